Source: an optimization exercise on an open RTL-to-GDS flow (aim: small area). Production flows keep margins and buffers that such runs may drop.
Where RTL was checked, it was by simulation tests only, not by an equivalence proof against the original.
The runs stand in the order in which they began. Some may have run side by side, so a run need not build on the results above it, and the first need not be the original design.
Some runs may be left out. An edit can pass the tests and still lose a function that they never use.
Function not checked in runs 1 to 4, 10, 11 and 30: the RTL went through the layout flow alone.
In runs 7 to 30 the design's own scripts or RTL, not TritonCTS, make the clock network.
The clock input has no modelled driver; a real chip could not lean on it and would need a root buffer or a full tree.
Power figures rest on the tool's default switching activity, not on a simulated workload.

===== flow/run.sh =====
#!/bin/bash
# synth_recipe.tcl (not shown) runs the flow's synth.tcl, then flattens the netlist and writes it again
# the make line also repeats each setting of config.mk as NAME=value (left out here)
make -C /OpenROAD-flow-scripts/flow DESIGN_CONFIG=/design/flow/config.mk WORK_HOME=/design/flow/orfs CLKGATE_MAP_FILE= SYNTH_SCRIPT=/design/flow/synth_recipe.tcl finish

===== flow/config.mk =====
export PLATFORM = sky130hd
export DESIGN_NAME = pwm_hw
export DESIGN_NICKNAME = pwm_hw
export VERILOG_FILES = /design/flow/design.v
export SDC_FILE = /design/flow/constraint.sdc
export NUM_CORES = 4
export LEC_CHECK = 0
export CAP_MARGIN = 20
export CORE_MARGIN = 2
export CORE_UTILIZATION = 40
export PLACE_DENSITY = 0.6
export SLEW_MARGIN = 20

===== flow/constraint.sdc =====
create_clock -name core_clock -period 2.0 [get_ports {clk}]
set_input_delay 0.4000 -clock core_clock [delete_from_list [all_inputs] [get_ports {clk}]]
set_output_delay 0.4000 -clock core_clock [all_outputs]
set_load 0.01 [all_outputs]

===== flow/design.v =====
module pwm_hw(
input clk,      			 
input reset,  			     
input red,                   
input green,                 
input blue,                  
output [19:0] Red_High_HW,   
output [19:0] Red_Low_HW,    
output [19:0] Green_High_HW, 
output [19:0] Green_Low_HW,  
output [19:0] Blue_High_HW,  
output [19:0] Blue_Low_HW    
             );
HW_PWM Red(.clk(clk),.reset(reset),.Colour_input(red),.High_Count(Red_High_HW),.Low_Count(Red_Low_HW));           
HW_PWM Green(.clk(clk),.reset(reset),.Colour_input(green),.High_Count(Green_High_HW), .Low_Count(Green_Low_HW));  
HW_PWM Blue(.clk(clk),.reset(reset),.Colour_input(blue),.High_Count(Blue_High_HW), .Low_Count(Blue_Low_HW));      
endmodule
module HW_PWM(
input clk,                     
input reset,                   
input Colour_input,            
output reg [19:0] High_Count,  
output reg [19:0] Low_Count    
            );
reg PrevPwm;                   
reg [19:0]Count;               
always@(posedge clk)
begin
if (!reset)                    
    begin
	Count<=20'b0;
	High_Count<=20'b0;
	Low_Count<=20'b0;          
	PrevPwm<=1'b0;
	end
else if(Colour_input==1)       
   begin
	if(PrevPwm!=Colour_input)  
		begin
 		Low_Count<=Count;      
		PrevPwm<=1'b1;         
		Count<=20'b0;          
		end
	else
		begin                  
		Count<=Count+1'b1;     
		end
  end
else if(Colour_input==0)       
	begin
	if(PrevPwm!=Colour_input)  
		begin
		High_Count<=Count;     
		PrevPwm<=Colour_input; 
		Count<=20'b0;          
		end
else
     begin                     
     Count<=Count+1'b1;        
     end     
end
end			
endmodule			

==> flow_summary.yaml, run 1 <==
global_route:
  globalRouteTotalUtil: 0.169
  grt_pass1_wl_microns: 27000
  grt_pass1_vias: 5449
  gr-total-overflow: 0
  antenna_found_initial: 0
  grt_max_degree: 46
critical_path:
  crit_family: "simple AND/OR/NAND/NOR gates"
  crit_arrival_ns: 2.10
  path_class: "register to register"
  cp-end-kind: "register"
  start_kind: "register"
  slowest_stage: "or4_4"
  crit_chain: "nand4_1 -> or4_4 -> or3_1 -> a21oi_1"
  worst-path-buf-inv: 0
  max_stage_delay_ns: 0.55
  required_ns: 2.35
  crit_fanout: 6
routing:
  first_pass_iters: 4
  wl_per_cell_microns: 14.8
  drt_iter0_drc: 155
  wl_microns: 16000
  routed_via_density: 4.92
  vias: 5327
  ant_nets: 0
  drc: 0
clocking:
  numCtsBuffers: 17
  cts_tree: "yes"
  root_buffer: "clkbuf_16"
  cts.repair.resized: 0
  post-cts-setup-buffers: 0
  cts_buffer_depth: 2
  clkSinkCount: 183
  htree_levels: 4
  cts_hold_buf: 0
  clk-insertion-delay-late_ns: 0.42
  clkTransAtPathRegs_ns: 0.07
finish:
  final_cell_mix: "dfxtp_1 (183), mux2i_1 (125), nor2b_1 (123), clkdlybuf4s50_1 (123), nor2_1 (43)"
  drive_gt1_frac: 0.0831
  final_area_sq_um: 9540
  final_cells: 1083
  final_nets: 856
  layout_commonest_cell: "dfxtp_1"
  utilization: 0.533
  diodes: 0
  area_growth_pct: 31.5
timing:
  max_slew.worst_pin.slew_ns: 0.356
  hold_slack_ns: 0.304
  relSlewSlack: 0.759
  maxSlewViolCount: 0
  clock_skew_ns: 0.00720
  hold_viol_final: 0
  finalCriticalPeriod_ns: 1.75
  fmax_ghz: 0.570
  rsz0062_at_grt: "false"
  fin_crit_sh: 0.877
  final.setup.tns_ns: 0
  finalSetupViolations: 0
synth:
  synthCells: 703
  ys_types: 33
  avgSynthCellArea_sq_um: 10.3
  yosysSeqAreaShare: 0.505
  syn_area_sq_um: 7260
  synth_warnings: 1
  synth_fp_nets: 717
  ys_ff_latch: 183
placed_design:
  dp.cells: 1052
  portBuffers: 124
  place_area_sq_um: 8940
  routabilityCongestion: 0.830
  hpwl_microns: 11400
job:
  maxCapViolCount: 0
min_path:
  hold_class: "input port to register"
floorplan:
  num_rows: 49
  ioPinCount: 125
  die_w_microns: 139
  die_h_microns: 139
  dieArea_sq_um: 19200
  core_sq_um: 17900
  initial_utilization: 0.405
outcome:
  outcome: "finished clean"
power_and_ir_drop:
  power_density_nw_per_um2: 788
  p_leak_nw: 3.33
  ir_drop_v: 0.000584
==> kinds of logic after synthesis <==
kind of cell,synth area share
compound gates,0.0247
xor+xnor,0.0434
fa+ha+maj,0.0155
buf+inv,0.0288
flops,0.505
mux,0.172
simple gates,0.210
==> worst reg2reg max path: stages (launching register included) <==
cell	delay (ns)
dfxtp_1	0.46
nand4_1	0.18
or4_4	0.55
or3_1	0.33
a21oi_1	0.16
==> routing by layer <==
metal | track usage | part of all wire | vias to the layer above
met5 | 0 | 0 | -
met4 | 0.0606 | 0.015 | 0
met3 | 0.0383 | 0.036 | 17
li1 | - | - | 2674
met2 | 0.290 | 0.49 | 114
met1 | 0.210 | 0.46 | 2522
==> final timing paths <==
path,slack [ns],start,cells after the start,to
worst max-delay path,0.25,Red.Count[4],4,Red.Count[15]
worst min-delay path,0.30,reset,2,Green.PrevPwm
worst max register to register,0.25,Red.Count[4],4,Red.Count[15]
worst min register to register,0.50,Red.Count[0],1,Red.Count[0]
==> registers in the layout, indices dropped and copies added (netlist names) <==
register / cells
Green.Low_Count: 20
Blue.Low_Count: 20
Green.PrevPwm: 1
Red.High_Count: 20
Blue.High_Count: 20
Green.High_Count: 20
Red.PrevPwm: 1
Green.Count: 20
Red.Low_Count: 20
Blue.Count: 20
Red.Count: 20
Blue.PrevPwm: 1
==> cell type report <==
cell class	instances	area (sq um)
multi-input combinational	470	3390
sequential	183	3660
fill	1599	8360
inverter	11	41.3
clock inverter	7	119
clock buffer	24	482
timing repair buffer	159	1560
tap	229	287
==> cells in the mapped netlist (all sizes together) <==
| cell | count | share of area |
|---|---|---|
| dfxtp | 183 | 0.50 |
| mux2i | 125 | 0.17 |
| nor2b | 123 | 0.11 |
| nor2 | 43 | 0.022 |
| clkbuf | 36 | 0.021 |
| nand3 | 27 | 0.019 |
| xnor2 | 23 | 0.028 |
| nand4 | 15 | 0.014 |
| a21oi | 13 | 0.0090 |
| nand2 | 13 | 0.0071 |
| xor2 | 13 | 0.016 |
| or3 | 12 | 0.010 |
| inv | 11 | 0.0057 |
| o21ai | 11 | 0.0076 |
| nor3 | 10 | 0.0069 |
| and3 | 9 | 0.0078 |
| ha | 9 | 0.016 |
| nor4 | 7 | 0.0060 |
| and4 | 4 | 0.0050 |
| buf | 3 | 0.0017 |
| a31o | 2 | 0.0024 |
| a31oi | 2 | 0.0017 |
| a41o | 2 | 0.0028 |
| nor4b | 2 | 0.0024 |
| or2 | 2 | 0.0017 |
| or4 | 2 | 0.0026 |
| o2111ai | 1 | 0.0012 |
==> through the flow <==
step                power, mW  setup slack (ns)
finish                   7.52             0.246
global route             7.78            0.0789
CTS                      7.61             0.228
detailed placement       4.19            0.0163
global placement         4.18            0.0309
floorplan                4.04             0.243
==> report_power, final <==
| group | total [mW] | switching [mW] | leakage [nW] | internal (mW) |
|---|---|---|---|---|
| sequential | 3.69 | 0.0254 | 1.48 | 3.67 |
| clock | 3.42 | 1.36 | 0.287 | 2.06 |
| combinational | 0.407 | 0.206 | 1.57 | 0.201 |
| total | 7.52 | 1.59 | 3.33 | 5.93 |
==> run 2: changes to the inputs <==
==> flow/design.v (replaced) <==
module pwm_hw(
input clk,                    
input reset,                  
input red,                    
input green,                  
input blue,                   
output [19:0] Red_High_HW,    
output [19:0] Red_Low_HW,     
output [19:0] Green_High_HW,  
output [19:0] Green_Low_HW,   
output [19:0] Blue_High_HW,   
output [19:0] Blue_Low_HW     
             );
HW_PWM Red  (.clk(clk), .reset(reset), .Colour_input(red),   .High_Count(Red_High_HW),   .Low_Count(Red_Low_HW));
HW_PWM Green(.clk(clk), .reset(reset), .Colour_input(green), .High_Count(Green_High_HW), .Low_Count(Green_Low_HW));
HW_PWM Blue (.clk(clk), .reset(reset), .Colour_input(blue),  .High_Count(Blue_High_HW),  .Low_Count(Blue_Low_HW));
endmodule
module HW_PWM(
input clk,
input reset,
input Colour_input,
output reg [19:0] High_Count,
output reg [19:0] Low_Count
            );
reg PrevPwm;
reg [19:0] Count;
wire rise = Colour_input & ~PrevPwm;
wire fall = ~Colour_input & PrevPwm;
wire run  = reset & ~(Colour_input ^ PrevPwm);    
wire ld_high   = reset & fall;
wire hold_high = reset & ~fall;
wire ld_low    = reset & rise;
wire hold_low  = reset & ~rise;
always @(posedge clk) begin
    PrevPwm    <= reset & Colour_input;
    Count      <= {20{run}} & (Count + 20'd1);
    High_Count <= ({20{ld_high}} & Count) | ({20{hold_high}} & High_Count);
    Low_Count  <= ({20{ld_low}}  & Count) | ({20{hold_low}}  & Low_Count);
end
endmodule
==> flow/flow/run.sh (new file) <==
#!/bin/bash
# Own layout flow: the standard ORFS flow, with the port buffers made as
# the smallest buffer and clock tree synthesis without dummy load cells.
set -euo pipefail
cd "$(dirname "$0")/.."
bash standard.sh finish \
  "BUFFER_PORTS_ARGS=-buffer_cell sky130_fd_sc_hd__buf_1" \
  "CTS_ARGS=-sink_clustering_enable -repair_clock_nets -dont_use_dummy_load" \
  > flow_make.log 2>&1
==> flow/standard.sh (new file) <==
#!/bin/bash
# synth_recipe.tcl (not shown) runs the flow's synth.tcl, then flattens the netlist and writes it again
# the make line also repeats each setting of config.mk as NAME=value (left out here)
make -C /OpenROAD-flow-scripts/flow DESIGN_CONFIG=/design/flow/config.mk WORK_HOME=/design/flow/orfs CLKGATE_MAP_FILE= SYNTH_SCRIPT=/design/flow/synth_recipe.tcl "${@:-finish}"
removed: flow/run.sh
==> run 2 against run 1 <==
  * Still clean
  * Power fell by 12%
  * Sequential share of layout area rose by 4.6 points
  * Worst hold slack got worse by 0.046 ns
  * Area after synthesis fell by 0.29%
  * Largest power group unchanged
==> flow_summary.yaml, run 2 <==
outcome:
  outcome: "finished clean"
job:
  maxCapViolCount: 0
power_and_ir_drop:
  pwr-share-seq: 0.554
  p_clk_frac: 0.404
  p_leak_nw: 2.87
  finalPower_mw: 6.64
  p_switching_mw: 1.38
  power_density_nw_per_um2: 779
  p_sw_frac: 0.207
  p_comb_frac: 0.042
  p_int_mw: 5.26
  ir_drop_v: 0.000575
finish:
  layout_commonest_cell: "dfxtp_1"
  final_cell_mix: "dfxtp_1 (183), buf_1 (123), mux2i_1 (121)"
  final_nets: 854
  drive_gt1_frac: 0.0752
  final_area_sq_um: 8520
  utilization: 0.478
  final_cells: 1067
  area_growth_pct: 17.7
  diodes: 0
synth:
  synth_top_area_cell: "dfxtp_1"
  ys_types: 29
  syn_area_sq_um: 7240
  yosysMostFrequentCell: "dfxtp_1"
  synth_warnings: 1
  async_flop_share: 0
  synth_fp_nets: 715
  ys.flop_type: "dfxtp_1"
  synth-edff-count: 0
  synth.area.top_cells: "dfxtp_1 (51%), mux2i_1 (17%), nor2b_1 (10%), xnor2_1 (2.7%), nor2_1 (1.8%)"
  synthCells: 701
  ys_ff_latch: 183
  avgSynthCellArea_sq_um: 10.3
  yosys.area.top_type_share: 0.506
  yosysSeqAreaShare: 0.506
  yosys-top-cells-count: "dfxtp_1 (183), mux2i_1 (121), nor2b_1 (120)"
placed_design:
  hpwl_microns: 10200
  pre_cts_slack_ns: 0.141
  portBuffers: 124
  routabilityCongestion: 0.764
  dp.cells: 1050
  place_area_sq_um: 8090
clocking:
  root_buffer: "clkbuf_16"
  cts_hold_buf: 0
  cts_tree: "yes"
  cts.repair.resized: 0
  clkTransAtPathRegs_ns: 0.06
  clkSinkCount: 183
  clk-insertion-delay-late_ns: 0.42
  numCtsBuffers: 17
  htree_levels: 4
  post-cts-setup-buffers: 0
  cts_buffer_depth: 2
timing:
  hold_viol_final: 0
  clock_skew_ns: 0.0180
  relSlewSlack: 0.737
  final.setup.tns_ns: 0
  fin_crit_sh: 0.918
  fmax_ghz: 0.545
  worst_slack_ns: 0.164
  finalSetupViolations: 0
  hold_slack_ns: 0.258
  max_slew.worst_pin.slew_ns: 0.389
  finalCriticalPeriod_ns: 1.84
  rsz0062_at_grt: "false"
  maxSlewViolCount: 0
critical_path:
  crit_chain: "nand3_2 -> or4_1 -> or3_1 -> a21oi_1"
  slowest_stage: "or4_1"
  max_stage_delay_ns: 0.66
  start_kind: "register"
  required_ns: 2.34
  path_class: "register to register"
  worstReg2RegStart: "Green.Count[10]"
  cp-end-kind: "register"
  crit_arrival_ns: 2.18
  startpoint: "Green.Count[10]"
  crit_fanout: 8
routing:
  first_pass_iters: 4
  routed_via_density: 4.77
  wl_microns: 14900
  vias: 5090
  drt_iter0_drc: 216
  wl_per_cell_microns: 14.0
  drc: 0
  ant_nets: 0
global_route:
  grt_pass1_vias: 5033
  globalRouteTotalUtil: 0.161
  gr-total-overflow: 0
  antenna_found_initial: 0
  grt_max_degree: 46
  grt_pass1_wl_microns: 25400
floorplan:
  ioPinCount: 125
  die_w_microns: 139
  die_h_microns: 139
  num_rows: 49
  dieArea_sq_um: 19200
  initial_utilization: 0.406
  core_sq_um: 17800
min_path:
  worstHoldStart: "green"
  hold_class: "input port to register"
[run 2: area by class of cell]
class                           instances  area [sq um]
Clock buffer                           17           425
Fill cell                            1733          9320
Sequential cell                       183          3660
Inverter                               12          45.0
Multi-Input combinational cell        468          3360
Tap cell                              229           287
Timing Repair Buffer                  158           734
[run 2: power by group through the flow]
stage,Sequential (mW),Clock (mW),Combinational [mW]
floorplan,3.76,0,0.204
global placement,3.76,0,0.285
detailed placement,3.76,0,0.286
CTS,3.68,2.77,0.285
global route,3.68,2.93,0.306
finish,3.68,2.68,0.279
[run 2: critical path: cells and delay by family, from the launching register on]
kind	cells	cell delay, ns
DFF	1	0.43
AOI/OAI and AO/OA	1	0.14
and+or+nand+nor	3	1.17
[run 2: worst paths after layout]
kind,slack [ns],cells past startpoint,to
worst min register to register,0.49,1,Blue.Count[0]
worst max-delay path,0.16,4,Green.Count[19]
worst min-delay path,0.26,2,Green.PrevPwm
worst max register to register,0.16,4,Green.Count[19]
[run 2: cell families (layout without fill, tap and decap cells)]
| group | after synthesis | after routing | share of synthesized area |
|---|---|---|---|
| multiplexers | 121 | 121 | 0.167 |
| buffers and inverters | 50 | 187 | 0.0294 |
| flip-flops | 183 | 183 | 0.506 |
| AND/OR/NAND/NOR | 264 | 264 | 0.214 |
| adder cells (fa/ha/maj) | 9 | 9 | 0.0156 |
| AO/OA/AOI/OAI | 42 | 42 | 0.0290 |
| XOR/XNOR | 32 | 32 | 0.0387 |
[run 2: per-layer routing]
layer	global-route usage	vias to the layer above	routed length, microns
met4	0.0596	0	266
met3	0.0447	18	608
li1	-	2653	-
met5	0	-	0
met1	0.219	2329	7440
met2	0.246	90	6600
==> run 3: changes to the inputs <==
==> flow/flow/run.sh (replaced) <==
#!/bin/bash
# Own layout flow: the standard ORFS flow with three changes:
#  - synthesis maps the logic with an area-oriented ABC script (flow/area.abc);
#    everything else in synthesis, including flip-flop mapping, is the standard flow's own
#    synth_recipe.tcl unchanged;
#  - the port buffers are the smallest buffer cell;
#  - clock tree synthesis uses small clock buffers and no dummy load cells.
# Each tool's output goes to flow_make.log here; ORFS keeps per-step logs in orfs/logs.
set -euo pipefail
W="$(cd "$(dirname "$0")/.." && pwd)"
cd "$W"
{
  echo "proc abc {args} {"
  echo "  set i [lsearch -exact \$args -script]"
  echo "  if {\$i >= 0} { lset args [expr {\$i + 1}] $W/flow/area.abc }"
  echo "  yosys abc {*}\$args"
  echo "}"
  cat synth_recipe.tcl
} > area_synth.tcl
bash standard.sh finish \
  "SYNTH_SCRIPT=$W/area_synth.tcl" \
  "BUFFER_PORTS_ARGS=-buffer_cell sky130_fd_sc_hd__buf_1" \
  "CTS_ARGS=-sink_clustering_enable -repair_clock_nets -dont_use_dummy_load -buf_list {sky130_fd_sc_hd__clkbuf_8} -root_buf sky130_fd_sc_hd__clkbuf_16" \
  > flow_make.log 2>&1
==> flow/flow/area.abc (new file) <==
strash
&get -n
&fraig -x
&syn2
&dch -f
&nf -R 1000
&put
--- a/flow/config.mk
+++ b/flow/config.mk
@@ -9,4 +9,5 @@
 export CORE_MARGIN = 2
 export CORE_UTILIZATION = 40
+export GPL_TIMING_DRIVEN = 0
 export PLACE_DENSITY = 0.6
 export SLEW_MARGIN = 20
==> run 3 against run 2 <==
  * Still clean on timing, DRC and antenna
  * Maximum frequency down 3.4%
  * Power down 4.4%
  * Area after synthesis down 11%
  * Via count up 5.3%
  * Sequential share of layout area up 5.5 points
  * Flip-flop and latch count unchanged
  * Final area down 11%
  * Synthesized cell count up 8.1%
  * Register-to-register slack worse by 0.07 ns
  * Sequential power up 5%
  * Worst hold slack better by 0.048 ns
  * Critical path type unchanged
  * Largest cell class unchanged
==> flow_summary.yaml, run 3 <==
synth:
  yosys.area.top_type_share: 0.570
  ys.flop_type: "dfxtp_1"
  synthCells: 758
  synth-edff-count: 0
  syn_area_sq_um: 6430
  synth.area.top_cells: "dfxtp_1 (57%), nor2_1 (17%), o21ai_0 (9.7%), xor2_1 (2.9%), and3_1 (2.4%)"
  yosysMostFrequentCell: "nor2_1"
  synth_warnings: 1
  async_flop_share: 0
  yosysSeqAreaShare: 0.570
  synth_fp_nets: 772
  ys_ff_latch: 183
  ys_types: 21
  synth_top_area_cell: "dfxtp_1"
  yosys-top-cells-count: "nor2_1 (284), dfxtp_1 (183), o21ai_0 (124)"
  avgSynthCellArea_sq_um: 8.48
finish:
  final_cell_mix: "nor2_1 (283), dfxtp_1 (178), o21ai_0 (124)"
  drive_gt1_frac: 0.0584
  final_cells: 1123
  final_nets: 923
  layout_commonest_cell: "nor2_1"
  final_area_sq_um: 7580
  area_growth_pct: 17.9
  diodes: 0
floorplan:
  ioPinCount: 125
  core_sq_um: 15800
  die_h_microns: 131
  die_w_microns: 131
  num_rows: 46
  dieArea_sq_um: 17100
  initial_utilization: 0.408
timing:
  clock_skew_ns: 0.0269
  hold_viol_final: 0
  max_slew.worst_pin.slew_ns: 0.689
  finalCriticalPeriod_ns: 1.90
  relSlewSlack: 0.539
  fmax_ghz: 0.526
  rsz0062_at_grt: "true"
  fin_crit_sh: 0.951
  maxSlewViolCount: 0
  hold_slack_ns: 0.306
  finalSetupViolations: 0
critical_path:
  crit_fanout: 5
  path_class: "register to register"
  start_kind: "register"
  required_ns: 2.25
  cp-end-kind: "register"
  crit_arrival_ns: 2.15
routing:
  ant_nets: 0
  drt_iter0_drc: 332
  wl_per_cell_microns: 12.9
  first_pass_iters: 4
  wl_microns: 14500
  drc: 0
  routed_via_density: 4.77
  vias: 5362
global_route:
  grt_pass1_wl_microns: 23200
  grt_max_degree: 59
  gr-total-overflow: 0
  grt_pass1_vias: 4730
  antenna_found_initial: 0
  globalRouteTotalUtil: 0.171
clocking:
  clk-insertion-delay-late_ns: 0.39
  root_buffer: "clkbuf_16"
  clkSinkCount: 183
  clkTransAtPathRegs_ns: 0.10
  cts_tree: "yes"
  htree_levels: 4
  numCtsBuffers: 17
  cts_buffer_depth: 2
power_and_ir_drop:
  p_leak_nw: 2.76
  p_sw_frac: 0.248
  ir_drop_v: 0.000465
  p_int_mw: 4.78
  power_density_nw_per_um2: 838
  pwr-share-seq: 0.609
  p_switching_mw: 1.57
  p_clk_frac: 0.303
  p_comb_frac: 0.088
placed_design:
  place_area_sq_um: 7210
  hpwl_microns: 9360
  dp.cells: 1100
  portBuffers: 124
  routabilityCongestion: 0.724
outcome:
  outcome: "finished clean"
job:
  maxCapViolCount: 0
min_path:
  hold_class: "input port to register"
==> run 3: changes by cell type in the layout (fill, tap and decap cells not counted), sizes merged, moves of 16 or more <==
cell	delta
and3	+20
o21ai	+103
nor2	+249
mux2i	-121
buf	-26
nor2b	-119
or3	-16
==> run 3: cell families (layout without fill, tap and decap cells) <==
group / after synthesis / in the layout / share of synthesized area
xor+xnor: 33 / 33 / 0.0450
compound gates: 150 / 150 / 0.120
flops: 183 / 183 / 0.570
simple gates: 371 / 371 / 0.240
fa+ha+maj: 9 / 9 / 0.0175
buf+inv: 12 / 161 / 0.00701
==> run 3: metrics by stage <==
stage          worst slack (ns)  power, mW  TNS [ns]  utilization
2_1_floorplan            0.0726       4.28         0            -
3_3_place_gp              -3.71       4.51   -456.78        0.454
3_5_place_dp             -0.727       4.52    -72.98        0.457
4_1_cts                  0.0140       6.44         0        0.476
5_1_grt                 -0.0361       6.66   -0.0361        0.481
6_report                 0.0987       6.35         0        0.481
==> run 3: final timing paths <==
kind                    startpoint               end  slack, ns  cells after the start
setup / recovery    Green.Count[6]   Green.Count[19]        0.1                      9
hold reg to reg   Red.Low_Count[4]  Red.Low_Count[4]       0.47                      2
setup reg to reg    Green.Count[6]   Green.Count[19]        0.1                      9
hold / removal               green     Green.PrevPwm       0.31                      2
==> run 3: cell type report <==
| class | count | area (sq um) |
|---|---|---|
| tap | 216 | 270 |
| inverter | 12 | 52.6 |
| multi-input combinational | 563 | 2770 |
| fill | 1660 | 8190 |
| timing repair buffer | 132 | 559 |
| sequential | 183 | 3680 |
| clock buffer | 17 | 245 |
==> run 3: what timing repair did <==
action                     4_1_cts  5_1_grt
hold endpoints to repair         0        0
hold buffers                     0        0
pin swaps                        2        3
setup endpoints to repair      131       12
setup buffers                    1        5
gates resized for setup         22       12
==> run 3: worst max-delay path: stages (launching register included) <==
cell     delay [ns]
dfxtp_4        0.36
and3_4         0.20
and3_4         0.20
and2_4         0.16
and3_4         0.19
nand4_1        0.14
nor2_2         0.16
nand4_1        0.12
xor2_1         0.18
nor2_1         0.05
==> run 3: layer usage <==
| layer | wire length, microns | global-route usage | vias to the layer above | part of all wire |
|---|---|---|---|---|
| met5 | 0 | 0 | - | 0 |
| met4 | 177 | 0.0732 | 0 | 0.012 |
| met3 | 793 | 0.0448 | 11 | 0.055 |
| met2 | 6520 | 0.267 | 104 | 0.45 |
| met1 | 7020 | 0.224 | 2427 | 0.48 |
| li1 | - | - | 2820 | - |
==> run 3: power by group through the flow <==
stage | sequential, mW | combinational, mW | clock [mW]
floorplan | 4.01 | 0.275 | 0
global placement | 3.95 | 0.560 | 0
detailed placement | 3.96 | 0.563 | 0
CTS | 3.87 | 0.568 | 2.00
global route | 3.89 | 0.647 | 2.13
finish | 3.87 | 0.558 | 1.92
==> run 4: changes to the inputs <==
--- a/flow/flow/run.sh
+++ b/flow/flow/run.sh
@@ -21,4 +21,4 @@
   "SYNTH_SCRIPT=$W/area_synth.tcl" \
   "BUFFER_PORTS_ARGS=-buffer_cell sky130_fd_sc_hd__buf_1" \
-  "CTS_ARGS=-sink_clustering_enable -repair_clock_nets -dont_use_dummy_load -buf_list {sky130_fd_sc_hd__clkbuf_8} -root_buf sky130_fd_sc_hd__clkbuf_16" \
+  "CTS_ARGS=-sink_clustering_enable -repair_clock_nets -dont_use_dummy_load -buf_list {sky130_fd_sc_hd__clkbuf_8} -root_buf sky130_fd_sc_hd__clkbuf_8 -sink_clustering_size 20" \
   > flow_make.log 2>&1
==> flow/flow/area.abc (replaced) <==
strash
&get -n
&fraig -x
&put
strash
&get -n
&dch -f
&nf -R 1000
&put
==> run 4 against run 3 <==
  * Clock power shrank 4%
  * Flip-flop and latch count is the same
  * Synthesized cell count shrank 28%
  * Area after synthesis shrank 4.8%
  * Utilization shrank 0.72 points
  * First-iteration DRC count shrank 27%
  * Combinational power shrank 66%
  * Critical endpoint is now Red.Count[18]
==> flow_summary.yaml, run 4 <==
outcome:
  outcome: "finished clean"
power_and_ir_drop:
  ir_drop_v: 0.000438
  p_clk_frac: 0.322
  finalPower_mw: 5.70
  p_leak_nw: 2.54
  pwr-share-seq: 0.645
  power_density_nw_per_um2: 798
  p_sw_frac: 0.219
  p_int_mw: 4.46
  p_comb_frac: 0.033
  p_switching_mw: 1.25
timing:
  rsz0062_at_grt: "false"
  fin_crit_sh: 0.917
  clock_skew_ns: 0.0256
  finalSetupViolations: 0
  finalCriticalPeriod_ns: 1.83
  worst_slack_ns: 0.166
  hold_viol_final: 0
  fmax_ghz: 0.545
  relSlewSlack: 0.382
  maxSlewViolCount: 0
  max_slew.worst_pin.slew_ns: 0.923
job:
  maxCapViolCount: 0
floorplan:
  dieArea_sq_um: 16300
  die_w_microns: 128
  die_h_microns: 128
  initial_utilization: 0.405
  num_rows: 45
  core_sq_um: 15100
  ioPinCount: 125
synth:
  yosys-top-cells-count: "dfxtp_1 (183), a22o_1 (120), nor2_1 (41)"
  synth_warnings: 1
  synth_fp_nets: 562
  ys_types: 23
  avgSynthCellArea_sq_um: 11.2
  synth_top_area_cell: "dfxtp_1"
  yosysMostFrequentCell: "dfxtp_1"
  ys_ff_latch: 183
  syn_area_sq_um: 6120
  synth-edff-count: 0
  synth.area.top_cells: "dfxtp_1 (60%), a22o_1 (17%), nor2_1 (2.5%), a21oi_1 (1.9%), xnor2_1 (1.9%)"
  async_flop_share: 0
  yosys.area.top_type_share: 0.599
  synthCells: 548
  yosysSeqAreaShare: 0.599
  ys.flop_type: "dfxtp_1"
finish:
  area_growth_pct: 16.8
  final_nets: 709
  final_area_sq_um: 7140
  final_cell_mix: "dfxtp_1 (183), buf_1 (124), a22o_1 (120)"
  layout_commonest_cell: "dfxtp_1"
  drive_gt1_frac: 0.0447
  diodes: 0
clocking:
  numCtsBuffers: 17
  clk-insertion-delay-late_ns: 0.46
  clkTransAtPathRegs_ns: 0.08
  cts_buffer_depth: 2
  root_buffer: "clkbuf_8"
  htree_levels: 4
  clkSinkCount: 183
  cts_tree: "yes"
  cts_hold_buf: 0
routing:
  routed_via_density: 5.42
  vias: 4779
  ant_nets: 0
  drt_iter0_drc: 243
  drc: 0
  wl_per_cell_microns: 16.2
  wl_microns: 14300
  first_pass_iters: 4
placed_design:
  place_area_sq_um: 6880
  pre_cts_slack_ns: -0.310
  hpwl_microns: 9840
  routabilityCongestion: 0.837
  portBuffers: 124
global_route:
  antenna_found_initial: 0
  globalRouteTotalUtil: 0.178
  grt_pass1_vias: 4570
  grt_pass1_wl_microns: 23000
  gr-total-overflow: 0
  grt_max_degree: 24
critical_path:
  cp-end-kind: "register"
  path_class: "register to register"
  crit_fanout: 4
  start_kind: "register"
  crit_arrival_ns: 2.18
  required_ns: 2.35
min_path:
  hold_class: "input port to register"
==> run 4: cell count changes in the layout (fill, tap and decap cells not counted), sizes merged, moves of 6 or more <==
cell    before  now
a22o         0  120
nor4         0   10
nand4        5   17
and3        25    9
xor2        21   12
a211oi       6    0
nor2       284   41
a21oi       14   23
o21ai      124   17
==> run 4: what timing repair did <==
item                                    CTS  global route
pin swaps                                 0             0
endpoints found under the setup margin    2             5
setup buffers                             0             0
resized for setup                         1             4
==> run 4: worst max-delay path, stage by stage, from the launching register on <==
cell,delay [ns]
dfxtp_1,0.41
ha_1,0.25
nand3_1,0.11
nor2_1,0.18
nand3_1,0.15
nor4_2,0.37
a21oi_1,0.12
o21a_1,0.13
==> run 4: through the flow <==
stage                     cells  setup TNS [ns]  hold slack (ns)   util
after floorplan             548               0            0.441      -
after global placement      860          -62.19            0.455  0.452
after detailed placement    864          -21.97            0.462  0.456
after CTS                   881               0            0.206  0.472
after global routing        881               0            0.211  0.473
final                       881               0            0.236  0.473
==> run 4: cells by family (layout without fill, tap and decap cells) <==
group                      count (synthesis)  count (layout)  synth area share
and+or+nand+nor                          151             151             0.124
DFF                                      183             183             0.599
adders and majority gates                  9               9            0.0184
xor gates and xnor gates                  25              25            0.0358
AOI/OAI and AO/OA                        171             171             0.218
buffers and inverters                      9             154           0.00552
==> run 4: final timing paths <==
| check | startpoint | end | slack, ns | cells past startpoint |
|---|---|---|---|---|
| setup / recovery | Red.Count[1] | Red.Count[18] | 0.17 | 7 |
| hold / removal | green | Green.PrevPwm | 0.24 | 2 |
| setup reg to reg | Red.Count[1] | Red.Count[18] | 0.17 | 7 |
| hold reg to reg | Green.Low_Count[13] | Green.Low_Count[13] | 0.48 | 1 |
==> run 4: metal layers <==
metal | global-route usage | share of wire | vias up
met5 | 0 | 0 | -
met4 | 0.0601 | 0.013 | 0
met1 | 0.223 | 0.46 | 2300
met3 | 0.0597 | 0.051 | 18
met2 | 0.288 | 0.48 | 107
li1 | - | - | 2354
==> run 4: area by class of cell <==
class / instances / area, sq um
Fill cell: 1456 / 7950
Sequential cell: 183 / 3660
Multi-Input combinational cell: 356 / 2460
Timing Repair Buffer: 128 / 514
Tap cell: 188 / 235
Clock buffer: 17 / 234
Inverter: 9 / 33.8
==> run 4: power groups by stage <==
stage	Sequential (mW)	Combinational (mW)	Clock, mW
global route	3.68	0.209	2.06
finish	3.68	0.190	1.84
floorplan	3.76	0.103	0
CTS	3.68	0.191	1.91
detailed placement	3.76	0.191	0
global placement	3.76	0.166	0
==> run 5: changes to the inputs <==
--- a/flow/design.v
+++ b/flow/design.v
@@ -32,7 +32,25 @@
 wire ld_low    = reset & rise;
 wire hold_low  = reset & ~rise;
+wire [19:0] c;
+wire [4:0]  g;                 
+wire [4:0]  p;                 
+genvar j;
+generate
+    for (j = 0; j < 5; j = j + 1) begin : grp
+        assign g[j] = &Count[4*j+3:4*j];
+        assign c[4*j]   = p[j];
+        assign c[4*j+1] = p[j] & Count[4*j];
+        assign c[4*j+2] = p[j] & (&Count[4*j+1:4*j]);
+        assign c[4*j+3] = p[j] & (&Count[4*j+2:4*j]);
+    end
+endgenerate
+assign p[0] = 1'b1;
+assign p[1] = g[0];
+assign p[2] = &g[1:0];
+assign p[3] = &g[2:0];
+assign p[4] = &g[3:0];
 always @(posedge clk) begin
     PrevPwm    <= reset & Colour_input;
-    Count      <= {20{run}} & (Count + 20'd1);
+    Count      <= {20{run}} & (Count ^ c);
     High_Count <= ({20{ld_high}} & Count) | ({20{hold_high}} & High_Count);
     Low_Count  <= ({20{ld_low}}  & Count) | ({20{hold_low}}  & Low_Count);
--- a/flow/flow/run.sh
+++ b/flow/flow/run.sh
@@ -20,4 +20,5 @@
 bash standard.sh finish \
   "SYNTH_SCRIPT=$W/area_synth.tcl" \
+  "ADDER_MAP_FILE=" \
   "BUFFER_PORTS_ARGS=-buffer_cell sky130_fd_sc_hd__buf_1" \
   "CTS_ARGS=-sink_clustering_enable -repair_clock_nets -dont_use_dummy_load -buf_list {sky130_fd_sc_hd__clkbuf_8} -root_buf sky130_fd_sc_hd__clkbuf_8 -sink_clustering_size 20" \
==> run 5 against run 4 <==
  * Largest cell class unchanged
  * Power rose by 0.43%
  * Combinational power down 4%
  * Setup slack worse by 0.060 ns
  * Final cell count is 6.5% lower
  * First-iteration DRC count is 33% higher
  * Final area down 3.9%
  * Highest routed layer unchanged
  * Sequential power hardly changed
  * Via count shrank 5.2%
==> flow_summary.yaml, run 5 <==
timing:
  max_slew.worst_pin.slew_ns: 0.925
  hold_viol_final: 0
  clock_skew_ns: 0.0219
  hold_slack_ns: 0.220
  finalSetupViolations: 0
  finalCriticalPeriod_ns: 1.89
  maxSlewViolCount: 0
  relSlewSlack: 0.383
  worst_slack_ns: 0.106
  fin_crit_sh: 0.947
  fmax_ghz: 0.528
routing:
  ant_nets: 0
  drt_iter0_drc: 324
  vias: 4530
  wl_per_cell_microns: 16.5
  first_pass_iters: 4
  wl_microns: 13600
  routed_via_density: 5.50
  drc: 0
placed_design:
  routabilityCongestion: 0.725
  hpwl_microns: 9020
  pre_cts_slack_ns: -0.715
  portBuffers: 124
synth:
  yosysSeqAreaShare: 0.638
  synth_top_area_cell: "dfxtp_1"
  avgSynthCellArea_sq_um: 11.6
  yosys-top-cells-count: "dfxtp_1 (183), a22o_1 (120), a21oi_1 (38)"
  yosysMostFrequentCell: "dfxtp_1"
  yosys.area.top_type_share: 0.638
  synth-edff-count: 0
  ys_types: 18
  synth_fp_nets: 500
  ys.flop_type: "dfxtp_1"
  syn_area_sq_um: 5740
  synth.area.top_cells: "dfxtp_1 (64%), a22o_1 (18%), a21oi_1 (3.3%), nor3_1 (2.5%), nor2_1 (2.4%)"
  ys_ff_latch: 183
  synth_warnings: 1
  async_flop_share: 0
  synthCells: 495
floorplan:
  die_h_microns: 124
  num_rows: 43
  initial_utilization: 0.412
  core_sq_um: 13900
  dieArea_sq_um: 15300
  die_w_microns: 124
  ioPinCount: 125
clocking:
  clkTransAtPathRegs_ns: 0.08
  clkSinkCount: 183
  numCtsBuffers: 17
  cts_tree: "yes"
  cts_buffer_depth: 2
  htree_levels: 4
  root_buffer: "clkbuf_8"
  clk-insertion-delay-late_ns: 0.47
finish:
  drive_gt1_frac: 0.0839
  diodes: 0
  area_growth_pct: 19.6
  layout_commonest_cell: "dfxtp_1"
  final_nets: 651
  final_cell_mix: "dfxtp_1 (175), buf_1 (124), a22o_1 (120)"
min_path:
  worstHoldStart: "red"
  hold_class: "input port to register"
critical_path:
  path_class: "register to register"
  worstReg2RegStart: "Red.Count[1]"
  crit_family: "simple AND/OR/NAND/NOR gates"
  crit_fanout: 7
  start_kind: "register"
  required_ns: 2.33
  crit_arrival_ns: 2.22
  worstSetupEndpoint: "Red.Count[19]"
  cp-end-kind: "register"
  r2r_end: "Red.Count[19]"
  crit_chain: "and4_4 -> nand4_1 -> nor4_4 -> and3_4 -> and3_1 -> nor3_1"
  r2r_cells: 6
  worstSetupPathDepth: 6
  slowest_stage: "nor4_4"
  max_stage_delay_ns: 0.41
  startpoint: "Red.Count[1]"
  worst-path-buf-inv: 0
  rrSetupSlack_ns: 0.11
outcome:
  outcome: "finished clean"
global_route:
  gr-total-overflow: 0
  antenna_found_initial: 0
  globalRouteTotalUtil: 0.179
  grt_max_degree: 21
  grt_pass1_vias: 4180
  grt_pass1_wl_microns: 21200
power_and_ir_drop:
  finalPower_mw: 5.73
  ir_drop_v: 0.000429
  power_density_nw_per_um2: 835
  p_leak_nw: 2.51
job:
  maxCapViolCount: 0
-- run 5: cell types whose count changed in the layout (fill, tap and decap cells not counted), sizes merged, moves of 11 or more --
cell	delta
a211oi	+13
a21oi	+15
nand2	-12
nand3	-14
nand4	-11
nor3	+16
xor2	-12
-- run 5: worst min-delay path by stage --
stage | to | slack, ns | cells past startpoint
after global routing | Green.PrevPwm | 0.22 | 3
after CTS | Red.PrevPwm | 0.20 | 3
final | Red.PrevPwm | 0.22 | 3
after floorplan | Blue.Count[0] | 0.46 | 1
after detailed placement | Green.Low_Count[10] | 0.46 | 1
after global placement | Blue.Low_Count[8] | 0.46 | 1
-- run 5: power breakdown --
group          internal [mW]  switching (mW)  total, mW
Clock                  0.751            1.11       1.86
Combinational         0.0417           0.142      0.183
Sequential              3.66          0.0214       3.68
-- run 5: logic make-up after synthesis --
family / after synthesis / share of synthesized area
buffers and inverters: 4 / 0.00262
AOI/OAI and AO/OA: 182 / 0.244
and+or+nand+nor: 122 / 0.109
xor gates and xnor gates: 4 / 0.00610
DFF: 183 / 0.638
-- run 5: cell type report --
type,instances,area (sq um)
multi-input combinational,308,2160
fill,1289,7070
inverter,4,18.8
tap,180,225
clock buffer,17,234
sequential,183,3680
timing repair buffer,132,544
-- run 5: repair_timing --
item / in CTS / in global routing
pin swaps: 3 / 2
setup buffers: 0 / 4
setup endpoints to repair: 44 / 18
hold buffers: 0 / 0
gates resized for setup: 13 / 20
hold endpoints to repair: 0 / 0
-- run 5: tightest hold or removal path, delay by kind of cell --
kind | cells | cell delay [ns]
simple gates | 1 | 0.04
buf+inv | 2 | 0.18
-- run 5: metrics by stage --
stage               setup TNS [ns]  utilization  instances  cell area, sq um
finish                           0        0.493        824              6860
global route               -0.0149        0.493        824              6860
CTS                              0        0.488        820              6800
detailed placement          -29.54        0.466        803              6500
global placement           -154.77        0.461        799              6430
floorplan                   -11.55            -        495              5740
-- run 5: routing by layer --
layer / track usage / part of all wire / vias up
met5: 0 / 0 / -
met4: 0.0632 / 0.012 / 0
met3: 0.0595 / 0.068 / 16
met2: 0.276 / 0.45 / 125
met1: 0.236 / 0.47 / 2182
li1: - / - / 2207
==> run 6: changes to the inputs <==
--- a/flow/config.mk
+++ b/flow/config.mk
@@ -8,6 +8,6 @@
 export CAP_MARGIN = 20
 export CORE_MARGIN = 2
-export CORE_UTILIZATION = 40
+export CORE_UTILIZATION = 65
 export GPL_TIMING_DRIVEN = 0
-export PLACE_DENSITY = 0.6
+export PLACE_DENSITY = 0.8
 export SLEW_MARGIN = 20
==> run 6 against run 5 <==
  * Still clean
  * Final cell count is 8.7% lower
  * Sequential power hardly changed
  * Via count is 1.5% higher
  * Power is 1.3% lower
  * Worst hold slack better by 0.0035 ns
  * Synthesized cell count stayed put
  * First-iteration DRC count is 40% lower
  * Utilization is 29 points higher
  * Register-to-register slack hardly changed
  * Die area is 37% lower
==> flow_summary.yaml, run 6 <==
timing:
  finalCriticalPeriod_ns: 1.90
  clock_skew_ns: 0.0399
  maxSlewViolCount: 0
  hold_slack_ns: 0.223
  hold_viol_final: 0
  max_slew.worst_pin.slew_ns: 0.967
  finalSetupViolations: 0
  relSlewSlack: 0.355
  fin_crit_sh: 0.948
  fmax_ghz: 0.527
finish:
  final_cell_mix: "dfxtp_1 (176), buf_1 (124), a22o_1 (120)"
  final_nets: 651
  utilization: 0.783
  final_area_sq_um: 6760
  drive_gt1_frac: 0.0839
  final_cells: 752
  area_growth_pct: 17.8
  layout_commonest_cell: "dfxtp_1"
  diodes: 0
clocking:
  cts_buffer_depth: 2
  htree_levels: 4
  numCtsBuffers: 17
  clkTransAtPathRegs_ns: 0.08
  cts_tree: "yes"
  clkSinkCount: 183
  root_buffer: "clkbuf_8"
  cts_hold_buf: 0
  clk-insertion-delay-late_ns: 0.44
critical_path:
  crit_fanout: 7
  start_kind: "register"
  required_ns: 2.29
  path_class: "register to register"
  cp-end-kind: "register"
  crit_arrival_ns: 2.19
routing:
  drt_iter0_drc: 195
  drc: 0
  wl_microns: 12900
  vias: 4600
  ant_nets: 0
  wl_per_cell_microns: 17.1
  routed_via_density: 6.12
  first_pass_iters: 6
floorplan:
  die_h_microns: 98.0
  dieArea_sq_um: 9600
  die_w_microns: 98.0
  initial_utilization: 0.664
  core_sq_um: 8640
  num_rows: 34
  ioPinCount: 125
power_and_ir_drop:
  finalPower_mw: 5.65
  ir_drop_v: 0.000483
  power_density_nw_per_um2: 836
  p_leak_nw: 2.50
synth:
  yosysMostFrequentCell: "dfxtp_1"
  yosys.area.top_type_share: 0.638
  synthAdderAreaFrac: 0
  synth_fp_nets: 500
  synth_mux_area_frac: 0
  ys_ff_latch: 183
  synth-edff-count: 0
  yosysSeqAreaShare: 0.638
  async_flop_share: 0
  yosys-top-cells-count: "dfxtp_1 (183), a22o_1 (120), a21oi_1 (38)"
  yosys.area_share.simple: 0.109
  ys_types: 18
  synth_top_family_by_area: "compound AO/OA/AOI/OAI gates"
  synth_top_area_cell: "dfxtp_1"
  avgSynthCellArea_sq_um: 11.6
  synth_warnings: 1
  synthXorXnorAreaFrac: 0.00611
  ys.flop_type: "dfxtp_1"
  synth_compound_area_frac: 0.244
  synthCells: 495
  synth.area.top_cells: "dfxtp_1 (64%), a22o_1 (18%), a21oi_1 (3.3%), nor3_1 (2.5%), nor2_1 (2.4%)"
  syn_area_sq_um: 5740
placed_design:
  hpwl_microns: 8420
  place_area_sq_um: 6390
  portBuffers: 124
  dp.cells: 730
  routabilityCongestion: 0.796
job:
  maxCapViolCount: 0
outcome:
  outcome: "finished clean"
global_route:
  grt_pass1_wl_microns: 20500
  antenna_found_initial: 0
  grt_pass1_vias: 4185
  grt_max_degree: 21
  globalRouteTotalUtil: 0.265
  gr-total-overflow: 0
min_path:
  hold_class: "input port to register"
run 6: worst max-delay path, cell delays in order, from the launching register on:
cell	delay [ns]
dfxtp_1	0.39
and4_4	0.28
nand4_1	0.19
nor4_4	0.43
and3_4	0.27
xnor2_1	0.14
nor2_1	0.07
run 6: worst paths after layout:
path                                          start                   to  slack (ns)  depth (start not counted)
worst min-delay path                            red          Red.PrevPwm        0.22                          3
worst min register to register  Blue.High_Count[15]  Blue.High_Count[15]        0.48                          1
worst max-delay path                 Green.Count[3]      Green.Count[18]        0.10                          6
worst max register to register       Green.Count[3]      Green.Count[18]        0.10                          6
run 6: timing repair:
item | in CTS | in global routing
endpoints found under the setup margin | 28 | 26
gates resized for setup | 14 | 17
pin swaps | 2 | 2
buffers inserted | 1 | 4
run 6: logic make-up (layout without fill, tap and decap cells):
group                  after synthesis  after routing
flip-flops                         183            183
XOR/XNOR                             4              4
AO/OA/AOI/OAI                      182            182
buffers and inverters                4            153
AND/OR/NAND/NOR                    122            122
run 6: cell type report:
| cell class | count | area (sq um) |
|---|---|---|
| tap | 108 | 135 |
| fill | 611 | 1880 |
| clock buffer | 17 | 234 |
| multi-input combinational | 308 | 2170 |
| inverter | 4 | 15.0 |
| timing repair buffer | 132 | 537 |
| sequential | 183 | 3670 |
run 6: power breakdown:
| part | internal, mW | switching, mW | total [mW] | leakage [nW] |
|---|---|---|---|---|
| registers | 3.66 | 0.0200 | 3.68 | 1.48 |
| clock network | 0.753 | 1.04 | 1.79 | 0.122 |
| logic | 0.0400 | 0.139 | 0.179 | 0.900 |
| total | 4.45 | 1.20 | 5.65 | 2.50 |
run 6: metrics by stage:
| step | setup slack [ns] | setup TNS [ns] |
|---|---|---|
| 5_1_grt | -0.0232 | -0.0765 |
| 6_report | 0.104 | 0 |
| 2_1_floorplan | -0.360 | -11.55 |
| 3_3_place_gp | -1.58 | -129.32 |
| 3_5_place_dp | -0.612 | -23.14 |
| 4_1_cts | 0.000866 | 0 |
run 6: routing by layer:
metal | up-vias | GRT usage | share of wire
li1 | 2204 | - | -
met1 | 2226 | 0.358 | 0.45
met2 | 155 | 0.415 | 0.47
met3 | 15 | 0.0795 | 0.065
met4 | 0 | 0.0812 | 0.013
met5 | - | 0 | 0
==> run 7: changes to the inputs <==
--- a/flow/flow/run.sh
+++ b/flow/flow/run.sh
@@ -5,5 +5,5 @@
 #    synth_recipe.tcl unchanged;
 #  - the port buffers are the smallest buffer cell;
-#  - clock tree synthesis uses small clock buffers and no dummy load cells.
+#  - the clock tree is built by hand from inverters (flow/cts_hook.tcl).
 # Each tool's output goes to flow_make.log here; ORFS keeps per-step logs in orfs/logs.
 set -euo pipefail
@@ -22,4 +22,4 @@
   "ADDER_MAP_FILE=" \
   "BUFFER_PORTS_ARGS=-buffer_cell sky130_fd_sc_hd__buf_1" \
-  "CTS_ARGS=-sink_clustering_enable -repair_clock_nets -dont_use_dummy_load -buf_list {sky130_fd_sc_hd__clkbuf_8} -root_buf sky130_fd_sc_hd__clkbuf_8 -sink_clustering_size 20" \
+  "PRE_CTS_TCL=$W/flow/cts_hook.tcl" \
   > flow_make.log 2>&1
==> flow/flow/cts_hook.tcl (new file) <==
# PRE_CTS_TCL hook: build the clock tree by hand (flow/manual_cts.tcl) from
# inverters, two levels (an even number of inversions): one root inverter on
# the clock port driving leaf inverters, each leaf driving a balanced cluster
# of flip-flops. ORFS's own clock_tree_synthesis and repair_clock_inverters
# are then skipped; the rest of cts.tcl (placement legalisation, timing
# repair) runs as usual.
set ::env(MCTS_NET) clk
set ::env(MCTS_LEAVES) 9
set ::env(MCTS_LEAF) sky130_fd_sc_hd__inv_8
set ::env(MCTS_ROOT) sky130_fd_sc_hd__inv_8
source [file join [file dirname [info script]] manual_cts.tcl]
mcts_build
set_propagated_clock [all_clocks]
proc repair_clock_inverters {args} { puts "repair_clock_inverters skipped: clock tree built by cts_hook.tcl" }
proc clock_tree_synthesis {args} { puts "clock_tree_synthesis skipped: clock tree built by cts_hook.tcl" }
==> flow/flow/manual_cts.tcl (new file) <==
proc mcts_split {pins n} {
  if {$n <= 1} { return [list $pins] }
  set xs {}; set ys {}
  foreach p $pins { lappend xs [lindex $p 1]; lappend ys [lindex $p 2] }
  set dx [expr {[tcl::mathfunc::max {*}$xs] - [tcl::mathfunc::min {*}$xs]}]
  set dy [expr {[tcl::mathfunc::max {*}$ys] - [tcl::mathfunc::min {*}$ys]}]
  set idx [expr {$dx >= $dy ? 1 : 2}]
  set sorted [lsort -real -index $idx $pins]
  set n1 [expr {$n / 2}]
  set k [expr {round(double([llength $pins]) * $n1 / $n)}]
  return [concat [mcts_split [lrange $sorted 0 [expr {$k - 1}]] $n1] \
                 [mcts_split [lrange $sorted $k end] [expr {$n - $n1}]]]
}
proc mcts_build {} {
  set db [ord::get_db]
  set block [ord::get_db_block]
  set clknet [$block findNet $::env(MCTS_NET)]
  set pins {}
  foreach it [$clknet getITerms] {
    set inst [$it getInst]
    set bb [$inst getBBox]
    lappend pins [list $it [expr {([$bb xMin] + [$bb xMax]) / 2.0}] [expr {([$bb yMin] + [$bb yMax]) / 2.0}]]
  }
  set nleaf $::env(MCTS_LEAVES)
  set clusters [mcts_split $pins $nleaf]
  set leafm [$db findMaster $::env(MCTS_LEAF)]
  set rootnet $clknet
  if {$::env(MCTS_ROOT) ne ""} {
    set rootm [$db findMaster $::env(MCTS_ROOT)]
    set root [odb::dbInst_create $block $rootm mcts_root]
    set rootnet [odb::dbNet_create $block mcts_clk_root]
    $rootnet setSigType CLOCK
    [$root findITerm A] connect $clknet
    [$root findITerm [expr {[$root findITerm X] ne "NULL" ? "X" : "Y"}]] connect $rootnet
  }
  set i 0; set sx 0; set sy 0
  foreach c $clusters {
    set net [odb::dbNet_create $block mcts_clk_$i]
    $net setSigType CLOCK
    set inst [odb::dbInst_create $block $leafm mcts_leaf_$i]
    set cx 0; set cy 0
    foreach p $c {
      set it [lindex $p 0]
      $it disconnect
      $it connect $net
      set cx [expr {$cx + [lindex $p 1]}]; set cy [expr {$cy + [lindex $p 2]}]
    }
    set cx [expr {int($cx / [llength $c])}]; set cy [expr {int($cy / [llength $c])}]
    $inst setLocation $cx $cy
    $inst setPlacementStatus PLACED
    [$inst findITerm A] connect $rootnet
    set out [$inst findITerm X]
    if {$out eq "NULL"} { set out [$inst findITerm Y] }
    $out connect $net
    puts "mcts leaf $i: [llength $c] sinks at $cx $cy"
    set sx [expr {$sx + $cx}]; set sy [expr {$sy + $cy}]
    incr i
  }
  if {$::env(MCTS_ROOT) ne ""} {
    $root setLocation [expr {int($sx / $i)}] [expr {int($sy / $i)}]
    $root setPlacementStatus PLACED
  }
}
--- a/flow/config.mk
+++ b/flow/config.mk
@@ -8,6 +8,6 @@
 export CAP_MARGIN = 20
 export CORE_MARGIN = 2
-export CORE_UTILIZATION = 65
+export CORE_UTILIZATION = 40
 export GPL_TIMING_DRIVEN = 0
-export PLACE_DENSITY = 0.8
+export PLACE_DENSITY = 0.6
 export SLEW_MARGIN = 20
==> run 7 against run 6 <==
  * Final area fell by 0.11%
  * Synthesized cell count did not move
  * Critical endpoint is now Red.Count[19]
  * Area after synthesis did not move
  * Worst hold slack improved by 0.20 ns
  * Flip-flop and latch count did not move
  * Setup slack improved by 0.027 ns
  * Still clean
  * Final cell count rose by 8.8%
==> flow_summary.yaml, run 7 <==
outcome:
  outcome: "finished clean"
placed_design:
  portBuffers: 124
  dp.cells: 803
  place_area_sq_um: 6500
  hpwl_microns: 9020
  routabilityCongestion: 0.725
floorplan:
  core_sq_um: 13900
  initial_utilization: 0.412
  die_h_microns: 124
  ioPinCount: 125
  die_w_microns: 124
  num_rows: 43
  dieArea_sq_um: 15300
finish:
  final_nets: 645
  final_area_sq_um: 6750
  diodes: 0
  final_cell_mix: "dfxtp_1 (174), buf_1 (124), a22o_1 (120)"
  fillers: 1304
  utilization: 0.485
  layout_commonest_cell: "dfxtp_1"
  drive_gt1_frac: 0.0799
  area_growth_pct: 17.7
  final_cells: 818
synth:
  synth_fp_nets: 500
  synth_top_area_cell: "dfxtp_1"
  ys_types: 18
  yosys-top-cells-count: "dfxtp_1 (183), a22o_1 (120), a21oi_1 (38)"
  yosys.area.top_type_share: 0.638
  yosysMostFrequentCell: "dfxtp_1"
  syn_area_sq_um: 5740
  synth_warnings: 1
  synthCells: 495
  synth-edff-count: 0
  ys.flop_type: "dfxtp_1"
  ys_ff_latch: 183
  synth.area.top_cells: "dfxtp_1 (64%), a22o_1 (18%), a21oi_1 (3.3%), nor3_1 (2.5%), nor2_1 (2.4%)"
  avgSynthCellArea_sq_um: 11.6
  async_flop_share: 0
  yosysSeqAreaShare: 0.638
timing:
  finalSetupViolations: 0
  finalCriticalPeriod_ns: 1.87
  clock_skew_ns: 0.0116
  fin_crit_sh: 0.935
  maxSlewViolCount: 0
  rsz0062_at_grt: "false"
  relSlewSlack: 0.384
  max_slew.worst_pin.slew_ns: 0.922
  hold_viol_final: 0
  fmax_ghz: 0.535
routing:
  wl_per_cell_microns: 16.5
  first_pass_iters: 4
  routed_via_density: 5.47
  ant_nets: 0
  drc: 0
  top_layer: "met4"
  wl_met1_microns: 6240
  drt_iter0_drc: 359
  wl_microns: 13500
  wl_met2_microns: 6170
  vias: 4473
  met3_length_microns: 883
critical_path:
  cp-end-kind: "register"
  crit_fanout: 7
  start_kind: "register"
  required_ns: 2.12
  path_class: "register to register"
  crit_arrival_ns: 1.99
power_and_ir_drop:
  pwr-share-seq: 0.697
  p_comb_frac: 0.035
  finalPower_mw: 5.28
  ir_drop_v: 0.000452
  p_sw_frac: 0.265
  power_density_nw_per_um2: 782
  p_int_mw: 3.88
  p_clk_frac: 0.268
  p_switching_mw: 1.40
  p_leak_nw: 2.45
min_path:
  hold_class: "input port to register"
global_route:
  antenna_found_initial: 0
  globalRouteTotalUtil: 0.167
  gr-total-overflow: 0
  grt_max_degree: 22
  grt_pass1_wl_microns: 21200
  grt_pass1_vias: 4151
clocking:
  clk-insertion-delay-late_ns: 0.24
  clkTransAtPathRegs_ns: 0.11
job:
  maxCapViolCount: 0
-- run 7: cell counts after synthesis --
Identical to the previous run, type by type.
-- run 7: metal layers --
layer	vias up	GRT usage
met2	123	0.274
li1	2192	-
met3	15	0.0275
met4	0	0.0263
met1	2143	0.236
met5	-	0
-- run 7: logic make-up after synthesis --
| kind of cell | Yosys count | share of synthesized area |
|---|---|---|
| flops | 183 | 0.638 |
| compound gates | 182 | 0.244 |
| simple gates | 122 | 0.109 |
| xor+xnor | 4 | 0.00610 |
| buf+inv | 4 | 0.00262 |
-- run 7: path summary, 6_finish.rpt --
path,from,endpoint,slack [ns],cells after the start
setup / recovery,Red.Count[1],Red.Count[19],0.13,6
hold / removal,red,Red.PrevPwm,0.42,3
setup reg to reg,Red.Count[1],Red.Count[19],0.13,6
hold reg to reg,Blue.Count[0],Blue.Count[0],0.48,1
-- run 7: timing repair --
action | CTS | global route
buffers inserted | 0 | 5
resized for setup | 16 | 21
endpoints found under the setup margin | 49 | 20
pin swaps | 3 | 3
endpoints found under the hold margin | 0 | 0
hold buffers | 0 | 0
-- run 7: layout make-up --
cell class                      count  area [sq um]  share of cell area
Sequential cell                   183          3680               0.545
Timing Repair Buffer              133           552              0.0817
Tap cell                          180           225              0.0334
Inverter                           14           129              0.0191
Multi-Input combinational cell    308          2170               0.321
-- run 7: power by group through the flow --
stage | Clock [mW] | Combinational, mW | Sequential (mW)
finish | 1.41 | 0.185 | 3.68
global placement | 0 | 0.158 | 3.76
global route | 1.61 | 0.202 | 3.69
floorplan | 0 | 0.0960 | 3.76
detailed placement | 0 | 0.178 | 3.76
CTS | 1.50 | 0.182 | 3.68
-- run 7: stage by stage --
| step | setup WS (ns) | hold WS (ns) | TNS (ns) |
|---|---|---|---|
| CTS | 0.0224 | 0.397 | 0 |
| global route | 0.00583 | 0.432 | 0 |
| detailed placement | -0.715 | 0.462 | -29.54 |
| finish | 0.131 | 0.419 | 0 |
| global placement | -1.82 | 0.459 | -154.77 |
| floorplan | -0.360 | 0.460 | -11.55 |
-- run 7: critical path, cell delays in order (launching register included) --
cell	delay (ns)
dfxtp_2	0.40
and4_4	0.27
nand4_1	0.20
nor4_4	0.41
and3_4	0.27
and3_1	0.15
nor3_1	0.04
==> run 8: changes to the inputs <==
--- a/flow/config.mk
+++ b/flow/config.mk
@@ -6,8 +6,8 @@
 export NUM_CORES = 4
 export LEC_CHECK = 0
-export CAP_MARGIN = 20
+export CAP_MARGIN = 0
 export CORE_MARGIN = 2
 export CORE_UTILIZATION = 40
 export GPL_TIMING_DRIVEN = 0
 export PLACE_DENSITY = 0.6
-export SLEW_MARGIN = 20
+export SLEW_MARGIN = 0
==> run 8 against run 7 <==
  * Clock power is essentially flat
  * Worst hold slack lost 0.0012 ns
  * Area after synthesis is the same
  * Utilization increased by 0.42 points
  * Critical path type unchanged
  * Critical endpoint unchanged
  * Largest power group unchanged
  * Highest routed layer unchanged
==> flow_summary.yaml, run 8 <==
outcome:
  outcome: "finished clean"
job:
  maxCapViolCount: 0
finish:
  final_cell_mix: "dfxtp_1 (175), buf_1 (124), a22o_1 (120)"
  layout_commonest_cell: "dfxtp_1"
  utilization: 0.489
  area_growth_pct: 18.7
  drive_gt1_frac: 0.0872
  diodes: 0
  final_cells: 822
  final_nets: 649
critical_path:
  slowest_stage: "nor4_4"
  required_ns: 2.12
  max_stage_delay_ns: 0.42
  cp-end-kind: "register"
  path_class: "register to register"
  crit_chain: "and4_4 -> nand4_1 -> nor4_4 -> and3_4 -> and3_1 -> nor3_1"
  crit_fanout: 7
  start_kind: "register"
  crit_arrival_ns: 2.01
synth:
  synth.area.top_cells: "dfxtp_1 (64%), a22o_1 (18%), a21oi_1 (3.3%), nor3_1 (2.5%), nor2_1 (2.4%)"
  async_flop_share: 0
  synth-edff-count: 0
  synthCells: 495
  avgSynthCellArea_sq_um: 11.6
  ys_ff_latch: 183
  yosys-top-cells-count: "dfxtp_1 (183), a22o_1 (120), a21oi_1 (38)"
  ys_types: 18
  yosysSeqAreaShare: 0.638
  synth_warnings: 1
  syn_area_sq_um: 5740
  ys.flop_type: "dfxtp_1"
  synth_fp_nets: 500
  synth_top_area_cell: "dfxtp_1"
  yosys.area.top_type_share: 0.638
  yosysMostFrequentCell: "dfxtp_1"
routing:
  drc: 0
  routed_via_density: 5.54
  wl_per_cell_microns: 16.6
  first_pass_iters: 4
  wl_microns: 13700
  vias: 4556
  drt_iter0_drc: 403
  ant_nets: 0
global_route:
  globalRouteTotalUtil: 0.169
  gr-total-overflow: 0
  grt_pass1_wl_microns: 21300
  grt_max_degree: 22
  antenna_found_initial: 0
  grt_pass1_vias: 4115
floorplan:
  num_rows: 43
  dieArea_sq_um: 15300
  initial_utilization: 0.412
  ioPinCount: 125
  die_h_microns: 124
  core_sq_um: 13900
  die_w_microns: 124
timing:
  hold_viol_final: 0
  fin_crit_sh: 0.943
  finalSetupViolations: 0
  worst_slack_ns: 0.115
  relSlewSlack: 0.203
  finalCriticalPeriod_ns: 1.89
  clock_skew_ns: 0.0163
  max_slew.worst_pin.slew_ns: 1.20
  fmax_ghz: 0.530
  maxSlewViolCount: 0
  hold_slack_ns: 0.418
clocking:
  clk-insertion-delay-late_ns: 0.25
  clkTransAtPathRegs_ns: 0.11
placed_design:
  portBuffers: 124
  pre_cts_slack_ns: -0.670
  routabilityCongestion: 0.725
  dp.cells: 804
  hpwl_microns: 9040
power_and_ir_drop:
  p_clk_frac: 0.269
  power_density_nw_per_um2: 780
  finalPower_mw: 5.31
  ir_drop_v: 0.000466
  p_leak_nw: 2.47
  pwr-share-seq: 0.694
  p_comb_frac: 0.037
  p_sw_frac: 0.268
  p_switching_mw: 1.42
  p_int_mw: 3.89
min_path:
  hold_class: "input port to register"
-- run 8: cell count changes in the layout (fill, tap and decap cells not counted), sizes merged --
cell,change
clkinv,-1
clkinvlp,+1
buf,+4
-- run 8: power groups by stage --
stage	clock, mW	combinational, mW	sequential (mW)
after detailed placement	0	0.182	3.76
final	1.43	0.197	3.68
after floorplan	0	0.0960	3.76
after CTS	1.50	0.191	3.68
after global routing	1.62	0.214	3.69
after global placement	0	0.158	3.76
-- run 8: final cells by class --
cell class | count | area [sq um]
inverter | 14 | 131
timing repair buffer | 137 | 593
multi-input combinational | 308 | 2190
fill | 1288 | 7120
sequential | 183 | 3680
tap | 180 | 225
-- run 8: critical path, delay by kind of cell, from the launching register on --
kind | cells | cell delay (ns)
and+or+nand+nor | 6 | 1.36
DFF | 1 | 0.39
-- run 8: logic make-up (layout without fill, tap and decap cells) --
logic type | count (synthesis) | count (layout) | share of synthesized area
xor gates and xnor gates | 4 | 4 | 0.00610
buffers and inverters | 4 | 151 | 0.00262
AOI/OAI and AO/OA | 182 | 182 | 0.244
DFF | 183 | 183 | 0.638
and+or+nand+nor | 122 | 122 | 0.109
-- run 8: per-layer routing --
layer	global-route usage	share of wire	up-vias
met3	0.0284	0.067	17
met1	0.243	0.46	2202
met5	0	0	-
li1	-	-	2205
met4	0.0298	0.019	0
met2	0.269	0.45	132
-- run 8: per-stage QoR --
step / instance area [sq um] / TNS, ns
finish: 6810 / 0
global route: 6810 / -0.000261
CTS: 6710 / 0
detailed placement: 6510 / -36.40
global placement: 6430 / -154.77
floorplan: 5740 / -11.55
-- run 8: worst paths after layout --
| path | startpoint | end | slack, ns | depth (start not counted) |
|---|---|---|---|---|
| max reg2reg | Red.Count[3] | Red.Count[19] | 0.11 | 6 |
| min reg2reg | Red.Count[0] | Red.Count[0] | 0.48 | 1 |
| max | Red.Count[3] | Red.Count[19] | 0.11 | 6 |
| min | red | Red.PrevPwm | 0.42 | 3 |
-- run 8: repair_timing --
item / in CTS / in global routing
resized for setup: 17 / 27
pin swaps: 3 / 5
endpoints found under the setup margin: 65 / 56
hold endpoints to repair: 0 / 0
hold buffers: 0 / 0
setup buffers: 2 / 6
==> run 9: changes to the inputs <==
--- a/flow/config.mk
+++ b/flow/config.mk
@@ -8,6 +8,6 @@
 export CAP_MARGIN = 0
 export CORE_MARGIN = 2
-export CORE_UTILIZATION = 40
+export CORE_UTILIZATION = 65
 export GPL_TIMING_DRIVEN = 0
-export PLACE_DENSITY = 0.6
+export PLACE_DENSITY = 0.8
 export SLEW_MARGIN = 0
==> run 9 against run 8 <==
  * Setup slack got worse by 0.0034 ns
  * Final cell count fell by 9.2%
  * Synthesized cell count did not move
  * Register-to-register slack barely moved
  * Largest power group unchanged
  * Critical path depth rose by 1
  * First-iteration DRC count fell by 40%
  * Power fell by 1.4%
  * Highest routed layer unchanged
  * Maximum frequency fell by 0.18%
  * Critical endpoint is now Red.Count[15]
  * Still clean
  * Final area fell by 2.1%
  * Die area fell by 37%
  * Area after synthesis did not move
==> flow_summary.yaml, run 9 <==
outcome:
  outcome: "finished clean"
global_route:
  grt_max_degree: 22
  globalRouteTotalUtil: 0.239
  grt_pass1_wl_microns: 19700
  grt_pass1_vias: 4030
  gr-total-overflow: 0
  antenna_found_initial: 0
floorplan:
  initial_utilization: 0.664
  die_w_microns: 98.0
  die_h_microns: 98.0
  dieArea_sq_um: 9600
  num_rows: 34
  core_sq_um: 8640
  ioPinCount: 125
placed_design:
  dp.cells: 729
  hpwl_microns: 8270
  place_area_sq_um: 6380
  portBuffers: 124
  routabilityCongestion: 0.796
  pre_cts_slack_ns: -0.882
synth:
  yosys.area.top_type_share: 0.638
  yosysSeqAreaShare: 0.638
  ys_types: 18
  synthCells: 495
  synth-edff-count: 0
  async_flop_share: 0
  avgSynthCellArea_sq_um: 11.6
  synth_warnings: 1
  synth_fp_nets: 500
  ys.flop_type: "dfxtp_1"
  ys_ff_latch: 183
  syn_area_sq_um: 5740
  yosys-top-cells-count: "dfxtp_1 (183), a22o_1 (120), a21oi_1 (38)"
  synth_top_area_cell: "dfxtp_1"
  synth.area.top_cells: "dfxtp_1 (64%), a22o_1 (18%), a21oi_1 (3.3%), nor3_1 (2.5%), nor2_1 (2.4%)"
  yosysMostFrequentCell: "dfxtp_1"
critical_path:
  required_ns: 2.15
  start_kind: "register"
  crit_fanout: 7
  crit_arrival_ns: 2.04
  path_class: "register to register"
  cp-end-kind: "register"
power_and_ir_drop:
  ir_drop_v: 0.000663
  p_leak_nw: 2.45
  power_density_nw_per_um2: 786
  finalPower_mw: 5.24
timing:
  worst_slack_ns: 0.111
  hold_viol_final: 0
  maxSlewViolCount: 0
  max_slew.worst_pin.slew_ns: 1.13
  relSlewSlack: 0.248
  finalCriticalPeriod_ns: 1.89
  clock_skew_ns: 0.00655
  hold_slack_ns: 0.408
  fmax_ghz: 0.529
  finalSetupViolations: 0
  fin_crit_sh: 0.944
routing:
  first_pass_iters: 5
  ant_nets: 0
  wl_per_cell_microns: 16.9
  drc: 0
  routed_via_density: 6.14
  wl_microns: 12600
  drt_iter0_drc: 242
  vias: 4579
finish:
  final_nets: 645
  drive_gt1_frac: 0.0784
  final_cells: 746
  final_cell_mix: "dfxtp_1 (174), buf_1 (124), a22o_1 (120)"
  layout_commonest_cell: "dfxtp_1"
  area_growth_pct: 16.2
  diodes: 0
  final_area_sq_um: 6670
job:
  maxCapViolCount: 0
min_path:
  hold_class: "input port to register"
clocking:
  cts_hold_buf: 0
  clk-insertion-delay-late_ns: 0.23
  clkTransAtPathRegs_ns: 0.10
[run 9: cell types whose count changed in the layout (fill, tap and decap cells not counted), moves of 2 or more]
cell,delta
buf_8,-2
and3_1,+2
buf_4,-2
a21oi_2,+2
[run 9: repair_timing]
action,CTS,global route
buffers inserted,0,6
gates resized for setup,20,23
pin swaps,3,4
cloned,0,1
setup endpoints to repair,100,82
[run 9: cell families after synthesis]
| logic type | after synthesis | synth area share |
|---|---|---|
| compound gates | 182 | 0.244 |
| simple gates | 122 | 0.109 |
| flops | 183 | 0.638 |
| buf+inv | 4 | 0.00262 |
| xor+xnor | 4 | 0.00610 |
[run 9: layout make-up]
type                    count  area (sq um)
multi-input cells         309          2180
inverters                  14           131
flip-flops and latches    183          3680
well taps                 108           135
repair buffers            132           537
fillers                   621          1970
[run 9: final timing paths]
path                  startpoint              to  slack (ns)  cells after the start
setup / recovery    Red.Count[2]   Red.Count[15]        0.11                      7
hold / removal               red     Red.PrevPwm        0.41                      3
setup reg to reg    Red.Count[2]   Red.Count[15]        0.11                      7
hold reg to reg   Green.Count[0]  Green.Count[0]        0.47                      1
[run 9: metal layers]
metal	global-route usage	vias to the layer above	share of wire	wire length, microns
met2	0.386	184	0.46	5760
met4	0.0556	0	0.022	278
met5	0	-	0	0
met3	0.0258	24	0.074	940
li1	-	2188	-	-
met1	0.350	2183	0.45	5640
[run 9: worst max-delay path, stage by stage (launching register included)]
cell,delay [ns]
dfxtp_1,0.42
and4_4,0.30
and4_2,0.29
and3_2,0.25
nand3_1,0.11
nor2_2,0.21
a21oi_1,0.11
nor3_1,0.14
[run 9: through the flow]
step            util  TNS, ns
6_report       0.772        0
5_1_grt        0.772  -0.0151
4_1_cts        0.761  -0.0366
3_5_place_dp   0.738   -47.33
3_3_place_gp   0.734  -129.32
2_1_floorplan      -   -11.55
[run 9: where the power goes]
| part | switching [mW] | internal, mW | leakage, nW |
|---|---|---|---|
| Combinational | 0.143 | 0.0422 | 0.907 |
| Clock | 1.19 | 0.177 | 0.0605 |
| Sequential | 0.0207 | 3.66 | 1.48 |
==> run 10: changes to the inputs <==
--- a/flow/design.v
+++ b/flow/design.v
@@ -32,4 +32,18 @@
 wire ld_low    = reset & rise;
 wire hold_low  = reset & ~rise;
+wire [19:0] Count_next;          
+HW_PWM_INC Inc(.Count(Count), .run(run), .Count_next(Count_next));
+always @(posedge clk) begin
+    PrevPwm    <= reset & Colour_input;
+    Count      <= Count_next;
+    High_Count <= ({20{ld_high}} & Count) | ({20{hold_high}} & High_Count);
+    Low_Count  <= ({20{ld_low}}  & Count) | ({20{hold_low}}  & Low_Count);
+end
+endmodule
+module HW_PWM_INC(
+input  [19:0] Count,
+input         run,
+output [19:0] Count_next
+            );
 wire [19:0] c;
 wire [4:0]  g;                 
@@ -50,9 +64,4 @@
 assign p[3] = &g[2:0];
 assign p[4] = &g[3:0];
-always @(posedge clk) begin
-    PrevPwm    <= reset & Colour_input;
-    Count      <= {20{run}} & (Count ^ c);
-    High_Count <= ({20{ld_high}} & Count) | ({20{hold_high}} & High_Count);
-    Low_Count  <= ({20{ld_low}}  & Count) | ({20{hold_low}}  & Low_Count);
-end
+assign Count_next = {20{run}} & (Count ^ c);
 endmodule
==> flow/flow/run.sh (replaced) <==
#!/bin/bash
# Own layout flow: the standard ORFS flow with these changes:
#  - synthesis: ORFS's adder extraction is off, the incrementer module
#    HW_PWM_INC is kept apart until mapping and mapped with flow/inc.abc, the
#    rest with the area-oriented flow/area.abc; everything else, including
#    flip-flop mapping and the final flatten, is the standard flow's own synth_recipe.tcl;
#  - the port buffers are the smallest buffer cell;
#  - the clock tree is built by hand from inverters (flow/cts_hook.tcl).
# Each tool's output goes to flow_make.log here; ORFS keeps per-step logs in orfs/logs.
set -euo pipefail
W="$(cd "$(dirname "$0")/.." && pwd)"
cd "$W"
{
  echo "proc abc {args} {"
  echo "  set i [expr {[lsearch -exact \$args -script] + 1}]"
  echo "  set a1 \$args; lset a1 \$i $W/flow/inc.abc"
  echo "  yosys abc {*}\$a1 HW_PWM_INC"
  echo "  set a2 \$args; lset a2 \$i $W/flow/area.abc"
  echo "  yosys abc {*}\$a2"
  echo "}"
  cat synth_recipe.tcl
} > area_synth.tcl
bash standard.sh finish \
  "SYNTH_SCRIPT=$W/area_synth.tcl" \
  "SYNTH_KEEP_MODULES=HW_PWM_INC" \
  "ADDER_MAP_FILE=" \
  "BUFFER_PORTS_ARGS=-buffer_cell sky130_fd_sc_hd__buf_1" \
  "PRE_CTS_TCL=$W/flow/cts_hook.tcl" \
  > flow_make.log 2>&1
==> flow/flow/inc.abc (new file) <==
strash
&get -n
&fraig -x
&put
strash
&get -n
&dch -f
&nf -R 1000
&put
--- a/flow/config.mk
+++ b/flow/config.mk
@@ -6,8 +6,8 @@
 export NUM_CORES = 4
 export LEC_CHECK = 0
-export CAP_MARGIN = 0
+export CAP_MARGIN = 20
 export CORE_MARGIN = 2
-export CORE_UTILIZATION = 65
+export CORE_UTILIZATION = 40
 export GPL_TIMING_DRIVEN = 0
-export PLACE_DENSITY = 0.8
-export SLEW_MARGIN = 0
+export PLACE_DENSITY = 0.6
+export SLEW_MARGIN = 20
==> run 10 against run 9 <==
  * Synthesized cell count up 0.61%
  * Utilization decreased by 28 points
  * Flip-flop and latch count unchanged
  * Sequential power hardly changed
  * Sequential share of layout area down 2.0 points
  * First-iteration DRC count down 11%
  * Setup slack gained 0.0097 ns
  * Register-to-register slack is essentially flat
  * Critical path depth shrank 2
  * Maximum frequency rose by 0.52%
  * Via count shrank 2.3%
  * Die area is 61% higher
  * Largest cell class unchanged
  * Highest routed layer unchanged
==> flow_summary.yaml, run 10 <==
outcome:
  outcome: "finished clean"
floorplan:
  initial_utilization: 0.414
  core_sq_um: 14000
  die_w_microns: 124
  dieArea_sq_um: 15500
  ioPinCount: 125
  die_h_microns: 124
  num_rows: 43
critical_path:
  path_class: "register to register"
  cp-end-kind: "register"
  worst-path-buf-inv: 2
  crit_fanout: 12
  crit_family: "simple AND/OR/NAND/NOR gates"
  crit_chain: "clkinv_1 -> nor2_1 -> and2_0 -> buf_6 -> a22o_1"
  start_kind: "register"
  crit_arrival_ns: 2.06
  slowest_stage: "and2_0"
  max_stage_delay_ns: 0.60
  required_ns: 2.18
synth:
  avgSynthCellArea_sq_um: 11.6
  synthXorXnorAreaFrac: 0
  yosysSeqAreaShare: 0.633
  ys_types: 17
  syn_area_sq_um: 5790
  synth.area.top_cells: "dfxtp_1 (63%), a22o_1 (18%), a21oi_1 (4.7%), nor3b_1 (2.7%), o21ai_0 (2.6%)"
  synth_top_area_cell: "dfxtp_1"
  ys.flop_type: "dfxtp_1"
  synthAdderAreaFrac: 0
  yosys.area_share.simple: 0.103
  yosysMostFrequentCell: "dfxtp_1"
  yosys.area.top_type_share: 0.633
  synth_fp_nets: 503
  yosys-top-cells-count: "dfxtp_1 (183), a22o_1 (120), a21oi_1 (54)"
  synth_compound_area_frac: 0.262
  synth_mux_area_frac: 0
  synthCells: 498
  async_flop_share: 0
  synth_top_family_by_area: "compound AO/OA/AOI/OAI gates"
  synth-edff-count: 0
  ys_ff_latch: 183
  synth_warnings: 1
finish:
  drive_gt1_frac: 0.0899
  final_cell_mix: "dfxtp_1 (177), buf_1 (123), a22o_1 (120)"
  layout_commonest_cell: "dfxtp_1"
  fillers: 1307
  multi_input_area_sq_um: 2320
  final_area_sq_um: 6900
  regArea_sq_um: 3670
  diodes: 0
  final_nets: 652
  utilization: 0.493
  area_growth_pct: 19.1
power_and_ir_drop:
  finalPower_mw: 5.28
  pwr-share-seq: 0.697
  p_int_mw: 3.90
  p_sw_frac: 0.262
  p_leak_nw: 2.49
  power_density_nw_per_um2: 765
  ir_drop_v: 0.000548
  p_switching_mw: 1.38
  p_clk_frac: 0.265
  p_comb_frac: 0.039
routing:
  vias: 4474
  first_pass_iters: 4
  drt_iter0_drc: 215
  routed_via_density: 5.42
  ant_nets: 0
  drc: 0
  wl_per_cell_microns: 16.6
  wl_microns: 13700
global_route:
  grt_max_degree: 22
  gr-total-overflow: 0
  grt_pass1_wl_microns: 21600
  antenna_found_initial: 0
  globalRouteTotalUtil: 0.159
  grt_pass1_vias: 4171
timing:
  fmax_ghz: 0.532
  fin_crit_sh: 0.940
  finalCriticalPeriod_ns: 1.88
  relSlewSlack: 0.431
  max_slew.worst_pin.slew_ns: 0.853
  finalSetupViolations: 0
  maxSlewViolCount: 0
  hold_slack_ns: 0.460
  hold_viol_final: 0
  clock_skew_ns: 0.0141
  rsz0062_at_grt: "true"
  final.setup.tns_ns: 0
placed_design:
  routabilityCongestion: 0.755
  hpwl_microns: 8900
  place_area_sq_um: 6580
  portBuffers: 124
min_path:
  hold_class: "register to register"
clocking:
  cts_hold_buf: 0
  clkTransAtPathRegs_ns: 0.11
  clk-insertion-delay-late_ns: 0.24
job:
  maxCapViolCount: 0
-- run 10: changes by cell type after synthesis, moves of 4 or more --
cell,previous run,this run
nor3_1,29,0
nor2_1,36,15
nor3b_1,0,21
o21ai_0,9,30
a21oi_1,38,54
a211oi_1,13,0
nor2b_1,0,9
and2_0,13,18
and3_1,14,9
xnor2_1,4,0
-- run 10: cells by family after synthesis --
logic type	count (synthesis)
AOI/OAI and AO/OA	210
and+or+nand+nor	102
buffers and inverters	3
DFF	183
-- run 10: metrics by stage --
stage	std cells	worst slack (ns)
final	825	0.121
after global routing	825	-0.0176
after CTS	821	0.00116
after detailed placement	808	-1.05
after global placement	802	-0.978
after floorplan	498	0.0611
-- run 10: final timing paths --
| check | slack (ns) | to | startpoint | cells past startpoint |
|---|---|---|---|---|
| hold reg to reg | 0.46 | Red.Count[0] | Red.Count[0] | 1 |
| hold / removal | 0.46 | Red.Count[0] | Red.Count[0] | 1 |
| setup / recovery | 0.12 | Blue.High_Count[9] | Blue.PrevPwm | 5 |
| setup reg to reg | 0.12 | Blue.High_Count[9] | Blue.PrevPwm | 5 |
-- run 10: per-module statistics from Yosys (local to each module, per instance) --
module      cells inside  times used  flops+latches  cell area (sq um)
HW_PWM_INC            57           3              0                313
pwm_hw               327           1            183               4850
-- run 10: repair_timing --
action                     in CTS  in global routing
gates cloned                    0                  3
gates resized for setup        29                 15
pin swaps                       3                  4
setup buffers                   3                  1
setup endpoints to repair      60                 41
-- run 10: worst reg2reg max path: stages, from the launching register on --
cell and delay (ns):
dfxtp_1 0.33, clkinv_1 0.17, nor2_1 0.33, and2_0 0.60, buf_6 0.25, a22o_1 0.15
-- run 10: routing by layer --
metal	up-vias	global-route usage	share of wire
met2	98	0.265	0.47
li1	2219	-	-
met5	-	0	0
met4	0	0.0159	0.0089
met1	2150	0.224	0.47
met3	7	0.0292	0.054
-- run 10: final cells by class --
type | instances | share of cell area
multi-input combinational | 315 | 0.336
sequential | 183 | 0.532
inverter | 13 | 0.0180
timing repair buffer | 134 | 0.0813
tap | 180 | 0.0327
-- run 10: power by group through the flow --
stage	logic [mW]	clock network, mW	registers, mW
floorplan	0.101	0	3.76
global placement	0.162	0	3.76
detailed placement	0.180	0	3.76
CTS	0.191	1.47	3.68
global route	0.224	1.60	3.68
finish	0.204	1.40	3.68
==> run 11: changes to the inputs <==
==> flow/flow/inc.abc (replaced) <==
&get -n
&st
&dch
&nf
&st
&syn2
&if -g -K 6
&synch2
&nf
&st
&syn2
&if -g -K 6
&synch2
&nf
&st
&syn2
&if -g -K 6
&synch2
&nf
&st
&syn2
&if -g -K 6
&synch2
&nf
&st
&syn2
&if -g -K 6
&synch2
&nf
&put
buffer -c
upsize -c
dnsize -c
==> run 11 against run 10 <==
  * Die area grew 7.1%
  * Setup slack got worse by 0.045 ns
  * Power rose by 0.57%
  * Maximum frequency fell by 2.3%
  * Final area is 5.1% higher
  * Sequential share of layout area down 2.0 points
  * First-iteration DRC count is 18% higher
  * Worst hold slack lost 0.018 ns
  * Combinational power decreased by 6%
  * Highest routed layer unchanged
==> flow_summary.yaml, run 11 <==
finish:
  area_growth_pct: 16.5
  final_nets: 707
  final_cell_mix: "dfxtp_1 (158), buf_1 (123), a22o_1 (120)"
  final_cells: 888
  layout_commonest_cell: "dfxtp_1"
  final_area_sq_um: 7250
  diodes: 0
  drive_gt1_frac: 0.0929
global_route:
  grt_pass1_vias: 4540
  use_met2: 0.285
  grt_pass1_wl_microns: 22800
  globalRouteTotalUtil: 0.162
  gr-total-overflow: 0
  antenna_found_initial: 0
  met1_usage: 0.219
  met3_usage: 0.0241
  grt_max_degree: 22
  busiest_layer: "met2"
power_and_ir_drop:
  power_density_nw_per_um2: 733
  p_leak_nw: 2.50
  ir_drop_v: 0.000590
  finalPower_mw: 5.31
synth:
  synth.area.top_cells: "dfxtp_1 (59%), a22o_1 (17%), xnor2_1 (3.4%), nor2_1 (2.9%), xor2_1 (2.5%)"
  yosysMostFrequentCell: "dfxtp_1"
  synthCells: 555
  synth-edff-count: 0
  ys_ff_latch: 183
  async_flop_share: 0
  synth_warnings: 1
  synth_fp_nets: 560
  yosys-top-cells-count: "dfxtp_1 (183), a22o_1 (120), nor2_1 (48)"
  ys.flop_type: "dfxtp_1"
  ys_types: 25
  yosys.area.top_type_share: 0.589
  synth_top_area_cell: "dfxtp_1"
  avgSynthCellArea_sq_um: 11.2
  syn_area_sq_um: 6220
  yosysSeqAreaShare: 0.589
timing:
  finalCriticalPeriod_ns: 1.92
  finalSetupViolations: 0
  fmax_ghz: 0.520
  worst_slack_ns: 0.0757
  rsz0062_at_grt: "false"
  hold_viol_final: 0
  final.setup.tns_ns: 0
  maxSlewViolCount: 0
  clock_skew_ns: 0.00878
  max_slew.worst_pin.slew_ns: 0.887
  fin_crit_sh: 0.962
  relSlewSlack: 0.409
floorplan:
  initial_utilization: 0.409
  die_w_microns: 129
  num_rows: 45
  ioPinCount: 125
  dieArea_sq_um: 16600
  core_sq_um: 15200
  die_h_microns: 129
critical_path:
  path_class: "register to register"
  crit_arrival_ns: 2.10
  max_stage_delay_ns: 0.60
  slowest_stage: "or4_4"
  required_ns: 2.18
  crit_chain: "nand4_4 -> or4_4 -> or4_1 -> a21oi_1"
  worst-path-buf-inv: 0
  start_kind: "register"
  cp-end-kind: "register"
  crit_family: "simple AND/OR/NAND/NOR gates"
  crit_fanout: 9
routing:
  vias: 4823
  ant_nets: 0
  drc: 0
  drt_iter0_drc: 254
  wl_microns: 14100
  routed_via_density: 5.43
  wl_per_cell_microns: 15.9
  first_pass_iters: 6
placed_design:
  place_area_sq_um: 7020
  hpwl_microns: 9760
  portBuffers: 124
  pre_cts_slack_ns: -0.244
  dp.cells: 874
  routabilityCongestion: 0.753
min_path:
  hold_class: "input port to register"
clocking:
  clk-insertion-delay-late_ns: 0.24
  cts_hold_buf: 0
  clkTransAtPathRegs_ns: 0.11
outcome:
  outcome: "finished clean"
job:
  maxCapViolCount: 0
[run 11: final timing paths]
path              slack (ns)            endpoint          startpoint  cells past startpoint
setup / recovery        0.08      Blue.Count[19]       Blue.Count[4]                      4
hold / removal          0.44        Blue.PrevPwm                blue                      2
hold reg to reg         0.49  Green.Low_Count[8]  Green.Low_Count[8]                      1
setup reg to reg        0.08      Blue.Count[19]       Blue.Count[4]                      4
[run 11: area by class of cell]
type,instances,area [sq um]
Inverter,28,180
Buffer,9,33.8
Timing Repair Buffer,135,576
Sequential cell,183,3710
Fill cell,1452,7960
Multi-Input combinational cell,345,2510
Tap cell,188,235
[run 11: logic make-up (layout without fill, tap and decap cells)]
kind of cell,count (synthesis),after routing,share of synthesized area
buf+inv,27,172,0.0163
xor+xnor,42,42,0.0591
flops,183,183,0.589
compound gates,150,150,0.197
simple gates,153,153,0.139
[run 11: per-layer routing]
layer / wire (microns) / vias to the layer above / part of all wire
met5: 0 / - / 0
met4: 136 / 0 / 0.0096
met3: 713 / 9 / 0.050
met2: 6800 / 106 / 0.48
met1: 6500 / 2352 / 0.46
li1: - / 2356 / -
[run 11: through the flow]
stage	hold WS [ns]	utilization
5_1_grt	0.475	0.477
2_1_floorplan	0.466	-
3_3_place_gp	0.460	0.455
4_1_cts	0.429	0.473
6_report	0.442	0.477
3_5_place_dp	0.462	0.462
[run 11: Yosys stat by module, one instance, submodules excluded]
module	cells inside	area [sq um]	flops+latches
pwm_hw	327	4850	183
HW_PWM_INC	76	455	0
[run 11: timing repair]
item                                    in CTS  in global routing
setup buffers                                2                  2
gates resized for setup                     18                 20
pin swaps                                    2                  1
endpoints found under the setup margin       6                 23
[run 11: report_power, final]
group          leakage, nW  total, mW  internal (mW)  switching, mW
combinational        0.948      0.192         0.0512          0.140
sequential            1.49       3.68           3.66         0.0256
clock               0.0605       1.44          0.177           1.26
[run 11: worst reg2reg max path, stage by stage, from the launching register on]
cell     delay [ns]
dfxtp_2        0.45
nand4_4        0.18
or4_4          0.60
or4_1          0.48
a21oi_1        0.14
==> run 12: changes to the inputs <==
--- a/flow/design.v
+++ b/flow/design.v
@@ -32,18 +32,4 @@
 wire ld_low    = reset & rise;
 wire hold_low  = reset & ~rise;
-wire [19:0] Count_next;          
-HW_PWM_INC Inc(.Count(Count), .run(run), .Count_next(Count_next));
-always @(posedge clk) begin
-    PrevPwm    <= reset & Colour_input;
-    Count      <= Count_next;
-    High_Count <= ({20{ld_high}} & Count) | ({20{hold_high}} & High_Count);
-    Low_Count  <= ({20{ld_low}}  & Count) | ({20{hold_low}}  & Low_Count);
-end
-endmodule
-module HW_PWM_INC(
-input  [19:0] Count,
-input         run,
-output [19:0] Count_next
-            );
 wire [19:0] c;
 wire [4:0]  g;                 
@@ -64,4 +50,9 @@
 assign p[3] = &g[2:0];
 assign p[4] = &g[3:0];
-assign Count_next = {20{run}} & (Count ^ c);
+always @(posedge clk) begin
+    PrevPwm    <= reset & Colour_input;
+    Count      <= {20{run}} & (Count ^ c);
+    High_Count <= ({20{ld_high}} & Count) | ({20{hold_high}} & High_Count);
+    Low_Count  <= ({20{ld_low}}  & Count) | ({20{hold_low}}  & Low_Count);
+end
 endmodule
==> flow/flow/run.sh (replaced) <==
#!/bin/bash
# Own layout flow: the standard ORFS flow with three changes:
#  - synthesis maps the logic with an area-oriented ABC script (flow/area.abc);
#    everything else in synthesis, including flip-flop mapping, is the standard flow's own
#    synth_recipe.tcl unchanged;
#  - the port buffers are the smallest buffer cell;
#  - the clock tree is built by hand from inverters (flow/cts_hook.tcl).
# Each tool's output goes to flow_make.log here; ORFS keeps per-step logs in orfs/logs.
set -euo pipefail
W="$(cd "$(dirname "$0")/.." && pwd)"
cd "$W"
{
  echo "proc abc {args} {"
  echo "  set i [lsearch -exact \$args -script]"
  echo "  if {\$i >= 0} { lset args [expr {\$i + 1}] $W/flow/area.abc }"
  echo "  yosys abc {*}\$args"
  echo "}"
  cat synth_recipe.tcl
} > area_synth.tcl
bash standard.sh finish \
  "SYNTH_SCRIPT=$W/area_synth.tcl" \
  "ADDER_MAP_FILE=" \
  "BUFFER_PORTS_ARGS=-buffer_cell sky130_fd_sc_hd__buf_1" \
  "RECOVER_POWER=100" \
  "PRE_CTS_TCL=$W/flow/cts_hook.tcl" \
  > flow_make.log 2>&1
removed: flow/flow/inc.abc
==> run 12 against run 11 <==
  * Still clean
  * Critical path depth increased by 2
  * Die area decreased by 7.5%
  * Utilization increased by 0.60 points
  * Clock power about the same
  * Via count decreased by 7.4%
  * Final area decreased by 7.2%
  * Register-to-register slack improved by 0.06 ns
  * Sequential share of layout area increased by 3.4 points
  * Setup slack improved by 0.056 ns
  * First-iteration DRC count increased by 41%
  * Flip-flop and latch count unchanged
  * Clock skew increased by 0.0031 ns
  * Largest power group unchanged
==> flow_summary.yaml, run 12 <==
outcome:
  outcome: "finished clean"
critical_path:
  startpoint: "Red.Count[1]"
  crit_fanout: 7
  worstReg2RegStart: "Red.Count[1]"
  rrSetupSlack_ns: 0.13
  cp-end-kind: "register"
  start_kind: "register"
  path_class: "register to register"
  crit_arrival_ns: 1.99
  required_ns: 2.12
power_and_ir_drop:
  ir_drop_v: 0.000452
  p_leak_nw: 2.45
  power_density_nw_per_um2: 784
timing:
  worst_slack_ns: 0.132
  hold_viol_final: 0
  clock_skew_ns: 0.0119
  fin_crit_sh: 0.934
  max_slew.worst_pin.slew_ns: 1.23
  finalCriticalPeriod_ns: 1.87
  relSlewSlack: 0.181
  finalSetupViolations: 0
  fmax_ghz: 0.535
  final.setup.tns_ns: 0
  maxSlewViolCount: 0
  rsz0062_at_grt: "false"
synth:
  ys_types: 18
  synth_fp_nets: 500
  avgSynthCellArea_sq_um: 11.6
  async_flop_share: 0
  ys.flop_type: "dfxtp_1"
  syn_area_sq_um: 5740
  ys_ff_latch: 183
  yosys-top-cells-count: "dfxtp_1 (183), a22o_1 (120), a21oi_1 (38)"
  synth.area.top_cells: "dfxtp_1 (64%), a22o_1 (18%), a21oi_1 (3.3%), nor3_1 (2.5%), nor2_1 (2.4%)"
  synth-edff-count: 0
  synth_top_area_cell: "dfxtp_1"
  yosysSeqAreaShare: 0.638
  yosys.area.top_type_share: 0.638
  synth_warnings: 1
  yosysMostFrequentCell: "dfxtp_1"
  synthCells: 495
placed_design:
  pre_cts_slack_ns: -0.715
  portBuffers: 124
  hpwl_microns: 9020
  routabilityCongestion: 0.725
  dp.cells: 803
  place_area_sq_um: 6500
global_route:
  grt_pass1_vias: 4151
  antenna_found_initial: 0
  globalRouteTotalUtil: 0.167
  grt_pass1_wl_microns: 21200
  gr-total-overflow: 0
  grt_max_degree: 22
finish:
  diodes: 0
  final_area_sq_um: 6730
  utilization: 0.483
  final_cell_mix: "dfxtp_1 (174), buf_1 (123), a22o_1 (120)"
  layout_commonest_cell: "dfxtp_1"
  area_growth_pct: 17.2
  fillers: 1310
  final_cells: 818
  final_nets: 645
  drive_gt1_frac: 0.0737
floorplan:
  die_w_microns: 124
  ioPinCount: 125
  initial_utilization: 0.412
  die_h_microns: 124
  num_rows: 43
  core_sq_um: 13900
  dieArea_sq_um: 15300
min_path:
  worstHoldStart: "red"
  hold_class: "input port to register"
routing:
  first_pass_iters: 4
  ant_nets: 0
  wl_per_cell_microns: 16.5
  drt_iter0_drc: 359
  routed_via_density: 5.46
  wl_microns: 13500
  drc: 0
  vias: 4464
clocking:
  clkTransAtPathRegs_ns: 0.11
  clk-insertion-delay-late_ns: 0.24
job:
  maxCapViolCount: 0
[run 12: cell types whose count changed after synthesis, sizes merged, moves of 13 or more]
cell / previous run / this run
xnor2: 24 / 4
and3: 0 / 14
inv: 15 / 0
nor3: 6 / 29
a211oi: 0 / 13
a21oi: 15 / 38
xor2: 18 / 0
[run 12: power by group]
group	switching, mW	internal [mW]	total (mW)
clock	1.24	0.177	1.41
sequential	0.0201	3.66	3.68
combinational	0.139	0.0412	0.181
[run 12: timing repair]
item	CTS	global route
setup buffers	0	5
hold buffers	0	0
pin swaps	3	3
resized for setup	16	21
endpoints found under the setup margin	49	20
[run 12: path summary, 6_finish.rpt]
path              cells past startpoint             to
setup / recovery                      6  Red.Count[19]
hold / removal                        3    Red.PrevPwm
setup reg to reg                      6  Red.Count[19]
hold reg to reg                       1   Red.Count[0]
[run 12: critical path, stage by stage, from the launching register on]
cell and delay [ns]:
dfxtp_2 0.40, and4_4 0.27, nand4_1 0.20, nor4_4 0.41
and3_4 0.27, and3_1 0.15, nor3_1 0.04
[run 12: area by class of cell]
type / count / area, sq um / share of cell area
Tap cell: 180 / 225 / 0.0335
Sequential cell: 183 / 3680 / 0.547
Timing Repair Buffer: 133 / 552 / 0.0820
Inverter: 14 / 129 / 0.0192
Multi-Input combinational cell: 308 / 2140 / 0.318
[run 12: cell families (layout without fill, tap and decap cells)]
logic type             after synthesis  count (layout)  share of synthesized area
AND/OR/NAND/NOR                    122             122                      0.109
flip-flops                         183             183                      0.638
AO/OA/AOI/OAI                      182             182                      0.244
XOR/XNOR                             4               4                    0.00610
buffers and inverters                4             147                    0.00262
[run 12: stage by stage]
stage | power (mW) | hold slack (ns)
after CTS | 5.36 | 0.397
after global placement | 3.92 | 0.459
after detailed placement | 3.94 | 0.462
after global routing | 5.50 | 0.392
after floorplan | 3.86 | 0.460
final | 5.28 | 0.379
[run 12: metal layers]
metal | global-route usage | wire, microns | up-vias
met5 | 0 | 0 | -
li1 | - | - | 2194
met1 | 0.236 | 6220 | 2132
met4 | 0.0263 | 216 | 0
met2 | 0.274 | 6160 | 123
met3 | 0.0275 | 893 | 15
==> run 13: changes to the inputs <==
--- a/flow/config.mk
+++ b/flow/config.mk
@@ -11,3 +11,4 @@
 export GPL_TIMING_DRIVEN = 0
 export PLACE_DENSITY = 0.6
+export SETUP_SLACK_MARGIN = -0.05
 export SLEW_MARGIN = 20
==> run 13 against run 12 <==
  * Via count decreased by 0.11%
  * Register-to-register slack worse by 0.03 ns
  * Sequential share of layout area about the same
  * Maximum frequency fell by 1.4%
  * Clock power hardly changed
  * Flip-flop and latch count stayed put
  * Die area stayed put
  * Critical endpoint is now Red.Count[14]
  * Largest power group unchanged
==> flow_summary.yaml, run 13 <==
timing:
  max_slew.worst_pin.slew_ns: 0.931
  fmax_ghz: 0.528
  clock_skew_ns: 0.0155
  relSlewSlack: 0.379
  maxSlewViolCount: 0
  final.setup.tns_ns: 0
  hold_slack_ns: 0.414
  fin_crit_sh: 0.947
  hold_viol_final: 0
  finalSetupViolations: 0
  finalCriticalPeriod_ns: 1.89
critical_path:
  start_kind: "input port"
  crit_arrival_ns: 2.07
  r2r_end: "Red.Count[19]"
  r2r_cells: 6
  crit_fanout: 20
  cp-end-kind: "register"
  required_ns: 2.17
  path_class: "input port to register"
  worstReg2RegStart: "Red.Count[0]"
  rrSetupSlack_ns: 0.11
job:
  maxCapViolCount: 0
outcome:
  outcome: "finished clean"
synth:
  yosysMostFrequentCell: "dfxtp_1"
  ys_ff_latch: 183
  yosys-top-cells-count: "dfxtp_1 (183), a22o_1 (120), a21oi_1 (38)"
  syn_area_sq_um: 5740
  synth_top_area_cell: "dfxtp_1"
  ys.flop_type: "dfxtp_1"
  synth_warnings: 1
  synth_fp_nets: 500
  yosys.area.top_type_share: 0.638
  yosysSeqAreaShare: 0.638
  synthCells: 495
  synth-edff-count: 0
  ys_types: 18
  avgSynthCellArea_sq_um: 11.6
  synth.area.top_cells: "dfxtp_1 (64%), a22o_1 (18%), a21oi_1 (3.3%), nor3_1 (2.5%), nor2_1 (2.4%)"
  async_flop_share: 0
finish:
  area_growth_pct: 17.0
  final_cells: 815
  utilization: 0.482
  fillers: 1302
  diodes: 0
  multi_input_area_sq_um: 2160
  regArea_sq_um: 3670
  final_cell_mix: "dfxtp_1 (175), buf_1 (124), a22o_1 (120)"
  drive_gt1_frac: 0.0709
  layout_commonest_cell: "dfxtp_1"
  final_nets: 642
global_route:
  grt_pass1_vias: 4133
  grt_pass1_wl_microns: 21100
  gr-total-overflow: 0
  antenna_found_initial: 0
  globalRouteTotalUtil: 0.167
  grt_max_degree: 22
power_and_ir_drop:
  ir_drop_v: 0.000453
  p_leak_nw: 2.44
  power_density_nw_per_um2: 788
  finalPower_mw: 5.29
floorplan:
  num_rows: 43
  initial_utilization: 0.412
  die_h_microns: 124
  die_w_microns: 124
  core_sq_um: 13900
  dieArea_sq_um: 15300
  ioPinCount: 125
clocking:
  clkTransAtPathRegs_ns: 0.11
  clk-insertion-delay-late_ns: 0.24
  cts_hold_buf: 0
routing:
  ant_nets: 0
  wl_per_cell_microns: 16.6
  first_pass_iters: 4
  drc: 0
  wl_microns: 13500
  drt_iter0_drc: 338
  routed_via_density: 5.47
  vias: 4459
min_path:
  whs_path_depth: 3
  min_to: "Red.PrevPwm"
  hold_class: "input port to register"
  worstHoldStart: "red"
placed_design:
  routabilityCongestion: 0.725
  portBuffers: 124
  dp.cells: 803
  hpwl_microns: 9020
## run 13: cell counts after synthesis
No cell type changed its count.
## run 13: how the worst max path moves through the flow
stage	startpoint	depth (start not counted)	slack (ns)	end
floorplan	reset	5	-0.36	Green.Count[14]
global placement	reset	6	-1.82	Red.Count[14]
detailed placement	reset	7	-0.72	Red.Count[14]
CTS	Blue.Count[1]	6	-0.05	Blue.Count[19]
global route	reset	7	-0.05	Red.Count[14]
finish	reset	7	0.11	Red.Count[14]
## run 13: worst max-delay path: stages
cell	delay [ns]
buf_1	0.23
clkinv_2	0.24
a21oi_4	0.35
buf_8	0.21
nand2_2	0.26
o21bai_1	0.26
a21oi_1	0.11
## run 13: stage by stage
stage	setup slack, ns	cell area (sq um)
final	0.105	6720
after global routing	-0.0490	6720
after CTS	-0.0469	6680
after detailed placement	-0.715	6500
after global placement	-1.82	6430
after floorplan	-0.360	5740
## run 13: per-layer routing
metal,GRT usage,routed length [microns]
met1,0.236,6350
met2,0.272,6160
met3,0.0275,822
met4,0.0263,199
met5,0,0
## run 13: layout make-up
cell class,count,area share
repair buffers,130,0.0788
multi-input cells,308,0.321
well taps,180,0.0335
inverters,14,0.0192
flip-flops and latches,183,0.547
## run 13: logic make-up (layout without fill, tap and decap cells)
family,Yosys count,in the layout,share of synthesized area
XOR/XNOR,4,4,0.00610
AO/OA/AOI/OAI,182,182,0.244
flip-flops,183,183,0.638
AND/OR/NAND/NOR,122,122,0.109
buffers and inverters,4,144,0.00262
## run 13: report_power, final
| group | internal (mW) | leakage, nW | total (mW) | switching, mW |
|---|---|---|---|---|
| clock network | 0.177 | 0.0605 | 1.43 | 1.25 |
| logic | 0.0416 | 0.898 | 0.183 | 0.141 |
| registers | 3.66 | 1.48 | 3.68 | 0.0211 |
| total | 3.88 | 2.44 | 5.29 | 1.41 |
## run 13: repair_timing
action,4_1_cts,5_1_grt
gates cloned,0,0
pin swaps,2,3
endpoints found under the hold margin,0,0
setup buffers,0,2
gates resized for setup,15,16
endpoints found under the setup margin,43,15
==> run 14: changes to the inputs <==
--- a/flow/flow/run.sh
+++ b/flow/flow/run.sh
@@ -14,5 +14,5 @@
   echo "  set i [lsearch -exact \$args -script]"
   echo "  if {\$i >= 0} { lset args [expr {\$i + 1}] $W/flow/area.abc }"
-  echo "  yosys abc {*}\$args"
+  echo "  yosys abc {*}\$args -dont_use sky130_fd_sc_hd__nor4_* -dont_use sky130_fd_sc_hd__or4_* -dont_use sky130_fd_sc_hd__nor4b_* -dont_use sky130_fd_sc_hd__or4b_*"
   echo "}"
   cat synth_recipe.tcl
--- a/flow/config.mk
+++ b/flow/config.mk
@@ -11,4 +11,4 @@
 export GPL_TIMING_DRIVEN = 0
 export PLACE_DENSITY = 0.6
-export SETUP_SLACK_MARGIN = -0.05
+export SETUP_SLACK_MARGIN = -0.1
 export SLEW_MARGIN = 20
==> run 14 against run 13 <==
  * Setup slack worse by 0.030 ns
  * Synthesized cell count up 0.40%
  * Critical path depth down 1
==> flow_summary.yaml, run 14 <==
min_path:
  min_to: "Red.PrevPwm"
  worstHoldStart: "red"
  whs_path_depth: 3
  hold_class: "input port to register"
floorplan:
  ioPinCount: 125
  initial_utilization: 0.412
  die_w_microns: 124
  num_rows: 43
  dieArea_sq_um: 15300
  core_sq_um: 13900
  die_h_microns: 124
synth:
  ys.flop_type: "dfxtp_1"
  yosysMostFrequentCell: "dfxtp_1"
  yosys-top-cells-count: "dfxtp_1 (183), a22o_1 (120), nor2_1 (38)"
  ys_types: 17
  synth_fp_nets: 502
  async_flop_share: 0
  avgSynthCellArea_sq_um: 11.6
  synth_mux_area_frac: 0
  synthCells: 497
  synth-edff-count: 0
  yosys.area_share.simple: 0.115
  ys_ff_latch: 183
  synth_compound_area_frac: 0.239
  syn_area_sq_um: 5750
  synth_top_area_cell: "dfxtp_1"
  synthXorXnorAreaFrac: 0.00610
  synth_warnings: 1
  synth.area.top_cells: "dfxtp_1 (64%), a22o_1 (18%), a21oi_1 (3.1%), nor3_1 (3.0%), nor2_1 (2.5%)"
  yosysSeqAreaShare: 0.637
  synth_top_family_by_area: "compound AO/OA/AOI/OAI gates"
  synthAdderAreaFrac: 0
  yosys.area.top_type_share: 0.637
placed_design:
  routabilityCongestion: 0.726
  portBuffers: 124
  dp.cells: 805
  hpwl_microns: 8830
routing:
  vias: 4492
  drc: 0
  wl_per_cell_microns: 16.3
  drt_iter0_drc: 248
  ant_nets: 0
  first_pass_iters: 4
  routed_via_density: 5.51
  wl_microns: 13300
finish:
  area_growth_pct: 16.0
  fillers: 1292
  layout_commonest_cell: "dfxtp_1"
  utilization: 0.478
  final_nets: 642
  regArea_sq_um: 3670
  drive_gt1_frac: 0.0551
  multi_input_area_sq_um: 2130
  final_cells: 815
  final_cell_mix: "dfxtp_1 (179), buf_1 (123), a22o_1 (120)"
  diodes: 0
global_route:
  use_met2: 0.269
  globalRouteTotalUtil: 0.165
  grt_pass1_wl_microns: 21000
  grt_pass1_vias: 4171
  gr-total-overflow: 0
  met1_usage: 0.234
  busiest_layer: "met2"
  grt_max_degree: 22
  antenna_found_initial: 0
  met3_usage: 0.0261
power_and_ir_drop:
  ir_drop_v: 0.000459
  power_density_nw_per_um2: 794
  finalPower_mw: 5.29
  p_leak_nw: 2.38
critical_path:
  required_ns: 2.12
  crit_chain: "and4_2 -> nand4_1 -> nor3_2 -> and3_1 -> and3_1 -> nor3_1"
  crit_fanout: 7
  max_stage_delay_ns: 0.45
  worst-path-buf-inv: 0
  slowest_stage: "dfxtp_1"
  worstReg2RegStart: "Red.Count[1]"
  cp_common_cell: "and3_1"
  r2r_end: "Red.Count[19]"
  start_kind: "register"
  path_class: "register to register"
  crit_arrival_ns: 2.04
  crit_family: "simple AND/OR/NAND/NOR gates"
  rrSetupSlack_ns: 0.07
  cp-end-kind: "register"
  r2r_cells: 6
timing:
  max_slew.worst_pin.slew_ns: 0.942
  clock_skew_ns: 0.0114
  finalSetupViolations: 0
  fmax_ghz: 0.519
  final.setup.tns_ns: 0
  maxSlewViolCount: 0
  finalCriticalPeriod_ns: 1.93
  fin_crit_sh: 0.963
  hold_viol_final: 0
  relSlewSlack: 0.371
clocking:
  clkTransAtPathRegs_ns: 0.11
  clk-insertion-delay-late_ns: 0.24
  cts_hold_buf: 0
outcome:
  outcome: "finished clean"
job:
  maxCapViolCount: 0
## run 14: cell count changes in the layout (fill, tap and decap cells not counted), moves of 3 or more
| cell | before | now |
|---|---|---|
| dfxtp_2 | 8 | 4 |
| and3_2 | 3 | 0 |
| dfxtp_1 | 175 | 179 |
| nor4_4 | 3 | 0 |
| and3_1 | 11 | 14 |
| nand2_1 | 7 | 4 |
| nand4_1 | 6 | 9 |
| nor3_2 | 0 | 3 |
## run 14: layout make-up
class / instances / share of cell area
flip-flops and latches: 183 / 0.550
multi-input cells: 310 / 0.320
well taps: 180 / 0.0338
repair buffers: 128 / 0.0768
inverters: 14 / 0.0193
## run 14: logic make-up (layout without fill, tap and decap cells)
logic type,Yosys count,count (layout)
flops,183,183
compound gates,178,178
simple gates,128,128
xor+xnor,4,4
buf+inv,4,142
## run 14: tightest hold or removal path: stages
cell and delay, ns:
buf_1 0.09, clkinv_1 0.08, nor2_1 0.04
## run 14: routing by layer
layer  up-vias  part of all wire
met1      2183              0.47
met3        15             0.059
met2       114              0.46
met4         0             0.017
li1       2180                 -
met5         -                 0
## run 14: timing repair
action                     in CTS  in global routing
resized for setup               6                 13
buffers inserted                0                  0
setup endpoints to repair      30                 15
cloned                          0                  0
## run 14: worst max-delay path by stage
stage                 endpoint  cells past startpoint  slack (ns)           start
2_1_floorplan  Green.Count[14]                      5       -0.36           reset
3_3_place_gp   Green.Count[14]                      6       -1.67           reset
4_1_cts          Red.Count[19]                      6       -0.05    Red.Count[0]
5_1_grt        Green.Count[15]                      7       -0.09  Green.Count[1]
6_report         Red.Count[19]                      6        0.07    Red.Count[1]
3_5_place_dp   Green.Count[14]                      7       -0.70           reset
## run 14: power by group
group,internal (mW),switching [mW]
registers,3.66,0.0200
clock network,0.177,1.25
logic,0.0378,0.140
## run 14: stage by stage
stage | setup slack [ns] | cell area (sq um) | hold WS (ns)
2_1_floorplan | -0.361 | 5750 | 0.460
3_3_place_gp | -1.67 | 6440 | 0.460
3_5_place_dp | -0.696 | 6510 | 0.462
4_1_cts | -0.0519 | 6650 | 0.385
5_1_grt | -0.0920 | 6670 | 0.388
6_report | 0.0750 | 6670 | 0.406
==> run 15: changes to the inputs <==
--- a/flow/flow/run.sh
+++ b/flow/flow/run.sh
@@ -14,5 +14,5 @@
   echo "  set i [lsearch -exact \$args -script]"
   echo "  if {\$i >= 0} { lset args [expr {\$i + 1}] $W/flow/area.abc }"
-  echo "  yosys abc {*}\$args -dont_use sky130_fd_sc_hd__nor4_* -dont_use sky130_fd_sc_hd__or4_* -dont_use sky130_fd_sc_hd__nor4b_* -dont_use sky130_fd_sc_hd__or4b_*"
+  echo "  yosys abc {*}\$args"
   echo "}"
   cat synth_recipe.tcl
==> run 15 against run 14 <==
  * Still clean
  * Critical path depth is 1 higher
  * Clock skew decreased by 0.00063 ns
  * Flip-flop and latch count is the same
  * Global-route usage grew 0.20 points
  * Power fell by 0.31%
  * Utilization grew 0.21 points
  * Combinational power about the same
  * Final area rose by 0.43%
  * Maximum frequency fell by 0.31%
  * Worst hold slack got worse by 0.013 ns
  * Clock power about the same
==> flow_summary.yaml, run 15 <==
timing:
  maxSlewViolCount: 0
  finalSetupViolations: 0
  relSlewSlack: 0.384
  worst_slack_ns: 0.0690
  finalCriticalPeriod_ns: 1.93
  clock_skew_ns: 0.0108
  final.setup.tns_ns: 0
  fmax_ghz: 0.518
  hold_viol_final: 0
  fin_crit_sh: 0.965
  max_slew.worst_pin.slew_ns: 0.922
critical_path:
  start_kind: "register"
  required_ns: 2.16
  crit_fanout: 8
  worst-path-buf-inv: 0
  crit_chain: "and4_2 -> and4_2 -> and3_1 -> nand3_1 -> nor2_1 -> a21oi_1 -> nor3_1"
  path_class: "register to register"
  slowest_stage: "dfxtp_2"
  cp_common_cell: "and4_2"
  max_stage_delay_ns: 0.42
  crit_arrival_ns: 2.09
  rrSetupSlack_ns: 0.07
  cp-end-kind: "register"
  crit_family: "simple AND/OR/NAND/NOR gates"
min_path:
  hold_class: "input port to register"
synth:
  yosys-top-cells-count: "dfxtp_1 (183), a22o_1 (120), a21oi_1 (38)"
  yosysSeqAreaShare: 0.638
  yosysMostFrequentCell: "dfxtp_1"
  avgSynthCellArea_sq_um: 11.6
  ys_ff_latch: 183
  async_flop_share: 0
  synth.area.top_cells: "dfxtp_1 (64%), a22o_1 (18%), a21oi_1 (3.3%), nor3_1 (2.5%), nor2_1 (2.4%)"
  synth-edff-count: 0
  synth_warnings: 1
  syn_area_sq_um: 5740
  ys_types: 18
  synth_top_area_cell: "dfxtp_1"
  yosys.area.top_type_share: 0.638
  synthCells: 495
  ys.flop_type: "dfxtp_1"
  synth_fp_nets: 500
global_route:
  use_met2: 0.271
  grt_pass1_wl_microns: 21100
  grt_max_degree: 22
  busiest_layer: "met2"
  met3_usage: 0.0275
  met1_usage: 0.238
  antenna_found_initial: 0
  globalRouteTotalUtil: 0.167
  grt_pass1_vias: 4129
  gr-total-overflow: 0
placed_design:
  portBuffers: 124
  pre_cts_slack_ns: -0.715
  routabilityCongestion: 0.725
  hpwl_microns: 9020
routing:
  first_pass_iters: 4
  vias: 4460
  wl_per_cell_microns: 16.5
  wl_microns: 13500
  ant_nets: 0
  routed_via_density: 5.47
  drt_iter0_drc: 363
  drc: 0
job:
  maxCapViolCount: 0
power_and_ir_drop:
  power_density_nw_per_um2: 788
  p_comb_frac: 0.034
  pwr-share-seq: 0.698
  p_sw_frac: 0.264
  ir_drop_v: 0.000453
  p_leak_nw: 2.43
  p_switching_mw: 1.40
  p_clk_frac: 0.268
  p_int_mw: 3.88
finish:
  final_cell_mix: "dfxtp_1 (177), buf_1 (123), a22o_1 (120)"
  area_growth_pct: 16.7
  layout_commonest_cell: "dfxtp_1"
  drive_gt1_frac: 0.0614
  final_nets: 642
  diodes: 0
clocking:
  clk-insertion-delay-late_ns: 0.24
  clkTransAtPathRegs_ns: 0.10
floorplan:
  ioPinCount: 125
  initial_utilization: 0.412
  num_rows: 43
  die_w_microns: 124
  dieArea_sq_um: 15300
  core_sq_um: 13900
  die_h_microns: 124
outcome:
  outcome: "finished clean"
## run 15: changes by cell type after synthesis, sizes merged, moves of 3 or more
cell / change
nor3: -5
nand2: +3
nand4: -3
nor4: +3
## run 15: kinds of logic after synthesis
group / count (synthesis) / share of synthesized area
flip-flops: 183 / 0.638
buffers and inverters: 4 / 0.00262
XOR/XNOR: 4 / 0.00610
AO/OA/AOI/OAI: 182 / 0.244
AND/OR/NAND/NOR: 122 / 0.109
## run 15: path summary, 6_finish.rpt
path                                         start                  to  cells after the start
worst min-delay path                         green       Green.PrevPwm                      3
worst min register to register  Blue.Low_Count[11]  Blue.Low_Count[11]                      1
worst max register to register       Blue.Count[0]      Blue.Count[15]                      7
worst max-delay path                 Blue.Count[0]      Blue.Count[15]                      7
## run 15: cell type report
cell class,count,area (sq um)
repair buffers,130,529
well taps,180,225
fillers,1306,7240
multi-input cells,308,2140
flip-flops and latches,183,3670
inverters,14,129
## run 15: metrics by stage
step           hold WS, ns  instance area [sq um]   util  total power, mW  instances
6_report             0.393                   6700  0.480             5.28        815
5_1_grt              0.392                   6700  0.480             5.50        815
4_1_cts              0.397                   6690  0.480             5.37        814
3_5_place_dp         0.462                   6500  0.466             3.94        803
3_3_place_gp         0.459                   6430  0.461             3.92        799
2_1_floorplan        0.460                   5740      -             3.86        495
## run 15: timing repair
action	in CTS	in global routing
pin swaps	0	3
cloned	0	0
setup endpoints to repair	43	15
endpoints found under the hold margin	0	0
resized for setup	14	9
hold buffers	0	0
buffers inserted	1	1
## run 15: tightest hold or removal path, cell delays in order
cell      delay, ns
buf_1          0.09
clkinv_1       0.07
nor2_1         0.04
## run 15: power groups by stage
| stage | sequential (mW) | combinational (mW) | clock, mW |
|---|---|---|---|
| 6_report | 3.68 | 0.180 | 1.41 |
| 5_1_grt | 3.69 | 0.198 | 1.61 |
| 4_1_cts | 3.68 | 0.184 | 1.50 |
| 3_5_place_dp | 3.76 | 0.178 | 0 |
| 3_3_place_gp | 3.76 | 0.158 | 0 |
| 2_1_floorplan | 3.76 | 0.0960 | 0 |
## run 15: routing by layer
layer / vias up / share of wire
met5: - / 0
met4: 0 / 0.016
met3: 15 / 0.059
met2: 106 / 0.46
met1: 2148 / 0.47
li1: 2191 / -
==> run 16: changes to the inputs <==
--- a/flow/flow/run.sh
+++ b/flow/flow/run.sh
@@ -14,5 +14,5 @@
   echo "  set i [lsearch -exact \$args -script]"
   echo "  if {\$i >= 0} { lset args [expr {\$i + 1}] $W/flow/area.abc }"
-  echo "  yosys abc {*}\$args"
+  echo "  yosys abc {*}\$args -dont_use sky130_fd_sc_hd__nor4_*"
   echo "}"
   cat synth_recipe.tcl
==> flow/flow/area.abc (replaced) <==
strash
&get -n
&fraig -x
&put
strash
&get -n
&dch -f
&nf -R 1000
&put
strash
&get -n
&dch -f
&nf -R 1000
&put
strash
&get -n
&dch -f
&nf -R 1000
&put
strash
&get -n
&dch -f
&nf -R 1000
&put
strash
&get -n
&dch -f
&nf -R 1000
&put
==> run 16 against run 15 <==
  * Now fails the layout checks on negative setup slack
  * Wire length grew 8.0%
  * Via count grew 3.3%
  * Clock power is essentially flat
  * Global-route usage grew 1.5 points
  * Area after synthesis shrank 1.6%
  * Flip-flop and latch count is the same
  * Setup slack lost 0.40 ns
  * Critical path type unchanged
  * Critical endpoint is now Red.Count[19]
==> flow_summary.yaml, run 16 <==
critical_path:
  crit_arrival_ns: 2.45
  worstSetupPathDepth: 11
  max_stage_delay_ns: 0.36
  cp_common_cell: "and3_4"
  cp-end-kind: "register"
  worst-path-buf-inv: 0
  crit_chain: "and3_4 -> and3_4 -> and2_4 -> and3_4 -> and3_4 -> and3_4 -> and4_4 -> and2_4 -> and3_4 -> and3_1 -> nor3_1"
  startpoint: "Red.Count[1]"
  crit_fanout: 5
  rrSetupSlack_ns: -0.33
  worstSetupEndpoint: "Red.Count[19]"
  crit_family: "simple AND/OR/NAND/NOR gates"
  r2r_end: "Red.Count[19]"
  worstReg2RegStart: "Red.Count[1]"
  required_ns: 2.12
  start_kind: "register"
  r2r_cells: 11
  slowest_stage: "dfxtp_4"
  path_class: "register to register"
placed_design:
  portBuffers: 124
  hpwl_microns: 8640
  routabilityCongestion: 0.686
synth:
  synthCells: 481
  synth-edff-count: 0
  yosys-top-cells-count: "dfxtp_1 (183), a22o_1 (120), a21oi_1 (50)"
  ys.flop_type: "dfxtp_1"
  synthAdderAreaFrac: 0
  async_flop_share: 0
  synth_fp_nets: 486
  synthXorXnorAreaFrac: 0.00310
  yosysSeqAreaShare: 0.649
  synth_warnings: 1
  ys_ff_latch: 183
  synth_top_area_cell: "dfxtp_1"
  avgSynthCellArea_sq_um: 11.7
  yosys.area.top_type_share: 0.649
  yosys.area_share.simple: 0.0889
  synth_compound_area_frac: 0.256
  synth_mux_area_frac: 0
  synth_top_family_by_area: "compound AO/OA/AOI/OAI gates"
  synth.area.top_cells: "dfxtp_1 (65%), a22o_1 (19%), a21oi_1 (4.4%), and3_1 (3.0%), o21ai_0 (2.6%)"
  ys_types: 13
  syn_area_sq_um: 5640
  yosysMostFrequentCell: "dfxtp_1"
outcome:
  so_faults: "negative setup slack"
  outcome: "finished with violations"
floorplan:
  die_w_microns: 123
  ioPinCount: 125
  initial_utilization: 0.408
  dieArea_sq_um: 15100
  num_rows: 43
  die_h_microns: 123
  core_sq_um: 13800
global_route:
  grt_pass1_vias: 4414
  antenna_found_initial: 0
  grt_pass1_wl_microns: 22700
  gr-total-overflow: 0
  grt_max_degree: 22
  globalRouteTotalUtil: 0.182
timing:
  fmax_ghz: 0.429
  worst_slack_ns: -0.332
  rsz0062_at_grt: "true"
  finalSetupViolations: 13
  fin_crit_sh: 1.17
  hold_viol_final: 0
  finalCriticalPeriod_ns: 2.33
  clock_skew_ns: 0.00578
  max_slew.worst_pin.slew_ns: 0.981
  relSlewSlack: 0.346
  hold_slack_ns: 0.483
  maxSlewViolCount: 0
finish:
  final_nets: 678
  diodes: 0
  layout_commonest_cell: "dfxtp_1"
  area_growth_pct: 26.5
  final_cell_mix: "dfxtp_1 (174), buf_1 (122), a22o_1 (120)"
  drive_gt1_frac: 0.188
  utilization: 0.516
routing:
  vias: 4605
  routed_via_density: 5.41
  first_pass_iters: 5
  drc: 0
  ant_nets: 0
  wl_per_cell_microns: 17.1
  drt_iter0_drc: 287
  wl_microns: 14500
min_path:
  hold_class: "input port to register"
power_and_ir_drop:
  power_density_nw_per_um2: 744
  p_leak_nw: 2.71
  finalPower_mw: 5.31
  ir_drop_v: 0.000425
clocking:
  cts_hold_buf: 0
  clkTransAtPathRegs_ns: 0.10
  clk-insertion-delay-late_ns: 0.24
job:
  maxCapViolCount: 0
[run 16: changes by cell type after synthesis, sizes merged, moves of 3 or more]
cell    delta
a211oi    -13
a21oi     +12
and3      +13
and4       -4
nand2      -6
nand3      -3
nand4      -6
nor2      -18
nor3       -3
nor4       -3
o21ai     +20
[run 16: final cells by class]
cell class | instances | area (sq um)
Tap cell | 180 | 225
Fill cell | 1278 | 6690
Inverter | 14 | 129
Sequential cell | 183 | 3690
Timing Repair Buffer | 177 | 878
Multi-Input combinational cell | 297 | 2220
[run 16: what timing repair did]
action	CTS	global route
endpoints found under the setup margin	60	34
gates cloned	3	0
resized for setup	26	18
pin swaps	6	5
setup buffers	36	18
[run 16: how the worst min path moves through the flow]
stage	start	end	slack, ns	cells after the start
2_1_floorplan	Blue.Count[0]	Blue.Count[0]	0.44	1
3_3_place_gp	Blue.Count[0]	Blue.Count[0]	0.45	1
3_5_place_dp	Blue.Low_Count[1]	Blue.Low_Count[1]	0.46	1
4_1_cts	green	Green.PrevPwm	0.47	3
5_1_grt	red	Red.PrevPwm	0.49	3
6_report	red	Red.PrevPwm	0.48	3
[run 16: kinds of logic (layout without fill, tap and decap cells)]
kind of cell,after synthesis,in the layout
AND/OR/NAND/NOR,93,93
XOR/XNOR,2,2
flip-flops,183,183
AO/OA/AOI/OAI,199,202
buffers and inverters,4,191
[run 16: stage by stage]
step | TNS (ns) | std cells | setup slack (ns) | instance area, sq um
after CTS | -2.53 | 835 | -0.328 | 6980
after global routing | -5.05 | 851 | -0.416 | 7140
final | -2.51 | 851 | -0.332 | 7140
after detailed placement | -68.39 | 787 | -0.923 | 6500
after floorplan | -2.12 | 481 | -0.338 | 5780
after global placement | -79.60 | 785 | -0.794 | 6470
[run 16: routing by layer]
| layer | vias up | track usage | share of wire |
|---|---|---|---|
| met5 | - | 0 | 0 |
| met4 | 0 | 0.0374 | 0.021 |
| met3 | 22 | 0.0223 | 0.047 |
| met2 | 118 | 0.308 | 0.48 |
| met1 | 2225 | 0.251 | 0.45 |
| li1 | 2240 | - | - |
[run 16: report_power, final]
| group | internal [mW] | total, mW | switching, mW |
|---|---|---|---|
| clock | 0.177 | 1.42 | 1.24 |
| combinational | 0.0531 | 0.224 | 0.171 |
| sequential | 3.66 | 3.67 | 0.0129 |
[run 16: tightest hold or removal path, delay by kind of cell]
family	cells	cell delay (ns)
buf+inv	2	0.22
simple gates	1	0.06
==> run 17: changes to the inputs <==
--- a/flow/flow/area.abc
+++ b/flow/flow/area.abc
@@ -28,2 +28,17 @@
 &nf -R 1000
 &put
+strash
+&get -n
+&dch -f
+&nf -R 1000
+&put
+strash
+&get -n
+&dch -f
+&nf -R 1000
+&put
+strash
+&get -n
+&dch -f
+&nf -R 1000
+&put
==> run 17 against run 16 <==
  * Sequential share of layout area is 0.85 points higher
  * Synthesized cell count is 0.21% lower
  * Utilization is 0.85 points lower
  * Via count is 2.0% lower
  * Highest routed layer unchanged
  * Still fails the layout checks on negative setup slack
  * Worst hold slack worse by 0.069 ns
  * Maximum frequency is 0.57% lower
  * Critical path type unchanged
  * Clock power hardly changed
==> flow_summary.yaml, run 17 <==
outcome:
  outcome: "finished with violations"
  so_faults: "negative setup slack"
finish:
  diodes: 0
  area_growth_pct: 24.6
  final_cells: 836
  fillers: 1287
  final_nets: 663
  layout_commonest_cell: "dfxtp_1"
  final_area_sq_um: 7020
  drive_gt1_frac: 0.171
  final_cell_mix: "dfxtp_1 (173), buf_1 (123), a22o_1 (120)"
critical_path:
  cp_common_cell: "and3_4"
  cp-end-kind: "register"
  slowest_stage: "dfxtp_4"
  max_stage_delay_ns: 0.35
  crit_arrival_ns: 2.47
  worst-path-buf-inv: 0
  required_ns: 2.12
  crit_fanout: 5
  path_class: "register to register"
  start_kind: "register"
  crit_family: "simple AND/OR/NAND/NOR gates"
  crit_chain: "and3_4 -> and3_4 -> and3_4 -> and3_4 -> and3_4 -> and2_4 -> and3_4 -> and3_4 -> and3_4 -> and3_4 -> nor3_2"
synth:
  yosys.area.top_type_share: 0.650
  synthAdderAreaFrac: 0
  yosys-top-cells-count: "dfxtp_1 (183), a22o_1 (120), a21oi_1 (49)"
  synth_warnings: 1
  async_flop_share: 0
  syn_area_sq_um: 5640
  avgSynthCellArea_sq_um: 11.7
  synthCells: 480
  synth_top_area_cell: "dfxtp_1"
  synth_top_family_by_area: "compound AO/OA/AOI/OAI gates"
  synth_compound_area_frac: 0.257
  yosysMostFrequentCell: "dfxtp_1"
  yosysSeqAreaShare: 0.650
  ys_types: 13
  synthXorXnorAreaFrac: 0.00311
  synth_mux_area_frac: 0
  yosys.area_share.simple: 0.0877
  synth_fp_nets: 485
  ys_ff_latch: 183
  ys.flop_type: "dfxtp_1"
  synth-edff-count: 0
  synth.area.top_cells: "dfxtp_1 (65%), a22o_1 (19%), a21oi_1 (4.4%), and3_1 (2.8%), o21ai_0 (2.7%)"
timing:
  worst_slack_ns: -0.346
  fin_crit_sh: 1.17
  finalSetupViolations: 38
  max_slew.worst_pin.slew_ns: 0.918
  fmax_ghz: 0.426
  finalCriticalPeriod_ns: 2.35
  hold_slack_ns: 0.414
  clock_skew_ns: 0.00974
  relSlewSlack: 0.387
  hold_viol_final: 0
  maxSlewViolCount: 0
  rsz0062_at_grt: "true"
power_and_ir_drop:
  p_clk_frac: 0.266
  pwr-share-seq: 0.696
  p_sw_frac: 0.264
  p_leak_nw: 2.65
  ir_drop_v: 0.000461
  power_density_nw_per_um2: 751
  p_switching_mw: 1.39
  p_comb_frac: 0.038
  p_int_mw: 3.88
global_route:
  busiest_layer: "met2"
  gr-total-overflow: 0
  globalRouteTotalUtil: 0.168
  grt_pass1_vias: 4262
  grt_max_degree: 22
  met3_usage: 0.0125
  grt_pass1_wl_microns: 21100
  met1_usage: 0.232
  use_met2: 0.285
  antenna_found_initial: 0
floorplan:
  core_sq_um: 13800
  die_w_microns: 123
  num_rows: 43
  dieArea_sq_um: 15100
  initial_utilization: 0.408
  die_h_microns: 123
  ioPinCount: 125
routing:
  ant_nets: 0
  first_pass_iters: 4
  drc: 0
  drt_iter0_drc: 246
  vias: 4515
  wl_per_cell_microns: 16.3
  wl_microns: 13600
  routed_via_density: 5.40
clocking:
  clkTransAtPathRegs_ns: 0.10
  clk-insertion-delay-late_ns: 0.23
  cts_hold_buf: 0
placed_design:
  place_area_sq_um: 6520
  hpwl_microns: 8820
  dp.cells: 788
  routabilityCongestion: 0.727
  portBuffers: 124
min_path:
  hold_class: "input port to register"
job:
  maxCapViolCount: 0
## run 17: cells by family after synthesis
kind of cell | after synthesis
xor+xnor | 2
buf+inv | 4
simple gates | 92
compound gates | 199
flops | 183
## run 17: layout make-up
| class | instances | area (sq um) | area share |
|---|---|---|---|
| Inverter | 14 | 129 | 0.0184 |
| Multi-Input combinational cell | 293 | 2190 | 0.311 |
| Tap cell | 180 | 225 | 0.0321 |
| Timing Repair Buffer | 166 | 793 | 0.113 |
| Sequential cell | 183 | 3690 | 0.525 |
## run 17: stage by stage
step	TNS (ns)	utilization	power (mW)	setup slack, ns
3_3_place_gp	-144.43	0.467	3.92	-1.43
5_1_grt	-17.56	0.508	5.48	-0.425
2_1_floorplan	-5.86	-	3.86	-0.381
6_report	-5.10	0.508	5.27	-0.346
3_5_place_dp	-22.39	0.472	3.94	-0.565
4_1_cts	-2.57	0.503	5.34	-0.328
## run 17: final timing paths
kind | slack, ns | to | cells after the start | startpoint
worst max register to register | -0.35 | Blue.Count[19] | 11 | Blue.Count[1]
worst max-delay path | -0.35 | Blue.Count[19] | 11 | Blue.Count[1]
worst min register to register | 0.49 | Green.Low_Count[4] | 1 | Green.Low_Count[4]
worst min-delay path | 0.41 | Green.PrevPwm | 3 | green
## run 17: metal layers
metal / vias to the layer above / routed length, microns
met2: 109 / 6380
met4: 0 / 345
met5: - / 0
li1: 2196 / -
met1: 2189 / 6270
met3: 21 / 593
## run 17: power by group through the flow
stage                     combinational [mW]  sequential, mW  clock (mW)
final                                  0.199            3.67        1.40
after global routing                   0.218            3.67        1.58
after CTS                              0.203            3.67        1.47
after detailed placement               0.176            3.76           0
after global placement                 0.159            3.76           0
after floorplan                       0.0961            3.76           0
## run 17: worst min-delay path, stage by stage
cell and delay [ns]:
buf_1 0.10, clkinv_1 0.08, nor2_1 0.04
## run 17: timing repair
item	CTS	global route
gates resized for setup	26	19
pin swaps	5	6
endpoints found under the setup margin	30	38
endpoints found under the hold margin	0	0
setup buffers	33	8
==> run 18: changes to the inputs <==
==> flow/flow/area.abc (replaced) <==
strash
&get -n
&fraig -x
&put
strash
&get -n
&dch -f
&nf -R 1000
&put
==> run 18 against run 17 <==
  * First-iteration DRC count grew 0.81%
  * Synthesized cell count grew 3.5%
  * Maximum frequency grew 22%
  * Register-to-register slack gained 0.42 ns
  * Worst hold slack lost 0.0083 ns
  * Clock power is essentially flat
  * Wire length shrank 2.2%
  * Clock skew grew 0.0017 ns
  * Now clean on timing, DRC and antenna
  * Critical endpoint is now Red.Count[19]
  * Global-route usage shrank 0.29 points
==> flow_summary.yaml, run 18 <==
finish:
  layout_commonest_cell: "dfxtp_1"
  final_cell_mix: "dfxtp_1 (179), buf_1 (123), a22o_1 (120)"
  diodes: 0
  final_nets: 642
  drive_gt1_frac: 0.0551
  area_growth_pct: 16.0
  final_area_sq_um: 6670
synth:
  synth_fp_nets: 502
  yosysMostFrequentCell: "dfxtp_1"
  avgSynthCellArea_sq_um: 11.6
  synth_warnings: 1
  synth.area.top_cells: "dfxtp_1 (64%), a22o_1 (18%), a21oi_1 (3.1%), nor3_1 (3.0%), nor2_1 (2.5%)"
  synthCells: 497
  synth-edff-count: 0
  yosysSeqAreaShare: 0.637
  yosys-top-cells-count: "dfxtp_1 (183), a22o_1 (120), nor2_1 (38)"
  yosys.area.top_type_share: 0.637
  ys.flop_type: "dfxtp_1"
  ys_ff_latch: 183
  syn_area_sq_um: 5750
  async_flop_share: 0
  ys_types: 17
  synth_top_area_cell: "dfxtp_1"
timing:
  fin_crit_sh: 0.963
  finalSetupViolations: 0
  max_slew.worst_pin.slew_ns: 0.942
  clock_skew_ns: 0.0114
  maxSlewViolCount: 0
  relSlewSlack: 0.371
  finalCriticalPeriod_ns: 1.93
  hold_viol_final: 0
  fmax_ghz: 0.519
  worst_slack_ns: 0.0750
global_route:
  globalRouteTotalUtil: 0.165
  grt_max_degree: 22
  grt_pass1_wl_microns: 21000
  grt_pass1_vias: 4171
  antenna_found_initial: 0
  gr-total-overflow: 0
job:
  maxCapViolCount: 0
floorplan:
  initial_utilization: 0.412
  ioPinCount: 125
  num_rows: 43
  dieArea_sq_um: 15300
  die_h_microns: 124
  core_sq_um: 13900
  die_w_microns: 124
clocking:
  post-cts-setup-buffers: 0
  clkTransAtPathRegs_ns: 0.11
  clk-insertion-delay-late_ns: 0.24
  cts_hold_buf: 0
routing:
  vias: 4492
  wl_microns: 13300
  ant_nets: 0
  wl_per_cell_microns: 16.3
  routed_via_density: 5.51
  first_pass_iters: 4
  drc: 0
  drt_iter0_drc: 248
power_and_ir_drop:
  power_density_nw_per_um2: 794
  ir_drop_v: 0.000459
  p_leak_nw: 2.38
critical_path:
  cp_common_cell: "and3_1"
  slowest_stage: "dfxtp_1"
  worstReg2RegStart: "Red.Count[1]"
  max_stage_delay_ns: 0.45
  rrSetupSlack_ns: 0.07
  r2r_cells: 6
  crit_arrival_ns: 2.04
  crit_fanout: 7
  worstSetupEndpoint: "Red.Count[19]"
  path_class: "register to register"
  cp-end-kind: "register"
  startpoint: "Red.Count[1]"
  r2r_end: "Red.Count[19]"
  start_kind: "register"
  crit_chain: "and4_2 -> nand4_1 -> nor3_2 -> and3_1 -> and3_1 -> nor3_1"
  required_ns: 2.12
placed_design:
  portBuffers: 124
  hpwl_microns: 8830
  place_area_sq_um: 6510
  routabilityCongestion: 0.726
  pre_cts_slack_ns: -0.696
min_path:
  hold_class: "input port to register"
outcome:
  outcome: "finished clean"
[run 18: report_power, final]
part,internal [mW],switching (mW)
registers,3.66,0.0200
logic,0.0378,0.140
clock network,0.177,1.25
total,3.88,1.41
[run 18: cells by family after synthesis]
| logic type | after synthesis | synth area share |
|---|---|---|
| AO/OA/AOI/OAI | 178 | 0.239 |
| XOR/XNOR | 4 | 0.00610 |
| buffers and inverters | 4 | 0.00261 |
| flip-flops | 183 | 0.637 |
| AND/OR/NAND/NOR | 128 | 0.115 |
[run 18: routing by layer]
layer / share of wire / wire length [microns] / vias up / track usage
met5: 0 / 0 / - / 0
met4: 0.017 / 228 / 0 / 0.0284
met3: 0.059 / 780 / 15 / 0.0261
met2: 0.46 / 6070 / 114 / 0.269
met1: 0.47 / 6210 / 2183 / 0.234
li1: - / - / 2180 / -
[run 18: worst min path at each step]
stage | to | start | slack, ns | cells after the start
floorplan | Blue.Count[0] | Blue.Count[0] | 0.46 | 1
global placement | Blue.High_Count[10] | Blue.High_Count[10] | 0.46 | 1
detailed placement | Green.High_Count[9] | Green.High_Count[9] | 0.46 | 1
CTS | Red.PrevPwm | red | 0.38 | 3
global route | Red.PrevPwm | red | 0.39 | 3
finish | Red.PrevPwm | red | 0.41 | 3
[run 18: worst max-delay path: cells and delay by family (launching register included)]
| family | cells | cell delay (ns) |
|---|---|---|
| AND/OR/NAND/NOR | 6 | 1.34 |
| flip-flops | 1 | 0.45 |
[run 18: repair_timing]
action	4_1_cts	5_1_grt
resized for setup	6	13
pin swaps	0	0
setup endpoints to repair	30	15
cloned	0	0
[run 18: final cells by class]
cell class / count / area [sq um]
inverters: 14 / 129
repair buffers: 128 / 512
flip-flops and latches: 183 / 3670
well taps: 180 / 225
fillers: 1292 / 7270
multi-input cells: 310 / 2130
[run 18: per-stage QoR]
stage | util | power (mW) | instances | hold WS (ns) | setup TNS (ns)
after global routing | 0.478 | 5.51 | 815 | 0.388 | -0.645
after CTS | 0.477 | 5.35 | 815 | 0.385 | -0.144
after floorplan | - | 3.86 | 497 | 0.460 | -11.46
final | 0.478 | 5.29 | 815 | 0.406 | 0
after detailed placement | 0.467 | 3.94 | 805 | 0.462 | -27.71
after global placement | 0.462 | 3.92 | 801 | 0.460 | -151.86
==> run 19: changes to the inputs <==
--- a/flow/flow/cts_hook.tcl
+++ b/flow/flow/cts_hook.tcl
@@ -6,6 +6,6 @@
 # repair) runs as usual.
 set ::env(MCTS_NET) clk
-set ::env(MCTS_LEAVES) 9
-set ::env(MCTS_LEAF) sky130_fd_sc_hd__inv_8
+set ::env(MCTS_LEAVES) 6
+set ::env(MCTS_LEAF) sky130_fd_sc_hd__inv_12
 set ::env(MCTS_ROOT) sky130_fd_sc_hd__inv_8
 source [file join [file dirname [info script]] manual_cts.tcl]
==> run 19 against run 18 <==
  * Highest routed layer unchanged
  * Sequential share of layout area hardly changed
  * Combinational power is essentially flat
  * Still clean
  * Final area about the same
==> flow_summary.yaml, run 19 <==
synth:
  yosys.area.top_type_share: 0.637
  ys.flop_type: "dfxtp_1"
  ys_types: 17
  synth_top_area_cell: "dfxtp_1"
  synth-edff-count: 0
  yosys-top-cells-count: "dfxtp_1 (183), a22o_1 (120), nor2_1 (38)"
  syn_area_sq_um: 5750
  synthCells: 497
  ys_ff_latch: 183
  yosysSeqAreaShare: 0.637
  synth_warnings: 1
  async_flop_share: 0
  synth_fp_nets: 502
  synth.area.top_cells: "dfxtp_1 (64%), a22o_1 (18%), a21oi_1 (3.1%), nor3_1 (3.0%), nor2_1 (2.5%)"
  yosysMostFrequentCell: "dfxtp_1"
  avgSynthCellArea_sq_um: 11.6
power_and_ir_drop:
  p_clk_frac: 0.264
  p_sw_frac: 0.262
  power_density_nw_per_um2: 788
  p_switching_mw: 1.37
  p_leak_nw: 2.37
  ir_drop_v: 0.000485
  p_comb_frac: 0.034
  p_int_mw: 3.88
  pwr-share-seq: 0.702
critical_path:
  start_kind: "register"
  max_stage_delay_ns: 0.45
  crit_chain: "and4_2 -> and4_1 -> and3_1 -> nand3_1 -> nor2_2 -> a21oi_1 -> nor3_1"
  path_class: "register to register"
  rrSetupSlack_ns: 0.09
  r2r_cells: 7
  startpoint: "Green.Count[1]"
  crit_arrival_ns: 2.07
  crit_fanout: 7
  r2r_end: "Green.Count[15]"
  required_ns: 2.17
  cp-end-kind: "register"
  worstReg2RegStart: "Green.Count[1]"
  slowest_stage: "dfxtp_1"
floorplan:
  core_sq_um: 13900
  num_rows: 43
  die_h_microns: 124
  die_w_microns: 124
  initial_utilization: 0.412
  dieArea_sq_um: 15300
  ioPinCount: 125
timing:
  finalSetupViolations: 0
  hold_viol_final: 0
  final.setup.tns_ns: 0
  fmax_ghz: 0.524
  finalCriticalPeriod_ns: 1.91
  fin_crit_sh: 0.955
  clock_skew_ns: 0.0136
  hold_slack_ns: 0.401
  max_slew.worst_pin.slew_ns: 0.929
  maxSlewViolCount: 0
  relSlewSlack: 0.380
outcome:
  outcome: "finished clean"
global_route:
  globalRouteTotalUtil: 0.163
  busiest_layer: "met2"
  grt_pass1_vias: 4124
  antenna_found_initial: 0
  gr-total-overflow: 0
  met1_usage: 0.229
  grt_max_degree: 32
  grt_pass1_wl_microns: 20800
  use_met2: 0.272
  met3_usage: 0.0256
routing:
  wl_per_cell_microns: 16.2
  drc: 0
  drt_iter0_drc: 190
  vias: 4461
  first_pass_iters: 4
  wl_microns: 13200
  routed_via_density: 5.49
  ant_nets: 0
finish:
  final_nets: 639
  regArea_sq_um: 3670
  drive_gt1_frac: 0.0522
  diodes: 0
  area_growth_pct: 16.0
  fillers: 1293
  final_cell_mix: "dfxtp_1 (179), buf_1 (123), a22o_1 (120)"
  multi_input_area_sq_um: 2130
  layout_commonest_cell: "dfxtp_1"
min_path:
  hold_class: "input port to register"
  min_to: "Red.PrevPwm"
  worstHoldStart: "red"
  whs_path_depth: 3
job:
  maxCapViolCount: 0
placed_design:
  routabilityCongestion: 0.726
  hpwl_microns: 8830
  portBuffers: 124
clocking:
  clkTransAtPathRegs_ns: 0.12
  cts_hold_buf: 0
  clk-insertion-delay-late_ns: 0.24
==> run 19: cell type report <==
cell class,count,area share
inverters,11,0.0188
multi-input cells,310,0.320
flip-flops and latches,183,0.550
well taps,180,0.0338
repair buffers,128,0.0768
==> run 19: worst max-delay path by stage <==
stage	end	slack, ns
2_1_floorplan	Green.Count[14]	-0.36
3_3_place_gp	Green.Count[14]	-1.67
3_5_place_dp	Green.Count[14]	-0.70
4_1_cts	Red.Count[19]	-0.06
5_1_grt	Green.Count[15]	-0.09
6_report	Green.Count[15]	0.09
==> run 19: cells by family (layout without fill, tap and decap cells) <==
logic type / after synthesis / count (layout) / synth area share
buffers and inverters: 4 / 139 / 0.00261
and+or+nand+nor: 128 / 128 / 0.115
AOI/OAI and AO/OA: 178 / 178 / 0.239
xor gates and xnor gates: 4 / 4 / 0.00610
DFF: 183 / 183 / 0.637
==> run 19: through the flow <==
step                      instances  setup WS [ns]  utilization  cell area, sq um  power [mW]
after global routing            812        -0.0914        0.478              6670        5.45
after CTS                       812        -0.0582        0.477              6640        5.32
after detailed placement        805         -0.696        0.467              6510        3.94
after global placement          801          -1.67        0.462              6440        3.92
after floorplan                 497         -0.361            -              5750        3.86
final                           812         0.0909        0.478              6670        5.25
==> run 19: timing repair <==
item / CTS / global route
endpoints found under the setup margin: 30 / 16
cloned: 0 / 0
gates resized for setup: 6 / 14
buffers inserted: 0 / 0
==> run 19: worst max-delay path, delay by kind of cell (launching register included) <==
| kind | cells | cell delay (ns) |
|---|---|---|
| simple gates | 6 | 1.31 |
| compound gates | 1 | 0.09 |
| flops | 1 | 0.45 |
==> run 19: metal layers <==
metal / wire, microns / part of all wire
met1: 6150 / 0.47
met2: 6050 / 0.46
met3: 753 / 0.057
met4: 202 / 0.015
met5: 0 / 0
==> run 19: power groups by stage <==
stage               logic [mW]  registers [mW]  clock network [mW]
finish                   0.178            3.68                1.39
global route             0.195            3.69                1.57
CTS                      0.182            3.68                1.46
detailed placement       0.177            3.76                   0
global placement         0.155            3.76                   0
floorplan               0.0960            3.76                   0
==> run 20: changes to the inputs <==
--- a/flow/flow/run.sh
+++ b/flow/flow/run.sh
@@ -21,5 +21,6 @@
   "SYNTH_SCRIPT=$W/area_synth.tcl" \
   "ADDER_MAP_FILE=" \
-  "BUFFER_PORTS_ARGS=-buffer_cell sky130_fd_sc_hd__buf_1" \
+  "BUFFER_PORTS_ARGS=-outputs -buffer_cell sky130_fd_sc_hd__buf_1" \
+  "PRE_GLOBAL_PLACE_TCL=$W/flow/place_hook.tcl" \
   "RECOVER_POWER=100" \
   "PRE_CTS_TCL=$W/flow/cts_hook.tcl" \
--- a/flow/flow/cts_hook.tcl
+++ b/flow/flow/cts_hook.tcl
@@ -6,6 +6,6 @@
 # repair) runs as usual.
 set ::env(MCTS_NET) clk
-set ::env(MCTS_LEAVES) 6
-set ::env(MCTS_LEAF) sky130_fd_sc_hd__inv_12
+set ::env(MCTS_LEAVES) 9
+set ::env(MCTS_LEAF) sky130_fd_sc_hd__inv_8
 set ::env(MCTS_ROOT) sky130_fd_sc_hd__inv_8
 source [file join [file dirname [info script]] manual_cts.tcl]
==> flow/flow/place_hook.tcl (new file) <==
# PRE_GLOBAL_PLACE_TCL hook: buffer the input ports with buf_2 here; ORFS's own
# buffer_ports call that follows buffers the output ports (BUFFER_PORTS_ARGS).
buffer_ports -inputs -buffer_cell sky130_fd_sc_hd__buf_2
==> run 20 against run 19 <==
  * Register-to-register slack lost 0.03 ns
  * Power up 0.29%
  * Utilization rose by 0.11 points
  * Critical path depth decreased by 1
  * Clock skew down 0.0076 ns
  * Final area is 0.23% higher
  * Worst hold slack improved by 0.016 ns
  * Area after synthesis unchanged
  * Largest cell class unchanged
  * Largest power group unchanged
==> flow_summary.yaml, run 20 <==
routing:
  wl_microns: 13000
  drc: 0
  wl_per_cell_microns: 16.0
  vias: 4441
  routed_via_density: 5.45
  ant_nets: 0
  first_pass_iters: 4
  drt_iter0_drc: 210
placed_design:
  routabilityCongestion: 0.724
  portBuffers: 124
  hpwl_microns: 8850
job:
  maxCapViolCount: 0
timing:
  finalSetupViolations: 0
  relSlewSlack: 0.400
  final.setup.tns_ns: 0
  hold_viol_final: 0
  max_slew.worst_pin.slew_ns: 0.899
  fin_crit_sh: 0.970
  finalCriticalPeriod_ns: 1.94
  fmax_ghz: 0.515
  clock_skew_ns: 0.00607
  maxSlewViolCount: 0
clocking:
  clk-insertion-delay-late_ns: 0.24
  clkTransAtPathRegs_ns: 0.10
  post-cts-setup-buffers: 0
  cts_hold_buf: 0
synth:
  async_flop_share: 0
  synth_warnings: 1
  yosysMostFrequentCell: "dfxtp_1"
  synth.area.top_cells: "dfxtp_1 (64%), a22o_1 (18%), a21oi_1 (3.1%), nor3_1 (3.0%), nor2_1 (2.5%)"
  yosys.area.top_type_share: 0.637
  syn_area_sq_um: 5750
  ys_ff_latch: 183
  synth_top_area_cell: "dfxtp_1"
  synth-edff-count: 0
  synthCells: 497
  yosys-top-cells-count: "dfxtp_1 (183), a22o_1 (120), nor2_1 (38)"
  ys.flop_type: "dfxtp_1"
  avgSynthCellArea_sq_um: 11.6
  synth_fp_nets: 502
  yosysSeqAreaShare: 0.637
  ys_types: 17
finish:
  area_growth_pct: 16.2
  final_nets: 642
  layout_commonest_cell: "dfxtp_1"
  drive_gt1_frac: 0.0598
  final_cell_mix: "dfxtp_1 (179), a22o_1 (120), buf_1 (120)"
  diodes: 0
global_route:
  antenna_found_initial: 1
  grt_max_degree: 22
  globalRouteTotalUtil: 0.163
  grt_pass1_vias: 4159
  grt_pass1_wl_microns: 21000
  gr-total-overflow: 0
outcome:
  outcome: "finished clean"
power_and_ir_drop:
  ir_drop_v: 0.000509
  power_density_nw_per_um2: 788
  p_leak_nw: 2.41
  finalPower_mw: 5.26
critical_path:
  worst-path-buf-inv: 0
  crit_fanout: 7
  cp-end-kind: "register"
  max_stage_delay_ns: 0.45
  path_class: "register to register"
  start_kind: "register"
  crit_family: "simple AND/OR/NAND/NOR gates"
  slowest_stage: "dfxtp_1"
  required_ns: 2.12
  crit_arrival_ns: 2.06
  crit_chain: "and4_4 -> nand4_1 -> nor3_1 -> and3_1 -> and3_1 -> nor3_1"
floorplan:
  core_sq_um: 13900
  die_h_microns: 124
  ioPinCount: 125
  dieArea_sq_um: 15300
  die_w_microns: 124
  initial_utilization: 0.412
  num_rows: 43
min_path:
  hold_class: "input port to register"
run 20: path summary, 6_finish.rpt:
kind / from / end / slack, ns / cells after the start
setup / recovery: Red.Count[1] / Red.Count[19] / 0.06 / 6
hold / removal: red / Red.PrevPwm / 0.42 / 3
setup reg to reg: Red.Count[1] / Red.Count[19] / 0.06 / 6
hold reg to reg: Green.Count[0] / Green.Count[0] / 0.48 / 1
run 20: layer usage:
metal | wire length (microns) | global-route usage | vias up | share of wire
li1 | - | - | 2185 | -
met1 | 5980 | 0.222 | 2144 | 0.46
met2 | 6110 | 0.279 | 101 | 0.47
met3 | 757 | 0.0293 | 11 | 0.058
met4 | 155 | 0.0220 | 0 | 0.012
met5 | 0 | 0 | - | 0
run 20: stage by stage:
| step | setup WS, ns | cell area (sq um) | util | hold WS [ns] | cells |
|---|---|---|---|---|---|
| 6_report | 0.0599 | 6680 | 0.479 | 0.418 | 815 |
| 5_1_grt | -0.107 | 6680 | 0.479 | 0.413 | 815 |
| 4_1_cts | -0.0669 | 6640 | 0.476 | 0.401 | 815 |
| 3_5_place_dp | -0.529 | 6510 | 0.467 | 0.464 | 805 |
| 3_3_place_gp | -1.53 | 6440 | 0.462 | 0.460 | 801 |
| 2_1_floorplan | -0.361 | 5750 | - | 0.460 | 497 |
run 20: cell type report:
type	count	area [sq um]
repair buffers	128	523
multi-input cells	310	2140
fillers	1323	7250
flip-flops and latches	183	3670
well taps	180	225
inverters	14	128
run 20: worst register-to-register path: stages (launching register included):
cell     delay, ns
dfxtp_1       0.45
and4_4        0.30
nand4_1       0.16
nor3_1        0.39
and3_1        0.29
and3_1        0.18
nor3_1        0.04
run 20: repair_timing:
action	CTS	global route
gates resized for setup	2	16
endpoints found under the setup margin	17	23
pin swaps	0	0
run 20: cells by family after synthesis:
| logic type | after synthesis | share of synthesized area |
|---|---|---|
| AOI/OAI and AO/OA | 178 | 0.239 |
| and+or+nand+nor | 128 | 0.115 |
| buffers and inverters | 4 | 0.00261 |
| xor gates and xnor gates | 4 | 0.00610 |
| DFF | 183 | 0.637 |
run 20: report_power, final:
part | leakage (nW) | switching [mW] | internal, mW | total (mW)
Combinational | 0.869 | 0.139 | 0.0419 | 0.181
Clock | 0.0605 | 1.22 | 0.177 | 1.40
Sequential | 1.48 | 0.0205 | 3.66 | 3.68
==> run 21: changes to the inputs <==
--- a/flow/flow/run.sh
+++ b/flow/flow/run.sh
@@ -21,6 +21,5 @@
   "SYNTH_SCRIPT=$W/area_synth.tcl" \
   "ADDER_MAP_FILE=" \
-  "BUFFER_PORTS_ARGS=-outputs -buffer_cell sky130_fd_sc_hd__buf_1" \
-  "PRE_GLOBAL_PLACE_TCL=$W/flow/place_hook.tcl" \
+  "BUFFER_PORTS_ARGS=-buffer_cell sky130_fd_sc_hd__buf_1" \
   "RECOVER_POWER=100" \
   "PRE_CTS_TCL=$W/flow/cts_hook.tcl" \
==> flow/flow/area.abc (replaced) <==
strash
&get -n
&fraig -x
&put
strash
&get -n
&dch -f
&nf -R 1000
&put
strash
&get -n
&dch -f
&nf -R 1000
&put
removed: flow/flow/place_hook.tcl
==> run 21 against run 20 <==
  * Now fails the layout checks on negative setup slack
  * Flip-flop and latch count did not move
  * Combinational power rose by 19%
  * Sequential share of layout area fell by 1.7 points
  * Worst hold slack improved by 0.031 ns
  * Area after synthesis fell by 1.1%
  * Die area fell by 1.1%
  * Wire length rose by 8.1%
==> flow_summary.yaml, run 21 <==
power_and_ir_drop:
  p_leak_nw: 2.57
  pwr-share-seq: 0.691
  p_clk_frac: 0.268
  p_switching_mw: 1.43
  p_comb_frac: 0.040
  p_int_mw: 3.89
  power_density_nw_per_um2: 766
  p_sw_frac: 0.269
  ir_drop_v: 0.000454
timing:
  maxSlewViolCount: 0
  hold_viol_final: 0
  finalCriticalPeriod_ns: 2.06
  worst_slack_ns: -0.0616
  relSlewSlack: 0.415
  fmax_ghz: 0.485
  fin_crit_sh: 1.03
  rsz0062_at_grt: "true"
  clock_skew_ns: 0.00832
  finalSetupViolations: 3
  max_slew.worst_pin.slew_ns: 0.877
routing:
  routed_via_density: 5.50
  wl_per_cell_microns: 16.9
  drt_iter0_drc: 287
  wl_microns: 14100
  first_pass_iters: 5
  drc: 0
  vias: 4576
  ant_nets: 0
finish:
  final_cell_mix: "dfxtp_1 (174), buf_1 (123), a22o_1 (120)"
  diodes: 0
  final_cells: 832
  fillers: 1340
  final_nets: 659
  layout_commonest_cell: "dfxtp_1"
  area_growth_pct: 22.1
  drive_gt1_frac: 0.129
placed_design:
  pre_cts_slack_ns: -1.15
  hpwl_microns: 8700
  routabilityCongestion: 0.746
  portBuffers: 124
  dp.cells: 794
job:
  maxCapViolCount: 0
synth:
  synth-edff-count: 0
  synth.area.top_cells: "dfxtp_1 (64%), a22o_1 (18%), a21oi_1 (3.6%), and3_1 (3.1%), nor3_1 (2.8%)"
  synth_fp_nets: 492
  yosysMostFrequentCell: "dfxtp_1"
  ys_types: 17
  yosys.area.top_type_share: 0.645
  ys.flop_type: "dfxtp_1"
  async_flop_share: 0
  synthCells: 487
  ys_ff_latch: 183
  synth_warnings: 1
  yosysSeqAreaShare: 0.645
  yosys-top-cells-count: "dfxtp_1 (183), a22o_1 (120), a21oi_1 (41)"
  avgSynthCellArea_sq_um: 11.7
  syn_area_sq_um: 5680
  synth_top_area_cell: "dfxtp_1"
clocking:
  clk-insertion-delay-late_ns: 0.24
  clkTransAtPathRegs_ns: 0.11
  cts_hold_buf: 0
global_route:
  grt_pass1_vias: 4167
  grt_max_degree: 22
  gr-total-overflow: 0
  globalRouteTotalUtil: 0.175
  grt_pass1_wl_microns: 21800
  antenna_found_initial: 0
critical_path:
  path_class: "register to register"
  cp-end-kind: "register"
  crit_arrival_ns: 2.24
  crit_fanout: 5
  required_ns: 2.18
  start_kind: "register"
outcome:
  so_faults: "negative setup slack"
  outcome: "finished with violations"
floorplan:
  dieArea_sq_um: 15200
  die_h_microns: 123
  core_sq_um: 13900
  initial_utilization: 0.409
  die_w_microns: 123
  ioPinCount: 125
  num_rows: 43
min_path:
  hold_class: "register to register"
[run 21: timing repair]
action	in CTS	in global routing
buffers inserted	6	19
endpoints found under the setup margin	60	22
resized for setup	31	9
gates cloned	3	0
pin swaps	0	3
[run 21: cell families after synthesis]
logic type,count (synthesis),synth area share
compound gates,184,0.244
flops,183,0.645
simple gates,114,0.105
buf+inv,4,0.00264
xor+xnor,2,0.00308
[run 21: area by class of cell]
cell class / count / area [sq um] / area share
flip-flops and latches: 183 / 3690 / 0.532
multi-input cells: 303 / 2200 / 0.317
repair buffers: 152 / 691 / 0.0995
well taps: 180 / 225 / 0.0324
inverters: 14 / 129 / 0.0186
[run 21: worst paths after layout]
kind / start / end / slack (ns) / cells past startpoint
min: Red.Count[0] / Red.Count[0] / 0.45 / 1
max reg2reg: Green.Count[1] / Green.Count[19] / -0.06 / 10
min reg2reg: Red.Count[0] / Red.Count[0] / 0.45 / 1
max: Green.Count[1] / Green.Count[19] / -0.06 / 10
[run 21: critical path, stage by stage (launching register included)]
cell,delay [ns]
dfxtp_4,0.35
and3_4,0.19
and2_4,0.15
and3_4,0.21
and3_4,0.19
and3_4,0.20
and3_4,0.21
and3_4,0.20
and2_4,0.15
o21ai_2,0.05
a21oi_1,0.12
[run 21: metal layers]
| metal | routed length [microns] | vias to the layer above | global-route usage |
|---|---|---|---|
| li1 | - | 2198 | - |
| met1 | 6500 | 2250 | 0.255 |
| met2 | 6450 | 110 | 0.280 |
| met3 | 802 | 18 | 0.0189 |
| met4 | 311 | 0 | 0.0433 |
| met5 | 0 | - | 0 |
[run 21: per-stage QoR]
step           area, sq um  total power [mW]  hold WS [ns]  TNS [ns]   util
5_1_grt               6940              5.54         0.468    -0.896  0.500
4_1_cts               6770              5.37         0.455    -0.410  0.488
6_report              6940              5.32         0.449    -0.128  0.500
2_1_floorplan         5760              3.86         0.440    -0.308      -
3_3_place_gp          6450              3.92         0.459    -75.92  0.465
3_5_place_dp          6500              3.94         0.462    -64.39  0.468
[run 21: power groups by stage]
| stage | Combinational, mW | Clock, mW | Sequential [mW] |
|---|---|---|---|
| global placement | 0.163 | 0 | 3.76 |
| floorplan | 0.0989 | 0 | 3.76 |
| finish | 0.215 | 1.43 | 3.68 |
| detailed placement | 0.174 | 0 | 3.76 |
| global route | 0.235 | 1.63 | 3.68 |
| CTS | 0.201 | 1.49 | 3.68 |
==> run 22: changes to the inputs <==
==> flow/flow/area.abc (replaced) <==
strash
&get -n
&fraig -x
&put
strash
&get -n
&dch -f
&nf -R 100
&put
==> run 22 against run 21 <==
  * The run now finishes clean
  * Utilization shrank 2.4 points
  * Via count shrank 2.1%
  * Power shrank 0.98%
  * Combinational power shrank 17%
  * Synthesized cell count grew 1.6%
  * Largest power group unchanged
  * First-iteration DRC count shrank 20%
==> flow_summary.yaml, run 22 <==
critical_path:
  crit_family: "simple AND/OR/NAND/NOR gates"
  worst-path-buf-inv: 0
  required_ns: 2.15
  cp-end-kind: "register"
  start_kind: "register"
  max_stage_delay_ns: 0.45
  crit_arrival_ns: 2.10
  path_class: "register to register"
  crit_chain: "and4_2 -> and4_1 -> and3_1 -> nand3_1 -> nor2_2 -> a21oi_1 -> nor3_1"
  crit_fanout: 7
  slowest_stage: "dfxtp_1"
timing:
  clock_skew_ns: 0.0136
  finalCriticalPeriod_ns: 1.95
  max_slew.worst_pin.slew_ns: 1.00
  worst_slack_ns: 0.0517
  fin_crit_sh: 0.974
  finalSetupViolations: 0
  hold_viol_final: 0
  fmax_ghz: 0.513
  relSlewSlack: 0.332
  maxSlewViolCount: 0
  final.setup.tns_ns: 0
synth:
  synth_top_area_cell: "dfxtp_1"
  ys_types: 17
  syn_area_sq_um: 5750
  synth.area.top_cells: "dfxtp_1 (64%), a22o_1 (18%), nor3_1 (3.0%), nor2_1 (2.8%), a21oi_1 (2.7%)"
  yosysMostFrequentCell: "dfxtp_1"
  synthCells: 495
  avgSynthCellArea_sq_um: 11.6
  synth-edff-count: 0
  ys.flop_type: "dfxtp_1"
  yosys-top-cells-count: "dfxtp_1 (183), a22o_1 (120), nor2_1 (43)"
  yosys.area.top_type_share: 0.637
  ys_ff_latch: 183
  yosysSeqAreaShare: 0.637
  synth_warnings: 1
  synth_fp_nets: 500
  async_flop_share: 0
power_and_ir_drop:
  power_density_nw_per_um2: 790
  p_leak_nw: 2.37
  ir_drop_v: 0.000556
floorplan:
  ioPinCount: 125
  num_rows: 43
  die_h_microns: 124
  dieArea_sq_um: 15400
  die_w_microns: 124
  core_sq_um: 14000
  initial_utilization: 0.411
placed_design:
  hpwl_microns: 9050
  pre_cts_slack_ns: -0.654
  dp.cells: 803
  portBuffers: 124
  routabilityCongestion: 0.701
  place_area_sq_um: 6510
global_route:
  gr-total-overflow: 0
  grt_pass1_vias: 4100
  globalRouteTotalUtil: 0.164
  grt_max_degree: 22
  antenna_found_initial: 1
  grt_pass1_wl_microns: 20800
finish:
  final_cells: 814
  drive_gt1_frac: 0.0552
  final_cell_mix: "dfxtp_1 (180), buf_1 (123), a22o_1 (120)"
  final_nets: 641
  diodes: 0
  final_area_sq_um: 6660
  layout_commonest_cell: "dfxtp_1"
  area_growth_pct: 15.8
routing:
  ant_nets: 0
  vias: 4480
  drt_iter0_drc: 229
  wl_microns: 13400
  drc: 0
  wl_per_cell_microns: 16.5
  routed_via_density: 5.50
  first_pass_iters: 4
clocking:
  clk-insertion-delay-late_ns: 0.24
  clkTransAtPathRegs_ns: 0.11
job:
  maxCapViolCount: 0
outcome:
  outcome: "finished clean"
min_path:
  hold_class: "input port to register"
[run 22: cell families after synthesis]
group           share of synthesized area
compound gates                      0.234
xor+xnor                          0.00913
buf+inv                           0.00196
flops                               0.637
simple gates                        0.118
[run 22: power by group]
part           internal [mW]  switching (mW)  leakage (nW)
logic                 0.0377           0.141         0.830
clock network          0.177            1.23        0.0605
registers               3.66          0.0210          1.48
total                   3.88            1.39          2.37
[run 22: through the flow]
stage | hold slack, ns | utilization | total power [mW]
final | 0.420 | 0.476 | 5.27
after global routing | 0.421 | 0.476 | 5.48
after CTS | 0.385 | 0.475 | 5.33
after detailed placement | 0.463 | 0.465 | 3.94
after global placement | 0.461 | 0.461 | 3.92
after floorplan | 0.463 | - | 3.86
[run 22: path summary, 6_finish.rpt]
check                           start                   to  slack (ns)  depth (start not counted)
hold / removal                   blue         Blue.PrevPwm        0.42                          2
setup / recovery       Green.Count[1]      Green.Count[15]        0.05                          7
hold reg to reg   Blue.High_Count[17]  Blue.High_Count[17]        0.48                          1
setup reg to reg       Green.Count[1]      Green.Count[15]        0.05                          7
[run 22: worst register-to-register path, cell delays in order, from the launching register on]
cell and delay (ns):
dfxtp_1 0.45, and4_2 0.34, and4_1 0.29, and3_1 0.28
nand3_1 0.12, nor2_2 0.17, a21oi_1 0.09, nor3_1 0.13
[run 22: repair_timing]
| item | CTS | global route |
|---|---|---|
| pin swaps | 0 | 1 |
| endpoints found under the hold margin | 0 | 0 |
| resized for setup | 6 | 14 |
| gates cloned | 0 | 0 |
| hold buffers | 0 | 0 |
| setup endpoints to repair | 57 | 33 |
| setup buffers | 0 | 1 |
[run 22: cell type report]
type	count	area, sq um
Fill cell	1351	7330
Timing Repair Buffer	129	502
Inverter	13	128
Sequential cell	183	3670
Tap cell	180	225
Multi-Input combinational cell	309	2140
[run 22: layer usage]
layer | wire length [microns] | track usage | vias to the layer above | share of wire
li1 | - | - | 2183 | -
met1 | 6200 | 0.224 | 2179 | 0.46
met2 | 6180 | 0.276 | 105 | 0.46
met3 | 900 | 0.0357 | 11 | 0.067
met4 | 125 | 0.0183 | 2 | 0.0093
met5 | 13 | 0 | - | 0.00097
==> run 23: changes to the inputs <==
==> flow/flow/area.abc (replaced) <==
strash
&get -n
&fraig -x
&put
strash
&get -n
&dch
&nf -R 1000
&put
==> run 23 against run 22 <==
  * Still clean on timing, DRC and antenna
  * Clock skew is 0.0050 ns lower
  * Sequential power about the same
  * Critical path depth decreased by 1
  * Die area hardly changed
  * Critical path type is now input port to register
  * Largest cell class unchanged
==> flow_summary.yaml, run 23 <==
global_route:
  globalRouteTotalUtil: 0.176
  grt_max_degree: 22
  grt_pass1_vias: 4205
  gr-total-overflow: 0
  grt_pass1_wl_microns: 22000
  antenna_found_initial: 0
min_path:
  hold_class: "input port to register"
  worstHoldStart: "blue"
placed_design:
  place_area_sq_um: 6510
  hpwl_microns: 8890
  portBuffers: 124
  routabilityCongestion: 0.709
critical_path:
  slowest_stage: "nand2_1"
  startpoint: "reset"
  start_kind: "input port"
  worstReg2RegStart: "Green.Count[0]"
  required_ns: 2.17
  path_class: "input port to register"
  crit_chain: "clkbuf_1 -> clkinv_2 -> a21oi_4 -> nand2_1 -> o21bai_1 -> a21oi_1"
  worst-path-buf-inv: 2
  max_stage_delay_ns: 0.42
  cp-end-kind: "register"
  crit_fanout: 20
  crit_family: "compound AO/OA/AOI/OAI gates"
  crit_arrival_ns: 2.09
floorplan:
  initial_utilization: 0.411
  die_w_microns: 124
  die_h_microns: 124
  num_rows: 43
  ioPinCount: 125
  core_sq_um: 14000
  dieArea_sq_um: 15400
synth:
  avgSynthCellArea_sq_um: 11.7
  ys_types: 17
  synthAdderAreaFrac: 0
  synthXorXnorAreaFrac: 0.0167
  synth-edff-count: 0
  async_flop_share: 0
  synthCells: 494
  synth.area.top_cells: "dfxtp_1 (64%), a22o_1 (18%), nor3_1 (3.0%), nor2_1 (2.8%), a21oi_1 (2.6%)"
  yosys.area.top_type_share: 0.637
  yosysMostFrequentCell: "dfxtp_1"
  syn_area_sq_um: 5760
  synth_mux_area_frac: 0
  synth_warnings: 1
  yosys-top-cells-count: "dfxtp_1 (183), a22o_1 (120), nor2_1 (43)"
  ys_ff_latch: 183
  yosys.area_share.simple: 0.116
  synth_top_family_by_area: "compound AO/OA/AOI/OAI gates"
  synth_compound_area_frac: 0.228
  synth_fp_nets: 499
  ys.flop_type: "dfxtp_1"
  yosysSeqAreaShare: 0.637
  synth_top_area_cell: "dfxtp_1"
clocking:
  clk-insertion-delay-late_ns: 0.24
  cts_hold_buf: 0
  clkTransAtPathRegs_ns: 0.10
finish:
  fillers: 1309
  drive_gt1_frac: 0.0750
  layout_commonest_cell: "dfxtp_1"
  final_cell_mix: "dfxtp_1 (175), buf_1 (121), a22o_1 (120)"
  final_area_sq_um: 6740
  final_nets: 647
  area_growth_pct: 17.2
  diodes: 0
power_and_ir_drop:
  p_leak_nw: 2.38
  ir_drop_v: 0.000563
  p_sw_frac: 0.267
  pwr-share-seq: 0.695
  power_density_nw_per_um2: 786
  p_clk_frac: 0.267
  p_int_mw: 3.89
  p_comb_frac: 0.038
  p_switching_mw: 1.42
timing:
  fmax_ghz: 0.521
  clock_skew_ns: 0.00859
  max_slew.worst_pin.slew_ns: 0.885
  hold_slack_ns: 0.484
  hold_viol_final: 0
  finalSetupViolations: 0
  fin_crit_sh: 0.959
  maxSlewViolCount: 0
  relSlewSlack: 0.410
  finalCriticalPeriod_ns: 1.92
routing:
  ant_nets: 0
  drt_iter0_drc: 285
  wl_per_cell_microns: 17.4
  routed_via_density: 5.55
  drc: 0
  first_pass_iters: 5
  vias: 4553
  wl_microns: 14200
job:
  maxCapViolCount: 0
outcome:
  outcome: "finished clean"
-- run 23: changes by cell type after synthesis, moves of 2 or more --
cell,before,now
xnor2_1,6,11
and3_1,14,12
and2_0,13,15
a211oi_1,15,12
-- run 23: cells by family (layout without fill, tap and decap cells) --
| logic type | Yosys count | in the layout |
|---|---|---|
| buffers and inverters | 4 | 147 |
| XOR/XNOR | 11 | 11 |
| flip-flops | 183 | 183 |
| AND/OR/NAND/NOR | 131 | 131 |
| AO/OA/AOI/OAI | 165 | 168 |
-- run 23: worst reg2reg max path: stages, from the launching register on --
cell,delay [ns]
dfxtp_2,0.42
and4_4,0.29
and4_2,0.29
and3_2,0.24
nand3_1,0.08
nor2_1,0.17
and2_0,0.18
nor2_1,0.05
nor3_1,0.12
-- run 23: per-layer routing --
| metal | wire, microns | up-vias | GRT usage | share of wire |
|---|---|---|---|---|
| li1 | - | 2189 | - | - |
| met1 | 6560 | 2225 | 0.245 | 0.46 |
| met4 | 210 | 0 | 0.0211 | 0.015 |
| met5 | 0 | - | 0 | 0 |
| met2 | 6550 | 123 | 0.298 | 0.46 |
| met3 | 917 | 16 | 0.0270 | 0.064 |
-- run 23: area by class of cell --
cell class | instances | area, sq um | area share
Timing Repair Buffer | 133 | 546 | 0.0809
Inverter | 14 | 129 | 0.0191
Sequential cell | 183 | 3670 | 0.545
Multi-Input combinational cell | 310 | 2170 | 0.322
Tap cell | 180 | 225 | 0.0334
-- run 23: timing repair --
item,CTS,global route
cloned,3,0
setup endpoints to repair,60,29
resized for setup,10,19
buffers inserted,0,6
-- run 23: final timing paths --
check | to | slack (ns) | depth (start not counted)
hold reg to reg | Blue.Low_Count[0] | 0.49 | 1
setup / recovery | Red.Count[14] | 0.08 | 6
hold / removal | Blue.PrevPwm | 0.48 | 3
setup reg to reg | Green.Count[15] | 0.08 | 8
-- run 23: metrics by stage --
stage	std cells	utilization	worst slack [ns]	TNS, ns	total power [mW]
2_1_floorplan	494	-	0.0351	0	3.86
3_3_place_gp	798	0.462	-1.02	-78.78	3.92
3_5_place_dp	801	0.465	-1.19	-71.36	3.94
4_1_cts	814	0.478	-0.0764	-0.565	5.37
5_1_grt	820	0.482	-0.0934	-0.550	5.50
6_report	820	0.482	0.0821	0	5.30
-- run 23: power groups by stage --
stage               logic, mW  clock network (mW)  registers, mW
CTS                     0.196                1.49           3.68
detailed placement      0.173                   0           3.76
global route            0.217                1.60           3.69
floorplan              0.0989                   0           3.76
finish                  0.201                1.42           3.68
global placement        0.160                   0           3.76
==> run 24: changes to the inputs <==
==> flow/flow/area.abc (replaced) <==
strash
&get -n
&fraig -x
&put
strash
&get -n
&dch -f
&nf -R 1000
&put
--- a/flow/config.mk
+++ b/flow/config.mk
@@ -8,7 +8,7 @@
 export CAP_MARGIN = 20
 export CORE_MARGIN = 2
-export CORE_UTILIZATION = 40
+export CORE_UTILIZATION = 55
 export GPL_TIMING_DRIVEN = 0
-export PLACE_DENSITY = 0.6
-export SETUP_SLACK_MARGIN = -0.1
+export PLACE_DENSITY = 0.7000000000000001
+export SETUP_SLACK_MARGIN = -0.05
 export SLEW_MARGIN = 20
==> run 24 against run 23 <==
  * Via count down 2.2%
  * Wire length shrank 13%
  * First-iteration DRC count down 43%
  * Final area down 2.2%
  * Register-to-register slack better by 0.04 ns
  * Synthesized cell count increased by 0.61%
  * Sequential power about the same
  * Clock skew is 0.0056 ns higher
  * Setup slack better by 0.041 ns
  * Utilization increased by 16 points
  * Critical endpoint is now Red.Count[15]
  * Die area decreased by 27%
==> flow_summary.yaml, run 24 <==
synth:
  synth_top_area_cell: "dfxtp_1"
  synthCells: 497
  ys.flop_type: "dfxtp_1"
  synth_fp_nets: 502
  ys_ff_latch: 183
  avgSynthCellArea_sq_um: 11.6
  yosys-top-cells-count: "dfxtp_1 (183), a22o_1 (120), nor2_1 (38)"
  async_flop_share: 0
  yosysSeqAreaShare: 0.637
  synth-edff-count: 0
  synthAdderAreaFrac: 0
  synth_mux_area_frac: 0
  ys_types: 17
  syn_area_sq_um: 5750
  synth_warnings: 1
  yosysMostFrequentCell: "dfxtp_1"
  yosys.area.top_type_share: 0.637
  synth.area.top_cells: "dfxtp_1 (64%), a22o_1 (18%), a21oi_1 (3.1%), nor3_1 (3.0%), nor2_1 (2.5%)"
  synth_top_family_by_area: "compound AO/OA/AOI/OAI gates"
  yosys.area_share.simple: 0.115
  synth_compound_area_frac: 0.239
  synthXorXnorAreaFrac: 0.00610
timing:
  final.setup.tns_ns: 0
  hold_viol_final: 0
  relSlewSlack: 0.369
  fin_crit_sh: 0.938
  fmax_ghz: 0.533
  maxSlewViolCount: 0
  clock_skew_ns: 0.0141
  worst_slack_ns: 0.123
  max_slew.worst_pin.slew_ns: 0.946
  hold_slack_ns: 0.391
  finalCriticalPeriod_ns: 1.88
  finalSetupViolations: 0
floorplan:
  ioPinCount: 125
  core_sq_um: 10200
  initial_utilization: 0.562
  dieArea_sq_um: 11300
  num_rows: 37
  die_h_microns: 106
  die_w_microns: 106
power_and_ir_drop:
  p_leak_nw: 2.37
  ir_drop_v: 0.000464
  power_density_nw_per_um2: 794
clocking:
  post-cts-setup-buffers: 0
  clk-insertion-delay-late_ns: 0.23
  clkTransAtPathRegs_ns: 0.11
min_path:
  whs_path_depth: 3
  worstHoldStart: "green"
  hold_class: "input port to register"
  min_to: "Green.PrevPwm"
global_route:
  globalRouteTotalUtil: 0.208
  grt_max_degree: 22
  grt_pass1_vias: 4058
  antenna_found_initial: 0
  grt_pass1_wl_microns: 19900
  gr-total-overflow: 0
routing:
  drc: 0
  ant_nets: 0
  wl_per_cell_microns: 16.1
  wl_microns: 12400
  drt_iter0_drc: 163
  vias: 4454
  routed_via_density: 5.78
  first_pass_iters: 4
critical_path:
  r2r_end: "Red.Count[15]"
  required_ns: 2.15
  worstReg2RegStart: "Red.Count[1]"
  path_class: "register to register"
  crit_chain: "and4_2 -> and4_1 -> and3_1 -> nand3_1 -> nor2_2 -> a21oi_1 -> nor3_1"
  cp-end-kind: "register"
  r2r_cells: 7
  max_stage_delay_ns: 0.43
  crit_fanout: 7
  start_kind: "register"
  slowest_stage: "dfxtp_1"
  crit_arrival_ns: 2.03
  rrSetupSlack_ns: 0.12
finish:
  fillers: 858
  final_nets: 641
  diodes: 0
  layout_commonest_cell: "dfxtp_1"
  final_area_sq_um: 6600
  drive_gt1_frac: 0.0584
  final_cells: 770
  multi_input_area_sq_um: 2130
  final_cell_mix: "dfxtp_1 (178), buf_1 (123), a22o_1 (120)"
  area_growth_pct: 14.8
  regArea_sq_um: 3670
outcome:
  outcome: "finished clean"
placed_design:
  pre_cts_slack_ns: -0.639
  place_area_sq_um: 6430
  routabilityCongestion: 0.746
  hpwl_microns: 8410
  dp.cells: 760
  portBuffers: 124
job:
  maxCapViolCount: 0
[run 24: cell types whose count changed in the layout (fill, tap and decap cells not counted), sizes merged, moves of 2 or more]
cell    delta
o21ai      +9
a21oi      +3
buf        -3
and3       +2
clkbuf     -3
xnor2      -7
nor2       -5
[run 24: power breakdown]
part,total (mW),switching (mW),internal [mW]
logic,0.173,0.138,0.0354
clock network,1.38,1.20,0.177
registers,3.68,0.0196,3.66
[run 24: how the worst max path moves through the flow]
stage               depth (start not counted)           start  slack [ns]              end
floorplan                                   5           reset       -0.36  Green.Count[14]
global placement                            6           reset       -1.66    Red.Count[14]
detailed placement                          7           reset       -0.64    Red.Count[14]
CTS                                         7  Green.Count[0]       -0.03  Green.Count[15]
global route                                6    Red.Count[1]       -0.04    Red.Count[19]
finish                                      7    Red.Count[1]        0.12    Red.Count[15]
[run 24: stage by stage]
step                 util  power [mW]
floorplan               -        3.86
global placement    0.624        3.91
detailed placement  0.629        3.93
CTS                 0.643        5.27
global route        0.645        5.43
finish              0.645        5.23
[run 24: timing repair]
item / CTS / global route
resized for setup: 7 / 13
hold buffers: 0 / 0
endpoints found under the setup margin: 23 / 15
[run 24: cell type report]
type	count	share of cell area
flip-flops and latches	183	0.556
multi-input cells	310	0.324
repair buffers	127	0.0747
well taps	136	0.0258
inverters	14	0.0195
[run 24: worst max-delay path, delay by kind of cell (launching register included)]
kind             cells  cell delay, ns
AO/OA/AOI/OAI        1            0.09
flip-flops           1            0.43
AND/OR/NAND/NOR      6            1.28
[run 24: cell families after synthesis]
family	count (synthesis)
XOR/XNOR	4
flip-flops	183
AND/OR/NAND/NOR	128
buffers and inverters	4
AO/OA/AOI/OAI	178
[run 24: layer usage]
layer	routed length (microns)	GRT usage	part of all wire
met1	5660	0.285	0.46
met2	5780	0.357	0.47
met3	752	0.0300	0.061
met4	199	0.0301	0.016
met5	0	0	0
==> run 25: changes to the inputs <==
--- a/flow/config.mk
+++ b/flow/config.mk
@@ -10,5 +10,5 @@
 export CORE_UTILIZATION = 55
 export GPL_TIMING_DRIVEN = 0
-export PLACE_DENSITY = 0.7000000000000001
-export SETUP_SLACK_MARGIN = -0.05
+export PLACE_DENSITY = 0.7
+export SETUP_SLACK_MARGIN = -0.1
 export SLEW_MARGIN = 20
==> run 25 against run 24 <==
  * Setup slack got worse by 0.052 ns
  * Combinational power up 2%
  * Global-route usage down 0.053 points
  * Critical endpoint is now Green.Count[15]
  * Largest cell class unchanged
==> flow_summary.yaml, run 25 <==
outcome:
  outcome: "finished clean"
floorplan:
  num_rows: 37
  die_w_microns: 106
  core_sq_um: 10200
  ioPinCount: 125
  die_h_microns: 106
  initial_utilization: 0.562
  dieArea_sq_um: 11300
global_route:
  grt_max_degree: 22
  antenna_found_initial: 0
  grt_pass1_wl_microns: 19900
  gr-total-overflow: 0
  globalRouteTotalUtil: 0.207
  grt_pass1_vias: 4049
critical_path:
  startpoint: "Green.Count[2]"
  worst-path-buf-inv: 0
  slowest_stage: "dfxtp_1"
  cp-end-kind: "register"
  start_kind: "register"
  crit_chain: "and4_2 -> and4_1 -> and3_1 -> nand3_1 -> nor2_1 -> a21oi_1 -> nor3_1"
  crit_family: "simple AND/OR/NAND/NOR gates"
  required_ns: 2.16
  crit_fanout: 7
  worstReg2RegStart: "Green.Count[2]"
  path_class: "register to register"
  crit_arrival_ns: 2.09
  max_stage_delay_ns: 0.40
finish:
  final_cells: 771
  final_area_sq_um: 6600
  regArea_sq_um: 3670
  final_cell_mix: "dfxtp_1 (179), buf_1 (124), a22o_1 (120)"
  multi_input_area_sq_um: 2130
  drive_gt1_frac: 0.0535
  fillers: 861
  final_nets: 642
  area_growth_pct: 14.9
  diodes: 0
  layout_commonest_cell: "dfxtp_1"
job:
  maxCapViolCount: 0
clocking:
  clk-insertion-delay-late_ns: 0.23
  clkTransAtPathRegs_ns: 0.11
  cts_hold_buf: 0
routing:
  wl_microns: 12300
  routed_via_density: 5.77
  drt_iter0_drc: 149
  ant_nets: 0
  wl_per_cell_microns: 16.0
  first_pass_iters: 4
  vias: 4450
  drc: 0
min_path:
  worstHoldStart: "green"
  hold_class: "input port to register"
timing:
  clock_skew_ns: 0.0106
  max_slew.worst_pin.slew_ns: 0.942
  final.setup.tns_ns: 0
  relSlewSlack: 0.371
  hold_viol_final: 0
  fin_crit_sh: 0.965
  finalSetupViolations: 0
  fmax_ghz: 0.518
  finalCriticalPeriod_ns: 1.93
  maxSlewViolCount: 0
synth:
  synth.area.top_cells: "dfxtp_1 (64%), a22o_1 (18%), a21oi_1 (3.1%), nor3_1 (3.0%), nor2_1 (2.5%)"
  yosysSeqAreaShare: 0.637
  synth-edff-count: 0
  ys_types: 17
  ys_ff_latch: 183
  yosys-top-cells-count: "dfxtp_1 (183), a22o_1 (120), nor2_1 (38)"
  yosys.area.top_type_share: 0.637
  syn_area_sq_um: 5750
  avgSynthCellArea_sq_um: 11.6
  synth_top_area_cell: "dfxtp_1"
  yosysMostFrequentCell: "dfxtp_1"
  synthCells: 497
  async_flop_share: 0
  ys.flop_type: "dfxtp_1"
  synth_fp_nets: 502
  synth_warnings: 1
placed_design:
  hpwl_microns: 8410
  portBuffers: 124
  routabilityCongestion: 0.746
  place_area_sq_um: 6430
  dp.cells: 760
power_and_ir_drop:
  power_density_nw_per_um2: 792
  ir_drop_v: 0.000462
  p_leak_nw: 2.37
## run 25: cell counts after synthesis
No cell type changed its count.
## run 25: worst reg2reg max path, stage by stage (launching register included)
cell and delay [ns]:
dfxtp_1 0.40, and4_2 0.32, and4_1 0.31, and3_1 0.29
nand3_1 0.11, nor2_1 0.22, a21oi_1 0.11, nor3_1 0.12
## run 25: report_power, final
group | total (mW) | leakage [nW] | switching (mW) | internal (mW)
registers | 3.68 | 1.48 | 0.0195 | 3.66
logic | 0.177 | 0.838 | 0.138 | 0.0387
clock network | 1.37 | 0.0605 | 1.19 | 0.177
total | 5.23 | 2.37 | 1.35 | 3.88
## run 25: cell families after synthesis
| family | Yosys count | share of synthesized area |
|---|---|---|
| xor gates and xnor gates | 4 | 0.00610 |
| DFF | 183 | 0.637 |
| buffers and inverters | 4 | 0.00261 |
| and+or+nand+nor | 128 | 0.115 |
| AOI/OAI and AO/OA | 178 | 0.239 |
## run 25: per-stage QoR
step           hold slack (ns)  total power [mW]  setup slack, ns   util
3_5_place_dp             0.463              3.93           -0.639  0.629
5_1_grt                  0.395              5.43          -0.0973  0.645
3_3_place_gp             0.459              3.91            -1.66  0.624
2_1_floorplan            0.460              3.86           -0.361      -
6_report                 0.395              5.23           0.0709  0.645
4_1_cts                  0.389              5.27          -0.0935  0.641
## run 25: cell type report
cell class | instances | share of cell area
Timing Repair Buffer | 128 | 0.0767
Sequential cell | 183 | 0.556
Tap cell | 136 | 0.0258
Inverter | 14 | 0.0193
Multi-Input combinational cell | 310 | 0.323
## run 25: repair_timing
item	CTS	global route
setup endpoints to repair	20	50
gates resized for setup	2	15
buffers inserted	0	1
## run 25: worst paths after layout
check | end | slack, ns | cells past startpoint
max | Green.Count[15] | 0.07 | 7
min | Green.PrevPwm | 0.39 | 3
min reg2reg | Green.High_Count[18] | 0.49 | 1
max reg2reg | Green.Count[15] | 0.07 | 7
## run 25: metal layers
layer | up-vias | global-route usage | wire length (microns)
met4 | 0 | 0.0301 | 199
li1 | 2197 | - | -
met5 | - | 0 | 0
met1 | 2115 | 0.284 | 5670
met2 | 121 | 0.357 | 5710
met3 | 17 | 0.0300 | 722
==> run 26: changes to the inputs <==
--- a/flow/config.mk
+++ b/flow/config.mk
@@ -8,7 +8,7 @@
 export CAP_MARGIN = 20
 export CORE_MARGIN = 2
-export CORE_UTILIZATION = 55
+export CORE_UTILIZATION = 50
 export GPL_TIMING_DRIVEN = 0
-export PLACE_DENSITY = 0.7
-export SETUP_SLACK_MARGIN = -0.1
+export PLACE_DENSITY = 0.65
+export SETUP_SLACK_MARGIN = -0.08
 export SLEW_MARGIN = 20
==> run 26 against run 25 <==
  * Clock power is essentially flat
  * Maximum frequency shrank 0.56%
  * Critical path depth shrank 1
  * Area after synthesis is the same
  * Register-to-register slack is essentially flat
  * Clock skew shrank 0.0023 ns
  * Critical path type unchanged
  * Critical endpoint is now Green.Count[19]
  * Largest cell class unchanged
  * Largest power group unchanged
==> flow_summary.yaml, run 26 <==
floorplan:
  initial_utilization: 0.508
  die_w_microns: 111
  num_rows: 39
  dieArea_sq_um: 12400
  ioPinCount: 125
  core_sq_um: 11300
  die_h_microns: 111
min_path:
  hold_class: "input port to register"
  whs_path_depth: 3
  worstHoldStart: "red"
  min_to: "Red.PrevPwm"
critical_path:
  rrSetupSlack_ns: 0.06
  r2r_end: "Green.Count[19]"
  crit_fanout: 7
  cp-end-kind: "register"
  worstReg2RegStart: "Green.Count[1]"
  path_class: "register to register"
  required_ns: 2.11
  startpoint: "Green.Count[1]"
  r2r_cells: 6
  crit_arrival_ns: 2.05
  start_kind: "register"
finish:
  area_growth_pct: 15.6
  final_cells: 781
  utilization: 0.587
  fillers: 1044
  multi_input_area_sq_um: 2130
  drive_gt1_frac: 0.0580
  diodes: 0
  final_cell_mix: "dfxtp_1 (179), buf_1 (123), a22o_1 (120)"
  final_nets: 645
  layout_commonest_cell: "dfxtp_1"
  regArea_sq_um: 3670
routing:
  first_pass_iters: 4
  ant_nets: 0
  wl_microns: 12600
  drc: 0
  vias: 4424
  wl_per_cell_microns: 16.2
  routed_via_density: 5.66
  drt_iter0_drc: 171
placed_design:
  hpwl_microns: 8540
  dp.cells: 768
  portBuffers: 124
  routabilityCongestion: 0.732
synth:
  synth_top_area_cell: "dfxtp_1"
  yosysMostFrequentCell: "dfxtp_1"
  yosys.area.top_type_share: 0.637
  yosys-top-cells-count: "dfxtp_1 (183), a22o_1 (120), nor2_1 (38)"
  yosysSeqAreaShare: 0.637
  synth-edff-count: 0
  syn_area_sq_um: 5750
  ys_types: 17
  ys_ff_latch: 183
  synthCells: 497
  synth.area.top_cells: "dfxtp_1 (64%), a22o_1 (18%), a21oi_1 (3.1%), nor3_1 (3.0%), nor2_1 (2.5%)"
  avgSynthCellArea_sq_um: 11.6
  synth_warnings: 1
  synth_fp_nets: 502
  async_flop_share: 0
  ys.flop_type: "dfxtp_1"
global_route:
  globalRouteTotalUtil: 0.191
  antenna_found_initial: 0
  grt_max_degree: 22
  gr-total-overflow: 0
  grt_pass1_wl_microns: 20600
  grt_pass1_vias: 4123
timing:
  fin_crit_sh: 0.970
  hold_viol_final: 0
  clock_skew_ns: 0.00831
  relSlewSlack: 0.397
  finalSetupViolations: 0
  final.setup.tns_ns: 0
  finalCriticalPeriod_ns: 1.94
  maxSlewViolCount: 0
  max_slew.worst_pin.slew_ns: 0.903
  fmax_ghz: 0.515
power_and_ir_drop:
  p_switching_mw: 1.39
  power_density_nw_per_um2: 793
  pwr-share-seq: 0.699
  p_comb_frac: 0.035
  p_sw_frac: 0.263
  p_clk_frac: 0.266
  p_leak_nw: 2.39
  ir_drop_v: 0.000558
  p_int_mw: 3.88
outcome:
  outcome: "finished clean"
clocking:
  clk-insertion-delay-late_ns: 0.24
  clkTransAtPathRegs_ns: 0.10
  cts_hold_buf: 0
job:
  maxCapViolCount: 0
[run 26: repair_timing]
| action | CTS | global route |
|---|---|---|
| endpoints found under the setup margin | 49 | 58 |
| gates resized for setup | 3 | 16 |
| buffers inserted | 0 | 3 |
[run 26: area by class of cell]
type,instances,share of cell area
Inverter,14,0.0198
Multi-Input combinational cell,310,0.321
Sequential cell,183,0.552
Tap cell,143,0.0269
Timing Repair Buffer,131,0.0798
[run 26: cells by family (layout without fill, tap and decap cells)]
| family | Yosys count | count (layout) | synth area share |
|---|---|---|---|
| AOI/OAI and AO/OA | 178 | 178 | 0.239 |
| xor gates and xnor gates | 4 | 4 | 0.00610 |
| buffers and inverters | 4 | 145 | 0.00261 |
| DFF | 183 | 183 | 0.637 |
| and+or+nand+nor | 128 | 128 | 0.115 |
[run 26: through the flow]
step / hold WS [ns] / power, mW / cell area, sq um / setup slack [ns]
finish: 0.430 / 5.27 / 6640 / 0.0601
global route: 0.445 / 5.45 / 6640 / -0.0648
CTS: 0.390 / 5.30 / 6580 / -0.187
detailed placement: 0.465 / 3.94 / 6460 / -0.659
global placement: 0.459 / 3.92 / 6390 / -1.68
floorplan: 0.460 / 3.86 / 5750 / -0.361
[run 26: worst max-delay path, cell delays in order, from the launching register on]
cell and delay (ns):
dfxtp_1 0.44, and4_2 0.32, nand4_1 0.16, nor3_1 0.38
and3_1 0.30, and3_1 0.17, nor3_1 0.04
[run 26: worst max-delay path by stage]
stage,endpoint,slack (ns)
floorplan,Green.Count[14],-0.36
global placement,Green.Count[14],-1.68
detailed placement,Green.Count[14],-0.66
CTS,Blue.Count[14],-0.19
global route,Blue.Count[14],-0.06
finish,Green.Count[19],0.06
[run 26: layer usage]
metal  global-route usage  routed length (microns)  up-vias
li1                     -                        -     2195
met1                0.273                     5990     2100
met2                0.315                     5770      106
met3               0.0202                      602       23
met4               0.0428                      272        0
met5                    0                        0        -
[run 26: power by group through the flow]
| stage | Clock, mW | Sequential, mW | Combinational (mW) |
|---|---|---|---|
| after floorplan | 0 | 3.76 | 0.0960 |
| after global placement | 0 | 3.76 | 0.155 |
| after detailed placement | 0 | 3.76 | 0.174 |
| after CTS | 1.44 | 3.68 | 0.178 |
| after global routing | 1.56 | 3.69 | 0.203 |
| final | 1.40 | 3.68 | 0.185 |
==> run 27: changes to the inputs <==
==> flow/flow/run.sh (replaced) <==
#!/bin/bash
# Own layout flow: the standard ORFS flow (standard.sh) with these changes:
#  - synthesis: the standard flow's synth_recipe.tcl (ORFS synthesis, flip-flop mapping,
#    flatten and renames unchanged), except that the logic is mapped by ABC
#    with the area-oriented script flow/area.abc and without the slow nor4
#    cells, and ORFS's half/full-adder extraction is off (ADDER_MAP_FILE=);
#  - the port buffers are the smallest buffer cell (buf_1);
#  - the clock tree is built by hand from inverters (flow/cts_hook.tcl);
#  - the global-route stage recovers area on non-critical gates
#    (RECOVER_POWER), and timing repair stops at the margin in config.mk.
# make's output goes to flow_make.log here; ORFS writes each step's tool log
# under orfs/logs.
set -euo pipefail
W="$(cd "$(dirname "$0")/.." && pwd)"
cd "$W"
{
  echo "proc abc {args} {"
  echo "  set i [lsearch -exact \$args -script]"
  echo "  if {\$i >= 0} { lset args [expr {\$i + 1}] $W/flow/area.abc }"
  echo "  yosys abc {*}\$args -dont_use sky130_fd_sc_hd__nor4_*"
  echo "}"
  cat synth_recipe.tcl
} > area_synth.tcl
bash standard.sh finish \
  "SYNTH_SCRIPT=$W/area_synth.tcl" \
  "ADDER_MAP_FILE=" \
  "BUFFER_PORTS_ARGS=-buffer_cell sky130_fd_sc_hd__buf_1" \
  "RECOVER_POWER=100" \
  "PRE_CTS_TCL=$W/flow/cts_hook.tcl" \
  > flow_make.log 2>&1
--- a/flow/flow/manual_cts.tcl
+++ b/flow/flow/manual_cts.tcl
@@ -1,2 +1,9 @@
+# Manual clock tree: the clock net's sinks (the flip-flops) are split into
+# balanced clusters by recursive bisection of their placement; each cluster gets
+# a leaf driver at its centroid. The leaves are fed through one root driver at
+# the leaves' centroid (or from the clock net directly if MCTS_ROOT is empty).
+# Detailed placement afterwards legalises the new cells.
+# Env: MCTS_NET (clock net), MCTS_LEAVES (count), MCTS_LEAF (cell),
+# MCTS_ROOT (cell or empty).
 proc mcts_split {pins n} {
   if {$n <= 1} { return [list $pins] }
--- a/flow/config.mk
+++ b/flow/config.mk
@@ -8,7 +8,7 @@
 export CAP_MARGIN = 20
 export CORE_MARGIN = 2
-export CORE_UTILIZATION = 50
+export CORE_UTILIZATION = 55
 export GPL_TIMING_DRIVEN = 0
-export PLACE_DENSITY = 0.65
-export SETUP_SLACK_MARGIN = -0.08
+export PLACE_DENSITY = 0.7000000000000001
+export SETUP_SLACK_MARGIN = -0.05
 export SLEW_MARGIN = 20
==> run 27 against run 26 <==
  * Combinational power down 6%
  * Power down 0.67%
  * Via count up 0.68%
  * Utilization up 5.8 points
  * Setup slack better by 0.063 ns
  * Critical path depth up 1
  * Highest routed layer unchanged
  * Flip-flop and latch count unchanged
  * Global-route usage up 1.6 points
  * Clock power about the same
  * Largest power group unchanged
  * Still clean on timing, DRC and antenna
  * Largest cell class unchanged
==> flow_summary.yaml, run 27 <==
floorplan:
  num_rows: 37
  initial_utilization: 0.562
  core_sq_um: 10200
  ioPinCount: 125
  die_h_microns: 106
  dieArea_sq_um: 11300
  die_w_microns: 106
finish:
  final_area_sq_um: 6600
  final_nets: 641
  fillers: 858
  regArea_sq_um: 3670
  drive_gt1_frac: 0.0584
  diodes: 0
  layout_commonest_cell: "dfxtp_1"
  final_cell_mix: "dfxtp_1 (178), buf_1 (123), a22o_1 (120)"
  multi_input_area_sq_um: 2130
  area_growth_pct: 14.8
timing:
  hold_viol_final: 0
  fin_crit_sh: 0.938
  maxSlewViolCount: 0
  finalCriticalPeriod_ns: 1.88
  worst_slack_ns: 0.123
  finalSetupViolations: 0
  max_slew.worst_pin.slew_ns: 0.946
  relSlewSlack: 0.369
  fmax_ghz: 0.533
  clock_skew_ns: 0.0141
clocking:
  clk-insertion-delay-late_ns: 0.23
  post-cts-setup-buffers: 0
  clkTransAtPathRegs_ns: 0.11
  cts_hold_buf: 0
placed_design:
  pre_cts_slack_ns: -0.639
  hpwl_microns: 8410
  routabilityCongestion: 0.746
  place_area_sq_um: 6430
  portBuffers: 124
synth:
  ys_types: 17
  async_flop_share: 0
  synth-edff-count: 0
  synthXorXnorAreaFrac: 0.00610
  synth_compound_area_frac: 0.239
  synthCells: 497
  synthAdderAreaFrac: 0
  synth_top_area_cell: "dfxtp_1"
  yosys.area_share.simple: 0.115
  syn_area_sq_um: 5750
  ys.flop_type: "dfxtp_1"
  synth_warnings: 1
  synth_top_family_by_area: "compound AO/OA/AOI/OAI gates"
  yosys-top-cells-count: "dfxtp_1 (183), a22o_1 (120), nor2_1 (38)"
  yosysMostFrequentCell: "dfxtp_1"
  synth_fp_nets: 502
  synth.area.top_cells: "dfxtp_1 (64%), a22o_1 (18%), a21oi_1 (3.1%), nor3_1 (3.0%), nor2_1 (2.5%)"
  ys_ff_latch: 183
  yosys.area.top_type_share: 0.637
  synth_mux_area_frac: 0
  avgSynthCellArea_sq_um: 11.6
  yosysSeqAreaShare: 0.637
global_route:
  grt_pass1_vias: 4058
  grt_pass1_wl_microns: 19900
  globalRouteTotalUtil: 0.208
  grt_max_degree: 22
  antenna_found_initial: 0
  gr-total-overflow: 0
critical_path:
  start_kind: "register"
  slowest_stage: "dfxtp_1"
  crit_family: "simple AND/OR/NAND/NOR gates"
  rrSetupSlack_ns: 0.12
  required_ns: 2.15
  crit_chain: "and4_2 -> and4_1 -> and3_1 -> nand3_1 -> nor2_2 -> a21oi_1 -> nor3_1"
  cp-end-kind: "register"
  path_class: "register to register"
  crit_arrival_ns: 2.03
  crit_fanout: 7
  worst-path-buf-inv: 0
  r2r_cells: 7
  max_stage_delay_ns: 0.43
  worstSetupPathDepth: 7
routing:
  wl_microns: 12400
  wl_met1_microns: 5660
  drt_iter0_drc: 163
  top_layer: "met4"
  wl_per_cell_microns: 16.1
  routed_via_density: 5.78
  vias: 4454
  drc: 0
  ant_nets: 0
  first_pass_iters: 4
  wl_met2_microns: 5780
  met3_length_microns: 752
power_and_ir_drop:
  ir_drop_v: 0.000464
  power_density_nw_per_um2: 794
  p_leak_nw: 2.37
outcome:
  outcome: "finished clean"
min_path:
  whs_path_depth: 3
  hold_class: "input port to register"
job:
  maxCapViolCount: 0
[run 27: layout make-up]
type | count | share of cell area
tap | 136 | 0.0258
multi-input combinational | 310 | 0.324
sequential | 183 | 0.556
inverter | 14 | 0.0195
timing repair buffer | 127 | 0.0747
[run 27: worst reg2reg max path: stages (launching register included)]
cell and delay, ns:
dfxtp_1 0.43, and4_2 0.32, and4_1 0.30, and3_1 0.27, nand3_1 0.13, nor2_2 0.16
a21oi_1 0.09, nor3_1 0.12
[run 27: stage by stage]
stage	std cells	setup TNS (ns)	hold WS [ns]	util	power (mW)
after CTS	770	-0.0950	0.389	0.643	5.27
after global placement	757	-139.35	0.459	0.624	3.91
final	770	0	0.391	0.645	5.23
after global routing	770	-0.147	0.395	0.645	5.43
after detailed placement	760	-20.12	0.463	0.629	3.93
after floorplan	497	-11.46	0.460	-	3.86
[run 27: logic make-up (layout without fill, tap and decap cells)]
family | Yosys count | in the layout
flip-flops | 183 | 183
AO/OA/AOI/OAI | 178 | 178
AND/OR/NAND/NOR | 128 | 128
XOR/XNOR | 4 | 4
buffers and inverters | 4 | 141
[run 27: final timing paths]
check,startpoint,end
setup / recovery,Red.Count[1],Red.Count[15]
hold / removal,green,Green.PrevPwm
setup reg to reg,Red.Count[1],Red.Count[15]
hold reg to reg,Red.Count[0],Red.Count[0]
[run 27: metal layers]
metal  global-route usage  vias to the layer above
met5                    0                        -
met4               0.0301                        0
met3               0.0300                       17
met2                0.357                      121
met1                0.285                     2121
li1                     -                     2195
[run 27: what timing repair did]
item,in CTS,in global routing
endpoints found under the setup margin,23,15
pin swaps,0,0
gates resized for setup,7,13
cloned,0,0
[run 27: power breakdown]
part	switching, mW	total [mW]	internal [mW]
Combinational	0.138	0.173	0.0354
Sequential	0.0196	3.68	3.66
Clock	1.20	1.38	0.177
==> run 28: changes to the inputs <==
==> flow/flow/area.abc (replaced) <==
strash
&get -n
&fraig -x
&put
strash
&get -n
&dch -f
&nf -R 1000 -E 20
&put
==> run 28 against run 27 <==
  * Still clean on timing, DRC and antenna
  * Setup slack worse by 0.073 ns
  * Flip-flop and latch count unchanged
  * Maximum frequency down 3.7%
  * First-iteration DRC count down 4.3%
  * Register-to-register slack worse by 0.07 ns
  * Via count down 1.5%
  * Combinational power about the same
  * Critical path depth unchanged
  * Wire length down 2.4%
  * Global-route usage down 0.38 points
  * Sequential power about the same
==> flow_summary.yaml, run 28 <==
routing:
  ant_nets: 0
  routed_via_density: 5.73
  wl_microns: 12100
  first_pass_iters: 4
  drc: 0
  drt_iter0_drc: 156
  wl_per_cell_microns: 15.8
  vias: 4387
power_and_ir_drop:
  power_density_nw_per_um2: 792
  ir_drop_v: 0.000552
  finalPower_mw: 5.23
  p_leak_nw: 2.41
global_route:
  grt_max_degree: 22
  use_met2: 0.336
  busiest_layer: "met2"
  met3_usage: 0.0313
  globalRouteTotalUtil: 0.204
  grt_pass1_wl_microns: 19600
  grt_pass1_vias: 4031
  antenna_found_initial: 0
  met1_usage: 0.288
  gr-total-overflow: 0
synth:
  synth-edff-count: 0
  ys.flop_type: "dfxtp_1"
  synth_top_area_cell: "dfxtp_1"
  ys_ff_latch: 183
  yosysSeqAreaShare: 0.638
  synthCells: 490
  syn_area_sq_um: 5740
  yosys.area.top_type_share: 0.638
  synth.area.top_cells: "dfxtp_1 (64%), a22o_1 (18%), nor2_1 (2.9%), nor3_1 (2.9%), a21oi_1 (2.4%)"
  synth_warnings: 1
  yosys-top-cells-count: "dfxtp_1 (183), a22o_1 (120), nor2_1 (44)"
  ys_types: 18
  async_flop_share: 0
  synth_fp_nets: 495
  avgSynthCellArea_sq_um: 11.7
  yosysMostFrequentCell: "dfxtp_1"
finish:
  layout_commonest_cell: "dfxtp_1"
  regArea_sq_um: 3660
  fillers: 873
  multi_input_area_sq_um: 2120
  final_nets: 636
  utilization: 0.645
  area_growth_pct: 14.9
  drive_gt1_frac: 0.0477
  diodes: 0
  final_cell_mix: "dfxtp_1 (182), buf_1 (123), a22o_1 (120)"
critical_path:
  r2r_end: "Green.Count[19]"
  r2r_cells: 7
  worstSetupEndpoint: "Green.Count[19]"
  crit_fanout: 6
  rrSetupSlack_ns: 0.05
  worstReg2RegStart: "Green.Count[1]"
  start_kind: "register"
  required_ns: 2.11
  crit_arrival_ns: 2.06
  path_class: "register to register"
  cp-end-kind: "register"
  startpoint: "Green.Count[1]"
placed_design:
  hpwl_microns: 8250
  portBuffers: 124
  routabilityCongestion: 0.735
floorplan:
  num_rows: 37
  core_sq_um: 10200
  initial_utilization: 0.561
  ioPinCount: 125
  die_w_microns: 106
  dieArea_sq_um: 11300
  die_h_microns: 106
timing:
  fin_crit_sh: 0.975
  finalSetupViolations: 0
  finalCriticalPeriod_ns: 1.95
  maxSlewViolCount: 0
  relSlewSlack: 0.390
  rsz0062_at_grt: "true"
  clock_skew_ns: 0.00788
  max_slew.worst_pin.slew_ns: 0.914
  fmax_ghz: 0.513
  hold_viol_final: 0
clocking:
  clk-insertion-delay-late_ns: 0.23
  clkTransAtPathRegs_ns: 0.10
outcome:
  outcome: "finished clean"
min_path:
  hold_class: "input port to register"
job:
  maxCapViolCount: 0
run 28: changes by cell type in the layout (fill, tap and decap cells not counted), sizes merged, moves of 2 or more:
cell | before | now
nand3 | 3 | 0
o21ai | 9 | 0
o21bai | 2 | 0
xor2 | 0 | 3
a21oi | 36 | 27
and2 | 15 | 10
nor2 | 38 | 44
and3 | 14 | 18
o21a | 0 | 3
xnor2 | 4 | 11
a211oi | 11 | 6
nor3b | 0 | 3
run 28: worst min-delay path by stage:
stage                             startpoint                 end  slack (ns)  depth (start not counted)
after floorplan                Blue.Count[0]       Blue.Count[0]        0.46                          1
after global placement     Red.Low_Count[18]   Red.Low_Count[18]        0.46                          1
after detailed placement  Blue.High_Count[8]  Blue.High_Count[8]        0.46                          1
after CTS                              green       Green.PrevPwm        0.40                          3
after global routing                   green       Green.PrevPwm        0.43                          3
final                                  green       Green.PrevPwm        0.41                          3
run 28: final cells by class:
cell class / instances / share of cell area
inverter: 14 / 0.0199
multi-input combinational: 303 / 0.322
sequential: 183 / 0.555
tap: 136 / 0.0258
timing repair buffer: 129 / 0.0772
run 28: what timing repair did:
item / in CTS / in global routing
setup buffers: 0 / 1
endpoints found under the setup margin: 36 / 35
resized for setup: 6 / 9
pin swaps: 0 / 1
hold buffers: 0 / 0
run 28: power breakdown:
part	internal, mW	total (mW)	leakage, nW	switching [mW]
Clock	0.177	1.37	0.0605	1.20
Combinational	0.0382	0.175	0.873	0.137
Sequential	3.66	3.68	1.48	0.0194
run 28: per-layer routing:
metal,wire length [microns],part of all wire
met3,668,0.055
met5,0,0
met2,5500,0.45
met4,247,0.020
met1,5680,0.47
run 28: worst max-delay path, stage by stage (launching register included):
cell and delay [ns]:
dfxtp_1 0.43, and4_2 0.33, nand4_1 0.24, nor3_4 0.32, and3_1 0.24, nand2_1 0.09, xor2_1 0.13, nor2_1 0.05
run 28: through the flow:
step / worst slack [ns] / setup TNS (ns) / area, sq um / std cells / hold slack [ns]
CTS: -0.0486 / -0.0841 / 6580 / 764 / 0.396
finish: 0.0504 / 0 / 6600 / 765 / 0.410
global route: -0.139 / -0.501 / 6600 / 765 / 0.427
floorplan: -0.332 / -14.18 / 5740 / 490 / 0.463
global placement: -1.69 / -148.93 / 6380 / 750 / 0.459
detailed placement: -0.576 / -21.95 / 6440 / 754 / 0.463
run 28: logic make-up after synthesis:
group / after synthesis / share of synthesized area
flops: 183 / 0.638
compound gates: 157 / 0.220
simple gates: 132 / 0.118
xor+xnor: 14 / 0.0214
buf+inv: 4 / 0.00261
==> run 29: changes to the inputs <==
==> flow/flow/area.abc (replaced) <==
strash
&get -n
&fraig -x
&put
strash
dch -f
&get -n
&nf -R 1000
&put
==> run 29 against run 28 <==
  * Maximum frequency increased by 1.5%
  * Combinational power increased by 11%
  * Utilization rose by 0.60 points
  * Final cell count up 0.92%
  * Highest routed layer unchanged
==> flow_summary.yaml, run 29 <==
synth:
  synth-edff-count: 0
  synth_fp_nets: 500
  async_flop_share: 0
  synth_top_area_cell: "dfxtp_1"
  synthXorXnorAreaFrac: 0.00913
  syn_area_sq_um: 5750
  avgSynthCellArea_sq_um: 11.6
  yosys-top-cells-count: "dfxtp_1 (183), a22o_1 (120), nor2_1 (40)"
  yosys.area.top_type_share: 0.637
  synth_warnings: 1
  synth_compound_area_frac: 0.227
  yosys.area_share.simple: 0.125
  yosysSeqAreaShare: 0.637
  ys_ff_latch: 183
  ys_types: 17
  synth_mux_area_frac: 0
  ys.flop_type: "dfxtp_1"
  synthCells: 495
  yosysMostFrequentCell: "dfxtp_1"
  synth.area.top_cells: "dfxtp_1 (64%), a22o_1 (18%), nor3_1 (3.3%), a21oi_1 (2.7%), nor2_1 (2.6%)"
  synth_top_family_by_area: "compound AO/OA/AOI/OAI gates"
  synthAdderAreaFrac: 0
routing:
  first_pass_iters: 4
  wl_per_cell_microns: 16.0
  vias: 4434
  drc: 0
  routed_via_density: 5.74
  wl_microns: 12400
  ant_nets: 0
  drt_iter0_drc: 150
power_and_ir_drop:
  p_leak_nw: 2.46
  ir_drop_v: 0.000442
  p_int_mw: 3.89
  pwr-share-seq: 0.700
  p_clk_frac: 0.263
  finalPower_mw: 5.26
  p_comb_frac: 0.037
  p_sw_frac: 0.261
  p_switching_mw: 1.37
  power_density_nw_per_um2: 790
global_route:
  use_met2: 0.342
  gr-total-overflow: 0
  globalRouteTotalUtil: 0.206
  grt_pass1_vias: 4057
  met3_usage: 0.0313
  met1_usage: 0.294
  grt_max_degree: 22
  busiest_layer: "met2"
  grt_pass1_wl_microns: 19600
  antenna_found_initial: 0
critical_path:
  worstSetupEndpoint: "Red.Count[8]"
  startpoint: "reset"
  start_kind: "input port"
  crit_arrival_ns: 2.11
  rrSetupSlack_ns: 0.11
  path_class: "input port to register"
  required_ns: 2.19
  cp-end-kind: "register"
  crit_fanout: 20
  r2r_cells: 6
  r2r_end: "Blue.Count[15]"
  worstReg2RegStart: "Blue.Count[1]"
placed_design:
  hpwl_microns: 8410
  place_area_sq_um: 6450
  portBuffers: 124
  routabilityCongestion: 0.782
  pre_cts_slack_ns: -0.594
floorplan:
  core_sq_um: 10200
  initial_utilization: 0.562
  dieArea_sq_um: 11300
  ioPinCount: 125
  num_rows: 37
  die_w_microns: 106
  die_h_microns: 106
timing:
  hold_viol_final: 0
  worst_slack_ns: 0.0790
  finalCriticalPeriod_ns: 1.92
  fin_crit_sh: 0.960
  clock_skew_ns: 0.0111
  maxSlewViolCount: 0
  finalSetupViolations: 0
  max_slew.worst_pin.slew_ns: 0.899
  hold_slack_ns: 0.428
  fmax_ghz: 0.521
  relSlewSlack: 0.400
clocking:
  cts_hold_buf: 0
  clkTransAtPathRegs_ns: 0.10
  clk-insertion-delay-late_ns: 0.24
outcome:
  outcome: "finished clean"
finish:
  area_growth_pct: 15.7
  diodes: 0
  drive_gt1_frac: 0.0566
  final_area_sq_um: 6660
  layout_commonest_cell: "dfxtp_1"
  final_nets: 643
  final_cell_mix: "dfxtp_1 (180), buf_1 (124), a22o_1 (120)"
min_path:
  hold_class: "input port to register"
job:
  maxCapViolCount: 0
==> run 29: repair_timing <==
item | CTS | global route
pin swaps | 0 | 0
resized for setup | 6 | 12
setup buffers | 0 | 4
endpoints found under the setup margin | 59 | 41
==> run 29: cells by family (layout without fill, tap and decap cells) <==
| family | after synthesis | after routing |
|---|---|---|
| flip-flops | 183 | 183 |
| AO/OA/AOI/OAI | 164 | 164 |
| AND/OR/NAND/NOR | 138 | 138 |
| XOR/XNOR | 6 | 6 |
| buffers and inverters | 4 | 145 |
==> run 29: cell type report <==
| class | count | area (sq um) |
|---|---|---|
| sequential | 183 | 3670 |
| fill | 840 | 3570 |
| inverter | 14 | 131 |
| timing repair buffer | 131 | 537 |
| tap | 136 | 170 |
| multi-input combinational | 308 | 2150 |
==> run 29: stage by stage <==
| step | setup TNS, ns | std cells | util |
|---|---|---|---|
| after floorplan | -15.42 | 495 | - |
| after global placement | -145.39 | 755 | 0.625 |
| after detailed placement | -30.00 | 758 | 0.630 |
| after CTS | -0.135 | 768 | 0.644 |
| after global routing | -0.160 | 772 | 0.651 |
| final | 0 | 772 | 0.651 |
==> run 29: worst min-delay path by stage <==
stage / from / endpoint / slack, ns / depth (start not counted)
6_report: green / Green.PrevPwm / 0.43 / 3
3_5_place_dp: Green.Low_Count[2] / Green.Low_Count[2] / 0.46 / 1
3_3_place_gp: Green.Low_Count[18] / Green.Low_Count[18] / 0.46 / 1
2_1_floorplan: Blue.Count[0] / Blue.Count[0] / 0.46 / 1
4_1_cts: green / Green.PrevPwm / 0.42 / 3
5_1_grt: green / Green.PrevPwm / 0.44 / 3
==> run 29: power by group through the flow <==
stage	combinational [mW]	sequential [mW]	clock, mW
after global placement	0.160	3.76	0
after detailed placement	0.179	3.76	0
after CTS	0.186	3.68	1.43
after global routing	0.212	3.69	1.56
final	0.195	3.68	1.38
after floorplan	0.104	3.76	0
==> run 29: metal layers <==
metal  up-vias  part of all wire
li1       2176                 -
met1      2139              0.47
met2       104              0.46
met3        15             0.061
met4         0             0.013
met5         -                 0
==> run 29: worst max-delay path, cell delays in order <==
cell,delay (ns)
buf_1,0.27
clkinvlp_4,0.33
a21oi_4,0.38
nand2_2,0.33
a21oi_1,0.25
o21a_1,0.14
==> run 30: changes to the inputs <==
--- a/flow/design.v
+++ b/flow/design.v
@@ -24,5 +24,6 @@
             );
 reg PrevPwm;
-reg [19:0] Count;
+reg [19:0] nCount;              
+wire [19:0] Count = ~nCount;
 wire rise = Colour_input & ~PrevPwm;
 wire fall = ~Colour_input & PrevPwm;
@@ -52,5 +53,5 @@
 always @(posedge clk) begin
     PrevPwm    <= reset & Colour_input;
-    Count      <= {20{run}} & (Count ^ c);
+    nCount     <= ~({20{run}} & (Count ^ c));
     High_Count <= ({20{ld_high}} & Count) | ({20{hold_high}} & High_Count);
     Low_Count  <= ({20{ld_low}}  & Count) | ({20{hold_low}}  & Low_Count);
==> flow/flow/area.abc (replaced) <==
strash
&get -n
&fraig -x
&put
strash
&get -n
&dch -f
&nf -R 1000
&put
==> run 30 against run 29 <==
  * Now fails the layout checks on negative setup slack
  * Clock skew down 0.0024 ns
  * Utilization up 4.2 points
  * Flip-flop and latch count unchanged
  * Largest cell class unchanged
  * Worst hold slack worse by 0.024 ns
  * Wire length up 3.3%
  * Final cell count up 17%
  * Clock power about the same
  * Highest routed layer unchanged
  * Via count up 9.7%
==> flow_summary.yaml, run 30 <==
outcome:
  outcome: "finished with violations"
  so_faults: "negative setup slack"
routing:
  drc: 0
  wl_microns: 12800
  vias: 4862
  wl_per_cell_microns: 14.1
  routed_via_density: 5.37
  drt_iter0_drc: 182
  first_pass_iters: 7
  ant_nets: 0
placed_design:
  portBuffers: 124
  hpwl_microns: 8430
  place_area_sq_um: 6520
  routabilityCongestion: 0.774
critical_path:
  max_stage_delay_ns: 0.54
  worst-path-buf-inv: 0
  worstReg2RegStart: "Green.nCount[1]"
  cp-end-kind: "register"
  start_kind: "register"
  crit_chain: "or4_4 -> or4b_4 -> or3_4 -> or3_4 -> or3_1 -> nand3_1"
  required_ns: 2.18
  cp_common_cell: "or3_4"
  crit_arrival_ns: 2.80
  slowest_stage: "or4_4"
  r2r_end: "Green.nCount[19]"
  r2r_cells: 6
  crit_family: "simple AND/OR/NAND/NOR gates"
  rrSetupSlack_ns: -0.62
  path_class: "register to register"
  crit_fanout: 5
synth:
  synth-edff-count: 0
  synth.area.top_cells: "dfxtp_1 (64%), o21ai_0 (13%), nand2_1 (10%), o211ai_1 (3.0%), nand3_1 (2.8%)"
  avgSynthCellArea_sq_um: 9.48
  yosys-top-cells-count: "dfxtp_1 (183), nand2_1 (157), o21ai_0 (147)"
  yosys.area.top_type_share: 0.641
  synth_fp_nets: 608
  yosysMostFrequentCell: "dfxtp_1"
  synthCells: 603
  ys.flop_type: "dfxtp_1"
  synth_top_area_cell: "dfxtp_1"
  ys_types: 16
  async_flop_share: 0
  synth_warnings: 1
  syn_area_sq_um: 5720
  ys_ff_latch: 183
  yosysSeqAreaShare: 0.641
power_and_ir_drop:
  pwr-share-seq: 0.705
  p_comb_frac: 0.034
  p_int_mw: 3.88
  ir_drop_v: 0.000525
  p_sw_frac: 0.256
  p_clk_frac: 0.262
  p_switching_mw: 1.34
  p_leak_nw: 2.49
  power_density_nw_per_um2: 740
clocking:
  clkTransAtPathRegs_ns: 0.10
  clk-insertion-delay-late_ns: 0.23
  cts_hold_buf: 0
finish:
  area_growth_pct: 23.4
  drive_gt1_frac: 0.140
  diodes: 0
  final_nets: 776
  layout_commonest_cell: "dfxtp_1"
  final_area_sq_um: 7050
  fillers: 859
  final_cell_mix: "dfxtp_1 (176), nand2_1 (146), o21ai_0 (137)"
global_route:
  grt_pass1_vias: 4328
  globalRouteTotalUtil: 0.214
  gr-total-overflow: 0
  grt_pass1_wl_microns: 20400
  antenna_found_initial: 0
  grt_max_degree: 22
min_path:
  hold_class: "input port to register"
  min_to: "Green.PrevPwm"
  worstHoldStart: "green"
  whs_path_depth: 2
timing:
  hold_viol_final: 0
  max_slew.worst_pin.slew_ns: 0.748
  final.setup.tns_ns: -11.76
  finalCriticalPeriod_ns: 2.62
  hold_slack_ns: 0.404
  clock_skew_ns: 0.00869
  rsz0062_at_grt: "true"
  maxSlewViolCount: 0
  fin_crit_sh: 1.31
  finalSetupViolations: 47
  fmax_ghz: 0.382
  worst_slack_ns: -0.620
  relSlewSlack: 0.500
job:
  maxCapViolCount: 0
floorplan:
  initial_utilization: 0.561
  num_rows: 37
  ioPinCount: 125
  die_w_microns: 106
  dieArea_sq_um: 11200
  die_h_microns: 106
  core_sq_um: 10200
[run 30: power by group through the flow]
stage	Combinational [mW]	Sequential, mW	Clock (mW)
2_1_floorplan	0.0892	3.76	0
3_3_place_gp	0.145	3.76	0
3_5_place_dp	0.160	3.76	0
4_1_cts	0.177	3.68	1.41
5_1_grt	0.194	3.68	1.54
6_report	0.176	3.68	1.36
[run 30: routing by layer]
layer | vias up | track usage | share of wire | wire length, microns
met4 | 0 | 0.0367 | 0.020 | 257
met3 | 19 | 0.0270 | 0.061 | 776
li1 | 2440 | - | - | -
met1 | 2272 | 0.288 | 0.43 | 5470
met5 | - | 0 | 0 | 0
met2 | 131 | 0.376 | 0.49 | 6280
[run 30: what timing repair did]
item	in CTS	in global routing
setup endpoints to repair	60	34
pin swaps	13	11
gates resized for setup	36	29
buffers inserted	19	12
[run 30: final cells by class]
type | count | area, sq um | area share
flip-flops and latches | 183 | 3680 | 0.521
multi-input cells | 417 | 2300 | 0.326
repair buffers | 156 | 781 | 0.111
well taps | 136 | 170 | 0.0241
inverters | 13 | 124 | 0.0176
[run 30: cells by family after synthesis]
family          count (synthesis)  share of synthesized area
flops                         183                      0.641
buf+inv                         3                    0.00197
xor+xnor                        4                    0.00613
compound gates                173                      0.163
simple gates                  240                      0.188
[run 30: through the flow]
step / worst slack, ns / utilization / total power, mW / cells
final: -0.620 / 0.693 / 5.22 / 905
after global routing: -0.682 / 0.693 / 5.41 / 905
after floorplan: -0.577 / - / 3.85 / 603
after global placement: -0.743 / 0.636 / 3.91 / 863
after CTS: -0.603 / 0.677 / 5.26 / 895
after detailed placement: -0.826 / 0.640 / 3.92 / 866
[run 30: worst max path at each step]
stage	start	endpoint	slack [ns]	depth (start not counted)
5_1_grt	Green.nCount[1]	Green.nCount[19]	-0.68	6
6_report	Green.nCount[1]	Green.nCount[19]	-0.62	6
2_1_floorplan	Blue.nCount[3]	Blue.nCount[19]	-0.58	6
3_3_place_gp	reset	Green.nCount[4]	-0.74	4
4_1_cts	Green.nCount[1]	Green.nCount[19]	-0.60	6
3_5_place_dp	reset	Red.nCount[6]	-0.83	4

## static timing again, ports no longer ideal
The results above use ideal ports. As a check the final layouts listed here were re-extracted and re-timed, cells and wires unchanged.
Step 1 (the two cells are an assumption about what drives the block):
set clk [get_ports {clk}]
set_driving_cell -lib_cell sky130_fd_sc_hd__clkbuf_16 $clk
set_driving_cell -lib_cell sky130_fd_sc_hd__buf_2 [delete_from_list [all_inputs] $clk]
Step 2 moves the port delays by t, midway between the first and last clock arrival at a register: inputs arrive t later, outputs are due t later. That takes back most of the time a late clock gives input paths.
Three values: ideal, step 1, step 2; two values: the first two.
run | t (ns) | setup WS [ns] | hold WS [ns]
run 1 | 0.458 | 0.246 / 0.218 / 0.003 | 0.304 / 0.291 / 0.496
run 2 | 0.456 | 0.164 / 0.164 / 0.164 | 0.258 / 0.247 / 0.493
run 3 | 0.416 | 0.099 / 0.099 / -0.066 | 0.306 / 0.286 / 0.471
run 4 | 0.478 | 0.166 / 0.166 / -0.143 | 0.236 / 0.241 / 0.478
run 5 | 0.490 | 0.106 / 0.106 / -0.324 | 0.220 / 0.230 / 0.473
run 6 | 0.459 | 0.104 / 0.104 / -0.334 | 0.223 / 0.224 / 0.478
run 7 | 0.286 | 0.131 / 0.131 / -0.035 | 0.419 / 0.413 / 0.485
run 8 | 0.291 | 0.115 / 0.114 / -0.124 | 0.418 / 0.412 / 0.484
run 9 | 0.278 | 0.111 / 0.111 / -0.116 | 0.408 / 0.398 / 0.472
run 10 | 0.284 | 0.121 / 0.121 / -0.013 | 0.460 / 0.460 / 0.460
run 11 | 0.295 | 0.076 / 0.076 / 0.071 | 0.442 / 0.429 / 0.486
run 12 | 0.287 | 0.132 / 0.132 / -0.072 | 0.379 / 0.371 / 0.480
run 13 | 0.288 | 0.105 / 0.105 / -0.183 | 0.414 / 0.406 / 0.486
run 14 | 0.293 | 0.075 / 0.075 / -0.156 | 0.406 / 0.388 / 0.488
run 15 | 0.286 | 0.069 / 0.069 / -0.152 | 0.393 / 0.385 / 0.485
run 16 | 0.286 | -0.332 / -0.332 / -0.332 | 0.483 / 0.468 / 0.488
run 17 | 0.283 | -0.346 / -0.346 / -0.455 | 0.414 / 0.402 / 0.486
run 18 | 0.293 | 0.075 / 0.075 / -0.156 | 0.406 / 0.388 / 0.488
run 19 | 0.285 | 0.091 / 0.091 / -0.189 | 0.401 / 0.384 / 0.489
run 20 | 0.288 | 0.060 / 0.060 / -0.226 | 0.418 / 0.400 / 0.484
run 21 | 0.285 | -0.062 / -0.062 / -0.062 | 0.449 / 0.449 / 0.449
run 22 | 0.286 | 0.052 / 0.052 / -0.204 | 0.420 / 0.410 / 0.483
run 23 | 0.283 | 0.082 / 0.084 / -0.194 | 0.484 / 0.481 / 0.488
run 24 | 0.278 | 0.123 / 0.123 / -0.133 | 0.391 / 0.378 / 0.483
run 25 | 0.276 | 0.071 / 0.071 / -0.164 | 0.395 / 0.382 / 0.485
run 26 | 0.289 | 0.060 / 0.060 / -0.135 | 0.430 / 0.405 / 0.482
run 27 | 0.278 | 0.123 / 0.123 / -0.133 | 0.391 / 0.378 / 0.483
run 28 | 0.276 | 0.050 / 0.050 / -0.081 | 0.410 / 0.393 / 0.483
run 29 | 0.284 | 0.079 / 0.086 / -0.198 | 0.428 / 0.411 / 0.486
run 30 | 0.274 | -0.620 / -0.620 / -0.620 | 0.404 / 0.395 / 0.457
Met with ideal ports but missed after step 2: setup timing in 23 of these runs. For run 6, which loses most, drivers alone change the setup slack by 0.000 ns; drivers and shift together by -0.438 ns.
